Context: an optimization exercise on an open-source flow, tuned for small area. The choices shown serve that exercise and are no tape-out recipe.
Where RTL was checked, it was by simulation tests only, not by an equivalence proof against the original.
Order is by start time. A run may have started before the one above it ended, and the first run may already hold edits.
Not every run is shown, and edits may drop behaviour that the tests do not exercise.
The RTL of runs 4 and 5 was laid out without a check of its function.
Power is estimated from default activity; no workload was simulated.

==> design.v <==
`timescale 1ns / 1ps
module debounce(input logic clk, input logic rst, input logic button,output logic pulse );
logic [4:0] timer;
typedef enum logic [1:0]{S0,S1,S2,S3} states;
states state, nextState;
logic gotInput;
always_ff@(posedge clk)
    begin    
        if(rst)
            state <= S0;
        else
            state <= nextState;
        if(rst)
            timer <= 0;
        else if(gotInput)
            timer <= 24;
        else
            timer <= timer - 1;
    end
always_comb
    case(state)
        S0: if(button) 
            begin  
                nextState = S1;    
                gotInput = 1;
            end
            else begin nextState = S0; gotInput = 0; end
        S1: begin nextState = S2; gotInput = 0; end
        S2: begin nextState = S3; gotInput = 0; end
        S3: begin if(timer == 0) nextState = S0; else nextState = S3; gotInput = 0; end
        default: begin nextState = S0; gotInput = 0; end
        endcase
assign pulse = ( state == S1 );
endmodule
`timescale 1ns / 1ps
module instruction(
    input logic[4:0] readAddress,
    output logic [15:0] readData,
    output logic [15:0] readData2
    );
    logic [4:0] readAddress2;
    assign readAddress2 = readAddress + 5'd1;
    function automatic logic [15:0] instructions(input logic [4:0] a);
        case (a)
        5'd0: instructions = 16'b001_1_0000_0000_0100;  
        5'd1: instructions = 16'b001_1_0001_0000_0101;  
        5'd2: instructions = 16'b000_0_0000_0000_0000;  
        5'd3: instructions = 16'b000_0_0000_0001_0001;  
        5'd4: instructions = 16'b001_1_0100_00000010;  
        5'd5: instructions = 16'b001_1_0101_00000011;  
        5'd6: instructions = 16'b000_0_0000_0000_0100;  
        5'd7: instructions = 16'b000_0_0000_0001_0101;  
        5'd8: instructions = 16'b001_0_0000_0000_0000;  
        5'd9: instructions = 16'b001_0_0000_0001_0001;  
        5'd10: instructions = 16'b001_1_0010_00000000;  
        5'd11: instructions = 16'b001_1_1111_00000000;  
        5'd12: instructions = 16'b001_1_0100_00000001;  
        5'd13: instructions = 16'b101_10001_0010_0001;  
        5'd14: instructions = 16'b010_0_1111_1111_0000;  
        5'd15: instructions = 16'b010_0_0010_0010_0100;  
        5'd16: instructions = 16'b101_01101_0000_0000;  
        5'd17: instructions = 16'b000_0_0000_0011_1111;  
        5'd18: instructions = 16'b111_0_0000_0011_0011;  
        5'd19: instructions = 16'b001_1_0000_0000011;  
        default: instructions = 16'b0;  
        endcase
    endfunction
    assign readData = instructions(readAddress);
    assign readData2 = instructions(readAddress2);
endmodule
`timescale 1ns / 1ps
module controller(
        input logic clk,
        input logic rst,
        input logic [15:0]RDinst,
        input logic [7:0]regData1,
        input logic [7:0]regData2,
        input logic [7:0]memData,
        output logic ALUCONTROL,
        output logic Branch,
        output logic regWrite,
        output logic memWrite,
        output logic [3:0]Adress,
        output logic [7:0]Data,
        output logic jmp
    );
    logic [3:0]LAdress;
    logic LALUCONTROL;
    logic LBranch;
    logic LregWrite;
    logic LmemWrite;
    logic [7:0]LData;
    logic Ljmp;
assign LALUCONTROL = 0;
assign LBranch = 0;
      always_ff@ (posedge clk)
      begin
      if(rst)
      begin
      Ljmp <= 0;
      LmemWrite <= 0;
      LregWrite <= 0;
      LAdress <= 0;
      LData <= 0;
      end
      else if(RDinst[15:12] == 1)
      begin
      Ljmp <=0;
      LmemWrite <= 1;
      LregWrite <= 0;
      LAdress <= RDinst[11:8];
      LData <= RDinst[7:0];
      end
      else if(RDinst[15:12] == 0)
      begin
      Ljmp <=0;
      LmemWrite <= 1;
      LregWrite <= 0;
      LAdress <= RDinst[7:4];
      LData <= regData2;
      end
      else if(RDinst[15:12] == 3)
      begin
      Ljmp <=0;
      LregWrite <= 1;
      LmemWrite <= 0;
      LAdress <= RDinst[11:8];
      LData <= RDinst[7:0];
      end
      else if(RDinst[15:12] == 2)
      begin
      Ljmp <=0;
      LregWrite <= 1;
      LmemWrite <= 0;
      LAdress <= RDinst[7:4];
      LData <= memData;
      end
      else if(RDinst[15:12] == 4 || RDinst[15:12] == 5)
      begin
      Ljmp <=0;
      LregWrite <= 1;
      LmemWrite <= 0;
      LAdress <= RDinst[11:8];
      LData <= regData2+regData1;
     end
      else if((RDinst[15:12] == 10 || RDinst[15:12] == 11) && (regData2 == regData1 ))
      begin
      Ljmp <= 1;
      LregWrite <= 0;
      LmemWrite <= 0;
      end
      else
      begin
      Ljmp <= 0;
      LregWrite <= 0;
      LmemWrite <= 0;
      end
      end
assign ALUCONTROL = LALUCONTROL;
assign memWrite = LmemWrite;
assign regWrite = LregWrite;
assign Branch = LBranch;
assign Data = LData;
assign Adress = LAdress;
assign jmp = Ljmp;
endmodule
`timescale 1ns / 1ps
module registerFile(
    input logic clk,
    input logic reset,
    input logic writeEnable,
    input logic[3:0] A1,
    input logic[3:0] A2,
    input logic[3:0] A3,
    input logic[7:0] WD3,
    output logic[7:0] RD1,
    output logic[7:0] RD2
    );
    logic [7:0] registerArr [15:0];
    integer j;
    always_ff@ (posedge clk)
    begin
        if(writeEnable) registerArr[A3] <= WD3;
        if(reset)
        for (j=0; j < 16; j=j+1) begin
            registerArr[j] <= 8'b0;  
        end
       end
    assign RD1 = registerArr[A1];
    assign RD2 = registerArr[A2];
endmodule
`timescale 1ns / 1ps
module dataMemory(
input logic clk,
input logic reset,
input logic WE,
input logic [3:0] A,
input logic [3:0] A2,
input logic [3:0] address,
input logic [7:0] WD,
output logic [7:0] RD,
output logic [7:0] RD2
    );
    logic [7:0] memory [15:0];
    integer j;
    always_ff@(posedge clk)
    begin
    if(WE) memory[address] <= WD;
    if(reset)
    for (j=0; j < 16; j=j+1) begin
            memory[j] <= 8'b0;  
        end
    end
    assign RD = memory[A];
    assign RD2 = memory[A2];
endmodule
`timescale 1ns / 1ps
module SevSeg_4digit(
 input clk, 
 input rst,
 input [3:0] in3, in2, in1, in0,  
 output [6:0]seg, output logic dp,  
 output [3:0] an    
 );
localparam N = 4;
logic [N-1:0] count;
always@ (posedge clk)
	if (rst)
		count <= {N{1'b0}};
	else
		count <= count + 1;
logic [4:0]digit_val;  
logic [3:0]digit_en;   
always@ (*)
 begin
 digit_en = 4'b1111;  
 digit_val = in0;  
  case(count[N-1:N-2])  
   2'b00 :   
    begin
     digit_val = {1'b0, in0};
     digit_en = 4'b1110;
    end
   2'b01:   
    begin
     digit_val = {1'b0, in1};
     digit_en = 4'b1101;
    end
   2'b10:   
    begin
     digit_val = {1'b1, in2};
     digit_en = 4'b1011;
    end
   2'b11:   
    begin
     digit_val = {1'b0, in3};
     digit_en = 4'b0111;
    end
  endcase
 end
logic [6:0] sseg_LEDs; 
always @(*)
 begin 
  sseg_LEDs = 7'b1111111;  
  case( digit_val)
   5'd0 : sseg_LEDs = 7'b1000000;  
   5'd1 : sseg_LEDs = 7'b1111001;  
   5'd2 : sseg_LEDs = 7'b0100100;  
   5'd3 : sseg_LEDs = 7'b0110000;  
   5'd4 : sseg_LEDs = 7'b0011001;  
   5'd5 : sseg_LEDs = 7'b0010010;  
   5'd6 : sseg_LEDs = 7'b0000010;  
   5'd7 : sseg_LEDs = 7'b1111000;  
   5'd8 : sseg_LEDs = 7'b0000000;  
   5'd9 : sseg_LEDs = 7'b0010000;  
   5'd10: sseg_LEDs = 7'b0001000;  
   5'd11: sseg_LEDs = 7'b0000011;  
   5'd12: sseg_LEDs = 7'b1000110;  
   5'd13: sseg_LEDs = 7'b0100001;  
   5'd14: sseg_LEDs = 7'b0000110;  
   5'd15: sseg_LEDs = 7'b0001110;  
   5'd16: sseg_LEDs = 7'b0110111;  
   default : sseg_LEDs = 7'b0111111;  
  endcase
 end
assign an = digit_en;
assign seg = sseg_LEDs; 
assign dp = 1'b1;  
endmodule
`timescale 1ns / 1ps
module TopModule(
        input logic clk,
        input logic rst,
        input middleB,
        input upB,
        input leftB,
        input rightB,
        input downB,
        input [15:0]sw,
        output logic [6:0] seg, 
        output logic dp, 
        output logic [3:0]an,
        output logic [15:0]led
    );
    logic rightButtonPushed, leftButtonPushed, downButtonPushed, middleButtonPushed,upButtonPushed;
    debounce debounceModuleForRight(clk, rst, rightB, rightButtonPushed);
    debounce debounceModuleForLeft(clk, rst, leftB, leftButtonPushed);
    debounce debounceModuleForDown(clk, rst, downB, downButtonPushed);
    debounce debounceModuleForMid(clk, rst, middleB, middleButtonPushed);
    debounce debounceModuleForUp(clk, rst, upB, upButtonPushed);
    logic [4:0]Ains;
    logic [15:0]RDinst;
    logic [15:0]RDinst2;
    logic [7:0 ]RD1reg; 
    logic [7:0] RD2reg; 
    logic [3:0] Amem;
    logic [7:0] RDmem; 
    logic [7:0] RDmem2;
    logic  ALUCONTROL;
    logic  Branch;
    logic  regWrite;
    logic  memWrite;
    logic  [7:0]Data;
    logic  [3:0]Adress;
    logic jmp;
    logic reset;
    logic takeFromSw;
    logic [15:0]cntInput;
    logic clearMem;
    always_ff@ (posedge clk) begin
    if (rst) begin
    takeFromSw <= 0;
    reset <= 0;
    Amem <= 0;
    Ains <= 0;
    end
    else if (rightButtonPushed) begin 
    takeFromSw <= 0;
    reset <= 0;
        if (Amem < 15)
            Amem <= Amem + 1; 
        else 
            Amem <= 0; 
    end 
    else if (leftButtonPushed)begin 
      takeFromSw <= 0;
     reset <= 0;
        if (Amem > 0) 
            Amem <= Amem - 1; 
        else 
            Amem <= 15; 
    end
    else if(downButtonPushed)begin
        takeFromSw <= 0;
        reset <= 0;
       if(jmp)
            Ains <= cntInput[12:8];
        else
            Ains <= Ains + 1; 
    end
    else if (upButtonPushed)begin
    reset <= 1;
       takeFromSw <= 0;
   end
    else if(middleButtonPushed)begin
    takeFromSw <= 1;
     reset <= 0;
    end
   end  
   instruction instruction(Ains, RDinst,RDinst2);
    assign led = RDinst2;
     always_ff@ (posedge clk) 
    if(rst)
        cntInput <= 0;
    else if(takeFromSw)
        cntInput <= sw;
    else
        cntInput <= RDinst;
    controller controller(clk, rst, cntInput,RD1reg,RD2reg,RDmem2,
    ALUCONTROL, Branch, regWrite, memWrite, Adress,Data,jmp);
    assign clearMem = reset | rst;
    registerFile register(clk,clearMem, regWrite, cntInput[7:4], cntInput[3:0],Adress,Data ,RD1reg, RD2reg);
    dataMemory memoryModule(clk,clearMem, memWrite, Amem, cntInput[3:0], Adress, Data, RDmem,RDmem2); 
    SevSeg_4digit displayModule(clk, rst, Amem, 4'd1, RDmem[7:4], RDmem[3:0], seg, dp, an);
endmodule
==> run.sh <==
#!/bin/bash
# synth_recipe.tcl (not shown) runs the flow's synth.tcl, then flattens the netlist and writes it again
# the make line also repeats each setting of config.mk as NAME=value (left out here)
make -C /OpenROAD-flow-scripts/flow DESIGN_CONFIG=/design/flow/config.mk WORK_HOME=/design/flow/orfs CLKGATE_MAP_FILE= SYNTH_SCRIPT=/design/flow/synth_recipe.tcl finish
==> constraint.sdc <==
create_clock -name core_clock -period 6.0 [get_ports {clk}]
set_input_delay 1.2000 -clock core_clock [delete_from_list [all_inputs] [get_ports {clk}]]
set_output_delay 1.2000 -clock core_clock [all_outputs]
set_load 0.01 [all_outputs]
==> config.mk <==
export PLATFORM = sky130hd
export DESIGN_NAME = TopModule
export DESIGN_NICKNAME = TopModule
export VERILOG_FILES = /design/flow/design.v
export SDC_FILE = /design/flow/constraint.sdc
export NUM_CORES = 4
export LEC_CHECK = 0
export CAP_MARGIN = 20
export CORE_MARGIN = 2
export CORE_UTILIZATION = 40
export SLEW_MARGIN = 20
==> flow_summary.toml, run 1 <==
[drt]
via_per_inst = 5.69
wl_um = 49800
dr_total_vias = 13700
drcViolationCount = 0
ant_nets = 0
wl_per_cell_um = 20.7
drt-initial-drc-count = 1072
firstDrtPassIters = 6

[timing]
layout_min_cycle_time_ps = 5500
setup_viol = 0
rsz0062_at_grt = "no"
hold-worst-slack_ps = 435
fin_worst_skew_ps = 32.1
slew_violations = 0
worst_slew_pin_slew_ps = 1160
max_freq_ghz = 0.182
period_share_pct = 91.6
hold_viol_final = 0
finalSetupTns_ps = 0
relSlewSlack_pct = 22.3

[die]
die_h_um = 219
io_pins = 51
core_mm2 = 0.0455
start_util_pct = 40.6
fp.dieArea_mm2 = 0.0479
row_count = 78
fp.dieW_um = 219

[yosys]
synth_top_family_by_area = "multiplexers"
syn_area_per_cell_um2 = 10.4
yosysSeqAreaShare_pct = 38.6
synthMuxAreaShare_pct = 33.7
synth-edff-count = 0
synthFlopType = "dfxtp_1"
synth-warning-count = 7
synthCells = 1783
syn_nets = 1847
synth_xor_area_share_pct = 1.27
synth_compound_area_share_pct = 6.76
synth_adder_area_share_pct = 2.82
syn_area_mm2 = 0.0185
ys_types = 71
synthSimpleGateAreaFrac_pct = 12.6
synth-seq-cells = 356
synthArstFlopShare_pct = 0

[layout]
syn_to_final_growth_pct = 12.6
layout_common_cells = "351 x dfxtp_1, 332 x nor2_1, 265 x mux2i_1"
drive_gt1_share_pct = 15.4
antenna_cells = 0
layout_commonest_cell = "dfxtp_1"
fin_nets = 1843

[clock_network]
clk_latency_ps = 580
clk_path_buf_depth = 3
h-tree-depth = 2
hold_buffers = 0
clk_pin_slew_ps = 60
ctsResizeCount = 0
cts_made_buffers = 40
numClockSinks = 356
cts_root_buffer = "clkbuf_16"
cts_setup_buffers = 0
cts_tree = "done"

[worst_hold_path]
hold_depth = 1
worstHoldPathType = "flop to flop"

[critical_path]
timing_worst_setup_path_type = "flop to output pin"
end_kind = "output pin"
crit_fanout = 17
critPathLaunchType = "flop"
crit_chain = "buf_4 > mux4_2 > mux2i_1 > o32a_1 > o21ai_0 > a31oi_2 > ha_1 > o41a_1 > o221ai_1 > clkdlybuf4s50_1"
cp.arrival_ps = 4300
required_ps = 4800
crit_path_top_delay_cell = "dfxtp_2"
critPathMaxStageDelay_ps = 720
ff2ff_path_depth = 13

[global_route]
overflow = 0
grt_usage_pct = 20.8
grt_max_degree = 99
grt_pass1_wl_um = 77300
first_global_vias = 13400
antenna_found_initial = 0

[power_and_ir_drop]
leakage_nw = 7.81
ir_drop_v = 0.000204
power_density_mw_per_mm2 = 280

[status]
status = "timing/DRC/antenna clean"

[place]
dp_hpwl_um = 32500
place.gp.congestion = 0.881
portBuffers = 49

[flow_run]
cap_violations = 0
-- Yosys cell counts (7+ instances only) --
cell type  count  area (um^2)
nor2_1       336         1260
mux4_2       135         3040
mux2_2         7         78.8
inv_1         43          161
nor2b_1       14         87.6
clkbuf_2       8         40.0
nor3_1        25          125
a21oi_1       86          430
ha_1          40          500
clkbuf_1      88          330
dfxtp_1      356         7130
nand3_1       34          170
xnor2_1       19          166
mux4_1        17          447
o22ai_1        9         56.3
buf_2         19         95.1
nand2_1       97          364
a211oi_1      12         90.1
o21ai_0       35          175
o21bai_1       8         60.1
buf_1         14         52.6
mux2i_1      265         2650
nand2b_1      18          113
-- state kept, by name, summed over array words and instances, names as in the netlist, 5 cells and up, named ones only --
register,count
memoryModule.memory,128
debounceModuleForUp.timer,5
register.registerArr,128
debounceModuleForDown.timer,5
controller.LData,8
debounceModuleForLeft.timer,5
Ains,5
RDinst,15
debounceModuleForRight.timer,5
debounceModuleForMid.timer,5
cntInput,16
-- cell families (layout without fill, tap and decap cells) --
group / Yosys count / count (layout)
simple gates: 551 / 551
mux: 424 / 424
flops: 356 / 356
compound gates: 200 / 200
buf+inv: 184 / 211
fa+ha+maj: 41 / 41
xor+xnor: 26 / 26
other cells: 1 / 1
-- layout make-up --
| type | count | area, um^2 |
|---|---|---|
| clock inverters | 16 | 145 |
| fillers | 4273 | 24700 |
| repair buffers | 93 | 841 |
| clock buffers | 57 | 1160 |
| inverters | 45 | 169 |
| multi-input cells | 1243 | 10600 |
| well taps | 600 | 751 |
| flip-flops and latches | 356 | 7140 |
-- worst max-delay path: cells and delay by family (launching register included) --
family                     cells  cell delay, ps
DFF                            1             720
AOI/OAI and AO/OA              5            1130
muxes                          2             670
adders and majority gates      1             330
buffers and inverters          2             890
-- through the flow --
stage,instances,area [um^2],setup slack (ps),power [mW],utilization [%]
after floorplan,1783,18500,1940,3.20,-
after global placement,2337,19500,1120,3.43,42.8
after detailed placement,2337,19500,1070,3.44,42.8
after CTS,2410,20800,456,5.86,45.7
after global routing,2410,20800,254,6.05,45.7
final,2410,20800,504,5.81,45.7
-- metal layers --
metal | GRT usage, % | wire [um]
met3 | 3.40 | 2610
met2 | 34.2 | 23300
met1 | 27.7 | 22200
met5 | 0 | 0
met4 | 7.55 | 1780
-- power by group --
part | leakage (nW) | internal [mW] | switching, mW
combinational | 4.27 | 0.345 | 0.452
sequential | 2.89 | 2.45 | 0.148
clock | 0.652 | 1.40 | 1.01
total | 7.81 | 4.20 | 1.61
-- final timing paths --
path | from | end | slack [ps]
setup / recovery | flop | seg[3] | 500
hold / removal | displayModule.count[0]$_SDFF_PP0_ | displayModule.count[0]$_SDFF_PP0_ | 430
setup reg to reg | cntInput[4]$_SDFF_PP0_ | controller.LData[6]$_SDFFE_PP0P_ | 2030
hold reg to reg | displayModule.count[0]$_SDFF_PP0_ | displayModule.count[0]$_SDFF_PP0_ | 430
==> run 2, diff against run 1 <==
==> design.v (replaced) <==
`timescale 1ns / 1ps
module debounce(input logic clk, input logic rst, input logic button, output logic pulse);
  logic [4:0] cnt;
  always_ff @(posedge clk)
    if (rst)
      cnt <= 5'd0;
    else if (cnt == 5'd0)
      cnt <= button ? 5'd25 : 5'd0;
    else
      cnt <= cnt - 5'd1;
  assign pulse = (cnt == 5'd25);
endmodule
`timescale 1ns / 1ps
module instruction(
    input logic [4:0] readAddress,
    output logic [15:0] readData,
    output logic [15:0] readData2
    );
    logic [4:0] a;
    assign a = readAddress;
    assign readData[0] = (a == 5'd1) | (a == 5'd3) | (a == 5'd5) | (a == 5'd7) | (a == 5'd9) | (a == 5'd12) | (a == 5'd13) | (a == 5'd17) | (a == 5'd18) | (a == 5'd19);
    assign readData[1] = (a == 5'd4) | (a == 5'd5) | (a == 5'd17) | (a == 5'd18) | (a == 5'd19);
    assign readData[2] = (a == 5'd0) | (a == 5'd1) | (a == 5'd6) | (a == 5'd7) | (a == 5'd15) | (a == 5'd17);
    assign readData[3] = (a == 5'd17);
    assign readData[4] = (a == 5'd3) | (a == 5'd7) | (a == 5'd9) | (a == 5'd14) | (a == 5'd17) | (a == 5'd18);
    assign readData[5] = (a == 5'd13) | (a == 5'd14) | (a == 5'd15) | (a == 5'd17) | (a == 5'd18);
    assign readData[6] = (a == 5'd14);
    assign readData[7] = (a == 5'd14);
    assign readData[8] = (a == 5'd1) | (a == 5'd5) | (a == 5'd11) | (a == 5'd13) | (a == 5'd14) | (a == 5'd16);
    assign readData[9] = (a == 5'd10) | (a == 5'd11) | (a == 5'd14) | (a == 5'd15);
    assign readData[10] = (a == 5'd4) | (a == 5'd5) | (a == 5'd11) | (a == 5'd12) | (a == 5'd14) | (a == 5'd16);
    assign readData[11] = (a == 5'd11) | (a == 5'd14) | (a == 5'd16) | (a == 5'd19);
    assign readData[12] = (a == 5'd0) | (a == 5'd1) | (a == 5'd4) | (a == 5'd5) | (a == 5'd10) | (a == 5'd11) | (a == 5'd12) | (a == 5'd13) | (a == 5'd19);
    assign readData[13] = (a == 5'd0) | (a == 5'd1) | (a == 5'd4) | (a == 5'd5) | (a == 5'd8) | (a == 5'd9) | (a == 5'd10) | (a == 5'd11) | (a == 5'd12) | (a == 5'd13) | (a == 5'd16) | (a == 5'd18);
    assign readData[14] = (a == 5'd14) | (a == 5'd15) | (a == 5'd18);
    assign readData[15] = (a == 5'd13) | (a == 5'd16) | (a == 5'd18);
    assign readData2[0] = (a == 5'd0) | (a == 5'd2) | (a == 5'd4) | (a == 5'd6) | (a == 5'd8) | (a == 5'd11) | (a == 5'd12) | (a == 5'd16) | (a == 5'd17) | (a == 5'd18);
    assign readData2[1] = (a == 5'd3) | (a == 5'd4) | (a == 5'd16) | (a == 5'd17) | (a == 5'd18);
    assign readData2[2] = (a == 5'd0) | (a == 5'd5) | (a == 5'd6) | (a == 5'd14) | (a == 5'd16) | (a == 5'd31);
    assign readData2[3] = (a == 5'd16);
    assign readData2[4] = (a == 5'd2) | (a == 5'd6) | (a == 5'd8) | (a == 5'd13) | (a == 5'd16) | (a == 5'd17);
    assign readData2[5] = (a == 5'd12) | (a == 5'd13) | (a == 5'd14) | (a == 5'd16) | (a == 5'd17);
    assign readData2[6] = (a == 5'd13);
    assign readData2[7] = (a == 5'd13);
    assign readData2[8] = (a == 5'd0) | (a == 5'd4) | (a == 5'd10) | (a == 5'd12) | (a == 5'd13) | (a == 5'd15);
    assign readData2[9] = (a == 5'd9) | (a == 5'd10) | (a == 5'd13) | (a == 5'd14);
    assign readData2[10] = (a == 5'd3) | (a == 5'd4) | (a == 5'd10) | (a == 5'd11) | (a == 5'd13) | (a == 5'd15);
    assign readData2[11] = (a == 5'd10) | (a == 5'd13) | (a == 5'd15) | (a == 5'd18);
    assign readData2[12] = (a == 5'd0) | (a == 5'd3) | (a == 5'd4) | (a == 5'd9) | (a == 5'd10) | (a == 5'd11) | (a == 5'd12) | (a == 5'd18) | (a == 5'd31);
    assign readData2[13] = (a == 5'd0) | (a == 5'd3) | (a == 5'd4) | (a == 5'd7) | (a == 5'd8) | (a == 5'd9) | (a == 5'd10) | (a == 5'd11) | (a == 5'd12) | (a == 5'd15) | (a == 5'd17) | (a == 5'd31);
    assign readData2[14] = (a == 5'd13) | (a == 5'd14) | (a == 5'd17);
    assign readData2[15] = (a == 5'd12) | (a == 5'd15) | (a == 5'd17);
endmodule
`timescale 1ns / 1ps
module controller(
        input logic clk,
        input logic rst,
        input logic [15:0] RDinst,
        input logic [7:0] regData1,    
        input logic [7:0] regData2,    
        input logic [7:0] memData,     
        output logic regWrite,
        output logic memWrite,
        output logic [3:0] Adress,
        output logic [7:0] Data,
        output logic jmp
    );
    logic [3:0] op;
    assign op = RDinst[15:12];
    always_ff @(posedge clk) begin
        if (rst) begin
            regWrite <= 1'b0;
            memWrite <= 1'b0;
        end else begin
            regWrite <= (op == 4'd2) || (op == 4'd3) || (op == 4'd4) || (op == 4'd5);
            memWrite <= (op == 4'd0) || (op == 4'd1);
        end
        jmp <= ((op == 4'd10) || (op == 4'd11)) && (regData1 == regData2);
        Adress <= (op[2] | op[0]) ? RDinst[11:8] : RDinst[7:4];
        Data <= op[2] ? regData1 + regData2 :
                op[0] ? RDinst[7:0] :
                op[1] ? memData : regData2;
    end
endmodule
`timescale 1ns / 1ps
module registerFile(
    input logic clk,
    input logic reset,
    input logic writeEnable,
    input logic [3:0] A1,
    input logic [3:0] A2,
    input logic [3:0] A3,
    input logic [7:0] WD3,
    output logic [7:0] RD1,
    output logic [7:0] RD2
    );
    logic [15:0][7:0] registerArr;
    logic [7:0] wd;
    assign wd = reset ? 8'd0 : WD3;
    genvar i;
    generate
        for (i = 0; i < 16; i = i + 1) begin : g_entry
            always_ff @(posedge clk)
                if (reset || (writeEnable && A3 == i))
                    registerArr[i] <= wd;
        end
    endgenerate
        assign RD1 = registerArr[A1];
    assign RD2 = registerArr[A2];
endmodule
`timescale 1ns / 1ps
module dataMemory(
    input logic clk,
    input logic reset,
    input logic WE,
    input logic [3:0] A,
    input logic [3:0] A2,
    input logic [3:0] address,
    input logic [7:0] WD,
    output logic [7:0] RD,
    output logic [7:0] RD2
    );
    logic [15:0][7:0] memory;
    logic [7:0] wd;
    assign wd = reset ? 8'd0 : WD;
    genvar i;
    generate
        for (i = 0; i < 16; i = i + 1) begin : g_entry
            always_ff @(posedge clk)
                if (reset || (WE && address == i))
                    memory[i] <= wd;
        end
    endgenerate
        assign RD = memory[A];
    assign RD2 = memory[A2];
endmodule
`timescale 1ns / 1ps
module SevSeg_4digit(
 input clk, 
 input rst,
 input [3:0] in3, in2, in1, in0,  
 output [6:0]seg, output logic dp,  
 output [3:0] an    
 );
localparam N = 4;
logic [N-1:0] count;
always@ (posedge clk)
	if (rst)
		count <= {N{1'b0}};
	else
		count <= count + 1;
logic [4:0]digit_val;  
logic [3:0]digit_en;   
always@ (*)
 begin
 digit_en = 4'b1111;  
 digit_val = in0;  
  case(count[N-1:N-2])  
   2'b00 :   
    begin
     digit_val = {1'b0, in0};
     digit_en = 4'b1110;
    end
   2'b01:   
    begin
     digit_val = {1'b0, in1};
     digit_en = 4'b1101;
    end
   2'b10:   
    begin
     digit_val = {1'b1, in2};
     digit_en = 4'b1011;
    end
   2'b11:   
    begin
     digit_val = {1'b0, in3};
     digit_en = 4'b0111;
    end
  endcase
 end
logic [6:0] sseg_LEDs; 
always @(*)
 begin 
  sseg_LEDs = 7'b1111111;  
  case( digit_val)
   5'd0 : sseg_LEDs = 7'b1000000;  
   5'd1 : sseg_LEDs = 7'b1111001;  
   5'd2 : sseg_LEDs = 7'b0100100;  
   5'd3 : sseg_LEDs = 7'b0110000;  
   5'd4 : sseg_LEDs = 7'b0011001;  
   5'd5 : sseg_LEDs = 7'b0010010;  
   5'd6 : sseg_LEDs = 7'b0000010;  
   5'd7 : sseg_LEDs = 7'b1111000;  
   5'd8 : sseg_LEDs = 7'b0000000;  
   5'd9 : sseg_LEDs = 7'b0010000;  
   5'd10: sseg_LEDs = 7'b0001000;  
   5'd11: sseg_LEDs = 7'b0000011;  
   5'd12: sseg_LEDs = 7'b1000110;  
   5'd13: sseg_LEDs = 7'b0100001;  
   5'd14: sseg_LEDs = 7'b0000110;  
   5'd15: sseg_LEDs = 7'b0001110;  
   5'd16: sseg_LEDs = 7'b0110111;  
   default : sseg_LEDs = 7'b0111111;  
  endcase
 end
assign an = digit_en;
assign seg = sseg_LEDs; 
assign dp = 1'b1;  
endmodule
`timescale 1ns / 1ps
module TopModule(
        input logic clk,
        input logic rst,
        input middleB,
        input upB,
        input leftB,
        input rightB,
        input downB,
        input [15:0] sw,
        output logic [6:0] seg,
        output logic dp,
        output logic [3:0] an,
        output logic [15:0] led
    );
    logic rightButtonPushed, leftButtonPushed, downButtonPushed, middleButtonPushed, upButtonPushed;
    debounce debounceModuleForRight(clk, rst, rightB, rightButtonPushed);
    debounce debounceModuleForLeft(clk, rst, leftB, leftButtonPushed);
    debounce debounceModuleForDown(clk, rst, downB, downButtonPushed);
    debounce debounceModuleForMid(clk, rst, middleB, middleButtonPushed);
    debounce debounceModuleForUp(clk, rst, upB, upButtonPushed);
    logic [4:0] Ains;
    logic [15:0] RDinst;
    logic [15:0] RDinst2;
    logic [7:0] RD1reg;
    logic [7:0] RD2reg;
    logic [3:0] Amem;
    logic [7:0] RDmem;
    logic [7:0] RDmem2;
    logic regWrite;
    logic memWrite;
    logic [7:0] Data;
    logic [3:0] Adress;
    logic jmp;
    logic reset;
    logic takeFromSw;
    logic [15:0] cntInput;
    logic clearMem;
    always_ff @(posedge clk) begin
        if (rst) begin
            takeFromSw <= 0;
            reset <= 0;
            Amem <= 0;
            Ains <= 0;
        end else if (rightButtonPushed) begin
            takeFromSw <= 0;
            reset <= 0;
            Amem <= Amem + 4'd1;
        end else if (leftButtonPushed) begin
            takeFromSw <= 0;
            reset <= 0;
            Amem <= Amem - 4'd1;
        end else if (downButtonPushed) begin
            takeFromSw <= 0;
            reset <= 0;
            if (jmp)
                Ains <= cntInput[12:8];
            else
                Ains <= Ains + 5'd1;
        end else if (upButtonPushed) begin
            reset <= 1;
            takeFromSw <= 0;
        end else if (middleButtonPushed) begin
            takeFromSw <= 1;
            reset <= 0;
        end
    end
    instruction instruction(Ains, RDinst, RDinst2);
    assign led = RDinst2;
    always_ff @(posedge clk)
        if (rst)
            cntInput <= 0;
        else if (takeFromSw)
            cntInput <= sw;
        else
            cntInput <= RDinst;
    controller controller(clk, rst, cntInput, RD1reg, RD2reg, RDmem2,
                          regWrite, memWrite, Adress, Data, jmp);
    assign clearMem = reset | rst;
    registerFile register(clk, clearMem, regWrite, cntInput[7:4], cntInput[3:0], Adress, Data, RD1reg, RD2reg);
    dataMemory memoryModule(clk, clearMem, memWrite, Amem, cntInput[3:0], Adress, Data, RDmem, RDmem2);
    SevSeg_4digit displayModule(clk, rst, Amem, 4'd1, RDmem[7:4], RDmem[3:0], seg, dp, an);
endmodule
--- a/config.mk
+++ b/config.mk
@@ -9,3 +9,4 @@
 export CORE_MARGIN = 2
 export CORE_UTILIZATION = 40
+export CTS_BUF_LIST = sky130_fd_sc_hd__clkbuf_4
 export SLEW_MARGIN = 20
==> flow_summary.toml, run 2 <==
[drt]
via_per_inst = 5.72
dr_total_vias = 10300
drt-initial-drc-count = 712
wl_per_cell_um = 22.3
firstDrtPassIters = 5
wl_um = 40100
ant_nets = 0
drcViolationCount = 0

[global_route]
first_global_vias = 10500
overflow = 0
grt_usage_pct = 19.4
antenna_found_initial = 2
grt_pass1_wl_um = 61800
grt_max_degree = 58

[layout]
n_fill_cell = 3641
fin_area_mm2 = 0.0186
fin_nets = 1265
top_regs = "memoryModule.memory x128, register.registerArr x128, cntInput x16"
layout_common_cells = "256 x edfxtp_1, 134 x clkbuf_4, 124 x mux4_2"
layout_commonest_cell = "edfxtp_1"
drive_gt1_share_pct = 26.8
register_area_mm2 = 0.00912
multi_input_area_mm2 = 0.00688
syn_to_final_growth_pct = 13.0
fin_util_pct = 45.6

[yosys]
syn_area_per_cell_um2 = 14.7
synth_compound_area_share_pct = 7.16
synthCells = 1118
synth_area_leaders = "edfxtp_1 47%, mux4_2 17%, dfxtp_1 8.6%, mux4_1 2.9%, ha_1 2.7%"
synth-seq-cells = 327
synth-edff-count = 256
synthFlopType = "edfxtp_1"
synth-warning-count = 6
yosys.area.top_type_share_pct = 46.7
ys_top_cells_by_count = "256 x edfxtp_1, 124 x mux4_2, 71 x dfxtp_1"
ys_types = 71
synthMuxAreaShare_pct = 22.9
synth_adder_area_share_pct = 2.98
synthArstFlopShare_pct = 0
yosysTopAreaCell = "edfxtp_1"
synth_xor_area_share_pct = 0.905
synthSimpleGateAreaFrac_pct = 7.47
syn_nets = 1179
yosysSeqAreaShare_pct = 55.3
synth_top_family_by_area = "multiplexers"
syn_area_mm2 = 0.0165
yosysMostFrequentCell = "edfxtp_1"

[critical_path]
crit_fanout = 34
cp_top_family = "buffers and inverters"
setup.worst_path.end = "seg[4]"
reg2reg_to = "controller.Data[7]$_DFF_P_"
crit_chain = "buf_4 > mux4_1 > mux2i_1 > nor3_1 > nor4_4 > inv_1 > ha_1 > mux2_1 > o21ai_1 > clkdlybuf4s50_1"
crit_path_top_delay_cell = "mux4_1"
r2r_slack_ps = 1960
critPathLaunchType = "flop"
startpoint = "Amem[0]$_SDFFE_PP0P_"
r2r_start = "cntInput[4]$_SDFF_PP0_"
critPathMaxStageDelay_ps = 610
required_ps = 4800
end_kind = "output pin"
ff2ff_path_depth = 9
cp.arrival_ps = 4430
path_buf_inv = 3
cp_num_cells = 10
timing_worst_setup_path_type = "flop to output pin"

[clock_network]
clk_pin_slew_ps = 60
cts_tree = "done"
clk_path_buf_depth = 3
numClockSinks = 327
h-tree-depth = 3
cts_root_buffer = "clkbuf_4"
hold_buffers = 0
cts_made_buffers = 87
ctsResizeCount = 0
cts_setup_buffers = 0
clk_latency_ps = 760

[timing]
layout_min_cycle_time_ps = 5630
relSlewSlack_pct = 25.7
max_freq_ghz = 0.178
worst_slew_pin_slew_ps = 1110
postLayoutSetupSlackWorst_ps = 372
period_share_pct = 93.8
slew_violations = 0
hold-worst-slack_ps = 436
hold_viol_final = 0
finalSetupTns_ps = 0
rsz0062_at_grt = "no"
setup_viol = 0
fin_worst_skew_ps = 52.8

[status]
status = "timing/DRC/antenna clean"

[flow_run]
cap_violations = 0

[worst_hold_path]
worstHoldPathType = "flop to flop"
hold_start = "displayModule.count[0]$_SDFF_PP0_"

[power_and_ir_drop]
leakage_nw = 6.51
power_density_mw_per_mm2 = 365
ir_drop_v = 0.000212

[die]
fp.dieW_um = 207
row_count = 74
fp.dieArea_mm2 = 0.0428
die_h_um = 207
core_mm2 = 0.0407
io_pins = 51
start_util_pct = 40.4

[place]
post-place-ws_ps = 1120
portBuffers = 49
place_area_mm2 = 0.0174
place.gp.congestion = 0.839
dp_hpwl_um = 26100
[run 2: cell count changes after synthesis, moves of 30 or more]
cell	before	now
a21oi_1	86	41
clkbuf_1	88	40
dfxtp_1	356	71
edfxtp_1	0	256
mux2i_1	265	32
nand2_1	97	54
nor2_1	336	66
o21ai_0	35	65
[run 2: report_power, final]
part	internal, mW	switching [mW]	leakage, nW	total, mW
combinational	0.827	0.863	2.61	1.69
clock	1.06	0.908	0.673	1.96
sequential	2.88	0.246	3.23	3.12
[run 2: stage by stage]
stage	std cells	power, mW
floorplan	1118	4.32
global placement	1646	4.82
detailed placement	1646	4.86
CTS	1801	6.84
global route	1803	7.17
finish	1803	6.78
[run 2: worst min-delay path by stage]
stage	to	depth (start not counted)	slack, ps
floorplan	displayModule.count[0]$_SDFF_PP0_	1	400
global placement	displayModule.count[0]$_SDFF_PP0_	1	410
detailed placement	displayModule.count[0]$_SDFF_PP0_	1	430
CTS	displayModule.count[0]$_SDFF_PP0_	1	440
global route	displayModule.count[0]$_SDFF_PP0_	1	480
finish	displayModule.count[0]$_SDFF_PP0_	1	440
[run 2: cell type report]
class	count	share of cell area (%)
sequential	327	49.0
multi-input combinational	675	37.0
clock buffer	134	5.41
tap	532	3.58
timing repair buffer	72	3.54
inverter	41	0.828
clock inverter	21	0.626
antenna	1	0.0135
[run 2: layer usage]
metal | GRT usage [%] | wire length [um] | vias to the layer above | share of wire, %
li1 | - | - | 4668 | -
met1 | 25.8 | 17000 | 5175 | 42
met2 | 31.2 | 19200 | 400 | 48
met3 | 4.73 | 2970 | 71 | 7.4
met4 | 6.89 | 885 | 2 | 2.2
met5 | 0 | 13 | - | 0.032
[run 2: logic make-up after synthesis]
kind of cell               count (synthesis)
AOI/OAI and AO/OA                        188
xor gates and xnor gates                  17
adders and majority gates                 38
buffers and inverters                    116
DFF                                      327
muxes                                    190
other                                      1
and+or+nand+nor                          241
==> run 3, diff against run 2 <==
==> flow/run.sh (new file) <==
#!/bin/bash
# Own layout flow: the standard synthesis, then the combinational logic
# between the (unchanged) registers is re-mapped by ABC with a stronger
# area script, then the standard layout from that netlist on, with
# clock-tree and port-buffer options for area. Each tool logs to its own file.
set -euo pipefail
HERE=$(pwd)
RES=$HERE/orfs/results/$FLOW_PLATFORM/TopModule/base
LIB=$FLOW_HOME/platforms/$FLOW_PLATFORM/lib/sky130_fd_sc_hd__tt_025C_1v80.lib

# 1. standard synthesis (the standard flow's own, unchanged)
bash standard.sh synth > log_synth.txt 2>&1

# 2. re-map the combinational logic; registers stay as they are
cp $RES/1_2_yosys.v $HERE/netlist_std.v
python3 flow/split_lib.py $LIB $HERE/comb.lib $HERE/seq.lib > log_split.txt 2>&1
DU=""
for c in $(grep -A40 '^export DONT_USE_CELLS' $FLOW_HOME/platforms/$FLOW_PLATFORM/config.mk | grep -o 'sky130_fd_sc_hd__[a-z0-9_]*'); do
  DU="$DU -dont_use $c"
done
cat > $HERE/reopt.ys <<EOY
read_liberty -ignore_miss_func -ignore_miss_data_latch $HERE/comb.lib
read_liberty -lib $HERE/seq.lib
read_verilog $HERE/netlist_std.v
hierarchy -top $FLOW_TOP
flatten
opt_clean -purge
abc -script $HERE/flow/abc_area.script -liberty $LIB $DU
opt_clean -purge
hilomap -singleton -hicell sky130_fd_sc_hd__conb_1 HI -locell sky130_fd_sc_hd__conb_1 LO
splitnets
opt_clean -purge
insbuf -buf sky130_fd_sc_hd__buf_4 A X
tee -o $HERE/reopt_stat.txt stat -liberty $LIB
write_verilog -noattr -nohex -nodec $HERE/netlist_reopt.v
EOY
yosys -l log_reopt.txt -q -s $HERE/reopt.ys > /dev/null 2>&1
cp $HERE/netlist_reopt.v $RES/1_2_yosys.v
touch $RES/1_2_yosys.v

# 3. the rest of the standard layout
export CTS_ARGS="-sink_clustering_enable -repair_clock_nets -dont_use_dummy_load -buf_list sky130_fd_sc_hd__clkbuf_4"
export BUFFER_PORTS_ARGS="-buffer_cell sky130_fd_sc_hd__buf_1"
bash standard.sh > log_layout.txt 2>&1
==> flow/abc_area.script (new file) <==
strash; balance; rewrite; refactor; balance; rewrite; rewrite -z; balance; refactor -z; rewrite -z; balance; dc2; balance; rewrite; refactor; balance; rewrite; rewrite -z; balance; refactor -z; rewrite -z; balance; dch -f; map -a; topo
==> flow/split_lib.py (new file) <==
# Split the platform's liberty file into its combinational cells (comb.lib)
# and its sequential cells (seq.lib), so that Yosys can model the former as
# logic and keep the latter (the registers) as black boxes.
import re, sys
txt = open(sys.argv[1]).read()
i = txt.index('cell (')
header = txt[:i]
cells = []
pos = i
while True:
    j = txt.find('cell (', pos)
    if j < 0:
        break
    k = txt.index('{', j)
    depth = 1
    p = k + 1
    while depth:
        c = txt[p]
        if c == '{':
            depth += 1
        elif c == '}':
            depth -= 1
        p += 1
    cells.append(txt[j:p])
    pos = p
comb = [c for c in cells if not re.search(r'\b(ff|latch|statetable)\s*\(', c)]
seq = [c for c in cells if re.search(r'\b(ff|latch|statetable)\s*\(', c)]
open(sys.argv[2], 'w').write(header + '\n'.join(comb) + '\n}\n')
open(sys.argv[3], 'w').write(header + '\n'.join(seq) + '\n}\n')
==> standard.sh (new file) <==
#!/bin/bash
# synth_recipe.tcl (not shown) runs the flow's synth.tcl, then flattens the netlist and writes it again
# the make line also repeats each setting of config.mk as NAME=value (left out here)
make -C /OpenROAD-flow-scripts/flow DESIGN_CONFIG=/design/flow/config.mk WORK_HOME=/design/flow/orfs CLKGATE_MAP_FILE= SYNTH_SCRIPT=/design/flow/synth_recipe.tcl "${@:-finish}"
--- a/config.mk
+++ b/config.mk
@@ -9,4 +9,3 @@
 export CORE_MARGIN = 2
 export CORE_UTILIZATION = 40
-export CTS_BUF_LIST = sky130_fd_sc_hd__clkbuf_4
 export SLEW_MARGIN = 20
removed: run.sh
==> flow_summary.toml, run 3 <==
[die]
io_pins = 51
core_mm2 = 0.0365
fp.dieW_um = 196
row_count = 70
start_util_pct = 40.5
die_h_um = 196
fp.dieArea_mm2 = 0.0385

[place]
dp_hpwl_um = 34200
portBuffers = 49
place.gp.congestion = 0.952
place_area_mm2 = 0.0159

[yosys]
synth-warning-count = 6
synthCells = 1395
syn_nets = 1418
syn_area_per_cell_um2 = 10.6
syn_area_mm2 = 0.0148

[clock_network]
clk_latency_ps = 750
clk_pin_slew_ps = 60
numClockSinks = 327
clk_path_buf_depth = 3
cts_made_buffers = 87
h-tree-depth = 3
cts_root_buffer = "clkbuf_4"
cts_tree = "done"

[critical_path]
critPathLaunchType = "flop"
timing_worst_setup_path_type = "flop to output pin"
crit_fanout = 14
required_ps = 4800
end_kind = "output pin"
cp.arrival_ps = 4510

[timing]
fin_worst_skew_ps = 48.5
slew_violations = 0
layout_min_cycle_time_ps = 5710
hold_viol_final = 0
relSlewSlack_pct = 25.2
worst_slew_pin_slew_ps = 1110
hold-worst-slack_ps = 425
max_freq_ghz = 0.175
rsz0062_at_grt = "no"
period_share_pct = 95.1
setup_viol = 0
finalSetupTns_ps = 0

[global_route]
antenna_found_initial = 1
overflow = 0
grt_max_degree = 47
grt_usage_pct = 26.2
grt_pass1_wl_um = 75100
first_global_vias = 12200

[drt]
wl_per_cell_um = 24.6
wl_um = 50300
drt-initial-drc-count = 1406
drcViolationCount = 0
via_per_inst = 6.21
dr_total_vias = 12700
ant_nets = 0
firstDrtPassIters = 8

[power_and_ir_drop]
ir_drop_v = 0.000216
leakage_nw = 5.66
total_power_mw = 5.29
power_density_mw_per_mm2 = 318

[worst_hold_path]
worstHoldPathType = "flop to flop"

[layout]
syn_to_final_growth_pct = 12.4
top_regs = "memoryModule.memory x128, register.registerArr x128, cntInput x16"
layout_commonest_cell = "edfxtp_1"
drive_gt1_share_pct = 10.7
n_fill_cell = 3359
fin_area_mm2 = 0.0166
layout_common_cells = "256 x edfxtp_1, 209 x a22oi_1, 177 x nand2_1"
register_area_mm2 = 0.00911
multi_input_area_mm2 = 0.00530
fin_nets = 1598

[status]
status = "timing/DRC/antenna clean"

[flow_run]
cap_violations = 0
-- run 3: per-layer routing --
metal,global-route usage (%),up-vias,part of all wire [%]
met1,37.8,6107,44
met3,5.33,100,9.5
met5,0,-,0
met4,9.12,0,2.4
met2,39.2,722,44
li1,-,5754,-
-- run 3: repair_timing --
action,4_1_cts,5_1_grt
setup endpoints to repair,0,6
hold buffers,0,0
endpoints found under the hold margin,0,0
resized for setup,0,3
setup buffers,0,0
-- run 3: per-stage QoR --
stage | util [%] | cells | setup WS (ps)
after floorplan | - | 1395 | 1430
after global placement | 43.6 | 1954 | 1030
after detailed placement | 43.6 | 1954 | 832
after CTS | 45.4 | 2041 | 13.2
after global routing | 45.5 | 2043 | 26.0
final | 45.5 | 2043 | 292
-- run 3: path summary, 6_finish.rpt --
| path | depth (start not counted) | to | slack, ps | startpoint |
|---|---|---|---|---|
| max reg2reg | 21 | controller.Data[7]$_DFF_P_ | 1260 | cntInput[1]$_SDFF_PP0_ |
| min | 2 | controller.Adress[3]$_DFF_P_ | 420 | cntInput[11]$_SDFF_PP0_ |
| max | 13 | seg[3] | 290 | Amem[2]$_SDFFE_PP0P_ |
| min reg2reg | 2 | controller.Adress[3]$_DFF_P_ | 420 | cntInput[11]$_SDFF_PP0_ |
-- run 3: area by class of cell --
class | instances | area share, %
diodes | 2 | 0.0301
clock buffers | 87 | 3.93
well taps | 468 | 3.52
flip-flops and latches | 327 | 54.8
multi-input cells | 946 | 31.9
inverters | 121 | 2.76
repair buffers | 92 | 3.05
-- run 3: worst max-delay path, stage by stage (launching register included) --
cell	delay, ps
dfxtp_1	710
clkinvlp_4	460
nor2_2	450
clkinv_1	370
nor2_1	160
o21ai_0	100
nand4_1	130
nand3_1	120
nor2_1	290
clkinv_1	160
nor2_1	230
nor2_1	90
a221o_2	360
buf_1	130
-- run 3: where the power goes --
| part | internal (mW) | total, mW | switching [mW] |
|---|---|---|---|
| Combinational | 0.294 | 0.918 | 0.624 |
| Clock | 0.655 | 1.47 | 0.814 |
| Sequential | 2.73 | 2.91 | 0.172 |
| Total | 3.68 | 5.29 | 1.61 |
==> run 4, diff against run 3 <==
--- a/design.v
+++ b/design.v
@@ -1,13 +1,13 @@
 `timescale 1ns / 1ps
 module debounce(input logic clk, input logic rst, input logic button, output logic pulse);
-  logic [4:0] cnt;
+  logic [4:0] s;
+  logic fb;
+  assign fb = (s == 5'd0) ? button : (~s[4] ^ (s[1] & ~s[2]));
   always_ff @(posedge clk)
     if (rst)
-      cnt <= 5'd0;
-    else if (cnt == 5'd0)
-      cnt <= button ? 5'd25 : 5'd0;
+      s <= 5'd0;
     else
-      cnt <= cnt - 5'd1;
-  assign pulse = (cnt == 5'd25);
+      s <= {s[3:0], fb};
+  assign pulse = (s == 5'd1);
 endmodule
 `timescale 1ns / 1ps
@@ -55,5 +55,5 @@
 module controller(
         input logic clk,
-        input logic rst,
+        input logic kill,              
         input logic [15:0] RDinst,
         input logic [7:0] regData1,    
@@ -69,12 +69,13 @@
     assign op = RDinst[15:12];
     always_ff @(posedge clk) begin
-        if (rst) begin
+        if (kill) begin
             regWrite <= 1'b0;
             memWrite <= 1'b0;
+            jmp <= 1'b0;
         end else begin
             regWrite <= (op == 4'd2) || (op == 4'd3) || (op == 4'd4) || (op == 4'd5);
             memWrite <= (op == 4'd0) || (op == 4'd1);
-        end
-        jmp <= ((op == 4'd10) || (op == 4'd11)) && (regData1 == regData2);
+            jmp <= ((op == 4'd10) || (op == 4'd11)) && (regData1 == regData2);
+        end
         Adress <= (op[2] | op[0]) ? RDinst[11:8] : RDinst[7:4];
         Data <= op[2] ? regData1 + regData2 :
@@ -97,5 +98,5 @@
     logic [15:0][7:0] registerArr;
     logic [7:0] wd;
-    assign wd = reset ? 8'd0 : WD3;
+    assign wd = reset ? 8'hff : ~WD3;
     genvar i;
     generate
@@ -106,6 +107,12 @@
         end
     endgenerate
-        assign RD1 = registerArr[A1];
-    assign RD2 = registerArr[A2];
+    always_comb begin
+        RD1 = 8'd0;
+        RD2 = 8'd0;
+        for (int j = 0; j < 16; j = j + 1) begin
+            RD1 = RD1 | (~registerArr[j] & {8{A1 == j}});
+            RD2 = RD2 | (~registerArr[j] & {8{A2 == j}});
+        end
+    end
 endmodule
 `timescale 1ns / 1ps
@@ -123,5 +130,5 @@
     logic [15:0][7:0] memory;
     logic [7:0] wd;
-    assign wd = reset ? 8'd0 : WD;
+    assign wd = reset ? 8'hff : ~WD;
     genvar i;
     generate
@@ -132,6 +139,12 @@
         end
     endgenerate
-        assign RD = memory[A];
-    assign RD2 = memory[A2];
+    always_comb begin
+        RD = 8'd0;
+        RD2 = 8'd0;
+        for (int j = 0; j < 16; j = j + 1) begin
+            RD = RD | (~memory[j] & {8{A == j}});
+            RD2 = RD2 | (~memory[j] & {8{A2 == j}});
+        end
+    end
 endmodule
 `timescale 1ns / 1ps
@@ -278,11 +291,13 @@
     assign led = RDinst2;
     always_ff @(posedge clk)
-        if (rst)
-            cntInput <= 0;
-        else if (takeFromSw)
+        if (takeFromSw)
             cntInput <= sw;
         else
             cntInput <= RDinst;
-    controller controller(clk, rst, cntInput, RD1reg, RD2reg, RDmem2,
+    logic rstd, kill;
+    always_ff @(posedge clk)
+        rstd <= rst;
+    assign kill = rst | rstd;
+    controller controller(clk, kill, cntInput, RD1reg, RD2reg, RDmem2,
                           regWrite, memWrite, Adress, Data, jmp);
     assign clearMem = reset | rst;
--- a/flow/run.sh
+++ b/flow/run.sh
@@ -14,4 +14,5 @@
 # 2. re-map the combinational logic; registers stay as they are
 cp $RES/1_2_yosys.v $HERE/netlist_std.v
+cp $RES/1_2_yosys.v $RES/1_2_yosys_std.v
 python3 flow/split_lib.py $LIB $HERE/comb.lib $HERE/seq.lib > log_split.txt 2>&1
 DU=""
@@ -36,9 +37,10 @@
 EOY
 yosys -l log_reopt.txt -q -s $HERE/reopt.ys > /dev/null 2>&1
+rm -f $HERE/comb.lib $HERE/seq.lib
 cp $HERE/netlist_reopt.v $RES/1_2_yosys.v
 touch $RES/1_2_yosys.v
 
 # 3. the rest of the standard layout
-export CTS_ARGS="-sink_clustering_enable -repair_clock_nets -dont_use_dummy_load -buf_list sky130_fd_sc_hd__clkbuf_4"
+export CTS_ARGS="-sink_clustering_enable -repair_clock_nets -dont_use_dummy_load -buf_list sky130_fd_sc_hd__clkbuf_8 -sink_clustering_size 30 -sink_clustering_max_diameter 50"
 export BUFFER_PORTS_ARGS="-buffer_cell sky130_fd_sc_hd__buf_1"
 bash standard.sh > log_layout.txt 2>&1
--- a/config.mk
+++ b/config.mk
@@ -6,4 +6,5 @@
 export NUM_CORES = 4
 export LEC_CHECK = 0
+export ABC_AREA = 1
 export CAP_MARGIN = 20
 export CORE_MARGIN = 2
==> flow_summary.toml, run 4 <==
[die]
row_count = 68
fp.dieW_um = 192
die_h_um = 192
fp.dieArea_mm2 = 0.0368
core_mm2 = 0.0346
start_util_pct = 40.8
io_pins = 51

[critical_path]
end_kind = "output pin"
timing_worst_setup_path_type = "flop to output pin"
cp.arrival_ps = 3770
critPathLaunchType = "flop"
required_ps = 4800
crit_fanout = 8

[clock_network]
clk_path_buf_depth = 3
ctsResizeCount = 0
cts_root_buffer = "clkbuf_8"
cts_tree = "done"
clk_pin_slew_ps = 80
cts_setup_buffers = 0
hold_buffers = 0
cts_made_buffers = 34
clk_latency_ps = 590
numClockSinks = 328
h-tree-depth = 2

[status]
status = "timing/DRC/antenna clean"

[yosys]
synth-warning-count = 6
synthCells = 1315
syn_nets = 1338
syn_area_mm2 = 0.0141
syn_area_per_cell_um2 = 10.7

[global_route]
grt_usage_pct = 29.8
grt_max_degree = 33
antenna_found_initial = 0
first_global_vias = 11900
overflow = 0
grt_pass1_wl_um = 78600

[drt]
drcViolationCount = 0
ant_nets = 0
firstDrtPassIters = 6
wl_per_cell_um = 28.4
drt-initial-drc-count = 1784
wl_um = 53900
dr_total_vias = 12200
via_per_inst = 6.43

[timing]
layout_min_cycle_time_ps = 4970
worst_slew_pin_slew_ps = 1150
fin_worst_skew_ps = 57.1
rsz0062_at_grt = "no"
relSlewSlack_pct = 22.5
finalSetupTns_ps = 0
setup_viol = 0
max_freq_ghz = 0.201
hold_viol_final = 0
period_share_pct = 82.8
slew_violations = 0

[power_and_ir_drop]
ir_drop_v = 0.000196
leakage_nw = 4.48
power_density_mw_per_mm2 = 302

[place]
dp.cells = 1865
portBuffers = 49
place.gp.congestion = 0.992
dp_hpwl_um = 36800

[layout]
layout_commonest_cell = "edfxtp_1"
top_regs = "memoryModule.memory x128, register.registerArr x128, cntInput x16"
n_fill_cell = 3235
syn_to_final_growth_pct = 11.2
fin_nets = 1469
drive_gt1_share_pct = 6.86
layout_common_cells = "256 x edfxtp_1, 225 x o22ai_1, 184 x nor2_1"
register_area_mm2 = 0.00913
final_cells = 1900
multi_input_area_mm2 = 0.00438

[worst_hold_path]
worstHoldPathType = "flop to flop"

[flow_run]
cap_violations = 0
run 4: worst max-delay path, cell delays in order, from the launching register on:
cell and delay, ps:
dfxtp_1 380, nor2_1 140, nand2_1 370, o22ai_1 150
or4_2 690, o41ai_1 330, nand2_1 240, nor2_1 290
clkinv_1 120, a221o_2 370, buf_1 130
run 4: final timing paths:
kind                                                            start                                    end  slack (ps)  cells past startpoint
worst max-delay path                             Amem[1]$_SDFFE_PP0P_                                 seg[2]        1030                     10
worst min-delay path            debounceModuleForLeft.s[3]$_SDFF_PP0_  debounceModuleForLeft.s[4]$_SDFF_PP0_         410                      2
worst max register to register                    cntInput[1]$_DFF_P_             controller.Data[7]$_DFF_P_        2090                     21
worst min register to register  debounceModuleForLeft.s[3]$_SDFF_PP0_  debounceModuleForLeft.s[4]$_SDFF_PP0_         410                      2
run 4: final cells by class:
type                            instances  area share [%]
Clock buffer                           34            2.98
Timing Repair Buffer                   96            3.42
Tap cell                              455            3.63
Sequential cell                       328            58.2
Antenna cell                            1          0.0159
Multi-Input combinational cell        824            27.9
Inverter                              162            3.87
run 4: power breakdown:
group,switching (mW),internal [mW]
Combinational,0.545,0.189
Sequential,0.122,2.66
Clock,0.715,0.506
Total,1.38,3.35
run 4: routing by layer:
layer / global-route usage (%) / part of all wire [%] / vias to the layer above / wire (um)
met5: 0 / 0 / - / 0
met4: 12.5 / 4.7 / 0 / 2550
met3: 9.59 / 14 / 187 / 7620
met2: 42.2 / 41 / 1011 / 21900
met1: 41.9 / 41 / 5753 / 21900
li1: - / - / 5259 / -
run 4: per-stage QoR:
stage / setup WS (ps) / instance area, um^2 / hold slack (ps) / util [%] / power (mW)
after CTS: 1090 / 15700 / 418 / 45.3 / 4.72
after floorplan: 2390 / 14100 / 397 / - / 3.18
after global routing: 800 / 15700 / 434 / 45.3 / 4.90
final: 1030 / 15700 / 413 / 45.3 / 4.73
after global placement: 1780 / 15200 / 405 / 44.0 / 3.53
after detailed placement: 1710 / 15200 / 406 / 44.0 / 3.53
==> run 5, diff against run 4 <==
--- a/flow/run.sh
+++ b/flow/run.sh
@@ -42,5 +42,5 @@
 
 # 3. the rest of the standard layout
-export CTS_ARGS="-sink_clustering_enable -repair_clock_nets -dont_use_dummy_load -buf_list sky130_fd_sc_hd__clkbuf_8 -sink_clustering_size 30 -sink_clustering_max_diameter 50"
+export CTS_ARGS="-sink_clustering_enable -repair_clock_nets -dont_use_dummy_load -buf_list sky130_fd_sc_hd__clkbuf_8 -sink_clustering_size 20 -sink_clustering_max_diameter 60"
 export BUFFER_PORTS_ARGS="-buffer_cell sky130_fd_sc_hd__buf_1"
 bash standard.sh > log_layout.txt 2>&1
==> flow_summary.toml, run 5 <==
[timing]
layout_min_cycle_time_ps = 5000
max_freq_ghz = 0.200
worst_slew_pin_slew_ps = 1140
hold_viol_final = 0
relSlewSlack_pct = 23.4
postLayoutSetupSlackWorst_ps = 997
finalSetupTns_ps = 0
rsz0062_at_grt = "no"
slew_violations = 0
period_share_pct = 83.4
setup_viol = 0
fin_worst_skew_ps = 59.4

[layout]
syn_to_final_growth_pct = 10.6
top_regs = "memoryModule.memory x128, register.registerArr x128, cntInput x16"
n_fill_cell = 3247
antenna_cells = 0
layout_commonest_cell = "edfxtp_1"
fin_util_pct = 45.1
fin_nets = 1463
layout_common_cells = "256 x edfxtp_1, 225 x o22ai_1, 184 x nor2_1"
final_cells = 1893
drive_gt1_share_pct = 6.47

[status]
status = "timing/DRC/antenna clean"

[critical_path]
end_kind = "output pin"
crit_chain = "nor2_1 > nand2_1 > o22ai_1 > or4_2 > o41ai_1 > nand2_1 > nor2_1 > clkinv_1 > a221o_2 > buf_1"
required_ps = 4800
critPathLaunchType = "flop"
crit_path_top_delay_cell = "or4_2"
critPathMaxStageDelay_ps = 690
cp.arrival_ps = 3800
path_buf_inv = 2
crit_fanout = 8
cp_top_family = "simple AND/OR/NAND/NOR gates"
timing_worst_setup_path_type = "flop to output pin"

[power_and_ir_drop]
total_power_mw = 4.62
power_density_mw_per_mm2 = 296
ir_drop_v = 0.000218
leakage_nw = 4.44

[clock_network]
clk_path_buf_depth = 3
cts_made_buffers = 28
ctsResizeCount = 0
cts_root_buffer = "clkbuf_8"
hold_buffers = 0
clk_pin_slew_ps = 90
numClockSinks = 328
cts_setup_buffers = 0
clk_latency_ps = 610
cts_tree = "done"
h-tree-depth = 1

[global_route]
first_global_vias = 11900
grt_pass1_wl_um = 78300
antenna_found_initial = 0
overflow = 0
grt_usage_pct = 29.5
grt_max_degree = 33

[place]
dp_hpwl_um = 36800
post-place-ws_ps = 1710
place.gp.congestion = 0.992
portBuffers = 49
dp.cells = 1865

[worst_hold_path]
worstHoldPathType = "flop to flop"

[die]
fp.dieArea_mm2 = 0.0368
start_util_pct = 40.8
fp.dieW_um = 192
die_h_um = 192
io_pins = 51
row_count = 68
core_mm2 = 0.0346

[drt]
drcViolationCount = 0
drt-initial-drc-count = 1812
dr_total_vias = 12200
via_per_inst = 6.47
ant_nets = 0
wl_per_cell_um = 28.5
wl_um = 53900
firstDrtPassIters = 5

[yosys]
syn_area_per_cell_um2 = 10.7
synth-warning-count = 6
syn_area_mm2 = 0.0141
synthCells = 1315
syn_nets = 1338

[flow_run]
cap_violations = 0
[run 5: metal layers]
layer  track usage, %  part of all wire [%]  up-vias
met5                0                     0        -
li1                 -                     -     5240
met4             11.3                   4.2        0
met3             8.70                    14      165
met1             42.2                    41     5823
met2             42.1                    41     1012
[run 5: power by group]
group / switching (mW) / total, mW / internal, mW
logic: 0.543 / 0.732 / 0.189
registers: 0.123 / 2.78 / 2.66
clock network: 0.696 / 1.11 / 0.414
[run 5: worst reg2reg max path, stage by stage (launching register included)]
cell,delay [ps]
dfxtp_1,450
clkinv_1,120
nor2_1,120
clkinv_1,110
nor2_1,110
clkinv_1,820
o22ai_1,410
nor4_1,100
nand2_1,220
xnor2_1,250
nor2_1,70
a21oi_1,160
nor2_1,60
clkinv_1,80
nand3_1,80
nand2_1,90
nand2_1,80
nand2_1,100
nor3_1,50
a21oi_1,150
xor2_1,160
a32oi_1,60
[run 5: final cells by class]
class	instances	area, um^2	area share, %
clock buffers	28	385	2.47
inverters	162	608	3.89
multi-input cells	824	4380	28.1
flip-flops and latches	328	9130	58.5
well taps	455	569	3.65
repair buffers	96	537	3.44
[run 5: final timing paths]
| kind | startpoint | end | slack [ps] | cells after the start |
|---|---|---|---|---|
| worst max-delay path | Amem[1]$_SDFFE_PP0P_ | seg[2] | 1000 | 10 |
| worst min-delay path | debounceModuleForUp.s[3]$_SDFF_PP0_ | debounceModuleForUp.s[4]$_SDFF_PP0_ | 420 | 2 |
| worst max register to register | cntInput[2]$_DFF_P_ | controller.Data[7]$_DFF_P_ | 1970 | 21 |
| worst min register to register | debounceModuleForUp.s[3]$_SDFF_PP0_ | debounceModuleForUp.s[4]$_SDFF_PP0_ | 420 | 2 |
[run 5: per-stage QoR]
stage               hold slack, ps  area [um^2]
global placement               405        15200
detailed placement             406        15200
CTS                            421        15600
finish                         418        15600
floorplan                      397        14100
global route                   435        15600
==> run 6, diff against run 5 <==
--- a/design.v
+++ b/design.v
@@ -68,4 +68,16 @@
     logic [3:0] op;
     assign op = RDinst[15:12];
+    logic [7:0] p, g, sum;
+    logic [8:0] cy;
+    assign p = regData1 ^ regData2;
+    assign g = regData1 & regData2;
+    assign cy[0] = 1'b0;
+    genvar k;
+    generate
+        for (k = 0; k < 8; k = k + 1) begin : g_add
+            assign cy[k + 1] = g[k] | (p[k] & cy[k]);
+        end
+    endgenerate
+    assign sum = p ^ cy[7:0];
     always_ff @(posedge clk) begin
         if (kill) begin
@@ -76,8 +88,8 @@
             regWrite <= (op == 4'd2) || (op == 4'd3) || (op == 4'd4) || (op == 4'd5);
             memWrite <= (op == 4'd0) || (op == 4'd1);
-            jmp <= ((op == 4'd10) || (op == 4'd11)) && (regData1 == regData2);
+            jmp <= ((op == 4'd10) || (op == 4'd11)) && (p == 8'd0);
         end
         Adress <= (op[2] | op[0]) ? RDinst[11:8] : RDinst[7:4];
-        Data <= op[2] ? regData1 + regData2 :
+        Data <= op[2] ? sum :
                 op[0] ? RDinst[7:0] :
                 op[1] ? memData : regData2;
==> flow/abc_area.script (replaced) <==
strash; balance; rewrite; refactor; balance; rewrite; rewrite -z; balance; refactor -z; rewrite -z; balance; dc2; balance; rewrite; refactor; balance; rewrite; rewrite -z; balance; refactor -z; rewrite -z; balance; &get -n; &dch -f; &nf -p -R 1000 -F 8 -A 4; &put; topo
--- a/config.mk
+++ b/config.mk
@@ -9,4 +9,5 @@
 export CAP_MARGIN = 20
 export CORE_MARGIN = 2
-export CORE_UTILIZATION = 40
+export CORE_UTILIZATION = 55
+export GPL_TIMING_DRIVEN = 0
 export SLEW_MARGIN = 20
==> flow_summary.toml, run 6 <==
[power_and_ir_drop]
p_int_mw = 3.23
pwr-share-comb_pct = 14.3
ir_drop_v = 0.000203
clkPwrFrac_pct = 24.5
power_density_mw_per_mm2 = 303
p_sw_mw = 1.31
p_seq_share_pct = 61.2
switching_share_pct = 28.8
leakage_nw = 4.19

[global_route]
met3_usage_pct = 11.9
gr-usage-met2_pct = 51.1
first_global_vias = 10900
grt_usage_pct = 35.1
grt_pass1_wl_um = 67500
antenna_found_initial = 3
overflow = 0
grt_max_degree = 41
use_met1_pct = 48.3
grt.busiest_layer = "met2"

[drt]
drt-initial-drc-count = 2341
dr_total_vias = 11700
wl_um = 46800
drcViolationCount = 0
firstDrtPassIters = 8
ant_nets = 0
wl_per_cell_um = 29.1
via_per_inst = 7.27

[timing]
max_freq_ghz = 0.186
setup_viol = 0
layout_min_cycle_time_ps = 5370
period_share_pct = 89.6
fin_worst_skew_ps = 83.8
slew_violations = 0
hold_viol_final = 0
hold-worst-slack_ps = 426
worst_slew_pin_slew_ps = 1230
finalSetupTns_ps = 0
rsz0062_at_grt = "no"
relSlewSlack_pct = 17.5

[worst_hold_path]
hold_depth = 1
worstHoldPathType = "flop to flop"
hold_start = "rstd$_DFF_P_"
min_to = "controller.regWrite$_SDFF_PP0_"

[clock_network]
cts_root_buffer = "clkbuf_8"
cts_made_buffers = 28
hold_buffers = 0
cts_tree = "done"
clk_pin_slew_ps = 110
clk_path_buf_depth = 3
ctsResizeCount = 0
h-tree-depth = 1
cts_setup_buffers = 0
clk_latency_ps = 630
numClockSinks = 328

[critical_path]
critPathMaxStageDelay_ps = 740
required_ps = 4800
crit_fanout = 12
r2r_start = "cntInput[3]$_DFF_P_"
timing_worst_setup_path_type = "flop to output pin"
end_kind = "output pin"
cp.arrival_ps = 4170
critPathLaunchType = "flop"
crit_chain = "nor2_1 > nand2_1 > o22ai_1 > nor4_1 > o211ai_1 > nor4_1 > a21oi_1 > nand2_1 > nor2_1 > a21boi_0 > o21ai_0 > buf_1"
crit_path_top_delay_cell = "nor4_1"
r2r_slack_ps = 1290
ff2ff_path_depth = 15
reg2reg_to = "controller.Data[7]$_DFF_P_"

[layout]
layout_common_cells = "256 x edfxtp_1, 241 x o22ai_1, 141 x nand2_1"
multi_input_area_mm2 = 0.00471
top_regs = "memoryModule.memory x128, register.registerArr x128, cntInput x16"
drive_gt1_share_pct = 3.05
register_area_mm2 = 0.00913
layout_commonest_cell = "edfxtp_1"
n_fill_cell = 2082
syn_to_final_growth_pct = 7.73
fin_nets = 1305

[status]
status = "timing/DRC/antenna clean"

[die]
row_count = 58
core_mm2 = 0.0250
die_h_um = 163
start_util_pct = 55.6
io_pins = 51
fp.dieArea_mm2 = 0.0266
fp.dieW_um = 163

[place]
place.gp.congestion = 0.964
dp_hpwl_um = 28700
portBuffers = 49

[yosys]
syn_area_per_cell_um2 = 11.6
syn_nets = 1222
synth-warning-count = 6
synthCells = 1199
syn_area_mm2 = 0.0139

[flow_run]
cap_violations = 0
run 6: cell type report:
class	instances	area share, %
Antenna cell	1	0.0167
Buffer	1	0.0501
Clock buffer	28	2.57
Inverter	25	0.626
Multi-Input combinational cell	845	31.4
Sequential cell	328	60.9
Tap cell	330	2.75
Timing Repair Buffer	53	1.67
run 6: worst max-delay path, delay by kind of cell, from the launching register on:
family                 cells  cell delay, ps
AO/OA/AOI/OAI              5             870
buffers and inverters      1             140
flip-flops                 1             560
AND/OR/NAND/NOR            6            2030
run 6: per-layer routing:
layer  routed length [um]  share of wire (%)
met5                   26              0.056
met3                 7210                 15
met2                19800                 42
met4                 2410                5.1
met1                17400                 37
run 6: power groups by stage:
stage / combinational, mW / clock, mW / sequential (mW)
floorplan: 0.391 / 0 / 2.77
global placement: 0.616 / 0 / 2.82
CTS: 0.623 / 1.10 / 2.77
finish: 0.649 / 1.11 / 2.78
global route: 0.688 / 1.19 / 2.79
detailed placement: 0.624 / 0 / 2.82
run 6: how the worst max path moves through the flow:
stage / start / end / slack [ps] / depth (start not counted)
global route: Amem[2]$_SDFFE_PP0P_ / seg[1] / 460 / 12
floorplan: rst / memoryModule.memory[0]$_DFFE_PP_ / 2410 / 2
CTS: Amem[0]$_SDFFE_PP0P_ / seg[1] / 840 / 12
finish: Amem[2]$_SDFFE_PP0P_ / seg[1] / 630 / 12
detailed placement: Amem[2]$_SDFFE_PP0P_ / seg[1] / 1460 / 12
global placement: rst / memoryModule.memory[97]$_DFFE_PP_ / 280 / 3
run 6: through the flow:
step           cell area (um^2)  setup slack [ps]  std cells  utilization [%]  power [mW]
2_1_floorplan             13900              2410       1199                -        3.16
3_3_place_gp              14500               277       1578             58.0        3.44
3_5_place_dp              14600              1460       1581             58.2        3.44
4_1_cts                   15000               838       1609             59.8        4.49
5_1_grt                   15000               458       1610             59.9        4.67
6_report                  15000               626       1611             59.9        4.54
==> run 7, diff against run 6 <==
--- a/config.mk
+++ b/config.mk
@@ -9,5 +9,5 @@
 export CAP_MARGIN = 20
 export CORE_MARGIN = 2
-export CORE_UTILIZATION = 55
+export CORE_UTILIZATION = 40
 export GPL_TIMING_DRIVEN = 0
 export SLEW_MARGIN = 20
==> flow_summary.toml, run 7 <==
[status]
status = "timing/DRC/antenna clean"

[layout]
fin_nets = 1305
layout_commonest_cell = "edfxtp_1"
n_fill_cell = 3262
final_cells = 1735
drive_gt1_share_pct = 3.20
syn_to_final_growth_pct = 9.00
antenna_cells = 0
top_regs = "memoryModule.memory x128, register.registerArr x128, cntInput x16"
layout_common_cells = "256 x edfxtp_1, 241 x o22ai_1, 141 x nand2_1"

[drt]
wl_um = 48800
firstDrtPassIters = 8
ant_nets = 0
dr_total_vias = 11800
via_per_inst = 6.79
drt-initial-drc-count = 2108
wl_per_cell_um = 28.1
drcViolationCount = 0

[timing]
max_freq_ghz = 0.188
rsz0062_at_grt = "no"
layout_min_cycle_time_ps = 5320
relSlewSlack_pct = 15.3
hold_viol_final = 0
finalSetupTns_ps = 0
period_share_pct = 88.7
fin_worst_skew_ps = 42.6
setup_viol = 0
worst_slew_pin_slew_ps = 1270
slew_violations = 0
hold-worst-slack_ps = 450

[critical_path]
crit_fanout = 8
critPathLaunchType = "flop"
end_kind = "output pin"
required_ps = 4800
timing_worst_setup_path_type = "flop to output pin"
cp.arrival_ps = 4120

[power_and_ir_drop]
power_density_mw_per_mm2 = 301
ir_drop_v = 0.000140
leakage_nw = 4.19

[clock_network]
clk_latency_ps = 600
numClockSinks = 328
clk_pin_slew_ps = 110
cts_root_buffer = "clkbuf_8"
ctsResizeCount = 0
h-tree-depth = 1
cts_setup_buffers = 0
cts_made_buffers = 28
clk_path_buf_depth = 3
hold_buffers = 0
cts_tree = "done"

[die]
io_pins = 51
die_h_um = 191
fp.dieW_um = 191
core_mm2 = 0.0344
start_util_pct = 40.5
row_count = 68
fp.dieArea_mm2 = 0.0363

[place]
dp_hpwl_um = 29400
place.gp.congestion = 0.946
dp.cells = 1707
portBuffers = 49

[global_route]
grt_pass1_wl_um = 69600
grt_usage_pct = 26.3
grt_max_degree = 41
first_global_vias = 10900
antenna_found_initial = 0
overflow = 0

[yosys]
synth-warning-count = 6
syn_area_mm2 = 0.0139
syn_area_per_cell_um2 = 11.6
syn_nets = 1222
synthCells = 1199

[flow_run]
cap_violations = 0

[worst_hold_path]
worstHoldPathType = "flop to flop"
## run 7: final timing paths
check	start	end	slack (ps)	cells after the start
worst max-delay path	Amem[1]$_SDFFE_PP0P_	seg[1]	680	12
worst max register to register	cntInput[3]$_DFF_P_	controller.Data[7]$_DFF_P_	1260	15
worst min-delay path	debounceModuleForMid.s[3]$_SDFF_PP0_	debounceModuleForMid.s[4]$_SDFF_PP0_	450	2
worst min register to register	debounceModuleForMid.s[3]$_SDFF_PP0_	debounceModuleForMid.s[4]$_SDFF_PP0_	450	2
## run 7: worst max-delay path, cell delays in order (launching register included)
cell and delay [ps]:
dfxtp_1 470, nor2b_1 410, nand3_1 590, o22a_1 380, o211ai_1 120, nor4_1 120, a21oi_1 380, nand2_1 250
or2_0 290, nand3_1 140, nand2_1 90, o21ai_0 140, buf_1 160
## run 7: power by group
part,internal [mW],switching (mW),total (mW)
clock,0.415,0.707,1.12
combinational,0.168,0.494,0.661
sequential,2.65,0.129,2.78
## run 7: cell type report
type | count | area, um^2 | area share [%]
Inverter | 25 | 93.8 | 0.619
Clock buffer | 28 | 385 | 2.54
Tap cell | 455 | 569 | 3.75
Sequential cell | 328 | 9130 | 60.2
Buffer | 1 | 7.51 | 0.0495
Timing Repair Buffer | 53 | 263 | 1.73
Multi-Input combinational cell | 845 | 4720 | 31.1
## run 7: through the flow
step	util, %	power, mW	cell area, um^2	worst slack [ps]
global placement	42.7	3.45	14700	247
CTS	44.1	4.52	15200	815
finish	44.1	4.56	15200	679
floorplan	-	3.16	13900	2410
detailed placement	43.0	3.46	14800	1450
global route	44.1	4.70	15200	533
## run 7: metal layers
| layer | share of wire (%) | track usage (%) | routed length [um] |
|---|---|---|---|
| met5 | 0 | 0 | 0 |
| met4 | 4.7 | 11.0 | 2270 |
| met3 | 14 | 6.55 | 6910 |
| met2 | 43 | 39.5 | 20900 |
| met1 | 38 | 36.4 | 18700 |
==> run 8, diff against run 7 <==
--- a/flow/run.sh
+++ b/flow/run.sh
@@ -42,5 +42,5 @@
 
 # 3. the rest of the standard layout
-export CTS_ARGS="-sink_clustering_enable -repair_clock_nets -dont_use_dummy_load -buf_list sky130_fd_sc_hd__clkbuf_8 -sink_clustering_size 20 -sink_clustering_max_diameter 60"
+export CTS_ARGS="-sink_clustering_enable -repair_clock_nets -dont_use_dummy_load -buf_list sky130_fd_sc_hd__clkbuf_16 -sink_clustering_size 30 -sink_clustering_max_diameter 60"
 export BUFFER_PORTS_ARGS="-buffer_cell sky130_fd_sc_hd__buf_1"
 bash standard.sh > log_layout.txt 2>&1
==> flow_summary.toml, run 8 <==
[timing]
finalSetupTns_ps = 0
layout_min_cycle_time_ps = 5300
slew_violations = 0
setup_viol = 0
fin_worst_skew_ps = 44.7
relSlewSlack_pct = 15.3
hold_viol_final = 0
worst_slew_pin_slew_ps = 1270
postLayoutSetupSlackWorst_ps = 698
rsz0062_at_grt = "no"
period_share_pct = 88.4
max_freq_ghz = 0.189

[die]
fp.dieArea_mm2 = 0.0363
die_h_um = 191
io_pins = 51
fp.dieW_um = 191
row_count = 68
start_util_pct = 40.5
core_mm2 = 0.0344

[global_route]
grt_max_degree = 41
gr-usage-met2_pct = 39.5
first_global_vias = 11000
use_met1_pct = 36.3
antenna_found_initial = 0
grt_usage_pct = 26.4
grt_pass1_wl_um = 69800
grt.busiest_layer = "met2"
met3_usage_pct = 7.09
overflow = 0

[place]
place.gp.congestion = 0.946
dp_hpwl_um = 29400
portBuffers = 49
dp.cells = 1707
post-place-ws_ps = 1450

[layout]
multi_input_area_mm2 = 0.00472
top_regs = "memoryModule.memory x128, register.registerArr x128, cntInput x16"
register_area_mm2 = 0.00913
final_cells = 1737
layout_common_cells = "256 x edfxtp_1, 241 x o22ai_1, 142 x nand2_1"
syn_to_final_growth_pct = 11.5
fin_nets = 1307
n_fill_cell = 3224
layout_commonest_cell = "edfxtp_1"
drive_gt1_share_pct = 3.28
antenna_cells = 0
fin_util_pct = 45.1

[clock_network]
ctsResizeCount = 0
cts_tree = "done"
h-tree-depth = 1
cts_root_buffer = "clkbuf_16"
numClockSinks = 328
clk_pin_slew_ps = 60
hold_buffers = 0
clk_path_buf_depth = 3
clk_latency_ps = 580
cts_setup_buffers = 0
cts_made_buffers = 28

[power_and_ir_drop]
power_density_mw_per_mm2 = 325
total_power_mw = 5.04
ir_drop_v = 0.000194
leakage_nw = 4.35

[drt]
wl_per_cell_um = 28.2
wl_um = 49000
firstDrtPassIters = 6
ant_nets = 0
dr_total_vias = 11700
drt-initial-drc-count = 2095
via_per_inst = 6.73
drcViolationCount = 0

[critical_path]
critPathLaunchType = "flop"
cp.arrival_ps = 4100
timing_worst_setup_path_type = "flop to output pin"
required_ps = 4800
crit_fanout = 8
end_kind = "output pin"

[yosys]
syn_area_mm2 = 0.0139
syn_area_per_cell_um2 = 11.6
synth-warning-count = 6
synthCells = 1199
syn_nets = 1222

[flow_run]
cap_violations = 0

[worst_hold_path]
worstHoldPathType = "flop to flop"

[status]
status = "timing/DRC/antenna clean"
## run 8: final timing paths
check                       start  slack (ps)  depth (start not counted)                              to
max          Amem[0]$_SDFFE_PP0P_         700                         11                          seg[1]
min          cntInput[15]$_DFF_P_         450                          1  controller.regWrite$_SDFF_PP0_
max reg2reg   cntInput[3]$_DFF_P_        1270                         15      controller.Data[7]$_DFF_P_
min reg2reg  cntInput[15]$_DFF_P_         450                          1  controller.regWrite$_SDFF_PP0_
## run 8: layout make-up
type / count / area share [%]
sequential: 328 / 58.9
multi-input combinational: 845 / 30.4
clock buffer: 28 / 4.52
tap: 455 / 3.67
timing repair buffer: 55 / 1.89
inverter: 25 / 0.605
buffer: 1 / 0.0484
## run 8: report_power, final
group          internal (mW)  switching, mW
Sequential              2.65          0.128
Clock                  0.816          0.772
Combinational          0.170          0.497
Total                   3.64           1.40
## run 8: through the flow
stage	hold slack, ps	cell area [um^2]
floorplan	409	13900
global placement	427	14700
detailed placement	444	14800
CTS	454	15500
global route	459	15500
finish	449	15500
## run 8: worst max-delay path: stages, from the launching register on
cell and delay (ps):
dfxtp_1 460, nor2b_1 430, nand3_1 630, o22ai_1 410
nor4_1 130, a21oi_1 390, nand2_1 240, or2_0 290
nand3_1 140, nand2_1 90, o21ai_0 150, buf_1 170
## run 8: routing by layer
metal	vias up	share of wire [%]
met5	-	0
met4	0	4.6
met3	197	13
met2	938	43
met1	5581	39
li1	4978	-
==> run 9, diff against run 8 <==
--- a/flow/run.sh
+++ b/flow/run.sh
@@ -42,5 +42,5 @@
 
 # 3. the rest of the standard layout
-export CTS_ARGS="-sink_clustering_enable -repair_clock_nets -dont_use_dummy_load -buf_list sky130_fd_sc_hd__clkbuf_16 -sink_clustering_size 30 -sink_clustering_max_diameter 60"
+export CTS_ARGS="-sink_clustering_enable -repair_clock_nets -dont_use_dummy_load -buf_list sky130_fd_sc_hd__clkbuf_8 -sink_clustering_size 20 -sink_clustering_max_diameter 60"
 export BUFFER_PORTS_ARGS="-buffer_cell sky130_fd_sc_hd__buf_1"
 bash standard.sh > log_layout.txt 2>&1
==> flow/abc_area.script (replaced) <==
strash; balance; rewrite; refactor; balance; rewrite; rewrite -z; balance; refactor -z; rewrite -z; balance; dc2; balance; rewrite; refactor; balance; rewrite; rewrite -z; balance; refactor -z; rewrite -z; balance; &get -n; &deepsyn -T 60; &put; &get -n; &dch -f; &nf -p -R 1000 -F 8 -A 4; &put; topo; strash; &get -n; &dch -f; &nf -p -R 1000 -F 8 -A 4; &put; topo
==> flow_summary.toml, run 9 <==
[timing]
max_freq_ghz = 0.175
relSlewSlack_pct = 17.7
finalSetupTns_ps = 0
fin_worst_skew_ps = 86.0
setup_viol = 0
period_share_pct = 95.4
slew_violations = 0
worst_slew_pin_slew_ps = 1230
hold_viol_final = 0
layout_min_cycle_time_ps = 5720
rsz0062_at_grt = "no"

[drt]
wl_um = 47300
dr_total_vias = 11400
wl_per_cell_um = 27.7
via_per_inst = 6.67
ant_nets = 0
firstDrtPassIters = 8
drcViolationCount = 0
drt-initial-drc-count = 1630

[clock_network]
cts_made_buffers = 25
cts_tree = "done"
numClockSinks = 328
h-tree-depth = 1
clk_path_buf_depth = 3
clk_pin_slew_ps = 110
cts_root_buffer = "clkbuf_8"
cts_setup_buffers = 0
clk_latency_ps = 630

[power_and_ir_drop]
ir_drop_v = 0.000191
power_density_mw_per_mm2 = 301
p_sw_mw = 1.34
p_int_mw = 3.24
switching_share_pct = 29.3
p_seq_share_pct = 60.9
leakage_nw = 4.20
pwr-share-comb_pct = 15.9
clkPwrFrac_pct = 23.2

[layout]
n_fill_cell = 3137
top_regs = "memoryModule.memory x128, register.registerArr x128, cntInput x16"
multi_input_area_mm2 = 0.00471
antenna_cells = 0
final_cells = 1705
layout_commonest_cell = "edfxtp_1"
drive_gt1_share_pct = 7.32
fin_nets = 1282
fin_area_mm2 = 0.0152
layout_common_cells = "256 x edfxtp_1, 237 x o22ai_1, 115 x nor2_1"
syn_to_final_growth_pct = 10.8
register_area_mm2 = 0.00913

[global_route]
grt_usage_pct = 25.8
grt_pass1_wl_um = 68000
grt_max_degree = 40
overflow = 0
antenna_found_initial = 0
first_global_vias = 10800

[critical_path]
timing_worst_setup_path_type = "flop to output pin"
critPathMaxStageDelay_ps = 540
path_buf_inv = 1
cp.arrival_ps = 4520
crit_fanout = 8
required_ps = 4800
crit_chain = "nor2b_1 > nand3_2 > o22ai_1 > nor3_1 > o2111ai_1 > nor4_2 > a221o_1 > nor2_1 > nor2b_1 > nor3b_1 > nor2_1 > nand2_1 > nand3_1 > o41ai_1 > buf_1"
critPathLaunchType = "flop"
crit_path_top_delay_cell = "dfxtp_1"
end_kind = "output pin"
cp_top_family = "simple AND/OR/NAND/NOR gates"

[status]
status = "timing/DRC/antenna clean"

[die]
core_mm2 = 0.0337
start_util_pct = 40.7
io_pins = 51
fp.dieW_um = 189
fp.dieArea_mm2 = 0.0358
row_count = 67
die_h_um = 189

[place]
dp.cells = 1678
dp_hpwl_um = 30000
portBuffers = 49
place_area_mm2 = 0.0148
place.gp.congestion = 0.934

[worst_hold_path]
worstHoldPathType = "flop to flop"

[yosys]
syn_area_per_cell_um2 = 11.8
synthCells = 1162
syn_nets = 1185
synth-warning-count = 6
syn_area_mm2 = 0.0137

[flow_run]
cap_violations = 0
run 9: cell count changes in the layout (fill, tap and decap cells not counted), sizes merged, moves of 9 or more:
cell,delta
a21oi,-15
clkinv,-12
buf,+15
nand2,-38
nor2,+26
o21ai,+37
nor3,+9
nand4,-15
nand3,-24
run 9: path summary, 6_finish.rpt:
check                                           from                           end  slack, ps  cells after the start
worst max-delay path            Amem[3]$_SDFFE_PP0P_                        seg[6]        280                     15
worst min-delay path            cntInput[10]$_DFF_P_  controller.Adress[2]$_DFF_P_        440                      1
worst max register to register   cntInput[3]$_DFF_P_    controller.Data[7]$_DFF_P_       1400                     16
worst min register to register  cntInput[10]$_DFF_P_  controller.Adress[2]$_DFF_P_        440                      1
run 9: layout make-up:
class	instances	area share, %
sequential	328	60.1
multi-input combinational	820	30.9
tap	448	3.69
timing repair buffer	70	2.68
clock buffer	25	2.26
inverter	13	0.321
buffer	1	0.0494
run 9: layer usage:
layer  track usage [%]  vias up  share of wire [%]  wire length [um]
met2              40.1      926                 44             21000
met1              34.1     5371                 38             17900
li1                  -     4862                  -                 -
met4              12.1        0                4.9              2310
met3              6.12      209                 13              6070
met5                 0        -                  0                 0
run 9: repair_timing:
action | CTS | global route
setup endpoints to repair | 0 | 1
hold buffers | 0 | 0
gates resized for setup | 0 | 17
run 9: power by group through the flow:
stage / sequential [mW] / clock (mW) / combinational [mW]
floorplan: 2.78 / 0 / 0.410
global placement: 2.83 / 0 / 0.653
detailed placement: 2.82 / 0 / 0.691
CTS: 2.78 / 1.06 / 0.691
global route: 2.80 / 1.15 / 0.771
finish: 2.79 / 1.06 / 0.729
run 9: per-stage QoR:
stage                     utilization (%)  total power, mW  hold WS, ps  setup slack [ps]
after detailed placement             43.8             3.51          442               881
after global placement               42.9             3.49          431               449
after global routing                 45.1             4.72          447              55.6
final                                45.1             4.58          440               278
after CTS                            44.8             4.53          434               197
after floorplan                         -             3.19          408              1680
==> run 10, diff against run 9 <==
==> flow/abc_area.script (replaced) <==
strash; balance; rewrite; refactor; balance; rewrite; rewrite -z; balance; refactor -z; rewrite -z; balance; dc2; balance; rewrite; refactor; balance; rewrite; rewrite -z; balance; refactor -z; rewrite -z; balance; &get -n; &dch -f; &nf -p -R 1000 -F 8 -A 4; &put; topo; strash; &get -n; &dch -f; &nf -p -R 1000 -F 8 -A 4; &put; topo
--- a/config.mk
+++ b/config.mk
@@ -7,7 +7,7 @@
 export LEC_CHECK = 0
 export ABC_AREA = 1
-export CAP_MARGIN = 20
+export CAP_MARGIN = 10
 export CORE_MARGIN = 2
 export CORE_UTILIZATION = 40
 export GPL_TIMING_DRIVEN = 0
-export SLEW_MARGIN = 20
+export SLEW_MARGIN = 10
==> flow_summary.toml, run 10 <==
[die]
io_pins = 51
fp.dieArea_mm2 = 0.0361
die_h_um = 190
core_mm2 = 0.0343
start_util_pct = 40.3
fp.dieW_um = 190
row_count = 68

[place]
dp.cells = 1691
place_area_mm2 = 0.0149
post-place-ws_ps = 1240
place.gp.congestion = 0.928
dp_hpwl_um = 30000
portBuffers = 49

[power_and_ir_drop]
power_density_mw_per_mm2 = 294
leakage_nw = 4.16
total_power_mw = 4.47
ir_drop_v = 0.000167

[yosys]
synthCells = 1161
syn_nets = 1184
synth-warning-count = 6
syn_area_per_cell_um2 = 11.9
syn_area_mm2 = 0.0138

[status]
status = "complete, but fails checks"
so.violations = "max-capacitance violations, max-slew violations"

[timing]
hold_viol_final = 0
period_share_pct = 92.1
relSlewSlack_pct = -0.169
setup_viol = 0
worst_slew_pin_slew_ps = 1500
max_freq_ghz = 0.181
rsz0062_at_grt = "no"
layout_min_cycle_time_ps = 5520
finalSetupTns_ps = 0
slew_violations = 1
fin_worst_skew_ps = 38.5
postLayoutSetupSlackWorst_ps = 476
hold-worst-slack_ps = 455

[flow_run]
cap_violations = 1

[layout]
fin_area_mm2 = 0.0152
drive_gt1_share_pct = 4.77
layout_commonest_cell = "edfxtp_1"
syn_to_final_growth_pct = 9.87
fin_nets = 1284
final_cells = 1714
top_regs = "memoryModule.memory x128, register.registerArr x128, cntInput x16"
layout_common_cells = "256 x edfxtp_1, 227 x o22ai_1, 100 x nand2_1"
antenna_cells = 0
fin_util_pct = 44.3

[critical_path]
timing_worst_setup_path_type = "flop to output pin"
required_ps = 4800
critPathLaunchType = "flop"
r2r_start = "cntInput[3]$_DFF_P_"
crit_fanout = 12
end_kind = "output pin"
startpoint = "Amem[1]$_SDFFE_PP0P_"
cp.arrival_ps = 4320

[drt]
firstDrtPassIters = 6
wl_per_cell_um = 27.9
drcViolationCount = 0
via_per_inst = 6.71
wl_um = 47800
dr_total_vias = 11500
drt-initial-drc-count = 1771
ant_nets = 0

[global_route]
antenna_found_initial = 0
overflow = 0
first_global_vias = 10800
grt_usage_pct = 25.7
grt_pass1_wl_um = 68000
grt_max_degree = 41

[clock_network]
numClockSinks = 328
hold_buffers = 0
ctsResizeCount = 0
cts_setup_buffers = 0
clk_path_buf_depth = 3
clk_pin_slew_ps = 110
cts_made_buffers = 23
clk_latency_ps = 600
cts_root_buffer = "clkbuf_8"
h-tree-depth = 1
cts_tree = "done"

[worst_hold_path]
hold_start = "debounceModuleForDown.s[1]$_SDFF_PP0_"
worstHoldPathType = "flop to flop"
-- run 10: cell count changes in the layout (fill, tap and decap cells not counted), sizes merged, moves of 5 or more --
cell    delta
o221ai    +15
nand3     +10
a221oi     +5
buf        +5
nor4       -9
a21oi      +9
nor2      -25
o22ai     -10
clkinv     +8
o21ai      -9
-- run 10: final cells by class --
cell class,instances,area (um^2)
Sequential cell,328,9130
Tap cell,455,569
Timing Repair Buffer,75,438
Clock buffer,23,317
Inverter,21,78.8
Buffer,1,7.51
Fill cell,3157,19100
Multi-Input combinational cell,811,4650
-- run 10: power breakdown --
group          leakage [nW]  switching (mW)  total, mW  internal, mW
clock                 0.165           0.664       1.01         0.345
sequential             2.54           0.131       2.78          2.65
combinational          1.45           0.492      0.678         0.186
total                  4.16            1.29       4.47          3.18
-- run 10: worst max-delay path, cell delays in order (launching register included) --
cell and delay (ps):
dfxtp_1 590, nor2b_1 430, nand3_1 560, o22ai_1 280, nor3_1 80, a31oi_1 430
a31oi_1 80, o21ai_0 210, nor2_1 150, a211oi_1 500, o21ai_0 180, nand2_1 100
buf_1 150
-- run 10: worst paths after layout --
check,to,slack (ps),cells after the start
max reg2reg,controller.Data[7]$_DFF_P_,1320,18
min reg2reg,debounceModuleForDown.s[2]$_SDFF_PP0_,460,2
max,seg[5],480,12
min,debounceModuleForDown.s[2]$_SDFF_PP0_,460,2
-- run 10: layer usage --
| layer | vias up | track usage (%) | share of wire (%) |
|---|---|---|---|
| met5 | - | 0 | 0 |
| met4 | 0 | 10.6 | 4.3 |
| met3 | 184 | 6.94 | 14 |
| met2 | 974 | 38.9 | 43 |
| met1 | 5430 | 35.1 | 38 |
| li1 | 4908 | - | - |
==> run 11, diff against run 10 <==
--- a/flow/run.sh
+++ b/flow/run.sh
@@ -42,5 +42,5 @@
 
 # 3. the rest of the standard layout
-export CTS_ARGS="-sink_clustering_enable -repair_clock_nets -dont_use_dummy_load -buf_list sky130_fd_sc_hd__clkbuf_8 -sink_clustering_size 20 -sink_clustering_max_diameter 60"
+export CTS_ARGS="-sink_clustering_enable -repair_clock_nets -dont_use_dummy_load -buf_list \"sky130_fd_sc_hd__clkbuf_4 sky130_fd_sc_hd__clkbuf_8\" -sink_clustering_size 20 -sink_clustering_max_diameter 60"
 export BUFFER_PORTS_ARGS="-buffer_cell sky130_fd_sc_hd__buf_1"
 bash standard.sh > log_layout.txt 2>&1
==> flow/abc_area.script (replaced) <==
strash; balance; rewrite; refactor; balance; rewrite; rewrite -z; balance; refactor -z; rewrite -z; balance; dc2; balance; rewrite; refactor; balance; rewrite; rewrite -z; balance; refactor -z; rewrite -z; balance; &get -n; &dch -f; &nf -p -R 1000 -F 8 -A 4; &put; topo
--- a/config.mk
+++ b/config.mk
@@ -7,5 +7,5 @@
 export LEC_CHECK = 0
 export ABC_AREA = 1
-export CAP_MARGIN = 10
+export CAP_MARGIN = 20
 export CORE_MARGIN = 2
 export CORE_UTILIZATION = 40
==> flow_summary.toml, run 11 <==
[clock_network]
hold_buffers = 0
cts_tree = "done"
ctsResizeCount = 0
cts_setup_buffers = 0
cts_root_buffer = "clkbuf_8"
clk_pin_slew_ps = 80
h-tree-depth = 1
numClockSinks = 328
cts_made_buffers = 28
clk_latency_ps = 620
clk_path_buf_depth = 3

[layout]
fin_util_pct = 44.3
top_regs = "memoryModule.memory x128, register.registerArr x128, cntInput x16"
multi_input_area_mm2 = 0.00469
fin_nets = 1310
fin_area_mm2 = 0.0152
drive_gt1_share_pct = 3.11
register_area_mm2 = 0.00913
n_fill_cell = 3252
layout_commonest_cell = "edfxtp_1"
syn_to_final_growth_pct = 9.41
layout_common_cells = "256 x edfxtp_1, 241 x o22ai_1, 142 x nand2_1"

[timing]
layout_min_cycle_time_ps = 5320
max_freq_ghz = 0.188
hold_viol_final = 0
setup_viol = 0
relSlewSlack_pct = 11.7
rsz0062_at_grt = "no"
fin_worst_skew_ps = 62.4
slew_violations = 0
period_share_pct = 88.7
hold-worst-slack_ps = 449
worst_slew_pin_slew_ps = 1320
finalSetupTns_ps = 0

[drt]
wl_per_cell_um = 28.2
dr_total_vias = 11800
via_per_inst = 6.77
firstDrtPassIters = 6
wl_um = 49000
drt-initial-drc-count = 2044
drcViolationCount = 0
ant_nets = 0

[critical_path]
critPathLaunchType = "flop"
r2r_slack_ps = 1340
startpoint = "Amem[1]$_SDFFE_PP0P_"
cp_top_family = "simple AND/OR/NAND/NOR gates"
critPathMaxStageDelay_ps = 590
cp_num_cells = 12
cp.arrival_ps = 4120
crit_fanout = 8
ff2ff_path_depth = 15
reg2reg_to = "controller.Data[7]$_DFF_P_"
end_kind = "output pin"
required_ps = 4800
path_buf_inv = 1
crit_chain = "nor2b_1 > nand3_1 > o22a_1 > o211ai_1 > nor4_1 > a21oi_1 > nand2_1 > or2_0 > nand3_1 > nand2_1 > o21ai_0 > buf_1"
r2r_start = "cntInput[3]$_DFF_P_"
crit_path_top_delay_cell = "nand3_1"
timing_worst_setup_path_type = "flop to output pin"
setup.worst_path.end = "seg[1]"

[die]
io_pins = 51
fp.dieW_um = 191
row_count = 68
core_mm2 = 0.0344
start_util_pct = 40.5
fp.dieArea_mm2 = 0.0363
die_h_um = 191

[global_route]
grt_usage_pct = 26.2
first_global_vias = 10800
grt_max_degree = 45
grt_pass1_wl_um = 69400
antenna_found_initial = 0
overflow = 0

[yosys]
synth-warning-count = 6
syn_area_per_cell_um2 = 11.6
synthCells = 1199
syn_area_mm2 = 0.0139
syn_nets = 1222

[worst_hold_path]
worstHoldPathType = "flop to flop"
hold_start = "debounceModuleForUp.s[3]$_SDFF_PP0_"

[place]
place_area_mm2 = 0.0148
place.gp.congestion = 0.946
portBuffers = 49
dp_hpwl_um = 29900

[power_and_ir_drop]
ir_drop_v = 0.000152
power_density_mw_per_mm2 = 299
leakage_nw = 4.24

[status]
status = "timing/DRC/antenna clean"

[flow_run]
cap_violations = 0
[run 11: cell types whose count changed in the layout (fill, tap and decap cells not counted), moves of 7 or more]
| cell | before | now |
|---|---|---|
| nand2_1 | 100 | 142 |
| o21ai_1 | 23 | 0 |
| o221ai_1 | 21 | 4 |
| buf_4 | 16 | 1 |
| nand3_1 | 41 | 56 |
| o22ai_1 | 227 | 241 |
| nand4_1 | 6 | 19 |
| nor4_1 | 39 | 52 |
| nor3_1 | 43 | 31 |
| buf_6 | 10 | 0 |
| a211oi_1 | 3 | 10 |
| buf_8 | 0 | 7 |
[run 11: layout make-up]
class	count	area share, %
Multi-Input combinational cell	845	30.8
Sequential cell	328	60.0
Clock buffer	28	2.53
Tap cell	455	3.74
Inverter	25	0.616
Antenna cell	1	0.0164
Timing Repair Buffer	58	2.27
Buffer	1	0.0493
[run 11: report_power, final]
part           internal [mW]  total [mW]  switching [mW]
Combinational          0.167       0.662           0.495
Clock                  0.415        1.12           0.702
Sequential              2.65        2.78           0.128
Total                   3.23        4.56            1.33
[run 11: stage by stage]
step	worst slack, ps	std cells	power [mW]
floorplan	2410	1199	3.16
global placement	247	1703	3.45
detailed placement	1500	1710	3.46
CTS	850	1738	4.53
global route	563	1740	4.69
finish	678	1741	4.56
[run 11: worst min-delay path by stage]
stage,to,slack (ps),depth (start not counted)
CTS,debounceModuleForUp.s[4]$_SDFF_PP0_,450,1
detailed placement,debounceModuleForUp.s[3]$_SDFF_PP0_,450,2
finish,debounceModuleForUp.s[4]$_SDFF_PP0_,450,1
global placement,controller.regWrite$_SDFF_PP0_,430,1
global route,debounceModuleForUp.s[4]$_SDFF_PP0_,460,1
floorplan,controller.regWrite$_SDFF_PP0_,410,1
[run 11: per-layer routing]
layer  GRT usage (%)  share of wire (%)  up-vias
li1                -                  -     4986
met1            36.2                 39     5616
met2            39.6                 43      982
met3            6.42                 14      199
met4            10.8                4.5        0
met5               0                  0        -
==> run 12, diff against run 11 <==
--- a/flow/run.sh
+++ b/flow/run.sh
@@ -42,5 +42,5 @@
 
 # 3. the rest of the standard layout
-export CTS_ARGS="-sink_clustering_enable -repair_clock_nets -dont_use_dummy_load -buf_list \"sky130_fd_sc_hd__clkbuf_4 sky130_fd_sc_hd__clkbuf_8\" -sink_clustering_size 20 -sink_clustering_max_diameter 60"
+export CTS_ARGS="-sink_clustering_enable -repair_clock_nets -dont_use_dummy_load -buf_list sky130_fd_sc_hd__clkbuf_8 -sink_clustering_size 20 -sink_clustering_max_diameter 60"
 export BUFFER_PORTS_ARGS="-buffer_cell sky130_fd_sc_hd__buf_1"
 bash standard.sh > log_layout.txt 2>&1
--- a/config.mk
+++ b/config.mk
@@ -11,3 +11,4 @@
 export CORE_UTILIZATION = 40
 export GPL_TIMING_DRIVEN = 0
-export SLEW_MARGIN = 10
+export PLACE_DENSITY = 0.75
+export SLEW_MARGIN = 20
==> flow_summary.toml, run 12 <==
[worst_hold_path]
min_to = "controller.regWrite$_SDFF_PP0_"
hold_start = "rstd$_DFF_P_"
hold_depth = 1
worstHoldPathType = "flop to flop"

[clock_network]
ctsResizeCount = 0
clk_latency_ps = 590
clk_path_buf_depth = 3
clk_pin_slew_ps = 110
h-tree-depth = 1
numClockSinks = 328
cts_setup_buffers = 0
hold_buffers = 0
cts_tree = "done"
cts_made_buffers = 22
cts_root_buffer = "clkbuf_8"

[timing]
relSlewSlack_pct = 17.1
period_share_pct = 89.2
hold_viol_final = 0
finalSetupTns_ps = 0
hold-worst-slack_ps = 457
fin_worst_skew_ps = 57.5
rsz0062_at_grt = "no"
worst_slew_pin_slew_ps = 1240
layout_min_cycle_time_ps = 5350
slew_violations = 0
max_freq_ghz = 0.187
setup_viol = 0

[place]
dp.cells = 1704
place.gp.congestion = 0.968
dp_hpwl_um = 27900
portBuffers = 49

[power_and_ir_drop]
ir_drop_v = 0.000155
leakage_nw = 4.13
power_density_mw_per_mm2 = 294

[critical_path]
r2r_slack_ps = 1380
crit_fanout = 8
crit_chain = "nor2b_1 > nand3_1 > o22a_1 > o211ai_1 > nor4_1 > a21oi_1 > nand2_1 > or2_0 > nand3_1 > nand2_1 > o21ai_0 > buf_1"
reg2reg_to = "controller.Data[7]$_DFF_P_"
ff2ff_path_depth = 15
end_kind = "output pin"
critPathLaunchType = "flop"
r2r_start = "cntInput[0]$_DFF_P_"
cp.arrival_ps = 4150
required_ps = 4800
crit_path_top_delay_cell = "nand3_1"
critPathMaxStageDelay_ps = 630
timing_worst_setup_path_type = "flop to output pin"

[layout]
top_regs = "memoryModule.memory x128, register.registerArr x128, cntInput x16"
final_cells = 1727
fin_nets = 1297
drive_gt1_share_pct = 2.52
register_area_mm2 = 0.00913
antenna_cells = 0
layout_commonest_cell = "edfxtp_1"
multi_input_area_mm2 = 0.00472
fin_util_pct = 43.7
syn_to_final_growth_pct = 8.02
n_fill_cell = 3250
layout_common_cells = "256 x edfxtp_1, 241 x o22ai_1, 142 x nand2_1"

[global_route]
grt_max_degree = 45
grt_pass1_wl_um = 67000
grt_usage_pct = 24.9
first_global_vias = 10900
antenna_found_initial = 0
overflow = 0

[die]
start_util_pct = 40.5
fp.dieArea_mm2 = 0.0363
core_mm2 = 0.0344
row_count = 68
die_h_um = 191
io_pins = 51
fp.dieW_um = 191

[drt]
drcViolationCount = 0
dr_total_vias = 11900
drt-initial-drc-count = 2281
wl_per_cell_um = 26.8
firstDrtPassIters = 7
ant_nets = 0
via_per_inst = 6.91
wl_um = 46400

[yosys]
synth-warning-count = 6
syn_nets = 1222
syn_area_per_cell_um2 = 11.6
syn_area_mm2 = 0.0139
synthCells = 1199

[flow_run]
cap_violations = 0

[status]
status = "timing/DRC/antenna clean"
run 12: cell type report:
| class | instances | share of cell area (%) |
|---|---|---|
| buffer | 1 | 0.0499 |
| clock buffer | 22 | 2.01 |
| tap | 455 | 3.79 |
| inverter | 25 | 0.624 |
| timing repair buffer | 51 | 1.41 |
| sequential | 328 | 60.7 |
| multi-input combinational | 845 | 31.4 |
run 12: routing by layer:
| layer | global-route usage (%) | up-vias | routed length (um) |
|---|---|---|---|
| li1 | - | 4958 | - |
| met1 | 31.6 | 5465 | 16100 |
| met2 | 38.6 | 1197 | 20000 |
| met3 | 6.68 | 316 | 7100 |
| met4 | 13.9 | 0 | 3200 |
| met5 | 0 | - | 0 |
run 12: critical path: cells and delay by family, from the launching register on:
family,cells,cell delay [ps]
DFF,1,480
AOI/OAI and AO/OA,4,990
buffers and inverters,1,170
and+or+nand+nor,7,1940
run 12: metrics by stage:
step | total power [mW] | worst slack (ps) | cell area (um^2)
6_report | 4.43 | 645 | 15000
4_1_cts | 4.37 | 900 | 15000
3_3_place_gp | 3.42 | 506 | 14700
2_1_floorplan | 3.16 | 2410 | 13900
5_1_grt | 4.54 | 513 | 15000
3_5_place_dp | 3.43 | 1510 | 14700
run 12: worst max-delay path by stage:
stage	startpoint	end	slack, ps
after global placement	rst	memoryModule.memory[8]$_DFFE_PP_	510
after floorplan	rst	memoryModule.memory[0]$_DFFE_PP_	2410
final	Amem[1]$_SDFFE_PP0P_	seg[1]	650
after detailed placement	Amem[1]$_SDFFE_PP0P_	seg[1]	1510
after CTS	Amem[1]$_SDFFE_PP0P_	seg[1]	900
after global routing	Amem[1]$_SDFFE_PP0P_	seg[1]	510
run 12: power breakdown:
group | total [mW] | switching, mW | internal, mW
Combinational | 0.655 | 0.489 | 0.166
Clock | 0.992 | 0.661 | 0.331
Sequential | 2.78 | 0.129 | 2.65
Total | 4.43 | 1.28 | 3.15
==> run 13, diff against run 12 <==
--- a/flow/run.sh
+++ b/flow/run.sh
@@ -42,5 +42,5 @@
 
 # 3. the rest of the standard layout
-export CTS_ARGS="-sink_clustering_enable -repair_clock_nets -dont_use_dummy_load -buf_list sky130_fd_sc_hd__clkbuf_8 -sink_clustering_size 20 -sink_clustering_max_diameter 60"
+export CTS_ARGS="-sink_clustering_enable -repair_clock_nets -dont_use_dummy_load -buf_list sky130_fd_sc_hd__clkbuf_8 -sink_clustering_size 16 -sink_clustering_max_diameter 60"
 export BUFFER_PORTS_ARGS="-buffer_cell sky130_fd_sc_hd__buf_1"
 bash standard.sh > log_layout.txt 2>&1
==> flow_summary.toml, run 13 <==
[power_and_ir_drop]
ir_drop_v = 0.000172
power_density_mw_per_mm2 = 298
leakage_nw = 4.14

[yosys]
syn_nets = 1222
syn_area_per_cell_um2 = 11.6
synthCells = 1199
synth-warning-count = 6
syn_area_mm2 = 0.0139

[layout]
n_fill_cell = 3236
top_regs = "memoryModule.memory x128, register.registerArr x128, cntInput x16"
layout_commonest_cell = "edfxtp_1"
register_area_mm2 = 0.00913
multi_input_area_mm2 = 0.00471
antenna_cells = 0
drive_gt1_share_pct = 2.59
final_cells = 1729
layout_common_cells = "256 x edfxtp_1, 241 x o22ai_1, 142 x nand2_1"
fin_nets = 1299
fin_area_mm2 = 0.0151
syn_to_final_growth_pct = 8.17

[critical_path]
r2r_start = "cntInput[1]$_DFF_P_"
timing_worst_setup_path_type = "flop to output pin"
required_ps = 4800
ff2ff_path_depth = 15
r2r_slack_ps = 1350
critPathLaunchType = "flop"
reg2reg_to = "controller.Data[7]$_DFF_P_"
crit_fanout = 8
end_kind = "output pin"
cp.arrival_ps = 4120

[status]
status = "timing/DRC/antenna clean"

[timing]
finalSetupTns_ps = 0
slew_violations = 0
max_freq_ghz = 0.188
worst_slew_pin_slew_ps = 1280
setup_viol = 0
rsz0062_at_grt = "no"
relSlewSlack_pct = 14.2
fin_worst_skew_ps = 65.8
layout_min_cycle_time_ps = 5320
hold_viol_final = 0
period_share_pct = 88.7

[global_route]
antenna_found_initial = 1
first_global_vias = 11000
grt_max_degree = 45
overflow = 0
grt_pass1_wl_um = 67000
grt_usage_pct = 24.9

[drt]
wl_um = 46400
via_per_inst = 6.85
dr_total_vias = 11800
firstDrtPassIters = 7
wl_per_cell_um = 26.8
ant_nets = 0
drt-initial-drc-count = 2399
drcViolationCount = 0

[worst_hold_path]
hold_start = "cntInput[15]$_DFF_P_"
worstHoldPathType = "flop to flop"
hold_depth = 1
min_to = "controller.regWrite$_SDFF_PP0_"

[clock_network]
hold_buffers = 0
cts_tree = "done"
h-tree-depth = 1
cts_made_buffers = 25
clk_latency_ps = 620
numClockSinks = 328
clk_path_buf_depth = 3
cts_setup_buffers = 0
clk_pin_slew_ps = 100
cts_root_buffer = "clkbuf_8"
ctsResizeCount = 0

[place]
dp_hpwl_um = 27900
dp.cells = 1704
portBuffers = 49
place.gp.congestion = 0.968
place_area_mm2 = 0.0147

[die]
core_mm2 = 0.0344
start_util_pct = 40.5
io_pins = 51
fp.dieArea_mm2 = 0.0363
row_count = 68
fp.dieW_um = 191
die_h_um = 191

[flow_run]
cap_violations = 0
==> run 13: per-stage QoR <==
stage / setup WS, ps / utilization (%) / power, mW / hold WS [ps]
after floorplan: 2410 / - / 3.16 / 409
after global placement: 506 / 42.7 / 3.42 / 430
after detailed placement: 1510 / 42.7 / 3.43 / 440
after CTS: 855 / 43.7 / 4.44 / 442
after global routing: 518 / 43.8 / 4.60 / 461
final: 681 / 43.8 / 4.49 / 433
==> run 13: power by group <==
| part | internal (mW) | leakage, nW | total (mW) | switching, mW |
|---|---|---|---|---|
| clock network | 0.373 | 0.180 | 1.06 | 0.690 |
| registers | 2.65 | 2.54 | 2.78 | 0.129 |
| logic | 0.163 | 1.42 | 0.649 | 0.486 |
==> run 13: worst max-delay path by stage <==
stage          slack, ps            startpoint                          endpoint
2_1_floorplan       2410                   rst  memoryModule.memory[0]$_DFFE_PP_
3_3_place_gp         510                   rst  memoryModule.memory[8]$_DFFE_PP_
3_5_place_dp        1510  Amem[1]$_SDFFE_PP0P_                            seg[1]
4_1_cts              850  Amem[1]$_SDFFE_PP0P_                            seg[1]
5_1_grt              520  Amem[1]$_SDFFE_PP0P_                            seg[1]
6_report             680  Amem[1]$_SDFFE_PP0P_                            seg[1]
==> run 13: final cells by class <==
cell class / count / share of cell area [%]
sequential: 328 / 60.6
multi-input combinational: 845 / 31.3
tap: 455 / 3.78
clock buffer: 25 / 2.29
timing repair buffer: 50 / 1.30
inverter: 25 / 0.623
buffer: 1 / 0.0499
==> run 13: routing by layer <==
layer	share of wire (%)	wire length [um]	vias up	global-route usage, %
met5	0	0	-	0
met4	6.0	2760	0	13.8
met3	16	7230	291	7.43
met2	44	20400	1150	38.5
met1	35	16000	5431	31.2
li1	-	-	4965	-
==> run 13: worst max-delay path: stages, from the launching register on <==
cell	delay, ps
dfxtp_1	470
nor2b_1	410
nand3_1	600
o22a_1	370
o211ai_1	100
nor4_1	110
a21oi_1	360
nand2_1	260
or2_0	300
nand3_1	130
nand2_1	80
o21ai_0	150
buf_1	170
==> run 14, diff against run 13 <==
--- a/config.mk
+++ b/config.mk
@@ -11,4 +11,4 @@
 export CORE_UTILIZATION = 40
 export GPL_TIMING_DRIVEN = 0
-export PLACE_DENSITY = 0.75
+export PLACE_DENSITY = 0.85
 export SLEW_MARGIN = 20
==> flow_summary.toml, run 14 <==
[place]
post-place-ws_ps = 1450
dp.cells = 1704
portBuffers = 49
place.gp.congestion = 0.971
dp_hpwl_um = 27400

[layout]
n_fill_cell = 3104
layout_common_cells = "256 x edfxtp_1, 241 x o22ai_1, 142 x nand2_1"
antenna_cells = 0
fin_nets = 1298
multi_input_area_mm2 = 0.00471
top_regs = "memoryModule.memory x128, register.registerArr x128, cntInput x16"
final_cells = 1728
syn_to_final_growth_pct = 8.07
drive_gt1_share_pct = 2.51
layout_commonest_cell = "edfxtp_1"
register_area_mm2 = 0.00913

[timing]
rsz0062_at_grt = "no"
layout_min_cycle_time_ps = 5160
slew_violations = 0
relSlewSlack_pct = 15.2
hold-worst-slack_ps = 453
finalSetupTns_ps = 0
max_freq_ghz = 0.194
period_share_pct = 86.1
hold_viol_final = 0
worst_slew_pin_slew_ps = 1270
fin_worst_skew_ps = 47.7
setup_viol = 0
postLayoutSetupSlackWorst_ps = 835

[critical_path]
cp_top_family = "simple AND/OR/NAND/NOR gates"
ff2ff_path_depth = 15
startpoint = "Amem[0]$_SDFFE_PP0P_"
cp.arrival_ps = 3960
timing_worst_setup_path_type = "flop to output pin"
path_buf_inv = 1
end_kind = "output pin"
r2r_start = "cntInput[1]$_DFF_P_"
r2r_slack_ps = 1260
reg2reg_to = "controller.Data[7]$_DFF_P_"
crit_chain = "and2_0 > nand2_1 > o22ai_1 > nor4_1 > o211ai_1 > nor4_1 > a21oi_1 > nand2_1 > nor2_1 > a21boi_0 > o21ai_0 > buf_1"
critPathLaunchType = "flop"
crit_path_top_delay_cell = "nor4_1"
crit_fanout = 8
critPathMaxStageDelay_ps = 510
required_ps = 4800

[flow_run]
cap_violations = 0

[global_route]
grt_usage_pct = 24.6
grt_max_degree = 45
overflow = 0
first_global_vias = 11300
antenna_found_initial = 0
grt_pass1_wl_um = 66900

[yosys]
synth-warning-count = 6
syn_nets = 1222
syn_area_mm2 = 0.0139
synthCells = 1199
syn_area_per_cell_um2 = 11.6

[drt]
dr_total_vias = 12100
wl_per_cell_um = 26.7
drcViolationCount = 0
via_per_inst = 7.00
drt-initial-drc-count = 2389
ant_nets = 0
wl_um = 46100
firstDrtPassIters = 10

[die]
die_h_um = 191
fp.dieW_um = 191
row_count = 68
core_mm2 = 0.0344
start_util_pct = 40.5
fp.dieArea_mm2 = 0.0363
io_pins = 51

[worst_hold_path]
hold_start = "rstd$_DFF_P_"
min_to = "controller.regWrite$_SDFF_PP0_"
hold_depth = 1
worstHoldPathType = "flop to flop"

[clock_network]
clk_pin_slew_ps = 100
clk_latency_ps = 580
numClockSinks = 328
cts_setup_buffers = 0
cts_root_buffer = "clkbuf_8"
cts_made_buffers = 24
h-tree-depth = 1
clk_path_buf_depth = 3
cts_tree = "done"
hold_buffers = 0
ctsResizeCount = 0

[power_and_ir_drop]
ir_drop_v = 0.000239
leakage_nw = 4.13
power_density_mw_per_mm2 = 297

[status]
status = "timing/DRC/antenna clean"
-- run 14: metrics by stage --
step	util [%]	cell area, um^2	power [mW]
detailed placement	42.7	14700	3.43
global placement	42.7	14700	3.41
CTS	43.7	15000	4.39
finish	43.8	15000	4.46
floorplan	-	13900	3.16
global route	43.8	15000	4.56
-- run 14: how the worst max path moves through the flow --
stage,end,slack [ps],depth (start not counted)
2_1_floorplan,memoryModule.memory[0]$_DFFE_PP_,2410,2
3_3_place_gp,memoryModule.memory[34]$_DFFE_PP_,570,3
3_5_place_dp,controller.Data[7]$_DFF_P_,1450,15
4_1_cts,seg[1],1080,13
5_1_grt,seg[1],710,12
6_report,seg[1],840,12
-- run 14: layout make-up --
type	instances	area share, %
plain buffers	1	0.0499
clock buffers	24	2.20
inverters	25	0.624
multi-input cells	845	31.3
flip-flops and latches	328	60.7
well taps	455	3.79
repair buffers	50	1.31
-- run 14: power by group --
group | internal [mW] | total [mW] | switching (mW)
sequential | 2.65 | 2.78 | 0.128
combinational | 0.163 | 0.654 | 0.490
clock | 0.359 | 1.03 | 0.675
-- run 14: per-layer routing --
| layer | vias up | global-route usage (%) | routed length, um |
|---|---|---|---|
| met5 | - | 0 | 0 |
| met4 | 0 | 12.7 | 3030 |
| met3 | 330 | 7.89 | 7840 |
| met2 | 1349 | 38.2 | 20000 |
| met1 | 5455 | 30.9 | 15300 |
| li1 | 4956 | - | - |
==> run 15, diff against run 14 <==
--- a/flow/run.sh
+++ b/flow/run.sh
@@ -42,5 +42,5 @@
 
 # 3. the rest of the standard layout
-export CTS_ARGS="-sink_clustering_enable -repair_clock_nets -dont_use_dummy_load -buf_list sky130_fd_sc_hd__clkbuf_8 -sink_clustering_size 16 -sink_clustering_max_diameter 60"
+export CTS_ARGS="-sink_clustering_enable -repair_clock_nets -dont_use_dummy_load -buf_list sky130_fd_sc_hd__clkbuf_4 -sink_clustering_size 10 -sink_clustering_max_diameter 40"
 export BUFFER_PORTS_ARGS="-buffer_cell sky130_fd_sc_hd__buf_1"
 bash standard.sh > log_layout.txt 2>&1
==> flow_summary.toml, run 15 <==
[critical_path]
critPathLaunchType = "flop"
r2r_start = "cntInput[3]$_DFF_P_"
timing_worst_setup_path_type = "flop to output pin"
critPathMaxStageDelay_ps = 540
startpoint = "Amem[1]$_SDFFE_PP0P_"
ff2ff_path_depth = 15
cp.arrival_ps = 4080
crit_chain = "nor2b_1 > nand3_1 > o22a_1 > o211ai_1 > nor4_1 > a21oi_1 > nand2_1 > or2_0 > nand3_1 > nand2_1 > o21ai_0 > buf_1"
required_ps = 4800
crit_path_top_delay_cell = "nand3_1"
end_kind = "output pin"
crit_fanout = 8

[flow_run]
cap_violations = 0

[clock_network]
hold_buffers = 0
cts_root_buffer = "clkbuf_4"
h-tree-depth = 2
cts_setup_buffers = 0
cts_tree = "done"
clk_latency_ps = 710
ctsResizeCount = 0
numClockSinks = 328
clk_path_buf_depth = 3
cts_made_buffers = 40
clk_pin_slew_ps = 110

[drt]
ant_nets = 0
wl_um = 46300
dr_total_vias = 12300
wl_per_cell_um = 26.5
firstDrtPassIters = 14
drt-initial-drc-count = 2648
via_per_inst = 7.03
drcViolationCount = 0

[timing]
slew_violations = 0
worst_slew_pin_slew_ps = 1280
period_share_pct = 87.9
relSlewSlack_pct = 14.5
fin_worst_skew_ps = 81.2
hold_viol_final = 0
setup_viol = 0
max_freq_ghz = 0.190
rsz0062_at_grt = "no"
finalSetupTns_ps = 0
layout_min_cycle_time_ps = 5280
hold-worst-slack_ps = 446

[yosys]
synthCells = 1199
syn_nets = 1222
synth-warning-count = 6
syn_area_per_cell_um2 = 11.6
syn_area_mm2 = 0.0139

[place]
portBuffers = 49
place.gp.congestion = 0.971
dp_hpwl_um = 27400
place_area_mm2 = 0.0147

[die]
fp.dieArea_mm2 = 0.0363
die_h_um = 191
start_util_pct = 40.5
fp.dieW_um = 191
core_mm2 = 0.0344
io_pins = 51
row_count = 68

[layout]
fin_nets = 1314
layout_common_cells = "256 x edfxtp_1, 241 x o22ai_1, 142 x nand2_1"
layout_commonest_cell = "edfxtp_1"
fin_area_mm2 = 0.0150
top_regs = "memoryModule.memory x128, register.registerArr x128, cntInput x16"
syn_to_final_growth_pct = 7.88
drive_gt1_share_pct = 3.72

[power_and_ir_drop]
switching_share_pct = 29.6
clkPwrFrac_pct = 22.6
p_seq_share_pct = 62.7
p_sw_mw = 1.31
pwr-share-comb_pct = 14.8
leakage_nw = 4.15
ir_drop_v = 0.000195
power_density_mw_per_mm2 = 295
p_int_mw = 3.12

[global_route]
grt_usage_pct = 24.9
grt_pass1_wl_um = 67200
grt_max_degree = 45
overflow = 0
antenna_found_initial = 1
first_global_vias = 11400

[status]
status = "timing/DRC/antenna clean"

[worst_hold_path]
worstHoldPathType = "flop to flop"
hold_depth = 1
hold_start = "rstd$_DFF_P_"
==> run 15: cell count changes in the layout (fill, tap and decap cells not counted), sizes merged <==
cell	delta
clkbuf	+16
diode	+1
==> run 15: critical path: cells and delay by family, from the launching register on <==
family,cells,cell delay [ps]
and+or+nand+nor,7,1760
AOI/OAI and AO/OA,4,920
DFF,1,490
buffers and inverters,1,170
==> run 15: layer usage <==
| layer | global-route usage (%) | share of wire, % | vias up |
|---|---|---|---|
| met4 | 13.7 | 6.8 | 0 |
| met3 | 9.15 | 17 | 341 |
| met2 | 38.0 | 43 | 1347 |
| li1 | - | - | 5006 |
| met5 | 0 | 0 | - |
| met1 | 30.7 | 33 | 5568 |
==> run 15: stage by stage <==
step                total power, mW  utilization (%)  setup WS (ps)  std cells
floorplan                      3.16                -           2410       1199
detailed placement             3.43             42.7           1450       1704
CTS                            4.37             43.6            925       1744
finish                         4.43             43.7            724       1745
global route                   4.54             43.7            529       1745
global placement               3.41             42.7            568       1703
==> run 15: power groups by stage <==
stage                     combinational, mW  clock [mW]  sequential, mW
after floorplan                       0.391           0            2.77
after global placement                0.597           0            2.81
after detailed placement              0.618           0            2.82
after CTS                             0.619       0.982            2.77
after global routing                  0.683        1.07            2.79
final                                 0.655        1.00            2.78
==> run 15: final timing paths <==
path / to / slack [ps]
setup / recovery: seg[1] / 720
hold / removal: controller.regWrite$_SDFF_PP0_ / 450
setup reg to reg: controller.Data[7]$_DFF_P_ / 1220
hold reg to reg: controller.regWrite$_SDFF_PP0_ / 450
==> run 15: final cells by class <==
class                           count  area, um^2
Multi-Input combinational cell    845        4710
Sequential cell                   328        9130
Fill cell                        3118       19400
Tap cell                          455         569
Antenna cell                        1        2.50
Inverter                           25        93.8
Clock buffer                       40         300
Timing Repair Buffer               50         196
Buffer                              1        7.51
==> run 16, diff against run 15 <==
--- a/flow/run.sh
+++ b/flow/run.sh
@@ -42,5 +42,5 @@
 
 # 3. the rest of the standard layout
-export CTS_ARGS="-sink_clustering_enable -repair_clock_nets -dont_use_dummy_load -buf_list sky130_fd_sc_hd__clkbuf_4 -sink_clustering_size 10 -sink_clustering_max_diameter 40"
+export CTS_ARGS="-sink_clustering_enable -repair_clock_nets -dont_use_dummy_load -buf_list sky130_fd_sc_hd__clkbuf_8 -sink_clustering_size 16 -sink_clustering_max_diameter 60"
 export BUFFER_PORTS_ARGS="-buffer_cell sky130_fd_sc_hd__buf_1"
 bash standard.sh > log_layout.txt 2>&1
--- a/config.mk
+++ b/config.mk
@@ -10,4 +10,5 @@
 export CORE_MARGIN = 2
 export CORE_UTILIZATION = 40
+export GPL_ROUTABILITY_DRIVEN = 0
 export GPL_TIMING_DRIVEN = 0
 export PLACE_DENSITY = 0.85
==> flow_summary.toml, run 16 <==
[drt]
dr_total_vias = 12300
wl_um = 44100
firstDrtPassIters = 12
via_per_inst = 7.13
wl_per_cell_um = 25.5
drt-initial-drc-count = 2847
ant_nets = 0
drcViolationCount = 0

[power_and_ir_drop]
ir_drop_v = 0.000249
power_density_mw_per_mm2 = 296
leakage_nw = 4.13

[layout]
drive_gt1_share_pct = 2.36
fin_area_mm2 = 0.0150
n_fill_cell = 3095
layout_common_cells = "256 x edfxtp_1, 241 x o22ai_1, 142 x nand2_1"
top_regs = "memoryModule.memory x128, register.registerArr x128, cntInput x16"
layout_commonest_cell = "edfxtp_1"
fin_nets = 1298
antenna_cells = 0
syn_to_final_growth_pct = 8.00

[timing]
hold-worst-slack_ps = 385
slew_violations = 0
relSlewSlack_pct = 13.5
period_share_pct = 86.7
fin_worst_skew_ps = 91.9
hold_viol_final = 0
setup_viol = 0
finalSetupTns_ps = 0
max_freq_ghz = 0.192
worst_slew_pin_slew_ps = 1290
layout_min_cycle_time_ps = 5200
rsz0062_at_grt = "no"

[status]
status = "timing/DRC/antenna clean"

[place]
place_area_mm2 = 0.0147
portBuffers = 49
dp_hpwl_um = 26900

[global_route]
grt_usage_pct = 23.6
antenna_found_initial = 0
overflow = 0
grt_max_degree = 45
first_global_vias = 11200
grt_pass1_wl_um = 65200

[die]
row_count = 68
fp.dieArea_mm2 = 0.0363
io_pins = 51
start_util_pct = 40.5
fp.dieW_um = 191
core_mm2 = 0.0344
die_h_um = 191

[clock_network]
cts_tree = "done"
hold_buffers = 0
clk_latency_ps = 610
clk_path_buf_depth = 3
cts_made_buffers = 24
ctsResizeCount = 0
cts_setup_buffers = 0
cts_root_buffer = "clkbuf_8"
h-tree-depth = 1
numClockSinks = 328
clk_pin_slew_ps = 110

[critical_path]
critPathMaxStageDelay_ps = 520
crit_path_top_delay_cell = "nand3_1"
required_ps = 4800
path_buf_inv = 1
crit_chain = "nor2b_1 > nand3_1 > o22a_1 > o211ai_1 > nor4_1 > a21oi_1 > nand2_1 > or2_0 > nand3_1 > nand2_1 > o21ai_0 > buf_1"
end_kind = "output pin"
cp_top_family = "simple AND/OR/NAND/NOR gates"
crit_fanout = 8
cp.arrival_ps = 4000
critPathLaunchType = "flop"
timing_worst_setup_path_type = "flop to output pin"

[yosys]
syn_area_mm2 = 0.0139
syn_area_per_cell_um2 = 11.6
syn_nets = 1222
synthCells = 1199
synth-warning-count = 6

[flow_run]
cap_violations = 0

[worst_hold_path]
worstHoldPathType = "flop to flop"
run 16: final cells by class:
class,count,area [um^2],share of cell area (%)
Buffer,1,7.51,0.0500
Clock buffer,24,330,2.20
Inverter,25,93.8,0.624
Multi-Input combinational cell,845,4700,31.3
Sequential cell,328,9130,60.7
Tap cell,455,569,3.79
Timing Repair Buffer,50,196,1.31
run 16: layer usage:
metal,part of all wire [%],global-route usage [%],up-vias
li1,-,-,4968
met1,32,29.5,5483
met5,0,0,-
met3,17,6.92,416
met4,8.2,13.6,0
met2,43,36.5,1453
run 16: path summary, 6_finish.rpt:
path	start	end	slack (ps)	depth (start not counted)
worst min-delay path	cntInput[15]$_DFF_P_	controller.regWrite$_SDFF_PP0_	390	1
worst max register to register	cntInput[3]$_DFF_P_	controller.Data[7]$_DFF_P_	1220	15
worst min register to register	cntInput[15]$_DFF_P_	controller.regWrite$_SDFF_PP0_	390	1
worst max-delay path	Amem[1]$_SDFFE_PP0P_	seg[1]	800	12
run 16: power by group:
part | internal [mW] | leakage (nW) | switching, mW | total, mW
logic | 0.163 | 1.42 | 0.477 | 0.640
registers | 2.65 | 2.54 | 0.131 | 2.78
clock network | 0.359 | 0.173 | 0.672 | 1.03
run 16: through the flow:
stage	utilization [%]	std cells	total power [mW]	setup slack [ps]
after floorplan	-	1199	3.16	2410
after global placement	42.7	1703	3.39	532
after detailed placement	42.7	1704	3.42	1640
after CTS	43.7	1728	4.38	986
after global routing	43.7	1728	4.55	563
final	43.7	1728	4.45	801
==> run 17, diff against run 16 <==
--- a/flow/run.sh
+++ b/flow/run.sh
@@ -37,9 +37,20 @@
 EOY
 yosys -l log_reopt.txt -q -s $HERE/reopt.ys > /dev/null 2>&1
-rm -f $HERE/comb.lib $HERE/seq.lib
-cp $HERE/netlist_reopt.v $RES/1_2_yosys.v
+
+# 3. prove the re-mapped logic equal to the standard synthesis's (registers
+#    cut open, SAT on the miter); keep the standard netlist if it is not
+python3 flow/cut.py $HERE/netlist_std.v $HERE/cut_std.v
+python3 flow/cut.py $HERE/netlist_reopt.v $HERE/cut_reopt.v
+if yosys -l log_equiv.txt -q -p "read_liberty -ignore_miss_func -ignore_miss_data_latch $HERE/comb.lib; read_verilog $HERE/cut_std.v; rename $FLOW_TOP gold; read_verilog $HERE/cut_reopt.v; rename $FLOW_TOP gate; flatten gold gate; opt_clean; miter -equiv -flatten -make_outputs gold gate miter; hierarchy -top miter; sat -verify -prove trigger 0" > /dev/null 2>&1; then
+  echo "re-mapped netlist proven equal; using it" > equiv_result.txt
+  cp $HERE/netlist_reopt.v $RES/1_2_yosys.v
+else
+  echo "re-mapped netlist NOT proven equal; keeping the standard one" > equiv_result.txt
+  cp $HERE/netlist_std.v $RES/1_2_yosys.v
+fi
+rm -f $HERE/comb.lib $HERE/seq.lib $HERE/cut_std.v $HERE/cut_reopt.v
 touch $RES/1_2_yosys.v
 
-# 3. the rest of the standard layout
+# 4. the rest of the standard layout
 export CTS_ARGS="-sink_clustering_enable -repair_clock_nets -dont_use_dummy_load -buf_list sky130_fd_sc_hd__clkbuf_8 -sink_clustering_size 16 -sink_clustering_max_diameter 60"
 export BUFFER_PORTS_ARGS="-buffer_cell sky130_fd_sc_hd__buf_1"
==> flow/cut.py (new file) <==
# cut.py in.v out.v: replace each register instance by ports (its Q becomes an
# input, its D and DE outputs), leaving only the combinational logic.
import re,sys
txt=open(sys.argv[1]).read()
m=re.search(r'module\s+TopModule\s*\((.*?)\);',txt,re.S)
ports=m.group(1)
newports=[];decls=[];
def repl(mm):
    typ,name,conns=mm.group(1),mm.group(2),mm.group(3)
    if not re.search(r'__(dfxtp|edfxtp|dfxbp|dfrtp)',typ): return mm.group(0)
    base=re.sub(r'[^A-Za-z0-9_]','_',name.lstrip('\\'))
    out=[]
    for pin,net in re.findall(r'\.(\w+)\(([^()]*)\)',conns):
        net=net.strip()
        if pin=='CLK': continue
        p='cut_%s_%s'%(base,pin)
        newports.append(p)
        if pin in ('Q','Q_N'):
            decls.append('  input %s;'%p); out.append('  assign %s = %s ;'%(net,p))
        else:
            decls.append('  output %s;'%p); out.append('  assign %s = %s ;'%(p,net))
    return '\n'.join(out)
body=re.sub(r'(sky130_fd_sc_hd__\w+)\s+(\S+)\s*\((.*?)\);',repl,txt,flags=re.S)
body=body.replace(m.group(0),'module TopModule(%s, %s);\n%s'%(ports,', '.join(newports),'\n'.join(decls)),1)
open(sys.argv[2],'w').write(body)
--- a/config.mk
+++ b/config.mk
@@ -10,5 +10,4 @@
 export CORE_MARGIN = 2
 export CORE_UTILIZATION = 40
-export GPL_ROUTABILITY_DRIVEN = 0
 export GPL_TIMING_DRIVEN = 0
 export PLACE_DENSITY = 0.85
==> flow_summary.toml, run 17 <==
[status]
status = "timing/DRC/antenna clean"

[place]
place.gp.congestion = 0.971
portBuffers = 49
dp_hpwl_um = 27400

[timing]
hold_viol_final = 0
finalSetupTns_ps = 0
setup_viol = 0
rsz0062_at_grt = "no"
relSlewSlack_pct = 15.2
layout_min_cycle_time_ps = 5160
slew_violations = 0
fin_worst_skew_ps = 47.7
worst_slew_pin_slew_ps = 1270
period_share_pct = 86.1
max_freq_ghz = 0.194

[clock_network]
cts_made_buffers = 24
numClockSinks = 328
clk_pin_slew_ps = 100
clk_path_buf_depth = 3
hold_buffers = 0
ctsResizeCount = 0
cts_tree = "done"
h-tree-depth = 1
cts_setup_buffers = 0
cts_root_buffer = "clkbuf_8"
clk_latency_ps = 580

[critical_path]
ff2ff_path_depth = 15
cp_top_family = "simple AND/OR/NAND/NOR gates"
critPathLaunchType = "flop"
cp.arrival_ps = 3960
end_kind = "output pin"
path_buf_inv = 1
crit_path_top_delay_cell = "nor4_1"
reg2reg_to = "controller.Data[7]$_DFF_P_"
r2r_start = "cntInput[1]$_DFF_P_"
crit_fanout = 8
cp_num_cells = 12
critPathMaxStageDelay_ps = 510
setup.worst_path.end = "seg[1]"
required_ps = 4800
crit_chain = "and2_0 > nand2_1 > o22ai_1 > nor4_1 > o211ai_1 > nor4_1 > a21oi_1 > nand2_1 > nor2_1 > a21boi_0 > o21ai_0 > buf_1"
startpoint = "Amem[0]$_SDFFE_PP0P_"
r2r_slack_ps = 1260
timing_worst_setup_path_type = "flop to output pin"

[global_route]
gr-usage-met2_pct = 38.2
first_global_vias = 11300
grt_usage_pct = 24.6
antenna_found_initial = 0
grt_max_degree = 45
use_met1_pct = 30.9
overflow = 0
grt.busiest_layer = "met2"
met3_usage_pct = 7.89
grt_pass1_wl_um = 66900

[yosys]
synthCells = 1199
synth-warning-count = 6
syn_area_per_cell_um2 = 11.6
syn_nets = 1222
syn_area_mm2 = 0.0139

[worst_hold_path]
hold_start = "rstd$_DFF_P_"
worstHoldPathType = "flop to flop"

[die]
io_pins = 51
core_mm2 = 0.0344
start_util_pct = 40.5
fp.dieArea_mm2 = 0.0363
row_count = 68
fp.dieW_um = 191
die_h_um = 191

[drt]
wl_um = 46100
wl_per_cell_um = 26.7
firstDrtPassIters = 10
drt-initial-drc-count = 2389
ant_nets = 0
via_per_inst = 7.00
drcViolationCount = 0
dr_total_vias = 12100

[layout]
fin_util_pct = 43.8
top_regs = "memoryModule.memory x128, register.registerArr x128, cntInput x16"
antenna_cells = 0
fin_nets = 1298
drive_gt1_share_pct = 2.51
layout_common_cells = "256 x edfxtp_1, 241 x o22ai_1, 142 x nand2_1"
syn_to_final_growth_pct = 8.07
layout_commonest_cell = "edfxtp_1"

[power_and_ir_drop]
ir_drop_v = 0.000239
power_density_mw_per_mm2 = 297
total_power_mw = 4.46
leakage_nw = 4.13

[flow_run]
cap_violations = 0
-- run 17: worst min-delay path by stage --
| stage | end | slack, ps | depth (start not counted) |
|---|---|---|---|
| after floorplan | controller.regWrite$_SDFF_PP0_ | 410 | 1 |
| after global routing | controller.regWrite$_SDFF_PP0_ | 480 | 1 |
| after detailed placement | controller.regWrite$_SDFF_PP0_ | 440 | 1 |
| after global placement | controller.regWrite$_SDFF_PP0_ | 420 | 1 |
| final | controller.regWrite$_SDFF_PP0_ | 450 | 1 |
| after CTS | controller.regWrite$_SDFF_PP0_ | 450 | 1 |
-- run 17: layout make-up --
type | count | area (um^2)
flip-flops and latches | 328 | 9130
inverters | 25 | 93.8
plain buffers | 1 | 7.51
well taps | 455 | 569
clock buffers | 24 | 330
fillers | 3104 | 19300
multi-input cells | 845 | 4710
repair buffers | 50 | 196
-- run 17: power breakdown --
group	switching (mW)	total (mW)	internal, mW
registers	0.128	2.78	2.65
logic	0.490	0.654	0.163
clock network	0.675	1.03	0.359
total	1.29	4.46	3.17
-- run 17: per-stage QoR --
stage / instance area (um^2) / hold WS, ps / setup WS, ps / std cells
after global routing: 15000 / 479 / 710 / 1728
final: 15000 / 453 / 835 / 1728
after global placement: 14700 / 424 / 568 / 1703
after floorplan: 13900 / 409 / 2410 / 1199
after CTS: 15000 / 455 / 1080 / 1728
after detailed placement: 14700 / 437 / 1450 / 1704
-- run 17: metal layers --
| layer | part of all wire (%) | wire [um] |
|---|---|---|
| met5 | 0 | 0 |
| met4 | 6.6 | 3030 |
| met3 | 17 | 7840 |
| met2 | 43 | 20000 |
| met1 | 33 | 15300 |
-- run 17: worst register-to-register path, stage by stage, from the launching register on --
cell and delay, ps:
dfxtp_1 540, nor2b_1 160, nand2_1 950, o22ai_1 180, nor4_1 420, nand2_1 190, nand2_1 140, o21ai_0 180
maj3_1 440, a21oi_1 300, maj3_1 320, o21ai_0 150, a21boi_0 310, o21ai_0 130, a21oi_1 160, a21oi_1 50
==> run 18, diff against run 17 <==
==> flow/abc_area.script (replaced) <==
strash; balance; rewrite; refactor; balance; rewrite; rewrite -z; balance; refactor -z; rewrite -z; balance; dc2; balance; rewrite; refactor; balance; rewrite; rewrite -z; balance; refactor -z; rewrite -z; balance; &get -n; &dch -f; &nf -p -R 1000 -F 8 -A 4; &put; topo; strash; &get -n; &dch -f; &nf -p -R 1000 -F 8 -A 4; &put; topo
==> flow_summary.toml, run 18 <==
[clock_network]
cts_tree = "done"
cts_root_buffer = "clkbuf_8"
clk_latency_ps = 600
cts_setup_buffers = 0
hold_buffers = 0
clk_path_buf_depth = 3
clk_pin_slew_ps = 90
cts_made_buffers = 24
numClockSinks = 328
h-tree-depth = 1
ctsResizeCount = 0

[timing]
setup_viol = 0
worst_slew_pin_slew_ps = 1280
period_share_pct = 91.7
finalSetupTns_ps = 0
fin_worst_skew_ps = 57.2
postLayoutSetupSlackWorst_ps = 495
layout_min_cycle_time_ps = 5500
relSlewSlack_pct = 14.6
max_freq_ghz = 0.182
hold_viol_final = 0
slew_violations = 0
rsz0062_at_grt = "no"
hold-worst-slack_ps = 444

[global_route]
antenna_found_initial = 0
grt_pass1_wl_um = 66000
grt_usage_pct = 24.1
first_global_vias = 11400
grt_max_degree = 40
overflow = 0

[layout]
syn_to_final_growth_pct = 9.71
layout_common_cells = "256 x edfxtp_1, 227 x o22ai_1, 100 x nand2_1"
multi_input_area_mm2 = 0.00469
register_area_mm2 = 0.00913
layout_commonest_cell = "edfxtp_1"
fin_nets = 1278
drive_gt1_share_pct = 4.95
fin_util_pct = 44.2
top_regs = "memoryModule.memory x128, register.registerArr x128, cntInput x16"
fin_area_mm2 = 0.0152
n_fill_cell = 3070

[drt]
via_per_inst = 7.05
firstDrtPassIters = 10
ant_nets = 0
drcViolationCount = 0
dr_total_vias = 12100
wl_per_cell_um = 26.4
drt-initial-drc-count = 2853
wl_um = 45000

[critical_path]
crit_fanout = 12
ff2ff_path_depth = 18
r2r_slack_ps = 1360
reg2reg_to = "controller.Data[7]$_DFF_P_"
critPathMaxStageDelay_ps = 620
crit_chain = "nor2b_1 > nand3_1 > o22ai_1 > nor3_1 > o221ai_1 > nor4_1 > a211o_1 > clkinv_1 > a211oi_1 > o21ai_0 > nand2_1 > buf_1"
end_kind = "output pin"
critPathLaunchType = "flop"
cp.arrival_ps = 4300
required_ps = 4800
r2r_start = "cntInput[2]$_DFF_P_"
crit_path_top_delay_cell = "dfxtp_1"
timing_worst_setup_path_type = "flop to output pin"

[yosys]
syn_area_per_cell_um2 = 11.9
synthCells = 1161
syn_nets = 1184
synth-warning-count = 6
syn_area_mm2 = 0.0138

[die]
start_util_pct = 40.3
io_pins = 51
die_h_um = 190
fp.dieW_um = 190
row_count = 68
fp.dieArea_mm2 = 0.0361
core_mm2 = 0.0343

[worst_hold_path]
hold_depth = 1
worstHoldPathType = "flop to flop"
min_to = "controller.Adress[2]$_DFF_P_"
hold_start = "cntInput[10]$_DFF_P_"

[power_and_ir_drop]
power_density_mw_per_mm2 = 296
ir_drop_v = 0.000224
leakage_nw = 4.13

[place]
dp_hpwl_um = 28100
place_area_mm2 = 0.0148
post-place-ws_ps = 1350
place.gp.congestion = 0.989
portBuffers = 49

[flow_run]
cap_violations = 0

[status]
status = "timing/DRC/antenna clean"
[run 18: area by class of cell]
cell class | instances | area share (%)
plain buffers | 1 | 0.0495
well taps | 455 | 3.75
multi-input cells | 811 | 30.9
inverters | 21 | 0.520
repair buffers | 68 | 2.37
diodes | 1 | 0.0165
flip-flops and latches | 328 | 60.2
clock buffers | 24 | 2.18
[run 18: worst max path at each step]
stage	end	start	slack (ps)	cells after the start
floorplan	seg[1]	Amem[0]$_SDFFE_PP0P_	2360	10
global placement	memoryModule.memory[18]$_DFFE_PP_	rst	690	3
detailed placement	seg[5]	Amem[0]$_SDFFE_PP0P_	1350	12
CTS	seg[5]	Amem[0]$_SDFFE_PP0P_	730	12
global route	seg[5]	Amem[1]$_SDFFE_PP0P_	190	12
finish	seg[5]	Amem[0]$_SDFFE_PP0P_	500	12
[run 18: layer usage]
metal  global-route usage [%]  wire (um)
met2                     37.8      19400
met1                     29.2      14600
met5                        0          0
met3                     8.49       7840
met4                     12.7       3150
[run 18: report_power, final]
part	internal [mW]	switching, mW	total, mW
sequential	2.65	0.132	2.78
combinational	0.181	0.496	0.677
clock	0.358	0.669	1.03
total	3.19	1.30	4.49
[run 18: metrics by stage]
step                      power, mW  cells
after floorplan                3.16   1161
after detailed placement       3.46   1683
after global placement         3.41   1665
after global routing           4.58   1708
after CTS                      4.42   1707
final                          4.49   1709
[run 18: worst max-delay path, delay by kind of cell, from the launching register on]
family | cells | cell delay [ps]
buffers and inverters | 2 | 330
AOI/OAI and AO/OA | 5 | 1250
DFF | 1 | 620
and+or+nand+nor | 5 | 1510
==> run 19, diff against run 18 <==
--- a/design.v
+++ b/design.v
@@ -2,6 +2,7 @@
 module debounce(input logic clk, input logic rst, input logic button, output logic pulse);
   logic [4:0] s;
-  logic fb;
-  assign fb = (s == 5'd0) ? button : (~s[4] ^ (s[1] & ~s[2]));
+  logic idle, fb;
+  assign idle = ~s[0] & ~s[1] & ~s[3] & ~s[4];
+  assign fb = idle ? button : (~s[3] ^ s[4] ^ (s[1] & ~s[2] & s[3]));
   always_ff @(posedge clk)
     if (rst)
@@ -9,5 +10,5 @@
     else
       s <= {s[3:0], fb};
-  assign pulse = (s == 5'd1);
+  assign pulse = s[0] & ~s[1] & ~s[2] & ~s[4];
 endmodule
 `timescale 1ns / 1ps
==> flow/abc_area.script (replaced) <==
strash; balance; rewrite; refactor; balance; rewrite; rewrite -z; balance; refactor -z; rewrite -z; balance; dc2; balance; rewrite; refactor; balance; rewrite; rewrite -z; balance; refactor -z; rewrite -z; balance; &get -n; &dch -f; &nf -p -R 1000 -F 8 -A 4; &put; topo
==> flow_summary.toml, run 19 <==
[die]
start_util_pct = 40.4
row_count = 68
fp.dieArea_mm2 = 0.0361
core_mm2 = 0.0343
die_h_um = 190
fp.dieW_um = 190
io_pins = 51

[global_route]
grt_max_degree = 44
grt_usage_pct = 24.9
overflow = 0
first_global_vias = 11200
grt_pass1_wl_um = 67300
antenna_found_initial = 1

[layout]
final_cells = 1705
top_regs = "memoryModule.memory x128, register.registerArr x128, cntInput x16"
fin_util_pct = 43.7
syn_to_final_growth_pct = 8.23
antenna_cells = 0
layout_commonest_cell = "edfxtp_1"
layout_common_cells = "256 x edfxtp_1, 245 x o22ai_1, 119 x nand2_1"
drive_gt1_share_pct = 2.64
fin_area_mm2 = 0.0150
fin_nets = 1275

[yosys]
syn_nets = 1197
synthCells = 1174
synth-warning-count = 6
syn_area_mm2 = 0.0139
syn_area_per_cell_um2 = 11.8

[clock_network]
numClockSinks = 328
clk_latency_ps = 610
cts_made_buffers = 24
clk_pin_slew_ps = 100
h-tree-depth = 1
hold_buffers = 0
ctsResizeCount = 0
cts_root_buffer = "clkbuf_8"
clk_path_buf_depth = 3
cts_tree = "done"
cts_setup_buffers = 0

[place]
dp.cells = 1681
dp_hpwl_um = 28100
place.gp.congestion = 0.970
place_area_mm2 = 0.0147
portBuffers = 49

[timing]
period_share_pct = 94.5
relSlewSlack_pct = 11.5
setup_viol = 0
worst_slew_pin_slew_ps = 1320
max_freq_ghz = 0.176
slew_violations = 0
layout_min_cycle_time_ps = 5670
hold_viol_final = 0
finalSetupTns_ps = 0
rsz0062_at_grt = "no"
fin_worst_skew_ps = 57.2

[drt]
drcViolationCount = 0
drt-initial-drc-count = 2449
via_per_inst = 7.06
ant_nets = 0
wl_per_cell_um = 27.1
dr_total_vias = 12000
wl_um = 46300
firstDrtPassIters = 9

[critical_path]
end_kind = "output pin"
critPathLaunchType = "flop"
timing_worst_setup_path_type = "flop to output pin"
required_ps = 4800
crit_fanout = 12
cp.arrival_ps = 4470

[power_and_ir_drop]
leakage_nw = 4.12
ir_drop_v = 0.000238
power_density_mw_per_mm2 = 293

[flow_run]
cap_violations = 0

[worst_hold_path]
worstHoldPathType = "flop to flop"

[status]
status = "timing/DRC/antenna clean"
-- run 19: cell count changes in the layout (fill, tap and decap cells not counted), moves of 7 or more --
cell,before,now
nor3_1,43,19
o21ai_1,16,0
nor4_1,39,59
nand3_1,40,52
buf_4,16,1
o22ai_1,227,245
nand2_1,100,119
a21oi_1,34,44
a31oi_1,8,1
nand4_1,6,17
o221ai_1,21,3
o21ai_2,12,0
-- run 19: power breakdown --
group / switching (mW) / total, mW / internal (mW)
registers: 0.118 / 2.74 / 2.63
logic: 0.457 / 0.609 / 0.152
clock network: 0.682 / 1.04 / 0.359
total: 1.26 / 4.40 / 3.14
-- run 19: per-layer routing --
layer	GRT usage [%]	part of all wire (%)
met1	30.9	33
met2	38.4	43
met3	8.67	17
met4	13.0	6.7
met5	0	0
-- run 19: per-stage QoR --
step           total power [mW]  setup slack, ps  hold WS (ps)
5_1_grt                    4.50              198           477
3_5_place_dp               3.36             1250           441
3_3_place_gp               3.33              512           429
6_report                   4.40              332           456
4_1_cts                    4.34              591           460
2_1_floorplan              3.10             2110           418
-- run 19: layout make-up --
class                   instances  area, um^2
well taps                     455         569
flip-flops and latches        328        9130
multi-input cells             824        4660
inverters                      21        78.8
fillers                      3101       19300
plain buffers                   1        7.51
clock buffers                  24         330
repair buffers                 52         219
-- run 19: final timing paths --
kind,from,to,slack (ps),cells past startpoint
worst min register to register,debounceModuleForMid.s[1]$_SDFF_PP0_,debounceModuleForMid.s[2]$_SDFF_PP0_,460,2
worst min-delay path,debounceModuleForMid.s[1]$_SDFF_PP0_,debounceModuleForMid.s[2]$_SDFF_PP0_,460,2
worst max-delay path,Amem[2]$_SDFFE_PP0P_,seg[3],330,14
worst max register to register,cntInput[3]$_DFF_P_,controller.Data[7]$_DFF_P_,1430,14
-- run 19: worst max-delay path: stages, from the launching register on --
cell      delay (ps)
dfxtp_1          570
nor2b_1          340
nand3_1          560
o22ai_1          370
or4_1            160
nor3_1            50
a22o_1           260
a21oi_1          440
nand3_1          240
clkinv_1         110
a21oi_1           70
o21a_1           250
a211oi_1         180
o21ai_0          120
buf_1            140
==> run 20, diff against run 19 <==
--- a/config.mk
+++ b/config.mk
@@ -9,5 +9,5 @@
 export CAP_MARGIN = 20
 export CORE_MARGIN = 2
-export CORE_UTILIZATION = 40
+export CORE_UTILIZATION = 55
 export GPL_TIMING_DRIVEN = 0
 export PLACE_DENSITY = 0.85
==> flow_summary.toml, run 20 <==
[critical_path]
ff2ff_path_depth = 14
startpoint = "Amem[0]$_SDFFE_PP0P_"
cp.arrival_ps = 4540
setup.worst_path.end = "seg[3]"
end_kind = "output pin"
crit_fanout = 13
r2r_slack_ps = 1330
timing_worst_setup_path_type = "flop to output pin"
reg2reg_to = "controller.Data[7]$_DFF_P_"
required_ps = 4800
r2r_start = "cntInput[1]$_DFF_P_"
critPathLaunchType = "flop"

[clock_network]
cts_root_buffer = "clkbuf_8"
numClockSinks = 328
ctsResizeCount = 0
cts_tree = "done"
cts_setup_buffers = 0
hold_buffers = 0
clk_latency_ps = 600
cts_made_buffers = 25
clk_pin_slew_ps = 100
clk_path_buf_depth = 3
h-tree-depth = 1

[timing]
hold_viol_final = 0
fin_worst_skew_ps = 57.2
max_freq_ghz = 0.174
period_share_pct = 95.7
slew_violations = 0
relSlewSlack_pct = 14.4
worst_slew_pin_slew_ps = 1280
rsz0062_at_grt = "no"
finalSetupTns_ps = 0
layout_min_cycle_time_ps = 5740
hold-worst-slack_ps = 460
setup_viol = 0

[global_route]
grt_usage_pct = 32.6
grt_pass1_wl_um = 64200
overflow = 0
grt_max_degree = 44
antenna_found_initial = 0
first_global_vias = 11000

[yosys]
syn_area_per_cell_um2 = 11.8
synth-warning-count = 6
syn_area_mm2 = 0.0139
synthCells = 1174
syn_nets = 1197

[place]
portBuffers = 49
dp_hpwl_um = 27100
place.gp.congestion = 1.05

[layout]
drive_gt1_share_pct = 2.40
layout_common_cells = "256 x edfxtp_1, 245 x o22ai_1, 119 x nand2_1"
layout_commonest_cell = "edfxtp_1"
antenna_cells = 0
top_regs = "memoryModule.memory x128, register.registerArr x128, cntInput x16"
fin_nets = 1274
syn_to_final_growth_pct = 6.97
fin_util_pct = 59.4

[drt]
dr_wl_met3_um = 8010
wl_per_cell_um = 27.7
dr_total_vias = 11800
drt-initial-drc-count = 2753
ant_nets = 0
route.layer.met1.wl_um = 14300
top_layer = "met4"
firstDrtPassIters = 9
wl_um = 43700
via_per_inst = 7.49
met2_length_um = 18300
drcViolationCount = 0

[die]
fp.dieArea_mm2 = 0.0265
start_util_pct = 55.5
core_mm2 = 0.0250
row_count = 58
io_pins = 51
fp.dieW_um = 163
die_h_um = 163

[power_and_ir_drop]
leakage_nw = 4.12
total_power_mw = 4.40
power_density_mw_per_mm2 = 297
ir_drop_v = 0.000179

[status]
status = "timing/DRC/antenna clean"

[flow_run]
cap_violations = 0

[worst_hold_path]
worstHoldPathType = "flop to flop"
## run 20: worst min-delay path by stage
| stage | start | end | slack, ps | cells after the start |
|---|---|---|---|---|
| CTS | debounceModuleForMid.s[1]$_SDFF_PP0_ | debounceModuleForMid.s[2]$_SDFF_PP0_ | 460 | 2 |
| detailed placement | displayModule.count[0]$_SDFF_PP0_ | displayModule.count[0]$_SDFF_PP0_ | 440 | 1 |
| floorplan | displayModule.count[0]$_SDFF_PP0_ | displayModule.count[0]$_SDFF_PP0_ | 420 | 1 |
| global route | debounceModuleForMid.s[3]$_SDFF_PP0_ | debounceModuleForMid.s[4]$_SDFF_PP0_ | 480 | 1 |
| finish | debounceModuleForMid.s[1]$_SDFF_PP0_ | debounceModuleForMid.s[2]$_SDFF_PP0_ | 460 | 2 |
| global placement | displayModule.count[0]$_SDFF_PP0_ | displayModule.count[0]$_SDFF_PP0_ | 430 | 1 |
## run 20: final cells by class
cell class	instances	area (um^2)
clock buffers	25	344
flip-flops and latches	328	9130
plain buffers	1	7.51
inverters	21	78.8
repair buffers	50	196
fillers	1981	10100
well taps	330	413
multi-input cells	824	4650
## run 20: report_power, final
group          internal (mW)  switching (mW)  leakage (nW)
sequential              2.63           0.123          2.54
clock                  0.372           0.683         0.180
combinational          0.152           0.438          1.40
total                   3.15            1.24          4.12
## run 20: worst max-delay path: stages (launching register included)
cell and delay [ps]:
dfxtp_1 650, nor2b_1 360, nand3_1 490, o22ai_1 320, or4_1 160, nor3_1 40, a22o_1 260, a21oi_1 570
nand3_1 240, clkinv_1 100, a21oi_1 70, o21a_1 260, a211oi_1 190, o21ai_0 110, buf_1 140
## run 20: routing by layer
metal | GRT usage, % | up-vias
met5 | 0 | -
met3 | 12.0 | 328
li1 | - | 4887
met4 | 17.1 | 0
met2 | 48.3 | 1366
met1 | 42.2 | 5247
## run 20: per-stage QoR
step | cells | cell area (um^2) | setup slack [ps]
floorplan | 1174 | 13900 | 2110
global placement | 1553 | 14500 | 522
detailed placement | 1554 | 14500 | 1150
CTS | 1579 | 14800 | 506
global route | 1579 | 14800 | 116
finish | 1579 | 14800 | 256
==> run 21, diff against run 20 <==
--- a/flow/run.sh
+++ b/flow/run.sh
@@ -53,5 +53,5 @@
 
 # 4. the rest of the standard layout
-export CTS_ARGS="-sink_clustering_enable -repair_clock_nets -dont_use_dummy_load -buf_list sky130_fd_sc_hd__clkbuf_8 -sink_clustering_size 16 -sink_clustering_max_diameter 60"
+export CTS_ARGS="-sink_clustering_enable -repair_clock_nets -dont_use_dummy_load -buf_list sky130_fd_sc_hd__clkbuf_8 -sink_clustering_size 18 -sink_clustering_max_diameter 60"
 export BUFFER_PORTS_ARGS="-buffer_cell sky130_fd_sc_hd__buf_1"
 bash standard.sh > log_layout.txt 2>&1
--- a/config.mk
+++ b/config.mk
@@ -9,5 +9,5 @@
 export CAP_MARGIN = 20
 export CORE_MARGIN = 2
-export CORE_UTILIZATION = 55
+export CORE_UTILIZATION = 40
 export GPL_TIMING_DRIVEN = 0
 export PLACE_DENSITY = 0.85
==> flow_summary.toml, run 21 <==
[timing]
slew_violations = 0
layout_min_cycle_time_ps = 5660
worst_slew_pin_slew_ps = 1300
period_share_pct = 94.3
fin_worst_skew_ps = 80.9
hold_viol_final = 0
setup_viol = 0
finalSetupTns_ps = 0
max_freq_ghz = 0.177
relSlewSlack_pct = 13.3
rsz0062_at_grt = "no"

[yosys]
synth-warning-count = 6
syn_area_mm2 = 0.0139
synthCells = 1174
syn_area_per_cell_um2 = 11.8
syn_nets = 1197

[critical_path]
required_ps = 4800
crit_fanout = 12
cp.arrival_ps = 4460
end_kind = "output pin"
timing_worst_setup_path_type = "flop to output pin"
critPathLaunchType = "flop"

[die]
io_pins = 51
row_count = 68
fp.dieW_um = 190
die_h_um = 190
fp.dieArea_mm2 = 0.0361
start_util_pct = 40.4
core_mm2 = 0.0343

[power_and_ir_drop]
power_density_mw_per_mm2 = 290
p_seq_share_pct = 63.1
clkPwrFrac_pct = 22.9
p_sw_mw = 1.24
leakage_nw = 4.11
ir_drop_v = 0.000215
switching_share_pct = 28.5
p_int_mw = 3.11
total_power_mw = 4.35
pwr-share-comb_pct = 14.0

[layout]
fin_util_pct = 43.7
top_regs = "memoryModule.memory x128, register.registerArr x128, cntInput x16"
fin_area_mm2 = 0.0150
syn_to_final_growth_pct = 8.07
antenna_cells = 0
layout_common_cells = "256 x edfxtp_1, 245 x o22ai_1, 119 x nand2_1"
final_cells = 1703
fin_nets = 1273
drive_gt1_share_pct = 2.56
n_fill_cell = 3105
layout_commonest_cell = "edfxtp_1"

[clock_network]
cts_setup_buffers = 0
ctsResizeCount = 0
h-tree-depth = 1
cts_tree = "done"
cts_root_buffer = "clkbuf_8"
hold_buffers = 0
numClockSinks = 328
cts_made_buffers = 22
clk_pin_slew_ps = 100
clk_latency_ps = 600
clk_path_buf_depth = 3

[global_route]
overflow = 0
first_global_vias = 11200
grt_usage_pct = 24.7
grt_pass1_wl_um = 66900
grt_max_degree = 44
antenna_found_initial = 1

[drt]
wl_um = 46100
dr_wl_met3_um = 7950
drcViolationCount = 0
top_layer = "met4"
ant_nets = 0
met2_length_um = 19900
wl_per_cell_um = 27.1
dr_total_vias = 11900
route.layer.met1.wl_um = 15100
firstDrtPassIters = 7
drt-initial-drc-count = 2426
via_per_inst = 7.00

[flow_run]
cap_violations = 0

[place]
dp_hpwl_um = 28100
place_area_mm2 = 0.0147
place.gp.congestion = 0.970
dp.cells = 1681
portBuffers = 49

[worst_hold_path]
worstHoldPathType = "flop to flop"

[status]
status = "timing/DRC/antenna clean"
==> run 21: worst max-delay path: stages (launching register included) <==
cell	delay [ps]
dfxtp_1	580
nor2b_1	340
nand3_1	540
o22ai_1	380
or4_1	160
nor3_1	50
a22o_1	250
a21oi_1	430
nand3_1	240
clkinv_1	120
a21oi_1	80
o21a_1	250
a211oi_1	180
o21ai_0	120
buf_1	150
==> run 21: final cells by class <==
type                       count  area [um^2]  share of cell area (%)
multi-input combinational    824         4670                    31.2
clock buffer                  22          303                    2.02
tap                          455          569                    3.80
timing repair buffer          52          219                    1.46
inverter                      21         78.8                   0.526
buffer                         1         7.51                  0.0501
sequential                   328         9130                    61.0
==> run 21: final timing paths <==
path	start	to	slack [ps]	depth (start not counted)
worst min register to register	debounceModuleForMid.s[1]$_SDFF_PP0_	debounceModuleForMid.s[2]$_SDFF_PP0_	460	2
worst min-delay path	debounceModuleForMid.s[1]$_SDFF_PP0_	debounceModuleForMid.s[2]$_SDFF_PP0_	460	2
worst max-delay path	Amem[1]$_SDFFE_PP0P_	seg[3]	340	14
worst max register to register	cntInput[1]$_DFF_P_	controller.Data[7]$_DFF_P_	1470	14
==> run 21: layer usage <==
layer	up-vias	global-route usage [%]
met5	-	0
met3	299	9.04
li1	4894	-
met1	5462	30.3
met2	1266	38.5
met4	0	12.2
==> run 21: through the flow <==
step	hold WS [ps]	setup slack (ps)
after floorplan	418	2110
after global placement	429	512
after detailed placement	441	1250
after CTS	461	592
after global routing	479	146
final	457	343
==> run 21: power groups by stage <==
stage / Combinational, mW / Clock [mW] / Sequential, mW
after detailed placement: 0.574 / 0 / 2.79
after floorplan: 0.359 / 0 / 2.75
after CTS: 0.576 / 0.977 / 2.74
final: 0.607 / 0.996 / 2.74
after global placement: 0.553 / 0 / 2.78
after global routing: 0.631 / 1.06 / 2.76

## separate check: timing with driven ports
The flow's constraints put no driver on any port. The routed layouts listed below were extracted and timed again, unchanged, in two steps.
Step 1 assumes that a clkbuf_16 drives the clock port and a buf_2 every other input.
Step 2, shift: input delay + t, output delay - t, t = (earliest + latest rising clock arrival at the registers) / 2. This alone moves slack from input paths to output paths.
Three values: ideal ports, drivers, drivers and shift; two values: the first two.
| run | t, ns | setup WS [ns] | worst setup path after step 2 | worst register clock-pin slew, ns |
|---|---|---|---|---|
| run 1 | 0.625 | 0.504 / 0.446 / 1.071 | register to output | 0.06 / 0.06 |
| run 2 | 0.771 | 0.372 / 0.326 / 1.097 | register to output | 0.08 / 0.08 |
| run 3 | 0.779 | 0.292 / 0.241 / 1.020 | register to output | 0.07 / 0.07 |
| run 4 | 0.605 | 1.032 / 0.983 / 1.588 | register to output | 0.10 / 0.10 |
| run 5 | 0.632 | 0.997 / 0.948 / 1.580 | register to output | 0.11 / 0.11 |
| run 6 | 0.632 | 0.626 / 0.579 / 1.211 | register to output | 0.12 / 0.12 |
| run 7 | 0.630 | 0.679 / 0.629 / 1.259 | register to output | 0.11 / 0.11 |
| run 8 | 0.602 | 0.698 / 0.646 / 1.248 | register to output | 0.08 / 0.08 |
| run 9 | 0.633 | 0.278 / 0.231 / 0.864 | register to output | 0.12 / 0.12 |
| run 10 | 0.621 | 0.476 / 0.431 / 1.052 | register to output | 0.12 / 0.12 |
| run 11 | 0.633 | 0.678 / 0.631 / 1.265 | register to output | 0.12 / 0.12 |
| run 12 | 0.606 | 0.645 / 0.599 / 1.205 | register to output | 0.12 / 0.12 |
| run 13 | 0.631 | 0.681 / 0.637 / 1.268 | register to output | 0.11 / 0.11 |
| run 14 | 0.598 | 0.835 / 0.792 / 1.261 | register to register | 0.11 / 0.11 |
| run 15 | 0.720 | 0.724 / 0.681 / 1.216 | register to register | 0.12 / 0.12 |
| run 16 | 0.613 | 0.801 / 0.756 / 1.216 | register to register | 0.11 / 0.11 |
| run 17 | 0.598 | 0.835 / 0.792 / 1.261 | register to register | 0.11 / 0.11 |
| run 18 | 0.619 | 0.495 / 0.450 / 1.069 | register to output | 0.11 / 0.11 |
| run 19 | 0.627 | 0.332 / 0.286 / 0.913 | register to output | 0.11 / 0.11 |
| run 20 | 0.616 | 0.256 / 0.212 / 0.828 | register to output | 0.11 / 0.11 |
| run 21 | 0.605 | 0.343 / 0.299 / 0.904 | register to output | 0.12 / 0.12 |
